This design comes from an exercise in tuning for small area on the open sky130 flow, not from production work. Where RTL was checked, it was by simulation tests only, not by an equivalence proof against the original. Order is by start time. A run may have started before the one above it ended, and the first run may already hold edits. Some runs may be left out. An edit can pass the tests and still lose a function that they never use. Only the layout flow was run in runs 1 and 3; the RTL was not checked for function there. No driver is modelled on the clock port, so clocking that relies on it looks cheaper here than on a real chip.

**design/flow/config.mk**
```make
export PLATFORM = sky130hd
export DESIGN_NAME = controlador
export DESIGN_NICKNAME = controlador
export VERILOG_FILES = /design/flow/design.v
export SDC_FILE = /design/flow/constraint.sdc
export NUM_CORES = 4
export LEC_CHECK = 0
export CAP_MARGIN = 20
export CORE_MARGIN = 2
export CORE_UTILIZATION = 45
export PLACE_DENSITY = 0.6
export SLEW_MARGIN = 20
```
**design/flow/constraint.sdc**
```tcl
create_clock -name core_clock -period 40.0 [get_ports {clk}]
set_input_delay 8.0000 -clock core_clock [delete_from_list [all_inputs] [get_ports {clk}]]
set_output_delay 8.0000 -clock core_clock [all_outputs]
set_load 0.01 [all_outputs]
```
**design/flow/design.v**
```verilog
module uart #(
    parameter int FRECUENCIA_RELOJ = 25000000,
    parameter int VELOCIDAD_BAUD   = 115200
) (
    input  logic       clk,
    input  logic       rst_n,     
    input  logic       rx_entrada,
    output logic       tx_salida,
    output logic [7:0] dato_rx,
    output logic       rx_valido,
    input  logic       rx_leido,
    input  logic [7:0] dato_tx,
    input  logic       tx_inicio,
    output logic       tx_ocupado
);
    localparam int DIVISOR = FRECUENCIA_RELOJ / VELOCIDAD_BAUD / 16;
    logic [15:0] contador_baud;
    logic        pulso_muestreo;
    assign pulso_muestreo = (contador_baud == 0);
    always_ff @(posedge clk) begin
        if (!rst_n) contador_baud <= DIVISOR - 1;
        else begin
            contador_baud <= contador_baud - 1;
            if (contador_baud == 0) contador_baud <= DIVISOR - 1;
        end
    end
    logic rx_sinc1, rx_sinc2;
    always_ff @(posedge clk) begin
        rx_sinc1 <= rx_entrada;
        rx_sinc2 <= rx_sinc1;
    end
    logic       rx_en_proceso;
    logic [3:0] rx_muestras;
    logic [3:0] rx_indice_bit;
    logic [7:0] rx_buffer;
    always_ff @(posedge clk) begin
        if (!rst_n) begin
            rx_en_proceso <= 0; rx_muestras <= 0; rx_indice_bit <= 0;
            rx_valido <= 0; rx_buffer <= 0; dato_rx <= 0;
        end else begin
            if (rx_leido) rx_valido <= 0;  
            if (pulso_muestreo) begin
                if (!rx_en_proceso) begin
                    if (!rx_sinc2) begin  
                        rx_en_proceso <= 1;
                        rx_muestras   <= 7;
                        rx_indice_bit <= 0;
                    end
                end else begin
                    rx_muestras <= rx_muestras + 1;
                    if (rx_muestras == 0) begin
                        rx_indice_bit <= rx_indice_bit + 1;
                        if (rx_indice_bit == 0) begin  
                            if (rx_sinc2) rx_en_proceso <= 0;
                        end else if (rx_indice_bit == 9) begin  
                            rx_en_proceso <= 0;
                            if (rx_sinc2) begin  
                                dato_rx   <= rx_buffer;
                                rx_valido <= 1;
                            end
                        end else begin  
                            rx_buffer <= {rx_sinc2, rx_buffer[7:1]};
                        end
                    end
                end
            end
        end
    end
    logic [3:0] tx_indice_bit;
    logic [3:0] tx_muestras;
    logic [7:0] tx_buffer;
    always_ff @(posedge clk) begin
        if (!rst_n) begin
            tx_ocupado <= 0; tx_salida <= 1; 
            tx_muestras <= 0; tx_indice_bit <= 0; tx_buffer <= 0;
        end else begin
            if (tx_inicio && !tx_ocupado) begin
                tx_buffer     <= dato_tx;
                tx_indice_bit <= 0;
                tx_muestras   <= 0;
                tx_ocupado    <= 1;
            end
            if (pulso_muestreo && tx_ocupado) begin
                tx_muestras <= tx_muestras + 1;
                if (tx_muestras == 0) begin
                    tx_indice_bit <= tx_indice_bit + 1;
                    if (tx_indice_bit == 0)      tx_salida <= 0;  
                    else if (tx_indice_bit == 9) tx_salida <= 1;  
                    else if (tx_indice_bit == 10) begin           
                        tx_indice_bit <= 0;
                        tx_ocupado    <= 0;
                    end else begin                                
                        tx_salida <= tx_buffer[0];
                        tx_buffer <= {1'b0, tx_buffer[7:1]};
                    end
                end
            end
        end
    end
endmodule
module multiplicador (
    input  logic        clk,
    input  logic        rst_n,
    input  logic        iniciar,
    input  logic [15:0] operando_a,
    input  logic [15:0] operando_b,
    output logic [31:0] producto,
    output logic        terminado
);
    logic [15:0] b_temp;
    logic [4:0]  contador;
    logic        ocupado;
    always_ff @(posedge clk) begin
        if (!rst_n) begin
            terminado <= 0; ocupado <= 0; producto <= 0; b_temp <= 0; contador <= 0;
        end else begin
            if (iniciar && !ocupado) begin
                b_temp   <= operando_b;
                producto <= 0;
                ocupado  <= 1;
                terminado <= 0;
                contador <= 0;
            end else if (ocupado) begin
                if (contador == 16) begin
                    terminado <= 1;
                    ocupado   <= 0;
                end else begin
                    if (b_temp[0]) begin
                        producto <= producto + (32'(operando_a) << contador);
                    end
                    b_temp   <= b_temp >> 1;
                    contador <= contador + 1;
                end
            end
        end
    end
endmodule
module divisor (
    input  logic        clk,
    input  logic        rst_n,
    input  logic        iniciar,
    input  logic [15:0] dividendo,
    input  logic [15:0] divisor,
    output logic [31:0] cociente,
    output logic        terminado
);
    typedef enum logic [2:0] {REPOSO, INICIO, DESPLAZAR, VERIFICAR, CHECK_FIN, FIN} estados_t;
    estados_t estado;
    logic [31:0] reg_a;
    logic [15:0] reg_b;
    logic [4:0]  iteracion;
    logic [15:0] diferencia;
    assign diferencia = reg_a[31:16] - reg_b;
    always_ff @(posedge clk) begin
        if (!rst_n) begin
            terminado <= 0; cociente <= 0; estado <= REPOSO;
            reg_a <= 0; reg_b <= 0; iteracion <= 0;
        end else begin
            case (estado)
                REPOSO: begin
                    terminado <= 0;
                    if (iniciar) estado <= INICIO;
                end
                INICIO: begin
                    reg_a <= {16'b0, dividendo};
                    reg_b <= divisor;
                    iteracion <= 16;
                    estado <= DESPLAZAR;
                end
                DESPLAZAR: begin
                    reg_a <= reg_a << 1;
                    iteracion <= iteracion - 1;
                    estado <= VERIFICAR;
                end
                VERIFICAR: begin
                    if (reg_a[31:16] >= reg_b) begin
                        reg_a[31:16] <= reg_a[31:16] - reg_b;
                        reg_a[0] <= 1;  
                    end
                    estado <= CHECK_FIN;
                end
                CHECK_FIN: begin
                    if (iteracion == 0) estado <= FIN;
                    else estado <= DESPLAZAR;
                end
                FIN: begin
                    cociente <= reg_a;
                    terminado <= 1;
                    estado <= REPOSO;
                end
            endcase
        end
    end
endmodule
module raiz (
    input  logic        clk,
    input  logic        rst_n,
    input  logic        iniciar,
    input  logic [15:0] radicando,
    output logic [15:0] raiz_res,
    output logic        terminado
);
    logic [31:0] op_actual;
    logic [15:0] raiz_temp;
    logic [15:0] uno;
    logic        ocupado;
    always_ff @(posedge clk) begin
        if (!rst_n) begin
            terminado <= 0; ocupado <= 0; raiz_res <= 0;
        end else begin
            if (iniciar && !ocupado) begin
                op_actual <= radicando;
                raiz_temp <= 0;
                uno <= 1 << 14;  
                ocupado <= 1;
                terminado <= 0;
            end else if (ocupado) begin
                if (uno != 0) begin
                    if (op_actual >= (raiz_temp + uno)) begin
                        op_actual <= op_actual - (raiz_temp + uno);
                        raiz_temp <= (raiz_temp >> 1) + uno;
                    end else begin
                        raiz_temp <= raiz_temp >> 1;
                    end
                    uno <= uno >> 2;
                end else begin
                    raiz_res <= raiz_temp;
                    terminado <= 1;
                    ocupado <= 0;
                end
            end
        end
    end
endmodule
module bcd (
    input  logic        clk,
    input  logic        rst_n,
    input  logic        iniciar,
    input  logic [15:0] binario,
    output logic [19:0] bcd_salida,
    output logic        terminado
);
    logic [35:0] registro;
    logic [4:0]  contador;
    logic        ocupado;
    always_ff @(posedge clk) begin
        logic [35:0] temp;
        if (!rst_n) begin
            terminado <= 0; ocupado <= 0; contador <= 0; registro <= 0; bcd_salida <= 0;
        end else begin
            if (iniciar && !ocupado) begin
                registro <= {20'd0, binario};
                contador <= 0;
                ocupado  <= 1;
                terminado <= 0;
            end else if (ocupado) begin
                if (contador == 16) begin
                    bcd_salida <= registro[35:16];
                    terminado  <= 1;
                    ocupado    <= 0;
                end else begin
                    temp = registro;
                    if (temp[19:16] >= 5) temp[19:16] += 3;
                    if (temp[23:20] >= 5) temp[23:20] += 3;
                    if (temp[27:24] >= 5) temp[27:24] += 3;
                    if (temp[31:28] >= 5) temp[31:28] += 3;
                    if (temp[35:32] >= 5) temp[35:32] += 3;
                    registro <= temp << 1;
                    contador <= contador + 1;
                end
            end
        end
    end
endmodule
module controlador (
    input  logic       clk,
    input  logic       rst_n,
    input  logic       rx_pin,
    output logic       tx_pin
);
    typedef enum logic [4:0] {
        REPOSO,
        LEER_A, LEER_OP, LEER_B,
        VERIFICAR_Q, VERIFICAR_R,
        CALCULAR,
        INICIO_OP,
        ESPERA_RESULTADO,
        INICIO_CONV, PAUSA_CONV, ESPERA_CONV,
        ESPERA_TX,
        ERROR_1, ERROR_2, ERROR_3,
        IMPRIMIR_DIG_4, IMPRIMIR_DIG_3, IMPRIMIR_DIG_2, IMPRIMIR_DIG_1, IMPRIMIR_DIG_0,
        SALTO_LINEA_1, SALTO_LINEA_2
    } estados_t;
    estados_t estado;
    estados_t estado_siguiente;
    logic [31:0] op1, op2, resultado_calc;
    logic [7:0]  codigo_op;
    logic        bandera_lectura;
    logic        ceros_visibles;
    logic [7:0] rx_dato, tx_dato;
    logic       rx_listo, rx_ack, tx_start, tx_busy;
    uart #(.FRECUENCIA_RELOJ(25000000)) modulo_com (
        .clk(clk), .rst_n(rst_n),
        .rx_entrada(rx_pin), .tx_salida(tx_pin),
        .dato_rx(rx_dato), .rx_valido(rx_listo), .rx_leido(rx_ack),
        .dato_tx(tx_dato), .tx_inicio(tx_start), .tx_ocupado(tx_busy)
    );
    logic [31:0] res_mult, res_div;
    logic [15:0] res_raiz;
    logic        fin_mult, fin_div, fin_raiz, fin_bcd;
    logic        start_mult, start_div, start_raiz, start_bcd;
    logic [19:0] res_bcd;
    multiplicador u_mult (.clk(clk), .rst_n(rst_n), .iniciar(start_mult), .operando_a(op1[15:0]), .operando_b(op2[15:0]), .producto(res_mult), .terminado(fin_mult));
    divisor       u_div  (.clk(clk), .rst_n(rst_n), .iniciar(start_div),  .dividendo(op1[15:0]),  .divisor(op2[15:0]),   .cociente(res_div),  .terminado(fin_div));
    raiz          u_raiz (.clk(clk), .rst_n(rst_n), .iniciar(start_raiz), .radicando(op1[15:0]), .raiz_res(res_raiz),   .terminado(fin_raiz));
    bcd           u_conv (.clk(clk), .rst_n(rst_n), .iniciar(start_bcd),  .binario(resultado_calc[15:0]), .bcd_salida(res_bcd), .terminado(fin_bcd));
    always_ff @(posedge clk) begin
        if (!rst_n) begin
            estado <= REPOSO;
            op1 <= 0; op2 <= 0; resultado_calc <= 0; codigo_op <= 0;
            tx_start <= 0; start_mult <= 0; start_div <= 0; start_raiz <= 0; start_bcd <= 0;
            rx_ack <= 0; bandera_lectura <= 0; ceros_visibles <= 0;
        end else begin
            tx_start <= 0; start_mult <= 0; start_div <= 0; start_raiz <= 0; start_bcd <= 0; rx_ack <= 0;
            if (!rx_listo) bandera_lectura <= 0;
            case (estado)
                REPOSO: begin
                    op1 <= 0; op2 <= 0; estado <= LEER_A;
                end
                LEER_A: begin
                    if (rx_listo && !bandera_lectura) begin
                        bandera_lectura <= 1; rx_ack <= 1;
                        if (rx_dato >= 48 && rx_dato <= 57) begin
                            op1 <= (op1 * 10) + (rx_dato - 48);
                            tx_dato <= rx_dato; tx_start <= 1;
                        end else if (rx_dato == "+" || rx_dato == "-" || rx_dato == "*" || rx_dato == "/") begin
                            codigo_op <= rx_dato; tx_dato <= rx_dato; tx_start <= 1;
                            estado <= LEER_B;
                        end else if (rx_dato == "s") begin
                            tx_dato <= rx_dato; tx_start <= 1;
                            estado <= VERIFICAR_Q;
                        end
                    end
                end
                VERIFICAR_Q: begin
                    if (rx_listo && !bandera_lectura) begin
                        bandera_lectura <= 1; rx_ack <= 1;
                        if (rx_dato == "q") begin
                            tx_dato <= rx_dato; tx_start <= 1; estado <= VERIFICAR_R;
                        end else estado <= REPOSO;
                    end
                end
                VERIFICAR_R: begin
                    if (rx_listo && !bandera_lectura) begin
                        bandera_lectura <= 1; rx_ack <= 1;
                        if (rx_dato == "r") begin
                            tx_dato <= rx_dato; tx_start <= 1;
                            codigo_op <= "s"; estado <= CALCULAR;
                        end else estado <= REPOSO;
                    end
                end
                LEER_B: begin
                    if (rx_listo && !bandera_lectura) begin
                        bandera_lectura <= 1; rx_ack <= 1;
                        if (rx_dato >= 48 && rx_dato <= 57) begin
                            op2 <= (op2 * 10) + (rx_dato - 48);
                            tx_dato <= rx_dato; tx_start <= 1;
                        end else if (rx_dato == 13 || rx_dato == 61) begin
                            tx_dato <= 61; tx_start <= 1; estado <= CALCULAR;
                        end
                    end
                end
                CALCULAR: begin
                    if (!tx_busy) begin
                        case (codigo_op)
                            "+": begin resultado_calc <= op1 + op2; estado <= INICIO_CONV; end
                            "-": begin resultado_calc <= op1 - op2; estado <= INICIO_CONV; end
                            "*": begin start_mult <= 1; estado <= INICIO_OP; end  
                            "/": begin
                                if (op2 == 0) estado <= ERROR_1;
                                else begin start_div <= 1; estado <= INICIO_OP; end
                            end
                            "s": begin start_raiz <= 1; estado <= INICIO_OP; end
                            default: estado <= REPOSO;
                        endcase
                    end
                end
                INICIO_OP: begin
                    estado <= ESPERA_RESULTADO;
                end
                ESPERA_RESULTADO: begin
                    case (codigo_op)
                        "*": if (fin_mult) begin resultado_calc <= res_mult; estado <= INICIO_CONV; end
                        "/": if (fin_div)  begin resultado_calc <= res_div;  estado <= INICIO_CONV; end
                        "s": if (fin_raiz) begin resultado_calc <= {16'b0, res_raiz}; estado <= INICIO_CONV; end
                    endcase
                end
                INICIO_CONV: begin start_bcd <= 1; ceros_visibles <= 0; estado <= PAUSA_CONV; end
                PAUSA_CONV:  begin start_bcd <= 0; estado <= ESPERA_CONV; end
                ESPERA_CONV: begin if (fin_bcd) estado <= IMPRIMIR_DIG_4; end
                ESPERA_TX: estado <= estado_siguiente;
                ERROR_1: if(!tx_busy) begin tx_dato <= "E"; tx_start <= 1; estado_siguiente <= ERROR_2; estado <= ESPERA_TX; end
                ERROR_2: if(!tx_busy) begin tx_dato <= "r"; tx_start <= 1; estado_siguiente <= ERROR_3; estado <= ESPERA_TX; end
                ERROR_3: if(!tx_busy) begin tx_dato <= "r"; tx_start <= 1; estado_siguiente <= SALTO_LINEA_1; estado <= ESPERA_TX; end
                IMPRIMIR_DIG_4: if(!tx_busy) begin
                    if(res_bcd[19:16] > 0) begin tx_dato <= res_bcd[19:16] + 48; tx_start <= 1; ceros_visibles <= 1; estado_siguiente <= IMPRIMIR_DIG_3; estado <= ESPERA_TX; end
                    else estado <= IMPRIMIR_DIG_3;
                end
                IMPRIMIR_DIG_3: if(!tx_busy) begin
                    if(res_bcd[15:12] > 0 || ceros_visibles) begin tx_dato <= res_bcd[15:12] + 48; tx_start <= 1; ceros_visibles <= 1; estado_siguiente <= IMPRIMIR_DIG_2; estado <= ESPERA_TX; end
                    else estado <= IMPRIMIR_DIG_2;
                end
                IMPRIMIR_DIG_2: if(!tx_busy) begin
                    if(res_bcd[11:8] > 0 || ceros_visibles) begin tx_dato <= res_bcd[11:8] + 48; tx_start <= 1; ceros_visibles <= 1; estado_siguiente <= IMPRIMIR_DIG_1; estado <= ESPERA_TX; end
                    else estado <= IMPRIMIR_DIG_1;
                end
                IMPRIMIR_DIG_1: if(!tx_busy) begin
                    if(res_bcd[7:4] > 0 || ceros_visibles) begin tx_dato <= res_bcd[7:4] + 48; tx_start <= 1; ceros_visibles <= 1; estado_siguiente <= IMPRIMIR_DIG_0; estado <= ESPERA_TX; end
                    else estado <= IMPRIMIR_DIG_0;
                end
                IMPRIMIR_DIG_0: if(!tx_busy) begin
                    tx_dato <= res_bcd[3:0] + 48; tx_start <= 1; estado_siguiente <= SALTO_LINEA_1; estado <= ESPERA_TX;
                end
                SALTO_LINEA_1: if(!tx_busy) begin tx_dato <= 13; tx_start <= 1; estado_siguiente <= SALTO_LINEA_2; estado <= ESPERA_TX; end
                SALTO_LINEA_2: if(!tx_busy) begin tx_dato <= 10; tx_start <= 1; estado_siguiente <= REPOSO; estado <= ESPERA_TX; end
            endcase
        end
    end
endmodule
```
**design/flow/run.sh**
```bash
#!/bin/bash
# synth_recipe.tcl (not shown) runs the flow's synth.tcl, then flattens the netlist and writes it again
# the make line also repeats each setting of config.mk as NAME=value (left out here)
make -C /OpenROAD-flow-scripts/flow DESIGN_CONFIG=/design/flow/config.mk WORK_HOME=/design/flow/orfs CLKGATE_MAP_FILE= SYNTH_SCRIPT=/design/flow/synth_recipe.tcl finish
```
==> results of run 1 <==
[through the flow]
| stage | instances | worst slack [ns] |
|---|---|---|
| 2_1_floorplan | 3309 | 28.17 |
| 3_3_place_gp | 3957 | 29.41 |
| 3_5_place_dp | 3957 | 29.36 |
| 4_1_cts | 4048 | 30.00 |
| 5_1_grt | 4048 | 29.84 |
| 6_report | 4048 | 29.96 |
[layout make-up]
class,instances,area [µm²]
fillers,5627,29800
multi-input cells,2629,16800
flip-flops and latches,409,8880
clock buffers,68,1420
well taps,773,967
inverters,116,440
clock inverters,23,304
repair buffers,30,228
[layout by cell type (no fill, tap or decap), types with 14 or more instances in the layout]
cell type	count
a211oi_1	40
a21o_1	49
a21oi_1	362
a22oi_1	54
a311oi_1	20
a31oi_1	31
and2_1	18
and3_1	35
buf_4	27
clkbuf_16	51
dfxtp_1	340
edfxtp_1	69
ha_1	234
inv_1	113
mux2i_1	77
nand2_1	450
nand2b_1	37
nand3_1	87
nand4_1	22
nor2_1	343
nor2b_1	47
nor3_1	78
nor4_1	15
o211ai_1	14
o21a_1	21
o21ai_0	143
o21bai_1	28
o31ai_1	14
or3_1	36
xnor2_1	109
xor2_1	86
[sequential cells by signal, indices dropped and copies added, names as in the netlist, 20 cells and up]
register / cells
op2: 32
u_div.reg_a: 32
u_conv.bcd_salida: 20
u_conv.registro: 36
u_raiz.op_actual: 32
[cell families (layout without fill, tap and decap cells)]
family                   after synthesis  count (layout)  share of synthesized area
AND/OR/NAND/NOR                     1229            1229                      0.209
AO/OA/AOI/OAI                        874             874                      0.204
flip-flops                           409             409                      0.332
buffers and inverters                271             237                     0.0390
adder cells (fa/ha/maj)              242             242                      0.116
XOR/XNOR                             196             196                     0.0648
multiplexers                          88              88                     0.0352
[critical path, delay by kind of cell]
kind | cells | cell delay (ns)
buffers and inverters | 4 | 2.18
AO/OA/AOI/OAI | 1 | 0.19
[metal layers]
metal	GRT usage	wire length, µm	vias up	part of all wire
met5	0	0	-	0
met4	0.0708	1940	0	0.027
met3	0.0365	3930	126	0.054
met2	0.379	32300	569	0.45
met1	0.315	33900	11100	0.47
li1	-	-	11700	-
[worst min-delay path by stage]
stage / start / endpoint
floorplan: modulo_com.rx_sinc1 / modulo_com.rx_sinc2
global placement: modulo_com.rx_sinc1 / modulo_com.rx_sinc2
detailed placement: modulo_com.rx_sinc1 / modulo_com.rx_sinc2
CTS: modulo_com.rx_sinc1 / modulo_com.rx_sinc2
global route: modulo_com.rx_sinc1 / modulo_com.rx_sinc2
finish: modulo_com.rx_sinc1 / modulo_com.rx_sinc2
==> flow_summary.json, run 1 <==
{
  "max_freq_mhz": 99.6,
  "drt_iter0_drc": 1717,
  "start_util": 0.454,
  "die_h_um": 248,
  "place_area_mm2": 0.0273,
  "cp_cell_sequence": "buf_2 -> inv_6 -> buf_4 -> buf_4 -> o41ai_1",
  "yosys_warnings": 6,
  "fin_crit_ns": 10.04,
  "startpoint": "rst_n",
  "min_path_cells": 0,
  "tightest_slew_ns": 1.06,
  "status": "complete, no violations",
  "hold_buffers": 0,
  "final_area_mm2": 0.0291,
  "slowest_stage": "buf_4",
  "r2r-start": "op2[3]",
  "rrSetupSlack_ns": 34.19,
  "port-buffer-count": 3,
  "critical_path_peak_fanout": 89,
  "maxCapViolCount": 0,
  "seq_area_frac_synth": 0.332,
  "fp.coreArea_mm2": 0.0589,
  "fp.dieArea_mm2": 0.0614,
  "crit_arrival_ns": 10.51,
  "async_flop_share": 0,
  "syn_area_per_cell_um2": 8.08,
  "setup-tns-final_ns": 0,
  "hold_slack_ns": 0.330,
  "syn2layout_area_growth_pct": 8.77,
  "drtPass1Iterations": 6,
  "r2r-end": "op2[30]",
  "synth_area_leaders": "dfxtp_1, ha_1, edfxtp_1",
  "gp_congestion": 0.877,
  "report.final.hold_viol_count": 0,
  "netlist.area_leader.share": 0.255,
  "hpwl_mm": 51.0,
  "cts_buffer_depth": 3,
  "grt_remaining_overflow": 0,
  "synth_area_mm2": 0.0267,
  "fin_nets": 3480,
  "yosys.area.top_type": "dfxtp_1",
  "grt_max_degree": 90,
  "r2r_cells": 21,
  "ys_seq_elements": 409,
  "clk_pin_slew_ns": 0.06,
  "cts_tree": "built",
  "start_kind": "input port",
  "cp-end-kind": "register",
  "via_per_inst": 5.81,
  "crit_path_end": "resultado_calc[14]",
  "ios": 4,
  "synthFlopType": "dfxtp_1",
  "synth_cell_type_count": 84,
  "die_x_um": 248,
  "cts_sinks": 409,
  "vias": 23500,
  "grt_pass1_wl_mm": 116,
  "synth_commonest_cells": "nand2_1, a21oi_1, nor2_1",
  "fin_skew_ns": 0.0276,
  "ant_nets": 0,
  "n_antenna_cell": 0,
  "clock_latency_ns": 0.61,
  "cts_root_buf": "clkbuf_16",
  "hold_path_class": "register to register",
  "path_class": "input port to register",
  "row_count": 89,
  "wl_mm": 72.1,
  "drc": 0,
  "slew_violations": 0,
  "worstPathRequired_ns": 40.47,
  "cpMostUsedCell": "buf_4",
  "syn_nets": 3554,
  "synthCells": 3309,
  "fin_crit_sh": 0.251,
  "synth_edf_count": 69,
  "drive_gt1_frac": 0.0504,
  "antenna_found_initial": 0,
  "relSlewSlack": 0.295,
  "cts_made_buffers": 49,
  "slowest_delay_ns": 0.82,
  "rsz0062_at_grt": "false",
  "cts_setup_buffers": 0,
  "finalSetupViolCount": 0,
  "post_drt_wl_per_cell_um": 17.8,
  "yosysMostFrequentCell": "nand2_1",
  "grt_pass1_vias": 22100,
  "cts_resized": 0,
  "grt_util_all_layers": 0.232,
  "fin_util": 0.493,
  "h-tree-depth": 2
}
Power of run 1 is not shown: the default activity estimate is doubtful for this run.
==> run 2: changes to the inputs <==
==> design/flow/design.v (replaced) <==
module controlador (
    input  logic clk,
    input  logic rst_n,
    input  logic rx_pin,
    output logic tx_pin
);
    localparam logic [3:0] CLR = 4'd0, IDLE = 4'd1, RX = 4'd2, PROC = 4'd3,
                           ACC5 = 4'd4, ACC2 = 4'd5, LOAD = 4'd6, TX = 4'd7,
                           ADDSUB = 4'd8, SWAP = 4'd9, MULP = 4'd10, DSS = 4'd11,
                           DCMP = 4'd12, FIN = 4'd13, CCMP = 4'd14, CSUB = 4'd15;
    logic [3:0]  st;
    logic [4:0]  j;
    logic [3:0]  m13;      
    logic [5:0]  cnt;      
    logic [3:0]  seq;      
    logic [1:0]  cs;       
    logic [1:0]  op;       
    logic        shown, txq, rxs;
    logic [7:0]  S;        
    logic [15:0] A;
    logic [31:0] B;
    logic        c, d, h1, h2, ah1;
    wire [3:0] jl = j[3:0];
    wire       w2 = j[4];
    wire       end_pass = (j == 5'd31);
    wire       tick = (jl == 4'd15) && (m13 == 4'd12);
    wire       A_out = A[0];
    wire       B_out = B[0];
    wire sq  = (cs == 2'd2);
    wire mul = (cs == 2'd3) && (op == 2'b00);
    wire div = (cs == 2'd3) && (op == 2'b11);
    wire isdig = (S[7:4] == 4'h3) && (!S[3] || (S[2:1] == 2'b00));
    wire isop  = (S == 8'h2B) || (S == 8'h2D) || (S == 8'h2A) || (S == 8'h2F);
    wire is_s  = (S == 8'h73);
    wire is_q  = (S == 8'h71);
    wire is_r  = (S == 8'h72);
    wire is_eq = (S == 8'h3D) || (S == 8'h0D);
    wire digb = (j[4:2] == 3'b000) && S[j[1:0]];
    logic [15:0] kw;
    always_comb begin
        case (seq[1:0])
            2'd0: kw = 16'd10000;
            2'd1: kw = 16'd1000;
            2'd2: kw = 16'd100;
            default: kw = 16'd10;
        endcase
    end
    wire cbit = kw[jl];
    wire t_ss  = (jl == 4'd0) || ((jl[3:1] != 3'b000) && A[15]);
    wire t_cmp = (jl == 4'd0) || ((jl[3:1] != 3'b000) && A[14]);
    wire y_ss  = sq ? t_ss  : A_out;
    wire y_cmp = sq ? t_cmp : A_out;
    logic [7:0] kb;
    always_comb begin
        case (seq)
            4'd5:  kb = 8'h0D;
            4'd6:  kb = 8'h0A;
            4'd9:  kb = 8'h3D;
            4'd10: kb = 8'h45;
            4'd11, 4'd12: kb = 8'h72;
            default: kb = 8'h30;
        endcase
    end
    wire load_bit = (seq[3:2] == 2'b00 && !j[2]) ? B_out :
                    (seq == 4'd4 && !j[2])      ? A_out : kb[j[2:0]];
    logic x, y, cinit, cfirst;
    logic a_in, b_in, h_in;
    wire cc = cfirst ? cinit : c;
    wire s  = x ^ y ^ cc;
    wire co = (x & y) | (cc & (x ^ y));
    always_comb begin
        x = A_out; y = 1'b0; cinit = 1'b0; cfirst = (jl == 4'd0);
        a_in = A_out; b_in = B_out; h_in = B_out;
        case (st)
            CLR: begin a_in = 1'b0; b_in = 1'b0; end
            ACC5: begin
                cfirst = (j == 5'd0);
                if (cs == 2'd3) begin
                    x = B_out; y = (j[4:1] != 4'd0) && h2; b_in = s;
                end else begin
                    h_in = A_out;
                    x = A_out; y = (j[4:1] != 4'd0) && h2;
                    if (!w2) a_in = s;
                end
            end
            ACC2: begin
                cfirst = (j == 5'd0);
                x = (j != 5'd0) && h1; y = digb;
                if (cs == 2'd3) b_in = s;
                else begin
                    h_in = A_out;
                    if (!w2) a_in = s;
                end
            end
            ADDSUB: begin
                x = A_out; y = B_out ^ op[1]; cinit = op[1];
                if (!w2) a_in = s;
            end
            SWAP: begin
                if (!w2) begin a_in = B_out; b_in = A_out; end
                else b_in = 1'b0;
            end
            MULP: begin
                if (!w2) b_in = (jl == 4'd0) ? 1'b0 : h1;
                else begin
                    x = (jl != 4'd0) && h1; y = d & A_out; b_in = s;
                end
            end
            DSS: begin
                x = B_out; y = ~(d & y_ss); cinit = 1'b1;
                if (!w2) b_in = sq ? h2 : ((jl == 4'd0) ? d : h1);
                else begin
                    h_in = s;
                    b_in = sq ? h2 : h1;
                    if (sq) a_in = (jl == 4'd0) ? d : ah1;
                end
            end
            DCMP: begin
                x = B_out; y = ~y_cmp; cinit = 1'b1;
            end
            FIN: begin
                b_in = 1'b0;
                if ((mul && w2) || (div && !w2)) a_in = B_out;
            end
            CCMP: begin
                x = A_out; y = ~cbit; cinit = 1'b1;
            end
            CSUB: begin
                cinit = 1'b1;
                if (!w2) begin x = A_out; y = ~cbit; a_in = s; end
                else begin x = B_out; y = 1'b0; b_in = s; end
            end
            LOAD: if (seq[3:2] == 2'b00) b_in = 1'b0;
            default: ;
        endcase
    end
    wire bitslot = (cnt != 6'd0) && (cnt[5:4] == 2'b00) && (cnt[3:0] <= 4'd8);
    wire s_shift = ((st == RX || st == TX) && tick && bitslot) ||
                   (st == LOAD && j[4:3] == 2'b10);
    wire s_in = (st == LOAD) ? load_bit : rxs;
    assign tx_pin = txq;
    always_ff @(posedge clk) begin
        rxs <= rx_pin;
        A   <= {a_in, A[15:1]};
        B   <= {b_in, B[31:1]};
        h1  <= h_in;
        h2  <= h1;
        ah1 <= A_out;
        c   <= (st == SWAP) ? (((j == 5'd0) ? 1'b0 : c) | B_out) : co;
        if (s_shift) S <= {s_in, S[7:1]};
        if (st == IDLE && !rxs) m13 <= 4'd6;
        else if (jl == 4'd15) m13 <= (m13 == 4'd12) ? 4'd0 : m13 + 4'd1;
        if (!rst_n) begin
            st <= CLR; j <= 5'd0; txq <= 1'b1; cs <= 2'd0;
        end else begin
            j <= j + 5'd1;
            case (st)
                CLR: begin
                    cs <= 2'd0;
                    if (end_pass) st <= IDLE;
                end
                IDLE: if (!rxs) begin st <= RX; cnt <= 6'd0; end
                RX: if (tick) begin
                    cnt <= cnt + 6'd1;
                    if (cnt == 6'd9) st <= PROC;
                end
                PROC: if (end_pass) begin
                    cnt <= 6'd0; seq <= 4'd8;
                    case (cs)
                        2'd0: begin
                            if (isdig) st <= ACC5;
                            else if (isop) begin
                                op <= {S[2], S[2] ? S[1] : S[0]}; cs <= 2'd3; st <= TX;
                            end else if (is_s) begin cs <= 2'd1; st <= TX; end
                            else st <= IDLE;
                        end
                        2'd1: if (is_q) begin cs <= 2'd2; st <= TX; end else st <= CLR;
                        2'd2: if (is_r) begin seq <= 4'd9; st <= TX; end else st <= CLR;
                        default: begin
                            if (isdig) st <= ACC5;
                            else if (is_eq) begin seq <= 4'd9; st <= LOAD; end
                            else st <= IDLE;
                        end
                    endcase
                end
                ACC5: if (end_pass) st <= ACC2;
                ACC2: if (end_pass) st <= TX;
                LOAD: if (j == 5'd23) begin st <= TX; cnt <= 6'd0; end
                TX: begin
                    if (tick && cnt != 6'd11) begin
                        cnt <= cnt + 6'd1;
                        if (cnt == 6'd0) txq <= 1'b0;
                        else if (cnt <= 6'd8) txq <= S[0];
                        else txq <= 1'b1;
                    end
                    if (cnt == 6'd11 && end_pass) begin
                        case (seq)
                            4'd8: st <= IDLE;
                            4'd9: st <= (cs == 2'd3 && (op[1] ^ op[0])) ? ADDSUB : SWAP;
                            4'd0, 4'd1, 4'd2: begin seq <= seq + 4'd1; st <= CCMP; end
                            4'd6: st <= CLR;
                            4'd12: begin seq <= 4'd5; st <= LOAD; end
                            default: begin seq <= seq + 4'd1; st <= LOAD; end
                        endcase
                    end
                end
                ADDSUB: if (end_pass) st <= FIN;
                SWAP: if (end_pass) begin
                    cnt <= 6'd0; d <= 1'b0;
                    if (div && !(c | B_out)) begin seq <= 4'd10; st <= LOAD; end
                    else st <= mul ? MULP : DSS;
                end
                MULP: begin
                    if (j == 5'd15) d <= B_out;
                    if (end_pass) begin
                        cnt <= cnt + 6'd1;
                        if (cnt == 6'd15) st <= FIN;
                    end
                end
                DSS: if (end_pass) begin
                    d <= s;
                    cnt <= cnt + 6'd1;
                    if (cnt == (sq ? 6'd16 : 6'd32)) st <= FIN;
                    else st <= DCMP;
                end
                DCMP: if (end_pass) begin
                    d <= d | co;
                    cnt <= cnt + 6'd1;
                    st <= DSS;
                end
                FIN: if (end_pass) begin
                    seq <= 4'd0; shown <= 1'b0; st <= CCMP;
                end
                CCMP: begin
                    if (j == 5'd15) d <= co;
                    if (end_pass) begin
                        if (d) st <= CSUB;
                        else if (shown) st <= LOAD;
                        else begin
                            seq <= seq + 4'd1;
                            if (seq == 4'd3) st <= LOAD;
                        end
                    end
                end
                CSUB: begin
                    shown <= 1'b1;
                    if (end_pass) st <= CCMP;
                end
                default: st <= CLR;
            endcase
        end
    end
endmodule
==> run 2 against run 1 <==
Compared with the run above:
- hold slack better by 0.0014 ns
- clock skew down 0.013 ns
- sequential share of layout area up 9.6 points
- cell area down 83%
- global-route usage up 0.30 points
- final cell count down 84%
- critical path depth down 1
- maximum frequency up 5.5%
- wire length down 82%
- critical endpoint is now seq[0]
- highest routed layer unchanged
==> flow_summary.json, run 2 <==
{
  "status": "complete, no violations",
  "fill_cells": 1015,
  "synth_area_mm2": 0.00478,
  "hold_path_class": "register to register",
  "hold_buffers": 0,
  "drc": 0,
  "largestRegisters": "B (32), A (16), S (8)",
  "yosysMostFrequentCell": "dfxtp_1",
  "cts_root_buf": "clkbuf_8",
  "post_drt_wl_per_cell_um": 19.5,
  "regMostFlops": "B",
  "fin_crit_ns": 9.52,
  "fp.dieArea_mm2": 0.0115,
  "seq_area_frac_synth": 0.427,
  "yosys.area.top_type": "dfxtp_1",
  "synth_commonest_cells": "dfxtp_1, nor2_1, nand2_1",
  "slowest_stage": "clkdlybuf4s50_1",
  "fin_crit_sh": 0.238,
  "cts_setup_buffers": 0,
  "cts_resized": 0,
  "report.final.hold_viol_count": 0,
  "die_x_um": 107,
  "relSlewSlack": 0.333,
  "cts_buffer_depth": 2,
  "grt_pass1_vias": 3844,
  "grt_util_all_layers": 0.235,
  "worstPathRequired_ns": 40.11,
  "h-tree-depth": 3,
  "tightest_slew_ns": 0.999,
  "cts_tree": "built",
  "die_h_um": 107,
  "ios": 4,
  "yosys_warnings": 1,
  "ys_seq_elements": 91,
  "setup-tns-final_ns": 0,
  "slowest_delay_ns": 0.65,
  "port-buffer-count": 3,
  "via_per_inst": 6.28,
  "rrSetupSlack_ns": 36.14,
  "r2r-end": "B[31]",
  "finalSetupViolCount": 0,
  "hpwl_mm": 8.82,
  "ant_nets": 0,
  "cts_made_buffers": 9,
  "max_freq_mhz": 105,
  "rsz0062_at_grt": "false",
  "clock_latency_ns": 0.39,
  "crit_arrival_ns": 9.62,
  "fp.coreArea_mm2": 0.0103,
  "syn_area_per_cell_um2": 8.92,
  "gp_congestion": 0.964,
  "netlist.area_leader.share": 0.289,
  "slew_violations": 0,
  "layout_commonest_cell": "dfxtp_1",
  "antenna_found_initial": 0,
  "drtPass1Iterations": 5,
  "synthCells": 536,
  "syn2layout_area_growth_pct": 6.33,
  "wl_mm": 12.9,
  "grt_remaining_overflow": 0,
  "syn_nets": 557,
  "async_flop_share": 0,
  "drive_gt1_frac": 0.0630,
  "whs_endpoint": "B[10]",
  "path_class": "input port to register",
  "synthFlopType": "dfxtp_1",
  "vias": 4146,
  "n_antenna_cell": 0,
  "synth_edf_count": 22,
  "start_kind": "input port",
  "row_count": 37,
  "synth_area_leaders": "dfxtp_1, edfxtp_1, ha_1",
  "r2r_cells": 13,
  "cts_sinks": 91,
  "clk_pin_slew_ns": 0.09,
  "cp-end-kind": "register",
  "grt_max_degree": 39,
  "critPathTopFamily": "buffers and inverters",
  "path_buf_inv": 3,
  "synth_cell_type_count": 71,
  "startpoint": "rst_n",
  "drt_iter0_drc": 567,
  "fin_nets": 540,
  "largest_register_ffs": 32,
  "grt_pass1_wl_mm": 20.7,
  "r2r-start": "st[2]",
  "hp-start": "B[11]",
  "maxCapViolCount": 0,
  "critical_path_peak_fanout": 10,
  "fin_skew_ns": 0.0149,
  "cp_cell_sequence": "clkdlybuf4s50_1 -> clkinv_1 -> a2111oi_0 -> buf_4",
  "min_path_cells": 0,
  "start_util": 0.463,
  "layout_common_cells": "dfxtp_1, nor2_1, nand2_1"
}
==> run 2: cell types whose count changed after synthesis, sizes merged, moves of 70 or more <==
cell / before / now
xnor2: 109 / 6
a21oi: 363 / 37
mux2i: 77 / 7
clkbuf: 139 / 17
xor2: 86 / 7
o21ai: 146 / 31
nand2: 450 / 42
nor2: 346 / 49
inv: 114 / 18
dfxtp: 340 / 69
ha: 234 / 17
==> run 2: how the worst max path moves through the flow <==
stage                  end  slack, ns  cells after the start
floorplan           seq[0]      30.66                      2
global placement    seq[1]      30.08                      4
detailed placement  seq[0]      30.05                      4
CTS                 seq[0]      30.47                      4
global route        seq[0]      30.42                      4
finish              seq[0]      30.48                      4
==> run 2: kinds of logic (layout without fill, tap and decap cells) <==
| family | Yosys count | in the layout | share of synthesized area |
|---|---|---|---|
| and+or+nand+nor | 201 | 201 | 0.224 |
| AOI/OAI and AO/OA | 149 | 149 | 0.206 |
| DFF | 91 | 91 | 0.427 |
| buffers and inverters | 56 | 44 | 0.0510 |
| adders and majority gates | 18 | 18 | 0.0487 |
| xor gates and xnor gates | 13 | 13 | 0.0238 |
| muxes | 8 | 8 | 0.0194 |
==> run 2: routing by layer <==
| metal | vias up | track usage | share of wire |
|---|---|---|---|
| li1 | 1934 | - | - |
| met1 | 1965 | 0.334 | 0.44 |
| met2 | 210 | 0.336 | 0.44 |
| met3 | 37 | 0.0486 | 0.075 |
| met4 | 0 | 0.118 | 0.038 |
| met5 | - | 0 | 0 |
==> run 2: area by class of cell <==
class | instances | area (µm²) | area share
Multi-Input combinational cell | 389 | 2500 | 0.491
Sequential cell | 91 | 2040 | 0.402
Tap cell | 136 | 170 | 0.0335
Clock buffer | 10 | 138 | 0.0271
Clock inverter | 6 | 92.6 | 0.0182
Timing Repair Buffer | 9 | 75.1 | 0.0148
Inverter | 19 | 71.3 | 0.0140
==> run 2: per-stage QoR <==
stage | cells | worst slack (ns) | utilization | hold WS, ns | area [µm²]
2_1_floorplan | 536 | 30.66 | - | 0.310 | 4780
3_3_place_gp | 644 | 30.08 | 0.470 | 0.311 | 4850
3_5_place_dp | 644 | 30.05 | 0.470 | 0.312 | 4850
4_1_cts | 660 | 30.47 | 0.493 | 0.331 | 5080
5_1_grt | 660 | 30.42 | 0.493 | 0.328 | 5080
6_report | 660 | 30.48 | 0.493 | 0.331 | 5080
Power of run 2 is not shown: the default activity estimate is doubtful for this run.
==> run 3: changes to the inputs <==
==> design/flow/design.v (replaced) <==
module controlador (
    input  logic clk,
    input  logic rst_n,
    input  logic rx_pin,
    output logic tx_pin
);
    localparam logic [3:0] CLR = 4'd0, IDLE = 4'd1, RX = 4'd2, PROC = 4'd3,
                           ACC5 = 4'd4, ACC2 = 4'd5, LOAD = 4'd6, TX = 4'd7,
                           INIT = 4'd8, MUL = 4'd9, DIV = 4'd10, FIN = 4'd11,
                           CONV = 4'd12;
    logic [3:0]  st;
    logic [4:0]  j;
    logic [3:0]  m13;      
    logic [4:0]  cnt;      
    logic [3:0]  seq;      
    logic [1:0]  cs;       
    logic [1:0]  op;       
    logic        shown, txq, rxs;
    logic [7:0]  S;        
    logic [15:0] A;
    logic [31:0] B;
    logic        c, c2, d, h1, h2, ah1;
    wire [3:0] jl = j[3:0];
    wire       w2 = j[4];
    wire       end_pass = (j == 5'd31);
    wire       tick = (jl == 4'd15) && (m13 == 4'd12);
    wire       A_out = A[0];
    wire       B_out = B[0];
    wire sq     = (cs == 2'd2);
    wire err    = (cs == 2'd1);
    wire mul    = (cs == 2'd3) && (op == 2'b00);
    wire div    = (cs == 2'd3) && (op == 2'b11);
    wire addsub = (cs == 2'd3) && (op[1] ^ op[0]);
    wire isdig = (S[7:4] == 4'h3) && (!S[3] || (S[2:1] == 2'b00));
    wire isop  = (S == 8'h2B) || (S == 8'h2D) || (S == 8'h2A) || (S == 8'h2F);
    wire is_s  = (S == 8'h73);
    wire is_q  = (S == 8'h71);
    wire is_r  = (S == 8'h72);
    wire is_eq = (S == 8'h3D) || (S == 8'h0D);
    wire digb = (j[4:2] == 3'b000) && S[j[1:0]];
    logic [15:0] kw;
    always_comb begin
        case (seq[1:0])
            2'd0: kw = 16'd10000;
            2'd1: kw = 16'd1000;
            2'd2: kw = 16'd100;
            default: kw = 16'd10;
        endcase
    end
    wire cbit = kw[jl];
    wire t_old = (jl == 4'd0) || ((jl[3:1] != 3'b000) && A[15]);
    wire t_new = (jl == 4'd0) || ((jl[3:1] != 3'b000) && A[14]);
    wire y_sub = sq ? t_old : A_out;
    wire y_cmp = sq ? t_new : A_out;
    wire hsel  = sq ? h2 : h1;
    logic [7:0] kb;
    always_comb begin
        case (seq[2:0])
            3'd2:    kb = err ? 8'h45 : 8'h30;
            3'd3:    kb = err ? 8'h72 : 8'h30;
            3'd4:    kb = err ? 8'h72 : 8'h30;
            3'd5:    kb = 8'h0D;
            3'd6:    kb = 8'h0A;
            3'd7:    kb = 8'h3D;
            default: kb = 8'h30;
        endcase
    end
    wire load_bit = (!err && seq[3:2] == 2'b00 && !j[2]) ? B_out :
                    (!err && seq == 4'd4 && !j[2])      ? A_out : kb[j[2:0]];
    logic x, y, cinit, cfirst, x2, y2;
    logic a_in, b_in, h_in;
    wire cc  = cfirst ? cinit : c;
    wire s   = x ^ y ^ cc;
    wire co  = (x & y) | (cc & (x ^ y));
    wire cc2 = (jl == 4'd0) ? 1'b1 : c2;
    wire co2 = (x2 & y2) | (cc2 & (x2 ^ y2));
    always_comb begin
        x = A_out; y = 1'b0; cinit = 1'b0; cfirst = (jl == 4'd0);
        x2 = s; y2 = ~cbit;
        a_in = A_out; b_in = B_out; h_in = B_out;
        case (st)
            CLR: begin a_in = 1'b0; b_in = 1'b0; end
            ACC5: begin
                cfirst = (j == 5'd0);
                if (cs == 2'd3) begin
                    x = B_out; y = (j[4:1] != 4'd0) && h2; b_in = s;
                end else begin
                    h_in = A_out;
                    x = A_out; y = (j[4:1] != 4'd0) && h2;
                    if (!w2) a_in = s;
                end
            end
            ACC2: begin
                cfirst = (j == 5'd0);
                x = (j != 5'd0) && h1; y = digb;
                if (cs == 2'd3) b_in = s;
                else begin
                    h_in = A_out;
                    if (!w2) a_in = s;
                end
            end
            INIT: begin
                cfirst = (j == 5'd0);
                x = B_out; y = 1'b1;
                if (!w2) begin a_in = B_out; b_in = A_out; end
                else b_in = 1'b0;
            end
            MUL: begin
                if (!w2) b_in = (jl == 4'd0) ? 1'b0 : h1;
                else begin
                    x = (jl != 4'd0) && h1; y = d & A_out; b_in = s;
                end
            end
            DIV: begin
                x = B_out; y = ~(d & y_sub); cinit = 1'b1;
                x2 = hsel; y2 = ~y_cmp;
                if (!w2) b_in = sq ? h2 : ((jl == 4'd0) ? d : h1);
                else begin
                    h_in = s;
                    b_in = hsel;
                    if (sq) a_in = (jl == 4'd0) ? d : ah1;
                end
            end
            FIN: begin
                b_in = 1'b0;
                x = A_out; y = B_out ^ op[1]; cinit = op[1];
                if (addsub && !w2) a_in = s;
                if ((mul && w2) || (div && !w2)) a_in = B_out;
            end
            CONV: begin
                cinit = 1'b1;
                if (!w2) begin x = A_out; y = ~(d & cbit); a_in = s; end
                else begin x = B_out; y = 1'b0; cinit = d; b_in = s; end
            end
            LOAD: if (seq[3:2] == 2'b00) b_in = 1'b0;
            default: ;
        endcase
    end
    wire bitslot = (cnt != 5'd0) && (cnt[4] == 1'b0) && (cnt[3:0] <= 4'd8);
    wire s_shift = ((st == RX || st == TX) && tick && bitslot) ||
                   (st == LOAD && j[4:3] == 2'b10);
    wire s_in = (st == LOAD) ? load_bit : rxs;
    assign tx_pin = txq;
    always_ff @(posedge clk) begin
        rxs <= rx_pin;
        A   <= {a_in, A[15:1]};
        B   <= {b_in, B[31:1]};
        h1  <= h_in;
        h2  <= h1;
        ah1 <= A_out;
        c   <= co;
        c2  <= co2;
        if (s_shift) S <= {s_in, S[7:1]};
        if (st == IDLE && !rxs) m13 <= 4'd6;
        else if (jl == 4'd15) m13 <= (m13 == 4'd12) ? 4'd0 : m13 + 4'd1;
        if (!rst_n) begin
            st <= CLR; j <= 5'd0; txq <= 1'b1; cs <= 2'd0;
        end else begin
            j <= j + 5'd1;
            case (st)
                CLR: begin
                    cs <= 2'd0;
                    if (end_pass) st <= IDLE;
                end
                IDLE: if (!rxs) begin st <= RX; cnt <= 5'd0; end
                RX: if (tick) begin
                    cnt <= cnt + 5'd1;
                    if (cnt == 5'd9) st <= PROC;
                end
                PROC: if (end_pass) begin
                    cnt <= 5'd0; seq <= 4'd8;
                    case (cs)
                        2'd0: begin
                            if (isdig) st <= ACC5;
                            else if (isop) begin
                                op <= {S[2], S[2] ? S[1] : S[0]}; cs <= 2'd3; st <= TX;
                            end else if (is_s) begin cs <= 2'd1; st <= TX; end
                            else st <= IDLE;
                        end
                        2'd1: if (is_q) begin cs <= 2'd2; st <= TX; end else st <= CLR;
                        2'd2: if (is_r) begin seq <= 4'd7; st <= TX; end else st <= CLR;
                        default: begin
                            if (isdig) st <= ACC5;
                            else if (is_eq) begin seq <= 4'd7; st <= LOAD; end
                            else st <= IDLE;
                        end
                    endcase
                end
                ACC5: if (end_pass) st <= ACC2;
                ACC2: if (end_pass) st <= TX;
                LOAD: if (j == 5'd23) begin st <= TX; cnt <= 5'd0; end
                TX: begin
                    if (tick && cnt != 5'd11) begin
                        cnt <= cnt + 5'd1;
                        if (cnt == 5'd0) txq <= 1'b0;
                        else if (cnt <= 5'd8) txq <= S[0];
                        else txq <= 1'b1;
                    end
                    if (cnt == 5'd11 && end_pass) begin
                        if (seq[3]) st <= IDLE;
                        else if (seq == 4'd7) st <= addsub ? FIN : INIT;
                        else if (seq == 4'd6) st <= CLR;
                        else begin
                            seq <= seq + 4'd1;
                            st <= (seq[2:0] < 3'd3 && !err) ? CONV : LOAD;
                        end
                    end
                end
                INIT: if (end_pass) begin
                    cnt <= 5'd0; d <= 1'b0;
                    if (div && !co) begin cs <= 2'd1; seq <= 4'd2; st <= LOAD; end
                    else st <= mul ? MUL : DIV;
                end
                MUL: begin
                    if (j == 5'd15) d <= B_out;
                    if (end_pass) begin
                        cnt <= cnt + 5'd1;
                        if (cnt == 5'd15) st <= FIN;
                    end
                end
                DIV: if (end_pass) begin
                    d <= co2 | s;
                    cnt <= cnt + 5'd1;
                    if (cnt == (sq ? 5'd8 : 5'd16)) st <= FIN;
                end
                FIN: if (end_pass) begin
                    seq <= 4'd0; shown <= 1'b0; d <= 1'b0; st <= CONV;
                end
                CONV: begin
                    if (j == 5'd15) begin
                        d <= co2;
                        if (co2) shown <= 1'b1;
                    end
                    if (end_pass && !d) begin
                        if (shown) st <= LOAD;
                        else begin
                            seq <= seq + 4'd1;
                            if (seq == 4'd3) st <= LOAD;
                        end
                    end
                end
                default: st <= CLR;
            endcase
        end
    end
endmodule
==> design/flow/flow/run.sh (new file) <==
#!/bin/bash
set -euo pipefail
here=$(pwd)
rm -rf "$here/scripts"
cp -r "$FLOW_HOME/scripts" "$here/scripts"
cp "$here/flow/abc_area.script" "$here/scripts/abc_area.script"
bash standard.sh SCRIPTS_DIR="$here/scripts" finish > "$here/flow.log" 2>&1
==> design/flow/flow/abc_area.script (new file) <==
strash
&get -n
&deepsyn -T 20
&put
dch -f
amap
stime -c
==> design/flow/standard.sh (new file) <==
#!/bin/bash
# synth_recipe.tcl (not shown) runs the flow's synth.tcl, then flattens the netlist and writes it again
# the make line also repeats each setting of config.mk as NAME=value (left out here)
make -C /OpenROAD-flow-scripts/flow DESIGN_CONFIG=/design/flow/config.mk WORK_HOME=/design/flow/orfs CLKGATE_MAP_FILE= SYNTH_SCRIPT=/design/flow/synth_recipe.tcl "${@:-finish}"
--- a/design/flow/config.mk
+++ b/design/flow/config.mk
@@ -6,4 +6,5 @@
 export NUM_CORES = 4
 export LEC_CHECK = 0
+export ABC_AREA = 1
 export CAP_MARGIN = 20
 export CORE_MARGIN = 2
removed: design/flow/run.sh
==> run 3 against run 2 <==
Compared with the run above:
- utilization up 1.4 points
- count of clock-buffer cells in the layout down 1
- setup slack worse by 0.22 ns
- wire length down 18%
- flip-flop and latch count unchanged
- sequential share of layout area up 5.8 points
- cell area down 13%
- final cell count down 9.7%
- maximum frequency down 2.3%
- register-to-register slack worse by 0.69 ns
- synthesized area down 15%
- critical path type unchanged
- critical endpoint is now cnt[0]
- highest routed layer unchanged
==> flow_summary.json, run 3 <==
{
  "status": "complete, no violations",
  "critPathTopFamily": "buffers and inverters",
  "drt_iter0_drc": 355,
  "hold_buffers": 0,
  "synthCells": 467,
  "crit_arrival_ns": 9.74,
  "drtPass1Iterations": 5,
  "fin_crit_sh": 0.244,
  "cts_resized": 0,
  "die_h_um": 98.8,
  "row_count": 34,
  "place_area_mm2": 0.00423,
  "worstPathRequired_ns": 40.00,
  "vias": 3546,
  "slew_violations": 0,
  "die_x_um": 98.8,
  "tightest_slew_ns": 0.776,
  "rsz0062_at_grt": "false",
  "synth_area_leaders": "dfxtp_1, edfxtp_1, nor2_1",
  "post_drt_wl_per_cell_um": 17.6,
  "setup-tns-final_ns": 0,
  "gp_congestion": 1.00,
  "multi_input_area_mm2": 0.00177,
  "grt_max_degree": 19,
  "grt_pass1_vias": 3391,
  "fin_nets": 506,
  "start_kind": "input port",
  "n_antenna_cell": 0,
  "synth_edf_count": 21,
  "wl_mm": 10.5,
  "syn_area_per_cell_um2": 8.67,
  "path_class": "input port to register",
  "antenna_found_initial": 0,
  "synthFlopType": "dfxtp_1",
  "path_buf_inv": 2,
  "fp.dieArea_mm2": 0.00977,
  "yosys_warnings": 1,
  "max_freq_mhz": 103,
  "cp-end-kind": "register",
  "synth_cell_type_count": 39,
  "ant_nets": 0,
  "cp_cell_sequence": "clkdlybuf4s50_1 -> clkinv_1 -> nor3_1",
  "largest_register_ffs": 32,
  "layout_commonest_cell": "nor2_1",
  "dp_slack_ns": 29.84,
  "cts_tree": "built",
  "relSlewSlack": 0.474,
  "cts_sinks": 91,
  "yosys.area.top_type": "dfxtp_1",
  "report.final.hold_viol_count": 0,
  "hpwl_mm": 7.87,
  "async_flop_share": 0,
  "fill_cells": 841,
  "clock_latency_ns": 0.36,
  "grt_util_all_layers": 0.228,
  "syn_nets": 490,
  "ys_seq_elements": 91,
  "cts_setup_buffers": 0,
  "drc": 0,
  "cts_buffer_depth": 2,
  "fin_crit_ns": 9.74,
  "fp.coreArea_mm2": 0.00872,
  "finalSetupViolCount": 0,
  "worst_slack_ns": 30.26,
  "ios": 4,
  "syn2layout_area_growth_pct": 9.18,
  "final_area_mm2": 0.00442,
  "critical_path_peak_fanout": 14,
  "slowest_delay_ns": 0.74,
  "cts_root_buf": "clkbuf_8",
  "regMostFlops": "B",
  "cts_made_buffers": 9,
  "clk_pin_slew_ns": 0.10,
  "hold_path_class": "register to register",
  "maxCapViolCount": 0,
  "grt_pass1_wl_mm": 17.3,
  "start_util": 0.464,
  "grt_remaining_overflow": 0,
  "fin_skew_ns": 0.0132,
  "via_per_inst": 5.95,
  "yosysMostFrequentCell": "nor2_1",
  "drive_gt1_frac": 0.0369,
  "netlist.area_leader.share": 0.346,
  "largestRegisters": "B (32), A (16), S (8)",
  "layout_common_cells": "nor2_1, dfxtp_1, clkinv_1",
  "port-buffer-count": 3,
  "synth_area_mm2": 0.00405,
  "synth_commonest_cells": "nor2_1, dfxtp_1, clkinv_1",
  "regArea_mm2": 0.00203,
  "slowest_stage": "nor3_1",
  "seq_area_frac_synth": 0.502,
  "h-tree-depth": 3
}
run 3: layout make-up:
class | instances | area share
clock inverters | 7 | 0.0153
inverters | 65 | 0.0552
repair buffers | 5 | 0.0102
flip-flops and latches | 91 | 0.460
multi-input cells | 311 | 0.401
well taps | 108 | 0.0306
clock buffers | 9 | 0.0280
run 3: kinds of logic (layout without fill, tap and decap cells):
family | Yosys count | after routing | synth area share
flip-flops | 91 | 91 | 0.502
buffers and inverters | 65 | 86 | 0.0603
AO/OA/AOI/OAI | 116 | 116 | 0.189
adder cells (fa/ha/maj) | 20 | 20 | 0.0637
AND/OR/NAND/NOR | 175 | 175 | 0.185
run 3: worst paths after layout:
kind | from | end | slack, ns | cells past startpoint
worst max-delay path | rst_n | cnt[0] | 30.26 | 3
worst min-delay path | B[2] | B[1] | 0.33 | 0
worst max register to register | st[1] | seq[1] | 35.45 | 14
worst min register to register | B[2] | B[1] | 0.33 | 0
run 3: metrics by stage:
step,std cells,hold slack (ns),utilization
after detailed placement,580,0.312,0.485
after CTS,596,0.335,0.507
after global routing,596,0.341,0.507
final,596,0.327,0.507
after global placement,580,0.313,0.485
after floorplan,467,0.310,-
run 3: per-layer routing:
metal	up-vias	GRT usage	routed length [µm]
met4	0	0.0948	329
met5	-	0	0
met2	161	0.337	4520
met3	21	0.0674	886
met1	1664	0.313	4770
li1	1700	-	-
Power of run 3 is not shown: the default activity estimate is doubtful for this run.
==> run 4: changes to the inputs <==
--- a/design/flow/design.v
+++ b/design/flow/design.v
@@ -12,8 +12,7 @@
     logic [4:0]  j;
     logic [3:0]  m13;      
-    logic [4:0]  cnt;      
+    logic [3:0]  cnt;      
     logic [3:0]  seq;      
-    logic [1:0]  cs;       
-    logic [1:0]  op;       
+    logic [2:0]  cs;       
     logic        shown, txq, rxs;
     logic [7:0]  S;        
@@ -27,9 +26,9 @@
     wire       A_out = A[0];
     wire       B_out = B[0];
-    wire sq     = (cs == 2'd2);
-    wire err    = (cs == 2'd1);
-    wire mul    = (cs == 2'd3) && (op == 2'b00);
-    wire div    = (cs == 2'd3) && (op == 2'b11);
-    wire addsub = (cs == 2'd3) && (op[1] ^ op[0]);
+    wire sq     = (cs == 3'd2);
+    wire err    = (cs == 3'd1);
+    wire mul    = (cs == 3'd4);
+    wire div    = (cs == 3'd7);
+    wire addsub = cs[2] && (cs[1] ^ cs[0]);
     wire isdig = (S[7:4] == 4'h3) && (!S[3] || (S[2:1] == 2'b00));
     wire isop  = (S == 8'h2B) || (S == 8'h2D) || (S == 8'h2A) || (S == 8'h2F);
@@ -83,5 +82,5 @@
             ACC5: begin
                 cfirst = (j == 5'd0);
-                if (cs == 2'd3) begin
+                if (cs[2]) begin
                     x = B_out; y = (j[4:1] != 4'd0) && h2; b_in = s;
                 end else begin
@@ -94,5 +93,5 @@
                 cfirst = (j == 5'd0);
                 x = (j != 5'd0) && h1; y = digb;
-                if (cs == 2'd3) b_in = s;
+                if (cs[2]) b_in = s;
                 else begin
                     h_in = A_out;
@@ -124,7 +123,9 @@
             FIN: begin
                 b_in = 1'b0;
-                x = A_out; y = B_out ^ op[1]; cinit = op[1];
-                if (addsub && !w2) a_in = s;
-                if ((mul && w2) || (div && !w2)) a_in = B_out;
+                x = A_out; y = B_out ^ cs[1]; cinit = cs[1];
+                if (!w2) begin
+                    if (addsub) a_in = s;
+                    if (div || sq) a_in = (jl == 4'd0) ? d : (sq ? ah1 : h1);
+                end else if (mul) a_in = B_out;
             end
             CONV: begin
@@ -137,5 +138,5 @@
         endcase
     end
-    wire bitslot = (cnt != 5'd0) && (cnt[4] == 1'b0) && (cnt[3:0] <= 4'd8);
+    wire bitslot = (cnt != 4'd0) && (cnt <= 4'd8);
     wire s_shift = ((st == RX || st == TX) && tick && bitslot) ||
                    (st == LOAD && j[4:3] == 2'b10);
@@ -155,29 +156,29 @@
         else if (jl == 4'd15) m13 <= (m13 == 4'd12) ? 4'd0 : m13 + 4'd1;
         if (!rst_n) begin
-            st <= CLR; j <= 5'd0; txq <= 1'b1; cs <= 2'd0;
+            st <= CLR; j <= 5'd0; txq <= 1'b1; cs <= 3'd0;
         end else begin
             j <= j + 5'd1;
             case (st)
                 CLR: begin
-                    cs <= 2'd0;
+                    cs <= 3'd0;
                     if (end_pass) st <= IDLE;
                 end
-                IDLE: if (!rxs) begin st <= RX; cnt <= 5'd0; end
+                IDLE: if (!rxs) begin st <= RX; cnt <= 4'd0; end
                 RX: if (tick) begin
-                    cnt <= cnt + 5'd1;
-                    if (cnt == 5'd9) st <= PROC;
+                    cnt <= cnt + 4'd1;
+                    if (cnt == 4'd9) st <= PROC;
                 end
                 PROC: if (end_pass) begin
-                    cnt <= 5'd0; seq <= 4'd8;
+                    cnt <= 4'd0; seq <= 4'd8;
                     case (cs)
-                        2'd0: begin
+                        3'd0: begin
                             if (isdig) st <= ACC5;
                             else if (isop) begin
-                                op <= {S[2], S[2] ? S[1] : S[0]}; cs <= 2'd3; st <= TX;
-                            end else if (is_s) begin cs <= 2'd1; st <= TX; end
+                                cs <= {1'b1, S[2], S[2] ? S[1] : S[0]}; st <= TX;
+                            end else if (is_s) begin cs <= 3'd1; st <= TX; end
                             else st <= IDLE;
                         end
-                        2'd1: if (is_q) begin cs <= 2'd2; st <= TX; end else st <= CLR;
-                        2'd2: if (is_r) begin seq <= 4'd7; st <= TX; end else st <= CLR;
+                        3'd1: if (is_q) begin cs <= 3'd2; st <= TX; end else st <= CLR;
+                        3'd2: if (is_r) begin seq <= 4'd7; st <= TX; end else st <= CLR;
                         default: begin
                             if (isdig) st <= ACC5;
@@ -189,13 +190,13 @@
                 ACC5: if (end_pass) st <= ACC2;
                 ACC2: if (end_pass) st <= TX;
-                LOAD: if (j == 5'd23) begin st <= TX; cnt <= 5'd0; end
+                LOAD: if (j == 5'd23) begin st <= TX; cnt <= 4'd0; end
                 TX: begin
-                    if (tick && cnt != 5'd11) begin
-                        cnt <= cnt + 5'd1;
-                        if (cnt == 5'd0) txq <= 1'b0;
-                        else if (cnt <= 5'd8) txq <= S[0];
+                    if (tick && cnt != 4'd11) begin
+                        cnt <= cnt + 4'd1;
+                        if (cnt == 4'd0) txq <= 1'b0;
+                        else if (cnt <= 4'd8) txq <= S[0];
                         else txq <= 1'b1;
                     end
-                    if (cnt == 5'd11 && end_pass) begin
+                    if (cnt == 4'd11 && end_pass) begin
                         if (seq[3]) st <= IDLE;
                         else if (seq == 4'd7) st <= addsub ? FIN : INIT;
@@ -208,6 +209,6 @@
                 end
                 INIT: if (end_pass) begin
-                    cnt <= 5'd0; d <= 1'b0;
-                    if (div && !co) begin cs <= 2'd1; seq <= 4'd2; st <= LOAD; end
+                    cnt <= 4'd0; d <= 1'b0;
+                    if (div && !co) begin cs <= 3'd1; seq <= 4'd2; st <= LOAD; end
                     else st <= mul ? MUL : DIV;
                 end
@@ -215,12 +216,12 @@
                     if (j == 5'd15) d <= B_out;
                     if (end_pass) begin
-                        cnt <= cnt + 5'd1;
-                        if (cnt == 5'd15) st <= FIN;
+                        cnt <= cnt + 4'd1;
+                        if (cnt == 4'd15) st <= FIN;
                     end
                 end
                 DIV: if (end_pass) begin
                     d <= co2 | s;
-                    cnt <= cnt + 5'd1;
-                    if (cnt == (sq ? 5'd8 : 5'd16)) st <= FIN;
+                    cnt <= cnt + 4'd1;
+                    if (cnt[2:0] == 3'd7 && (sq || cnt[3])) st <= FIN;
                 end
                 FIN: if (end_pass) begin
==> run 4 against run 3 <==
Compared with the run above:
- critical path depth is 1 higher
- via count is 3.0% lower
- wire length is 0.95% higher
- clock skew is 0.0060 ns lower
- sequential share of layout area is 0.90 points lower
- utilization is 0.53 points lower
- synthesized cell count is 2.6% lower
- global-route usage is 0.10 points higher
- setup slack better by 0.11 ns
- register-to-register slack worse by 0.06 ns
- maximum frequency is 1.1% higher
- critical endpoint is now seq[2]
- largest cell class unchanged
- highest routed layer unchanged
==> flow_summary.json, run 4 <==
{
  "status": "complete, no violations",
  "grt_pass1_vias": 3244,
  "drt_iter0_drc": 342,
  "via_per_inst": 5.90,
  "hpwl_mm": 8.00,
  "gp_congestion": 0.981,
  "grt_remaining_overflow": 0,
  "slew_violations": 0,
  "post_drt_wl_per_cell_um": 18.2,
  "clk_pin_slew_ns": 0.09,
  "synth_commonest_cells": "dfxtp_1, nor2_1, clkinv_1",
  "drtPass1Iterations": 5,
  "die_h_um": 98.3,
  "vias": 3441,
  "hold_path_class": "register to register",
  "h-tree-depth": 3,
  "ys_seq_elements": 89,
  "yosys.area_share.simple": 0.177,
  "fp.dieArea_mm2": 0.00966,
  "synth_edf_count": 18,
  "regMostFlops": "B",
  "synthMuxAreaShare": 0,
  "async_flop_share": 0,
  "synth-adder-area-share": 0.0706,
  "grt_util_all_layers": 0.229,
  "hold_buffers": 0,
  "path_class": "input port to register",
  "syn_nets": 480,
  "rrSetupSlack_ns": 35.39,
  "syn_area_per_cell_um2": 8.80,
  "cp-end-kind": "register",
  "synth_area_leaders": "dfxtp_1, edfxtp_1, ha_1",
  "synthCells": 455,
  "die_x_um": 98.3,
  "worstPathRequired_ns": 40.08,
  "row_count": 34,
  "synth_compound_gate_area_share": 0.204,
  "port-buffer-count": 3,
  "cts_tree": "built",
  "crit_arrival_ns": 9.71,
  "hold_slack_ns": 0.328,
  "grt_max_degree": 17,
  "cts_root_buf": "clkbuf_8",
  "layout_commonest_cell": "dfxtp_1",
  "final_cells": 583,
  "drc": 0,
  "n_antenna_cell": 0,
  "layout_common_cells": "dfxtp_1, nor2_1, clkinv_1",
  "syn2layout_area_growth_pct": 8.72,
  "fin_crit_sh": 0.241,
  "yosys_warnings": 1,
  "report.final.hold_viol_count": 0,
  "synth_cell_type_count": 42,
  "cts_buffer_depth": 2,
  "dp_cells": 567,
  "cts_resized": 0,
  "cts_made_buffers": 9,
  "cts_setup_buffers": 0,
  "netlist.area_leader.share": 0.355,
  "tightest_slew_ns": 0.850,
  "yosysMostFrequentCell": "dfxtp_1",
  "wl_mm": 10.6,
  "fin_nets": 495,
  "setup-tns-final_ns": 0,
  "start_util": 0.461,
  "yosys.area.top_type": "dfxtp_1",
  "finalSetupViolCount": 0,
  "ant_nets": 0,
  "synth_top_family_by_area": "compound AO/OA/AOI/OAI gates",
  "fin_crit_ns": 9.64,
  "maxCapViolCount": 0,
  "start_kind": "input port",
  "synth_area_mm2": 0.00400,
  "synthFlopType": "dfxtp_1",
  "drive_gt1_frac": 0.0337,
  "clock_latency_ns": 0.36,
  "ios": 4,
  "cts_sinks": 89,
  "fp.coreArea_mm2": 0.00868,
  "relSlewSlack": 0.418,
  "antenna_found_initial": 0,
  "fin_skew_ns": 0.00719,
  "synth_xor_area_frac": 0,
  "seq_area_frac_synth": 0.490,
  "grt_pass1_wl_mm": 17.4,
  "largest_register_ffs": 32,
  "max_freq_mhz": 104,
  "largestRegisters": "B (32), A (16), S (8)",
  "rsz0062_at_grt": "false",
  "critical_path_peak_fanout": 5
}
-- run 4: changes by cell type in the layout (fill, tap and decap cells not counted), moves of 3 or more --
| cell | change |
|---|---|
| a21oi_1 | +5 |
| o32a_1 | -3 |
| o31ai_1 | +3 |
| a2111oi_0 | +3 |
| a221oi_1 | -3 |
| nor2_1 | -18 |
| nand3_1 | -5 |
| clkinv_1 | -3 |
| o21a_1 | +3 |
| edfxtp_1 | -3 |
| o21ai_0 | -8 |
| a311oi_1 | +5 |
-- run 4: cell type report --
type	instances	area, µm²
clock inverters	6	48.8
well taps	108	135
clock buffers	10	128
inverters	62	233
flip-flops and latches	89	1960
fillers	868	4330
multi-input cells	304	1810
repair buffers	4	37.5
-- run 4: critical path: stages --
cell and delay, ns:
clkdlybuf4s50_1 0.61, nand2_1 0.08, a2111oi_0 0.73, o21a_1 0.29
-- run 4: cell families after synthesis --
group,after synthesis
adders and majority gates,22
buffers and inverters,62
DFF,89
AOI/OAI and AO/OA,122
and+or+nand+nor,160
-- run 4: worst paths after layout --
path / from / end / cells after the start
worst max-delay path: rst_n / seq[2] / 4
worst min-delay path: B[10] / B[9] / 0
worst max register to register: st[0] / d / 19
worst min register to register: B[10] / B[9] / 0
-- run 4: routing by layer --
layer | vias up | part of all wire | global-route usage
li1 | 1670 | - | -
met1 | 1607 | 0.49 | 0.339
met2 | 139 | 0.42 | 0.330
met3 | 25 | 0.061 | 0.0494
met4 | 0 | 0.029 | 0.0822
met5 | - | 0 | 0
-- run 4: stage by stage --
step           setup slack, ns  instance area, µm²   util
5_1_grt                  30.22                4350  0.501
6_report                 30.36                4350  0.501
3_5_place_dp             29.97                4180  0.481
3_3_place_gp             30.09                4180  0.481
4_1_cts                  30.41                4350  0.501
2_1_floorplan            30.93                4000      -
Power of run 4 is not shown: the default activity estimate is doubtful for this run.
==> run 5: changes to the inputs <==
--- a/design/flow/config.mk
+++ b/design/flow/config.mk
@@ -7,7 +7,8 @@
 export LEC_CHECK = 0
 export ABC_AREA = 1
-export CAP_MARGIN = 20
+export CAP_MARGIN = 0
 export CORE_MARGIN = 2
-export CORE_UTILIZATION = 45
-export PLACE_DENSITY = 0.6
-export SLEW_MARGIN = 20
+export CORE_UTILIZATION = 70
+export HOLD_SLACK_MARGIN = 0
+export PLACE_DENSITY = 0.85
+export SLEW_MARGIN = 0
==> run 5 against run 4 <==
Compared with the run above:
- still clean
- non-clock buffer count fell by 1
- count of clock-buffer cells in the layout is 1 lower
- final cell count decreased by 6.3%
- global-route usage is 15 points higher
- flip-flop and latch count unchanged
- via count grew 13%
- sequential share of layout area grew 0.46 points
- utilization up 28 points
- hold slack gained 0.0042 ns
- maximum frequency is 1.0% higher
- critical path type unchanged
==> flow_summary.json, run 5 <==
{
  "status": "complete, no violations",
  "worstPathRequired_ns": 40.08,
  "r2r-start": "st[1]",
  "drive_gt1_frac": 0.0316,
  "fin_crit_sh": 0.239,
  "hold_path_class": "register to register",
  "ys_seq_elements": 89,
  "via_per_inst": 7.13,
  "grt_util_all_layers": 0.384,
  "top_usage_layer": "met2",
  "fin_skew_ns": 0.00570,
  "met3_usage": 0.0928,
  "cts_buffer_depth": 2,
  "fp.coreArea_mm2": 0.00551,
  "syn_area_per_cell_um2": 8.80,
  "start_util": 0.727,
  "hp-start": "B[30]",
  "crit_arrival_ns": 9.62,
  "slowest_delay_ns": 0.64,
  "regMostFlops": "B",
  "clk_pin_slew_ns": 0.09,
  "rsz0062_at_grt": "false",
  "synth_commonest_cells": "dfxtp_1, nor2_1, clkinv_1",
  "critPathTopFamily": "compound AO/OA/AOI/OAI gates",
  "drt_iter0_drc": 807,
  "maxCapViolCount": 0,
  "use_met1": 0.501,
  "gr-usage-met2": 0.609,
  "min_path_cells": 0,
  "tightest_slew_ns": 1.25,
  "clock_latency_ns": 0.37,
  "row_count": 27,
  "hold_buffers": 0,
  "grt_pass1_wl_mm": 18.1,
  "wl_mm": 11.4,
  "synth_area_mm2": 0.00400,
  "yosysMostFrequentCell": "dfxtp_1",
  "layout_common_cells": "dfxtp_1, nor2_1, clkinv_1",
  "max_freq_mhz": 105,
  "cts_made_buffers": 9,
  "seq_area_frac_synth": 0.490,
  "report.final.hold_viol_count": 0,
  "die_h_um": 79.6,
  "start_kind": "input port",
  "ant_nets": 0,
  "slowest_stage": "a2111oi_0",
  "synth_edf_count": 18,
  "synth_area_leaders": "dfxtp_1, edfxtp_1, ha_1",
  "slew_violations": 0,
  "r2r_cells": 19,
  "yosys_warnings": 1,
  "ios": 4,
  "gp_congestion": 1.05,
  "netlist.area_leader.share": 0.355,
  "post_drt_wl_per_cell_um": 20.9,
  "fin_nets": 494,
  "synthFlopType": "dfxtp_1",
  "antenna_found_initial": 0,
  "drc": 0,
  "fin_crit_ns": 9.54,
  "cts_tree": "built",
  "drtPass1Iterations": 6,
  "cp_cell_sequence": "clkdlybuf4s50_1 -> nand2_1 -> a2111oi_0 -> o21a_1",
  "h-tree-depth": 3,
  "dp_cells": 530,
  "largest_register_ffs": 32,
  "synthCells": 455,
  "syn_nets": 480,
  "syn2layout_area_growth_pct": 7.63,
  "grt_max_degree": 18,
  "hpwl_mm": 8.35,
  "cts_setup_buffers": 0,
  "path_buf_inv": 1,
  "grt_remaining_overflow": 0,
  "relSlewSlack": 0.164,
  "grt_pass1_vias": 3489,
  "finalSetupViolCount": 0,
  "fill_cells": 388,
  "cts_resized": 0,
  "path_depth": 4,
  "yosys.area.top_type": "dfxtp_1",
  "path_class": "input port to register",
  "place_area_mm2": 0.00412,
  "die_x_um": 79.6,
  "async_flop_share": 0,
  "fp.dieArea_mm2": 0.00634,
  "synth_cell_type_count": 42,
  "largestRegisters": "B (32), A (16), S (8)",
  "layout_commonest_cell": "dfxtp_1",
  "rrSetupSlack_ns": 35.18,
  "final_cells": 546,
  "critical_path_peak_fanout": 5,
  "r2r-end": "d",
  "port-buffer-count": 3,
  "cts_sinks": 89,
  "whs_endpoint": "B[29]",
  "setup-tns-final_ns": 0,
  "cts_root_buf": "clkbuf_8",
  "final_area_mm2": 0.00431,
  "n_antenna_cell": 0,
  "cp-end-kind": "register",
  "vias": 3892
}
[run 5: metrics by stage]
stage | worst slack [ns] | util | hold slack [ns]
2_1_floorplan | 30.93 | - | 0.310
3_3_place_gp | 30.13 | 0.749 | 0.311
6_report | 30.46 | 0.782 | 0.332
3_5_place_dp | 30.10 | 0.749 | 0.313
4_1_cts | 30.50 | 0.782 | 0.333
5_1_grt | 30.39 | 0.782 | 0.339
[run 5: how the worst max path moves through the flow]
stage                      from  endpoint  slack (ns)
after CTS                 rst_n    seq[0]       30.50
after floorplan           rst_n    seq[0]       30.93
after detailed placement  rst_n    seq[1]       30.10
after global routing      rst_n    cnt[3]       30.39
final                     rst_n    seq[0]       30.46
after global placement    rst_n    seq[0]       30.13
[run 5: logic make-up after synthesis]
| logic type | after synthesis | synth area share |
|---|---|---|
| flip-flops | 89 | 0.490 |
| adder cells (fa/ha/maj) | 22 | 0.0706 |
| AO/OA/AOI/OAI | 122 | 0.204 |
| buffers and inverters | 62 | 0.0581 |
| AND/OR/NAND/NOR | 160 | 0.177 |
[run 5: routing by layer]
layer	part of all wire	wire length [µm]	up-vias
met5	0	0	-
met4	0.050	576	0
met3	0.13	1480	89
met2	0.45	5140	343
met1	0.37	4240	1789
li1	-	-	1671
[run 5: cell type report]
class	count	area (µm²)	share of cell area
Multi-Input combinational cell	304	1810	0.420
Timing Repair Buffer	3	30.0	0.00697
Clock buffer	9	124	0.0288
Sequential cell	89	1960	0.455
Inverter	62	233	0.0540
Clock inverter	7	61.3	0.0142
Tap cell	72	90.1	0.0209
Power of run 5 is not shown: the default activity estimate is doubtful for this run.
==> run 6: changes to the inputs <==
==> design/flow/config.mk (replaced) <==
export PLATFORM = sky130hd
export DESIGN_NAME = controlador
export DESIGN_NICKNAME = controlador
export VERILOG_FILES = /design/flow/design.v
export SDC_FILE = /design/flow/constraint.sdc
export NUM_CORES = 4
export LEC_CHECK = 0
export ABC_AREA = 1
export CAP_MARGIN = 20
export CORE_MARGIN = 2
export CORE_UTILIZATION = 45
export CTS_BUF_LIST = sky130_fd_sc_hd__clkbuf_8
export CTS_CLUSTER_DIAMETER = 150
export CTS_CLUSTER_SIZE = 40
export PLACE_DENSITY = 0.6
export SLEW_MARGIN = 20
==> run 6 against run 5 <==
Compared with the run above:
- highest routed layer unchanged
- first-iteration DRC count fell by 58%
- die area rose by 52%
- maximum frequency fell by 1.0%
- flip-flop and latch count did not move
- wire length fell by 7.4%
- clock skew rose by 0.00075 ns
- synthesized cell count did not move
==> flow_summary.json, run 6 <==
{
  "async_flop_share": 0,
  "syn_nets": 480,
  "cts_buffer_depth": 2,
  "tightest_slew_ns": 0.851,
  "grt_pass1_vias": 3244,
  "syn_area_per_cell_um2": 8.80,
  "n_antenna_cell": 0,
  "synth_edf_count": 18,
  "largest_register_ffs": 32,
  "crit_arrival_ns": 9.72,
  "synth_area_leaders": "dfxtp_1, edfxtp_1, ha_1",
  "slowest_delay_ns": 0.73,
  "drtPass1Iterations": 5,
  "maxCapViolCount": 0,
  "cts_made_buffers": 9,
  "critical_path_peak_fanout": 5,
  "cp-end-kind": "register",
  "ant_nets": 0,
  "die_x_um": 98.3,
  "grt_remaining_overflow": 0,
  "worstPathRequired_ns": 40.07,
  "rsz0062_at_grt": "false",
  "die_h_um": 98.3,
  "wl_mm": 10.6,
  "yosys.area.top_type": "dfxtp_1",
  "post_drt_wl_per_cell_um": 18.2,
  "synthCells": 455,
  "cts_setup_buffers": 0,
  "fp.dieArea_mm2": 0.00966,
  "row_count": 34,
  "slowest_stage": "a2111oi_0",
  "syn2layout_area_growth_pct": 8.72,
  "report.final.hold_viol_count": 0,
  "clk_pin_slew_ns": 0.09,
  "ys_seq_elements": 89,
  "path_class": "input port to register",
  "cts_tree": "built",
  "synth_commonest_cells": "dfxtp_1, nor2_1, clkinv_1",
  "slew_violations": 0,
  "grt_max_degree": 17,
  "finalSetupViolCount": 0,
  "antenna_found_initial": 0,
  "netlist.area_leader.share": 0.355,
  "start_util": 0.461,
  "relSlewSlack": 0.418,
  "synthFlopType": "dfxtp_1",
  "hold_buffers": 0,
  "hpwl_mm": 8.00,
  "h-tree-depth": 3,
  "layout_commonest_cell": "dfxtp_1",
  "gp_congestion": 0.981,
  "regMostFlops": "B",
  "via_per_inst": 5.98,
  "fin_crit_ns": 9.64,
  "hold_path_class": "register to register",
  "start_kind": "input port",
  "cts_root_buf": "clkbuf_8",
  "port-buffer-count": 3,
  "cts_resized": 0,
  "synth_cell_type_count": 42,
  "grt_pass1_wl_mm": 17.4,
  "yosys_warnings": 1,
  "cp_cell_sequence": "clkdlybuf4s50_1 -> nand2_1 -> a2111oi_0 -> o21a_1",
  "max_freq_mhz": 104,
  "drive_gt1_frac": 0.0337,
  "fin_skew_ns": 0.00645,
  "clock_latency_ns": 0.36,
  "fin_nets": 495,
  "drc": 0,
  "largestRegisters": "B (32), A (16), S (8)",
  "cts_sinks": 89,
  "vias": 3484,
  "layout_common_cells": "dfxtp_1, nor2_1, clkinv_1",
  "fin_crit_sh": 0.241,
  "fp.coreArea_mm2": 0.00868,
  "drt_iter0_drc": 342,
  "seq_area_frac_synth": 0.490,
  "yosysMostFrequentCell": "dfxtp_1",
  "setup-tns-final_ns": 0,
  "status": "complete, no violations",
  "ios": 4,
  "grt_util_all_layers": 0.229,
  "synth_area_mm2": 0.00400
}
run 6: critical path, delay by kind of cell:
family                 cells  cell delay (ns)
AND/OR/NAND/NOR            1             0.08
buffers and inverters      1             0.61
AO/OA/AOI/OAI              2             1.02
run 6: metrics by stage:
step | setup WS (ns) | hold slack, ns | utilization | std cells | instance area [µm²]
CTS | 30.41 | 0.329 | 0.501 | 583 | 4350
finish | 30.36 | 0.328 | 0.501 | 583 | 4350
detailed placement | 29.97 | 0.312 | 0.481 | 567 | 4180
global route | 30.22 | 0.335 | 0.501 | 583 | 4350
floorplan | 30.93 | 0.310 | - | 455 | 4000
global placement | 30.09 | 0.310 | 0.481 | 567 | 4180
run 6: layer usage:
| metal | GRT usage | share of wire | wire, µm | vias to the layer above |
|---|---|---|---|---|
| li1 | - | - | - | 1668 |
| met1 | 0.339 | 0.48 | 5090 | 1621 |
| met2 | 0.330 | 0.42 | 4420 | 163 |
| met3 | 0.0494 | 0.068 | 718 | 32 |
| met4 | 0.0822 | 0.033 | 348 | 0 |
| met5 | 0 | 0 | 0 | - |
run 6: layout make-up:
type                    count  area (µm²)
fillers                   868        4330
flip-flops and latches     89        1960
multi-input cells         304        1810
inverters                  62         233
well taps                 108         135
clock buffers               9         124
clock inverters             7        52.6
repair buffers              4        37.5
run 6: cells by family (layout without fill, tap and decap cells):
group	count (synthesis)	count (layout)	synth area share
buffers and inverters	62	82	0.0581
flip-flops	89	89	0.490
AO/OA/AOI/OAI	122	122	0.204
AND/OR/NAND/NOR	160	160	0.177
adder cells (fa/ha/maj)	22	22	0.0706
run 6: worst paths after layout:
path | to | from | cells after the start | slack [ns]
worst max-delay path | seq[2] | rst_n | 4 | 30.36
worst min-delay path | B[9] | B[10] | 0 | 0.33
worst max register to register | d | st[0] | 19 | 35.44
worst min register to register | B[9] | B[10] | 0 | 0.33
Power of run 6 is not shown: the default activity estimate is doubtful for this run.
==> run 7: changes to the inputs <==
--- a/design/flow/config.mk
+++ b/design/flow/config.mk
@@ -10,7 +10,7 @@
 export CORE_MARGIN = 2
 export CORE_UTILIZATION = 45
-export CTS_BUF_LIST = sky130_fd_sc_hd__clkbuf_8
-export CTS_CLUSTER_DIAMETER = 150
-export CTS_CLUSTER_SIZE = 40
+export CTS_BUF_LIST = sky130_fd_sc_hd__clkbuf_16
+export CTS_CLUSTER_DIAMETER = 200
+export CTS_CLUSTER_SIZE = 50
 export PLACE_DENSITY = 0.6
 export SLEW_MARGIN = 20
==> run 7 against run 6 <==
Compared with the run above:
- cell area is 2.3% higher
- critical path depth stayed put
- die area stayed put
- synthesized cell count stayed put
- clock skew is 0.0022 ns lower
- wire length hardly changed
- final cell count stayed put
==> flow_summary.json, run 7 <==
{
  "cts_root_buf": "clkbuf_16",
  "synth_commonest_cells": "dfxtp_1, nor2_1, clkinv_1",
  "path_class": "input port to register",
  "multi_input_area_mm2": 0.00181,
  "syn_nets": 480,
  "setup-tns-final_ns": 0,
  "fin_crit_sh": 0.242,
  "slowest_stage": "a2111oi_0",
  "synth_edf_count": 18,
  "via_per_inst": 5.97,
  "status": "complete, no violations",
  "n_antenna_cell": 0,
  "cp_cell_sequence": "clkdlybuf4s50_1 -> nand2_1 -> a2111oi_0 -> o21a_1",
  "drtPass1Iterations": 6,
  "drive_gt1_frac": 0.0337,
  "place_area_mm2": 0.00418,
  "fill_cells": 852,
  "grt_pass1_vias": 3254,
  "vias": 3479,
  "post_drt_wl_per_cell_um": 18.1,
  "regArea_mm2": 0.00196,
  "synth_area_leaders": "dfxtp_1, edfxtp_1, ha_1",
  "dp_cells": 567,
  "finalSetupViolCount": 0,
  "largest_register_ffs": 32,
  "start_util": 0.461,
  "slew_violations": 0,
  "drt_iter0_drc": 341,
  "grt_max_degree": 17,
  "crit_arrival_ns": 9.72,
  "die_h_um": 98.3,
  "worst_slack_ns": 30.32,
  "relSlewSlack": 0.431,
  "tightest_slew_ns": 0.832,
  "max_freq_mhz": 103,
  "syn_area_per_cell_um2": 8.80,
  "clock_latency_ns": 0.34,
  "cts_resized": 0,
  "layout_common_cells": "dfxtp_1, nor2_1, clkinv_1",
  "critPathTopFamily": "compound AO/OA/AOI/OAI gates",
  "wl_mm": 10.6,
  "slowest_delay_ns": 0.74,
  "netlist.area_leader.share": 0.355,
  "report.final.hold_viol_count": 0,
  "dp_slack_ns": 29.97,
  "yosys.area.top_type": "dfxtp_1",
  "grt_pass1_wl_mm": 17.3,
  "yosysMostFrequentCell": "dfxtp_1",
  "layout_commonest_cell": "dfxtp_1",
  "gp_congestion": 0.981,
  "largestRegisters": "B (32), A (16), S (8)",
  "fin_skew_ns": 0.00421,
  "seq_area_frac_synth": 0.490,
  "hold_path_class": "register to register",
  "hold_buffers": 0,
  "cts_made_buffers": 9,
  "cts_setup_buffers": 0,
  "final_area_mm2": 0.00445,
  "final_cells": 583,
  "syn2layout_area_growth_pct": 11.3,
  "maxCapViolCount": 0,
  "rsz0062_at_grt": "false",
  "path_buf_inv": 1,
  "cts_buffer_depth": 2,
  "regMostFlops": "B",
  "start_kind": "input port",
  "fp.dieArea_mm2": 0.00966,
  "h-tree-depth": 3,
  "synthCells": 455,
  "die_x_um": 98.3,
  "antenna_found_initial": 0,
  "ios": 4,
  "port-buffer-count": 3,
  "grt_remaining_overflow": 0,
  "cp-end-kind": "register",
  "hpwl_mm": 8.00,
  "async_flop_share": 0,
  "worstPathRequired_ns": 40.05,
  "grt_util_all_layers": 0.228,
  "synth_area_mm2": 0.00400,
  "yosys_warnings": 1,
  "fin_nets": 495,
  "ant_nets": 0,
  "synthFlopType": "dfxtp_1",
  "cts_tree": "built",
  "fin_crit_ns": 9.68,
  "cts_sinks": 89,
  "critical_path_peak_fanout": 5,
  "synth_cell_type_count": 42,
  "clk_pin_slew_ns": 0.07,
  "fp.coreArea_mm2": 0.00868,
  "row_count": 34,
  "ys_seq_elements": 89,
  "drc": 0
}
[run 7: worst paths after layout]
check | from | to | slack (ns) | cells after the start
setup / recovery | rst_n | seq[2] | 30.32 | 4
hold / removal | B[10] | B[9] | 0.32 | 0
setup reg to reg | st[0] | d | 35.40 | 19
hold reg to reg | B[10] | B[9] | 0.32 | 0
[run 7: worst register-to-register path: cells and delay by family, from the launching register on]
kind,cells,cell delay [ns]
DFF,1,0.42
AOI/OAI and AO/OA,6,0.77
buffers and inverters,5,1.04
and+or+nand+nor,6,1.28
adders and majority gates,2,0.85
[run 7: metal layers]
metal | global-route usage | vias up | part of all wire
li1 | - | 1675 | -
met1 | 0.336 | 1620 | 0.47
met2 | 0.325 | 157 | 0.42
met3 | 0.0487 | 27 | 0.074
met4 | 0.0885 | 0 | 0.030
met5 | 0 | - | 0
[run 7: through the flow]
stage               hold slack, ns   util
finish                       0.324  0.513
global route                 0.333  0.513
CTS                          0.325  0.513
detailed placement           0.312  0.481
global placement             0.310  0.481
floorplan                    0.310      -
[run 7: area by class of cell]
| type | instances | area share |
|---|---|---|
| tap | 108 | 0.0303 |
| sequential | 89 | 0.441 |
| clock inverter | 7 | 0.0118 |
| multi-input combinational | 304 | 0.406 |
| timing repair buffer | 4 | 0.00843 |
| clock buffer | 9 | 0.0506 |
| inverter | 62 | 0.0523 |
[run 7: logic make-up after synthesis]
kind of cell / Yosys count / synth area share
and+or+nand+nor: 160 / 0.177
AOI/OAI and AO/OA: 122 / 0.204
DFF: 89 / 0.490
buffers and inverters: 62 / 0.0581
adders and majority gates: 22 / 0.0706
Power of run 7 is not shown: the default activity estimate is doubtful for this run.
==> run 8: changes to the inputs <==
==> design/flow/flow/run.sh (replaced) <==
#!/bin/bash
# The standard layout (standard.sh, ORFS's own scripts), with three
# changes to how the layout is made:
#  - ABC's area script (combinational logic only; flip-flops are mapped
#    before ABC runs, so the registers are those of the standard synthesis)
#    is replaced by a stronger area-oriented one (flow/abc_area.script);
#  - CTS does not add dummy loads for skew balancing;
#  - the port buffers use the smallest buffer cell.
set -euo pipefail
here=$(pwd)
rm -rf "$here/scripts"
cp -r "$FLOW_HOME/scripts" "$here/scripts"
cp "$here/flow/abc_area.script" "$here/scripts/abc_area.script"
sed -i 's/^log_cmd clock_tree_synthesis {\*}\$cts_args/lappend cts_args -dont_use_dummy_load\nlog_cmd clock_tree_synthesis {*}$cts_args/' "$here/scripts/cts.tcl"
sed -i 's/buffer_ports {\*}\[env_var_or_empty BUFFER_PORTS_ARGS\]/buffer_ports -buffer_cell sky130_fd_sc_hd__buf_1/' "$here/scripts/global_place.tcl"
grep -q dont_use_dummy_load "$here/scripts/cts.tcl"
grep -q "buffer_cell sky130_fd_sc_hd__buf_1" "$here/scripts/global_place.tcl"
bash standard.sh SCRIPTS_DIR="$here/scripts" finish > "$here/flow.log" 2>&1
--- a/design/flow/config.mk
+++ b/design/flow/config.mk
@@ -10,7 +10,4 @@
 export CORE_MARGIN = 2
 export CORE_UTILIZATION = 45
-export CTS_BUF_LIST = sky130_fd_sc_hd__clkbuf_16
-export CTS_CLUSTER_DIAMETER = 200
-export CTS_CLUSTER_SIZE = 50
 export PLACE_DENSITY = 0.6
 export SLEW_MARGIN = 20
==> run 8 against run 7 <==
Compared with the run above:
- utilization is 2.0 points lower
- count of clock-buffer cells in the layout stayed put
- critical path depth stayed put
- still clean
- flip-flop and latch count stayed put
- hold slack worse by 0.010 ns
- setup slack better by 0.42 ns
- wire length is 0.34% higher
- die area stayed put
- clock skew is 0.014 ns higher
- sequential share of layout area is 1.8 points higher
==> flow_summary.json, run 8 <==
{
  "hold_buffers": 0,
  "worstPathRequired_ns": 40.05,
  "netlist.area_leader.share": 0.355,
  "setup-tns-final_ns": 0,
  "row_count": 34,
  "layout_commonest_cell": "dfxtp_1",
  "grt_pass1_vias": 3343,
  "via_per_inst": 6.04,
  "fp.dieArea_mm2": 0.00966,
  "crit_arrival_ns": 9.31,
  "synth_cell_type_count": 42,
  "syn_nets": 480,
  "slew_violations": 0,
  "syn2layout_area_growth_pct": 6.94,
  "relSlewSlack": 0.483,
  "start_kind": "input port",
  "largestRegisters": "B (32), A (16), S (8)",
  "yosys.area.top_type": "dfxtp_1",
  "synth_area_mm2": 0.00400,
  "hold_path_class": "register to register",
  "whs_endpoint": "B[17]",
  "maxCapViolCount": 0,
  "critical_path_peak_fanout": 5,
  "die_h_um": 98.3,
  "synthFlopType": "dfxtp_1",
  "drt_iter0_drc": 467,
  "tightest_slew_ns": 0.756,
  "synth_area_leaders": "dfxtp_1, edfxtp_1, ha_1",
  "post_drt_wl_per_cell_um": 18.4,
  "cts_resized": 0,
  "yosys_warnings": 1,
  "start_util": 0.461,
  "fin_nets": 495,
  "clock_latency_ns": 0.36,
  "cp-end-kind": "register",
  "rsz0062_at_grt": "false",
  "wl_mm": 10.6,
  "grt_remaining_overflow": 0,
  "hpwl_mm": 7.94,
  "max_freq_mhz": 108,
  "yosysMostFrequentCell": "dfxtp_1",
  "status": "complete, no violations",
  "report.final.hold_viol_count": 0,
  "r2r_cells": 19,
  "grt_util_all_layers": 0.235,
  "min_path_cells": 0,
  "die_x_um": 98.3,
  "largest_register_ffs": 32,
  "regMostFlops": "B",
  "synthCells": 455,
  "async_flop_share": 0,
  "fp.coreArea_mm2": 0.00868,
  "fin_crit_sh": 0.231,
  "cts_tree": "built",
  "grt_pass1_wl_mm": 17.8,
  "fin_skew_ns": 0.0178,
  "layout_common_cells": "dfxtp_1, nor2_1, clkinv_1",
  "synth_edf_count": 18,
  "cts_setup_buffers": 0,
  "cts_sinks": 89,
  "r2r-end": "d",
  "grt_max_degree": 17,
  "rrSetupSlack_ns": 35.28,
  "clk_pin_slew_ns": 0.08,
  "port-buffer-count": 3,
  "path_class": "input port to register",
  "n_antenna_cell": 0,
  "ys_seq_elements": 89,
  "hp-start": "B[18]",
  "drive_gt1_frac": 0.0214,
  "seq_area_frac_synth": 0.490,
  "antenna_found_initial": 0,
  "r2r-start": "st[1]",
  "gp_congestion": 0.965,
  "drtPass1Iterations": 6,
  "synth_commonest_cells": "dfxtp_1, nor2_1, clkinv_1",
  "ios": 4,
  "vias": 3478,
  "ant_nets": 0,
  "cts_made_buffers": 9,
  "finalSetupViolCount": 0,
  "fin_crit_ns": 9.26,
  "drc": 0,
  "syn_area_per_cell_um2": 8.80
}
run 8: cell counts after synthesis:
No cell type changed its count.
run 8: worst max-delay path by stage:
| stage | from | to | cells past startpoint |
|---|---|---|---|
| 4_1_cts | rst_n | seq[0] | 4 |
| 5_1_grt | rst_n | seq[0] | 4 |
| 3_5_place_dp | rst_n | shown | 4 |
| 6_report | rst_n | seq[0] | 4 |
| 2_1_floorplan | rst_n | seq[0] | 3 |
| 3_3_place_gp | rst_n | shown | 4 |
run 8: critical path, stage by stage:
cell and delay, ns:
buf_1 0.24, nand2_1 0.09, a2111oi_0 0.70, o21a_1 0.28
run 8: through the flow:
step	area, µm²	setup slack (ns)	hold slack [ns]	cells	util
after CTS	4280	30.77	0.311	576	0.493
after detailed placement	4160	30.42	0.312	567	0.479
final	4280	30.74	0.314	576	0.493
after global placement	4160	30.46	0.311	567	0.479
after floorplan	4000	30.93	0.310	455	-
after global routing	4280	30.62	0.322	576	0.493
run 8: cells by family (layout without fill, tap and decap cells):
family	after synthesis	after routing	share of synthesized area
adders and majority gates	22	22	0.0706
and+or+nand+nor	160	160	0.177
buffers and inverters	62	75	0.0581
AOI/OAI and AO/OA	122	122	0.204
DFF	89	89	0.490
run 8: area by class of cell:
cell class,count,area (µm²)
clock buffer,9,124
fill,858,4400
inverter,62,233
multi-input combinational,304,1810
sequential,89,1960
tap,108,135
timing repair buffer,4,18.8
run 8: layer usage:
metal,vias up,share of wire,global-route usage
li1,1661,-,-
met1,1591,0.46,0.335
met2,188,0.42,0.343
met3,38,0.088,0.0580
met4,0,0.036,0.0948
met5,-,0,0
Power of run 8 is not shown: the default activity estimate is doubtful for this run.
==> run 9: changes to the inputs <==
==> design/flow/flow/run.sh (replaced) <==
#!/bin/bash
# The standard layout (standard.sh, ORFS's own scripts), with these
# changes to how the layout is made:
#  - ABC's area script (combinational logic only; flip-flops are mapped
#    before ABC runs, so the registers are those of the standard synthesis)
#    is replaced by a stronger area-oriented one (flow/abc_area.script);
#  - CTS does not add dummy loads for skew balancing, and after CTS each
#    clock buffer is downsized as far as the clock-pin slew allows
#    (flow/ck_down.tcl);
#  - the port buffers use the smallest buffer cell.
# All tool output goes to flow.log and ORFS's per-step logs under orfs/logs.
set -euo pipefail
here=$(pwd)
rm -rf "$here/scripts"
cp -r "$FLOW_HOME/scripts" "$here/scripts"
cp "$here/flow/abc_area.script" "$here/scripts/abc_area.script"
cp "$here/flow/ck_down.tcl" "$here/scripts/ck_down.tcl"
sed -i 's/^log_cmd clock_tree_synthesis {\*}\$cts_args/lappend cts_args -dont_use_dummy_load\nlog_cmd clock_tree_synthesis {*}$cts_args\nsource $::env(SCRIPTS_DIR)\/ck_down.tcl/' "$here/scripts/cts.tcl"
sed -i 's/buffer_ports {\*}\[env_var_or_empty BUFFER_PORTS_ARGS\]/buffer_ports -buffer_cell sky130_fd_sc_hd__buf_1/' "$here/scripts/global_place.tcl"
grep -q dont_use_dummy_load "$here/scripts/cts.tcl"
grep -q ck_down.tcl "$here/scripts/cts.tcl"
grep -q "buffer_cell sky130_fd_sc_hd__buf_1" "$here/scripts/global_place.tcl"
bash standard.sh SCRIPTS_DIR="$here/scripts" finish > "$here/flow.log" 2>&1
==> design/flow/flow/ck_down.tcl (new file) <==
proc ck_max_slew {} {
  set mx 0
  foreach p [get_pins -of_objects [all_registers] -filter "is_clock==1"] {
    set s [get_property $p slew_max]
    if {$s > $mx} {set mx $s}
  }
  return $mx
}
set_propagated_clock [all_clocks]
estimate_parasitics -placement
puts "ck_down: max clock pin slew before [ck_max_slew]"
foreach inst [get_cells -filter "ref_name == sky130_fd_sc_hd__clkbuf_8"] {
  foreach smaller {sky130_fd_sc_hd__clkbuf_2 sky130_fd_sc_hd__clkbuf_4} {
    replace_cell $inst $smaller
    estimate_parasitics -placement
    if {[ck_max_slew] <= 0.110} {
      puts "ck_down: [get_full_name $inst] -> $smaller"
      break
    }
    replace_cell $inst sky130_fd_sc_hd__clkbuf_8
    estimate_parasitics -placement
  }
}
puts "ck_down: max clock pin slew after [ck_max_slew]"
unset_propagated_clock [all_clocks]
==> run 9 against run 8 <==
Compared with the run above:
- maximum frequency grew 1.6%
- via count grew 0.66%
- count of clock-buffer cells in the layout is the same
- cell area shrank 0.50%
- non-clock buffer count is the same
==> flow_summary.json, run 9 <==
{
  "status": "complete, no violations",
  "top_usage_layer": "met2",
  "drc": 0,
  "port-buffer-count": 3,
  "synth_area_mm2": 0.00400,
  "rsz0062_at_grt": "false",
  "fin_crit_sh": 0.228,
  "ys_seq_elements": 89,
  "cts_setup_buffers": 0,
  "fin_skew_ns": 0.0369,
  "syn_nets": 480,
  "rrSetupSlack_ns": 35.35,
  "critical_path_peak_fanout": 12,
  "grt_remaining_overflow": 0,
  "grt_pass1_vias": 3345,
  "crit_arrival_ns": 9.36,
  "post_drt_wl_per_cell_um": 18.5,
  "regMostFlops": "B",
  "grt_max_degree": 17,
  "yosys_warnings": 1,
  "synth_cell_type_count": 42,
  "die_x_um": 98.3,
  "via_per_inst": 6.08,
  "fin_nets": 495,
  "start_util": 0.461,
  "wl_mm": 10.6,
  "syn_area_per_cell_um2": 8.80,
  "vias": 3501,
  "max_freq_mhz": 110,
  "r2r-end": "d",
  "slew_violations": 0,
  "drtPass1Iterations": 5,
  "seq_area_frac_synth": 0.490,
  "use_met1": 0.334,
  "tightest_slew_ns": 0.799,
  "path_class": "input port to register",
  "gr-usage-met2": 0.343,
  "worstPathRequired_ns": 40.25,
  "clk_pin_slew_ns": 0.09,
  "synth_commonest_cells": "dfxtp_1, nor2_1, clkinv_1",
  "synth_area_leaders": "dfxtp_1, edfxtp_1, ha_1",
  "cts_made_buffers": 9,
  "whs_endpoint": "B[17]",
  "cp-end-kind": "register",
  "grt_pass1_wl_mm": 17.8,
  "maxCapViolCount": 0,
  "gp_congestion": 0.965,
  "yosysMostFrequentCell": "dfxtp_1",
  "grt_util_all_layers": 0.235,
  "synthFlopType": "dfxtp_1",
  "largestRegisters": "B (32), A (16), S (8)",
  "synth_edf_count": 18,
  "cts_sinks": 89,
  "row_count": 34,
  "min_path_cells": 0,
  "synthCells": 455,
  "fp.coreArea_mm2": 0.00868,
  "met3_usage": 0.0580,
  "cts_resized": 0,
  "layout_commonest_cell": "dfxtp_1",
  "die_h_um": 98.3,
  "drt_iter0_drc": 371,
  "fin_util": 0.491,
  "clock_latency_ns": 0.54,
  "fill_cells": 862,
  "antenna_found_initial": 0,
  "layout_common_cells": "dfxtp_1, nor2_1, clkinv_1",
  "largest_register_ffs": 32,
  "syn2layout_area_growth_pct": 6.41,
  "drive_gt1_frac": 0.0214,
  "hp-start": "B[18]",
  "finalSetupViolCount": 0,
  "r2r_cells": 19,
  "hold_buffers": 0,
  "setup-tns-final_ns": 0,
  "ios": 4,
  "n_antenna_cell": 0,
  "hpwl_mm": 7.94,
  "report.final.hold_viol_count": 0,
  "r2r-start": "st[0]",
  "relSlewSlack": 0.454,
  "fp.dieArea_mm2": 0.00966,
  "netlist.area_leader.share": 0.355,
  "yosys.area.top_type": "dfxtp_1",
  "async_flop_share": 0,
  "start_kind": "input port",
  "cts_tree": "built",
  "hold_path_class": "register to register",
  "ant_nets": 0,
  "fin_crit_ns": 9.11
}
-- run 9: cell count changes in the layout (fill, tap and decap cells not counted) --
| cell | change |
|---|---|
| clkbuf_2 | +1 |
| clkbuf_4 | +2 |
| clkbuf_8 | -3 |
-- run 9: cell type report --
class | instances | area (µm²) | area share
Clock buffer | 9 | 103 | 0.0241
Inverter | 62 | 233 | 0.0546
Multi-Input combinational cell | 304 | 1810 | 0.425
Sequential cell | 89 | 1960 | 0.461
Tap cell | 108 | 135 | 0.0317
Timing Repair Buffer | 4 | 18.8 | 0.00441
-- run 9: layer usage --
layer  vias to the layer above  share of wire  wire length, µm
li1                       1660              -                -
met1                      1608           0.46             4910
met2                       185           0.41             4390
met3                        48          0.083              884
met4                         0          0.043              463
met5                         -              0                0
-- run 9: worst max path at each step --
stage | startpoint | to | slack [ns] | cells past startpoint
floorplan | rst_n | seq[0] | 30.93 | 3
global placement | rst_n | shown | 30.46 | 4
detailed placement | rst_n | shown | 30.42 | 4
CTS | rst_n | shown | 30.38 | 4
global route | rst_n | shown | 30.86 | 4
finish | rst_n | shown | 30.89 | 4
-- run 9: worst max-delay path, stage by stage --
cell and delay (ns):
buf_1 0.24, clkinv_1 0.45, a211oi_1 0.48, o21a_1 0.19
-- run 9: cells by family after synthesis --
kind of cell / Yosys count / share of synthesized area
DFF: 89 / 0.490
adders and majority gates: 22 / 0.0706
AOI/OAI and AO/OA: 122 / 0.204
buffers and inverters: 62 / 0.0581
and+or+nand+nor: 160 / 0.177
-- run 9: stage by stage --
step / hold slack [ns] / setup slack (ns) / cells / instance area (µm²)
floorplan: 0.310 / 30.93 / 455 / 4000
global placement: 0.311 / 30.46 / 567 / 4160
detailed placement: 0.312 / 30.42 / 567 / 4160
CTS: 0.312 / 30.38 / 576 / 4260
global route: 0.323 / 30.86 / 576 / 4260
finish: 0.315 / 30.89 / 576 / 4260
Power of run 9 is not shown: the default activity estimate is doubtful for this run.
==> run 10: changes to the inputs <==
--- a/design/flow/design.v
+++ b/design/flow/design.v
@@ -13,6 +13,5 @@
     logic [3:0]  m13;      
     logic [3:0]  cnt;      
-    logic [3:0]  seq;      
-    logic [2:0]  cs;       
+    logic [3:0]  cs;
     logic        shown, txq, rxs;
     logic [7:0]  S;        
@@ -26,9 +25,9 @@
     wire       A_out = A[0];
     wire       B_out = B[0];
-    wire sq     = (cs == 3'd2);
-    wire err    = (cs == 3'd1);
-    wire mul    = (cs == 3'd4);
-    wire div    = (cs == 3'd7);
-    wire addsub = cs[2] && (cs[1] ^ cs[0]);
+    wire sq     = (cs == 4'd2);
+    wire mul    = (cs == 4'd4);
+    wire div    = (cs == 4'd7);
+    wire addsub = (cs[3:2] == 2'b01) && (cs[1] ^ cs[0]);
+    wire err    = d;           
     wire isdig = (S[7:4] == 4'h3) && (!S[3] || (S[2:1] == 2'b00));
     wire isop  = (S == 8'h2B) || (S == 8'h2D) || (S == 8'h2A) || (S == 8'h2F);
@@ -37,8 +36,9 @@
     wire is_r  = (S == 8'h72);
     wire is_eq = (S == 8'h3D) || (S == 8'h0D);
+    wire calc  = S[6] ? !S[0] : (S[4] && S[3] && S[2]);
     wire digb = (j[4:2] == 3'b000) && S[j[1:0]];
     logic [15:0] kw;
     always_comb begin
-        case (seq[1:0])
+        case (cs[1:0])
             2'd0: kw = 16'd10000;
             2'd1: kw = 16'd1000;
@@ -55,16 +55,16 @@
     logic [7:0] kb;
     always_comb begin
-        case (seq[2:0])
-            3'd2:    kb = err ? 8'h45 : 8'h30;
-            3'd3:    kb = err ? 8'h72 : 8'h30;
-            3'd4:    kb = err ? 8'h72 : 8'h30;
-            3'd5:    kb = 8'h0D;
-            3'd6:    kb = 8'h0A;
-            3'd7:    kb = 8'h3D;
-            default: kb = 8'h30;
+        case (cs)
+            4'd10:   kb = err ? 8'h45 : 8'h30;
+            4'd11:   kb = err ? 8'h72 : 8'h30;
+            4'd12:   kb = err ? 8'h72 : 8'h30;
+            4'd13:   kb = 8'h0D;
+            4'd14:   kb = 8'h0A;
+            4'd8, 4'd9: kb = 8'h30;
+            default: kb = 8'h3D;        
         endcase
     end
-    wire load_bit = (!err && seq[3:2] == 2'b00 && !j[2]) ? B_out :
-                    (!err && seq == 4'd4 && !j[2])      ? A_out : kb[j[2:0]];
+    wire load_bit = (!err && cs[3:2] == 2'b10 && !j[2]) ? B_out :
+                    (!err && cs == 4'd12 && !j[2])      ? A_out : kb[j[2:0]];
     logic x, y, cinit, cfirst, x2, y2;
     logic a_in, b_in, h_in;
@@ -134,5 +134,5 @@
                 else begin x = B_out; y = 1'b0; cinit = d; b_in = s; end
             end
-            LOAD: if (seq[3:2] == 2'b00) b_in = 1'b0;
+            LOAD: if (cs[3:2] == 2'b10) b_in = 1'b0;
             default: ;
         endcase
@@ -141,5 +141,5 @@
     wire s_shift = ((st == RX || st == TX) && tick && bitslot) ||
                    (st == LOAD && j[4:3] == 2'b10);
-    wire s_in = (st == LOAD) ? load_bit : rxs;
+    wire s_in = (st == LOAD) ? load_bit : (st == TX) ? S[0] : rxs;
     assign tx_pin = txq;
     always_ff @(posedge clk) begin
@@ -156,10 +156,10 @@
         else if (jl == 4'd15) m13 <= (m13 == 4'd12) ? 4'd0 : m13 + 4'd1;
         if (!rst_n) begin
-            st <= CLR; j <= 5'd0; txq <= 1'b1; cs <= 3'd0;
+            st <= CLR; j <= 5'd0; txq <= 1'b1; cs <= 4'd0;
         end else begin
             j <= j + 5'd1;
             case (st)
                 CLR: begin
-                    cs <= 3'd0;
+                    cs <= 4'd0;
                     if (end_pass) st <= IDLE;
                 end
@@ -170,18 +170,18 @@
                 end
                 PROC: if (end_pass) begin
-                    cnt <= 4'd0; seq <= 4'd8;
-                    case (cs)
+                    cnt <= 4'd0;
+                    case (cs[2:0])
                         3'd0: begin
                             if (isdig) st <= ACC5;
                             else if (isop) begin
-                                cs <= {1'b1, S[2], S[2] ? S[1] : S[0]}; st <= TX;
-                            end else if (is_s) begin cs <= 3'd1; st <= TX; end
+                                cs <= {2'b01, S[2], S[2] ? S[1] : S[0]}; st <= TX;
+                            end else if (is_s) begin cs <= 4'd1; st <= TX; end
                             else st <= IDLE;
                         end
-                        3'd1: if (is_q) begin cs <= 3'd2; st <= TX; end else st <= CLR;
-                        3'd2: if (is_r) begin seq <= 4'd7; st <= TX; end else st <= CLR;
+                        3'd1: if (is_q) begin cs <= 4'd2; st <= TX; end else st <= CLR;
+                        3'd2: if (is_r) st <= TX; else st <= CLR;
                         default: begin
                             if (isdig) st <= ACC5;
-                            else if (is_eq) begin seq <= 4'd7; st <= LOAD; end
+                            else if (is_eq) st <= LOAD;
                             else st <= IDLE;
                         end
@@ -199,10 +199,9 @@
                     end
                     if (cnt == 4'd11 && end_pass) begin
-                        if (seq[3]) st <= IDLE;
-                        else if (seq == 4'd7) st <= addsub ? FIN : INIT;
-                        else if (seq == 4'd6) st <= CLR;
+                        if (!cs[3]) st <= !calc ? IDLE : addsub ? FIN : INIT;
+                        else if (cs == 4'd14) st <= CLR;
                         else begin
-                            seq <= seq + 4'd1;
-                            st <= (seq[2:0] < 3'd3 && !err) ? CONV : LOAD;
+                            cs <= cs + 4'd1;
+                            st <= (cs < 4'd11 && !err) ? CONV : LOAD;
                         end
                     end
@@ -210,5 +209,5 @@
                 INIT: if (end_pass) begin
                     cnt <= 4'd0; d <= 1'b0;
-                    if (div && !co) begin cs <= 3'd1; seq <= 4'd2; st <= LOAD; end
+                    if (div && !co) begin cs <= 4'd10; d <= 1'b1; st <= LOAD; end
                     else st <= mul ? MUL : DIV;
                 end
@@ -226,5 +225,5 @@
                 end
                 FIN: if (end_pass) begin
-                    seq <= 4'd0; shown <= 1'b0; d <= 1'b0; st <= CONV;
+                    cs <= 4'd8; shown <= 1'b0; d <= 1'b0; st <= CONV;
                 end
                 CONV: begin
@@ -236,6 +235,6 @@
                         if (shown) st <= LOAD;
                         else begin
-                            seq <= seq + 4'd1;
-                            if (seq == 4'd3) st <= LOAD;
+                            cs <= cs + 4'd1;
+                            if (cs == 4'd11) st <= LOAD;
                         end
                     end
==> run 10 against run 9 <==
Compared with the run above:
- hold slack worse by 0.0070 ns
- global-route usage is 1.7 points higher
- synthesized cell count is 0.44% lower
- via count is 0.83% higher
- synthesized area is 3.7% lower
- die area is 3.5% lower
- final cell count is 0.69% lower
- maximum frequency is 0.40% higher
- critical endpoint unchanged
- highest routed layer unchanged
==> flow_summary.json, run 10 <==
{
  "status": "complete, no violations",
  "synth_edf_count": 14,
  "syn_nets": 473,
  "seq_area_frac_synth": 0.483,
  "start_util": 0.467,
  "clk_pin_slew_ns": 0.10,
  "report.final.hold_viol_count": 0,
  "cp-end-kind": "register",
  "drc": 0,
  "yosys.area.top_type": "dfxtp_1",
  "fp.coreArea_mm2": 0.00826,
  "drive_gt1_frac": 0.0236,
  "fin_skew_ns": 0.0268,
  "rsz0062_at_grt": "false",
  "regMostFlops": "B",
  "ys_seq_elements": 86,
  "syn_area_per_cell_um2": 8.51,
  "start_kind": "input port",
  "grt_pass1_vias": 3275,
  "synthFlopType": "dfxtp_1",
  "layout_commonest_cell": "nor2_1",
  "synth_cell_type_count": 40,
  "finalSetupViolCount": 0,
  "fp.dieArea_mm2": 0.00933,
  "yosys_warnings": 1,
  "use_met1": 0.358,
  "fin_crit_sh": 0.227,
  "syn2layout_area_growth_pct": 6.42,
  "hold_buffers": 0,
  "worstPathRequired_ns": 40.25,
  "synth_area_mm2": 0.00386,
  "vias": 3530,
  "row_count": 33,
  "synth_commonest_cells": "nor2_1, dfxtp_1, clkinv_1",
  "maxCapViolCount": 0,
  "slowest_stage": "a2111oi_0",
  "fin_util": 0.497,
  "cts_tree": "built",
  "cp_cell_sequence": "buf_1 -> clkinv_1 -> a2111oi_0 -> o21a_1",
  "max_freq_mhz": 110,
  "cts_sinks": 86,
  "via_per_inst": 6.17,
  "cts_made_buffers": 9,
  "slew_violations": 0,
  "whs_endpoint": "A[2]",
  "min_path_cells": 0,
  "critical_path_peak_fanout": 12,
  "yosysMostFrequentCell": "nor2_1",
  "r2r-start": "st[3]",
  "hp-start": "A[3]",
  "netlist.area_leader.share": 0.374,
  "grt_remaining_overflow": 0,
  "die_h_um": 96.6,
  "gp_congestion": 0.989,
  "ios": 4,
  "port-buffer-count": 3,
  "wl_mm": 10.9,
  "hold_path_class": "register to register",
  "cts_resized": 0,
  "r2r_cells": 19,
  "met3_usage": 0.0597,
  "r2r-end": "d",
  "cts_setup_buffers": 0,
  "relSlewSlack": 0.545,
  "n_antenna_cell": 0,
  "drtPass1Iterations": 5,
  "slowest_delay_ns": 0.64,
  "fin_crit_ns": 9.08,
  "ant_nets": 0,
  "grt_util_all_layers": 0.252,
  "fin_nets": 489,
  "largest_register_ffs": 32,
  "gr-usage-met2": 0.367,
  "die_x_um": 96.6,
  "clock_latency_ns": 0.53,
  "largestRegisters": "B (32), A (16), S (8)",
  "post_drt_wl_per_cell_um": 19.0,
  "antenna_found_initial": 0,
  "drt_iter0_drc": 364,
  "path_class": "input port to register",
  "tightest_slew_ns": 0.676,
  "top_usage_layer": "met2",
  "setup-tns-final_ns": 0,
  "hpwl_mm": 7.98,
  "layout_common_cells": "nor2_1, dfxtp_1, clkinv_1",
  "grt_pass1_wl_mm": 17.3,
  "async_flop_share": 0,
  "synthCells": 453,
  "crit_arrival_ns": 9.32,
  "synth_area_leaders": "dfxtp_1, edfxtp_1, nor2_1",
  "grt_max_degree": 18,
  "rrSetupSlack_ns": 34.96
}
[run 10: cell count changes in the layout (fill, tap and decap cells not counted), moves of 5 or more]
cell      before  now
a21oi_1       28   23
ha_1          21   16
nand2_1       37   27
nand3_1        6   16
nor2_1        67   86
nor3_1        28   20
o211ai_1       1    7
[run 10: logic make-up (layout without fill, tap and decap cells)]
| kind of cell | after synthesis | count (layout) | share of synthesized area |
|---|---|---|---|
| compound gates | 119 | 119 | 0.209 |
| fa+ha+maj | 17 | 17 | 0.0571 |
| buf+inv | 62 | 76 | 0.0603 |
| flops | 86 | 86 | 0.483 |
| simple gates | 169 | 169 | 0.190 |
[run 10: critical path: cells and delay by family]
kind	cells	cell delay [ns]
buf+inv	2	0.47
compound gates	2	0.85
[run 10: how the worst max path moves through the flow]
stage,from,cells after the start,endpoint
floorplan,rst_n,3,shown
global placement,rst_n,4,shown
detailed placement,rst_n,4,shown
CTS,rst_n,4,shown
global route,rst_n,4,shown
finish,rst_n,4,shown
[run 10: final cells by class]
| class | count | area [µm²] |
|---|---|---|
| timing repair buffer | 5 | 26.3 |
| tap | 105 | 131 |
| sequential | 86 | 1860 |
| clock buffer | 9 | 90.1 |
| fill | 832 | 4150 |
| inverter | 62 | 233 |
| multi-input combinational | 305 | 1760 |
[run 10: per-layer routing]
| layer | vias to the layer above | part of all wire |
|---|---|---|
| met5 | - | 0 |
| met2 | 202 | 0.44 |
| met4 | 0 | 0.025 |
| met1 | 1654 | 0.45 |
| li1 | 1640 | - |
| met3 | 34 | 0.087 |
[run 10: metrics by stage]
step | setup slack (ns) | area [µm²] | hold slack (ns) | std cells
global route | 30.64 | 4100 | 0.322 | 572
detailed placement | 30.35 | 4010 | 0.312 | 563
finish | 30.92 | 4100 | 0.308 | 572
floorplan | 30.82 | 3860 | 0.310 | 453
global placement | 30.41 | 4010 | 0.312 | 563
CTS | 30.35 | 4100 | 0.312 | 572
Power of run 10 is not shown: the default activity estimate is doubtful for this run.
==> run 11: changes to the inputs <==
--- a/design/flow/config.mk
+++ b/design/flow/config.mk
@@ -9,5 +9,5 @@
 export CAP_MARGIN = 20
 export CORE_MARGIN = 2
-export CORE_UTILIZATION = 45
-export PLACE_DENSITY = 0.6
+export CORE_UTILIZATION = 80
+export PLACE_DENSITY = 0.9
 export SLEW_MARGIN = 20
==> run 11 against run 10 <==
Compared with the run above:
- synthesized cell count unchanged
- utilization increased by 36 points
- sequential share of layout area increased by 0.73 points
==> flow_summary.json, run 11 <==
{
  "status": "complete, no violations",
  "start_util": 0.822,
  "drtPass1Iterations": 10,
  "fin_crit_sh": 0.227,
  "clk_pin_slew_ns": 0.08,
  "synth_cell_type_count": 40,
  "hold_path_class": "register to register",
  "setup-tns-final_ns": 0,
  "fill_cells": 274,
  "whs_endpoint": "B[20]",
  "grt_max_degree": 16,
  "die_h_um": 73.4,
  "yosys_warnings": 1,
  "max_freq_mhz": 110,
  "yosys.area.top_type": "dfxtp_1",
  "cp-end-kind": "register",
  "synth_edf_count": 14,
  "via_per_inst": 7.25,
  "hpwl_mm": 7.88,
  "netlist.area_leader.share": 0.374,
  "fin_skew_ns": 0.0256,
  "synthCells": 453,
  "syn_area_per_cell_um2": 8.51,
  "layout_commonest_cell": "nor2_1",
  "drive_gt1_frac": 0.0215,
  "port-buffer-count": 3,
  "synth_area_leaders": "dfxtp_1, edfxtp_1, nor2_1",
  "fp.dieArea_mm2": 0.00539,
  "grt_pass1_vias": 3458,
  "post_drt_wl_per_cell_um": 20.9,
  "start_kind": "input port",
  "yosysMostFrequentCell": "nor2_1",
  "fin_nets": 487,
  "die_x_um": 73.4,
  "grt_util_all_layers": 0.432,
  "layout_common_cells": "nor2_1, dfxtp_1, clkinv_1",
  "min_path_cells": 0,
  "async_flop_share": 0,
  "largest_register_ffs": 32,
  "rsz0062_at_grt": "false",
  "ios": 4,
  "crit_arrival_ns": 9.36,
  "fin_crit_ns": 9.08,
  "vias": 3765,
  "maxCapViolCount": 0,
  "critical_path_peak_fanout": 12,
  "slowest_stage": "a2111oi_0",
  "fp.coreArea_mm2": 0.00469,
  "largestRegisters": "B (32), A (16), S (8)",
  "syn2layout_area_growth_pct": 4.74,
  "ant_nets": 0,
  "seq_area_frac_synth": 0.483,
  "wl_mm": 10.8,
  "relSlewSlack": 0.334,
  "cts_sinks": 86,
  "regMostFlops": "B",
  "cts_tree": "built",
  "row_count": 25,
  "synthFlopType": "dfxtp_1",
  "drc": 0,
  "slew_violations": 0,
  "ys_seq_elements": 86,
  "path_class": "input port to register",
  "gp_congestion": 1.14,
  "tightest_slew_ns": 0.992,
  "syn_nets": 473,
  "synth_commonest_cells": "nor2_1, dfxtp_1, clkinv_1",
  "cts_resized": 0,
  "r2r-end": "d",
  "hold_buffers": 0,
  "antenna_found_initial": 0,
  "hp-start": "B[21]",
  "rrSetupSlack_ns": 34.59,
  "grt_remaining_overflow": 0,
  "cts_made_buffers": 9,
  "synth_area_mm2": 0.00386,
  "worstPathRequired_ns": 40.27,
  "cp_cell_sequence": "buf_1 -> clkinv_1 -> a2111oi_0 -> o21a_1",
  "hold_slack_ns": 0.324,
  "r2r_cells": 18,
  "regArea_mm2": 0.00186,
  "n_antenna_cell": 0,
  "multi_input_area_mm2": 0.00177,
  "cts_setup_buffers": 0,
  "r2r-start": "cs[1]",
  "report.final.hold_viol_count": 0,
  "drt_iter0_drc": 701,
  "slowest_delay_ns": 0.65,
  "finalSetupViolCount": 0,
  "clock_latency_ns": 0.56,
  "grt_pass1_wl_mm": 17.1
}
run 11: cell counts after synthesis:
Identical to the previous run, type by type.
run 11: per-stage QoR:
step | setup slack, ns | area, µm² | utilization | instances
after floorplan | 30.82 | 3860 | - | 453
after global placement | 30.45 | 3940 | 0.839 | 510
after detailed placement | 30.38 | 3940 | 0.839 | 510
after CTS | 30.37 | 4030 | 0.859 | 519
after global routing | 30.75 | 4040 | 0.861 | 519
final | 30.92 | 4040 | 0.861 | 519
run 11: worst max-delay path by stage:
stage                     start  endpoint  cells past startpoint
after detailed placement  rst_n     shown                      4
final                     rst_n     shown                      4
after floorplan           rst_n     shown                      3
after global placement    rst_n     shown                      4
after CTS                 rst_n     shown                      4
after global routing      rst_n     shown                      4
run 11: cells by family (layout without fill, tap and decap cells):
family / after synthesis / after routing / share of synthesized area
adder cells (fa/ha/maj): 17 / 17 / 0.0571
AO/OA/AOI/OAI: 119 / 119 / 0.209
buffers and inverters: 62 / 74 / 0.0603
AND/OR/NAND/NOR: 169 / 169 / 0.190
flip-flops: 86 / 86 / 0.483
run 11: area by class of cell:
class | count | area share
Sequential cell | 86 | 0.461
Inverter | 62 | 0.0576
Tap cell | 54 | 0.0167
Multi-Input combinational cell | 305 | 0.438
Timing Repair Buffer | 3 | 0.00279
Clock buffer | 9 | 0.0239
run 11: worst max-delay path, delay by kind of cell:
kind | cells | cell delay (ns)
buf+inv | 2 | 0.48
compound gates | 2 | 0.87
run 11: layer usage:
| metal | GRT usage | share of wire |
|---|---|---|
| met5 | 0 | 0 |
| met1 | 0.545 | 0.36 |
| met4 | 0.248 | 0.059 |
| met2 | 0.646 | 0.44 |
| met3 | 0.148 | 0.14 |
Power of run 11 is not shown: the default activity estimate is doubtful for this run.
==> run 12: changes to the inputs <==
--- a/design/flow/config.mk
+++ b/design/flow/config.mk
@@ -9,5 +9,5 @@
 export CAP_MARGIN = 20
 export CORE_MARGIN = 2
-export CORE_UTILIZATION = 80
-export PLACE_DENSITY = 0.9
+export CORE_UTILIZATION = 65
+export PLACE_DENSITY = 0.8
 export SLEW_MARGIN = 20
==> run 12 against run 11 <==
Compared with the run above:
- synthesized cell count decreased by 1.5%
- utilization decreased by 16 points
- synthesized area increased by 0.13%
- die area increased by 22%
- count of clock-buffer cells in the layout unchanged
- critical path type is now register to output pin
- sequential share of layout area decreased by 0.14 points
- cell area increased by 0.31%
- final cell count increased by 2.9%
- via count decreased by 7.6%
- flip-flop and latch count unchanged
- wire length decreased by 5.2%
==> flow_summary.json, run 12 <==
{
  "critPathTopFamily": "flip-flops",
  "gp_congestion": 1.01,
  "fill_cells": 479,
  "report.final.hold_viol_count": 0,
  "row_count": 28,
  "synth_cell_type_count": 43,
  "cts_made_buffers": 9,
  "synthFlopType": "dfxtp_1",
  "yosys.area.top_type": "dfxtp_1",
  "post_drt_wl_per_cell_um": 19.2,
  "antenna_found_initial": 0,
  "grt_pass1_wl_mm": 16.5,
  "relSlewSlack": 0.482,
  "cts_resized": 0,
  "startpoint": "txq",
  "hold_buffers": 0,
  "die_h_um": 81.1,
  "grt_max_degree": 16,
  "drtPass1Iterations": 6,
  "synth_area_leaders": "dfxtp_1, edfxtp_1, nor2_1",
  "start_kind": "register",
  "synth_xor_area_frac": 0,
  "netlist.area_leader.share": 0.373,
  "grt_pass1_vias": 3291,
  "clock_latency_ns": 0.52,
  "yosys_warnings": 1,
  "hpwl_mm": 7.67,
  "hp-start": "B[18]",
  "layout_common_cells": "nor2_1, dfxtp_1, clkinv_1",
  "synth_edf_count": 14,
  "vias": 3478,
  "fin_crit_sh": 0.224,
  "fin_nets": 481,
  "maxCapViolCount": 0,
  "grt_util_all_layers": 0.337,
  "synthCells": 446,
  "drt_iter0_drc": 579,
  "fp.coreArea_mm2": 0.00582,
  "syn_nets": 466,
  "cts_tree": "built",
  "slew_violations": 0,
  "r2r-start": "cs[1]",
  "ant_nets": 0,
  "synth_area_mm2": 0.00386,
  "fin_crit_ns": 8.97,
  "finalSetupViolCount": 0,
  "clk_pin_slew_ns": 0.11,
  "synth-adder-area-share": 0.0570,
  "tightest_slew_ns": 0.758,
  "ios": 4,
  "fin_skew_ns": 0.0332,
  "port-buffer-count": 3,
  "fp.dieArea_mm2": 0.00657,
  "worstPathRequired_ns": 32.00,
  "drive_gt1_frac": 0.0218,
  "max_freq_mhz": 111,
  "rrSetupSlack_ns": 35.16,
  "cp-end-kind": "output pin",
  "start_util": 0.664,
  "synth_top_family_by_area": "compound AO/OA/AOI/OAI gates",
  "async_flop_share": 0,
  "largestRegisters": "B (32), A (16), S (8)",
  "cp_cell_sequence": "buf_1",
  "n_antenna_cell": 0,
  "via_per_inst": 6.51,
  "ys_seq_elements": 86,
  "yosysMostFrequentCell": "nor2_1",
  "cts_sinks": 86,
  "seq_area_frac_synth": 0.482,
  "layout_commonest_cell": "nor2_1",
  "setup-tns-final_ns": 0,
  "yosys.area_share.simple": 0.177,
  "wl_mm": 10.3,
  "largest_register_ffs": 32,
  "synth_commonest_cells": "nor2_1, dfxtp_1, clkinv_1",
  "path_buf_inv": 1,
  "slowest_stage": "dfxtp_1",
  "synthMuxAreaShare": 0,
  "hold_path_class": "register to register",
  "crit_arrival_ns": 0.97,
  "status": "complete, no violations",
  "synth_compound_gate_area_share": 0.220,
  "cts_setup_buffers": 0,
  "rsz0062_at_grt": "false",
  "regMostFlops": "B",
  "die_x_um": 81.1,
  "critical_path_peak_fanout": 2,
  "path_class": "register to output pin",
  "syn2layout_area_growth_pct": 4.93,
  "drc": 0,
  "syn_area_per_cell_um2": 8.66,
  "slowest_delay_ns": 0.33,
  "grt_remaining_overflow": 0
}
run 12: path summary, 6_finish.rpt:
path	end	depth (start not counted)
max	tx_pin	1
min reg2reg	B[17]	0
min	B[17]	0
max reg2reg	d	19
run 12: layout make-up:
cell class	instances	area, µm²	share of cell area
inverters	66	248	0.0611
clock buffers	9	77.6	0.0191
multi-input cells	294	1750	0.432
flip-flops and latches	86	1860	0.460
well taps	75	93.8	0.0232
repair buffers	4	18.8	0.00463
run 12: kinds of logic (layout without fill, tap and decap cells):
logic type                 after synthesis  in the layout
adders and majority gates               17             17
and+or+nand+nor                        155            155
AOI/OAI and AO/OA                      122            122
buffers and inverters                   66             79
DFF                                     86             86
run 12: routing by layer:
layer,vias up,global-route usage,share of wire
met5,-,0,0
met4,0,0.115,0.032
met3,45,0.0900,0.097
met2,228,0.538,0.46
met1,1561,0.444,0.41
li1,1644,-,-
run 12: metrics by stage:
step	cell area, µm²	util	hold slack, ns	setup slack, ns	cells
2_1_floorplan	3860	-	0.310	31.04	446
3_3_place_gp	3970	0.683	0.311	30.61	525
3_5_place_dp	3970	0.683	0.312	30.55	525
4_1_cts	4050	0.697	0.312	30.55	534
5_1_grt	4050	0.697	0.304	30.98	534
6_report	4050	0.697	0.302	31.03	534
run 12: worst register-to-register path: cells and delay by family (launching register included):
kind	cells	cell delay [ns]
AO/OA/AOI/OAI	7	1.07
adder cells (fa/ha/maj)	3	1.33
buffers and inverters	4	0.61
flip-flops	1	0.53
AND/OR/NAND/NOR	5	1.05
Power of run 12 is not shown: the default activity estimate is doubtful for this run.
==> run 13: changes to the inputs <==
==> design/flow/flow/abc_area.script (replaced) <==
strash
&get -n
&deepsyn -J 1000
&put
dch -f
amap
stime -c
==> run 13 against run 12 <==
Compared with the run above:
- hold slack better by 0.013 ns
- flip-flop and latch count stayed put
- still clean
- largest cell class unchanged
- critical path type is now input port to register
- global-route usage is 0.085 points higher
- die area is 1.3% lower
- sequential share of layout area is 0.68 points higher
- cell area is 1.5% lower
==> flow_summary.json, run 13 <==
{
  "report.final.hold_viol_count": 0,
  "post_drt_wl_per_cell_um": 19.2,
  "synth_commonest_cells": "nor2_1, dfxtp_1, clkinv_1",
  "fin_crit_ns": 9.17,
  "relSlewSlack": 0.477,
  "yosys.area.top_type": "dfxtp_1",
  "layout_common_cells": "nor2_1, dfxtp_1, clkinv_1",
  "via_per_inst": 6.64,
  "setup-tns-final_ns": 0,
  "fin_skew_ns": 0.0359,
  "clock_latency_ns": 0.53,
  "rrSetupSlack_ns": 35.34,
  "grt_max_degree": 17,
  "cp-end-kind": "register",
  "fp.coreArea_mm2": 0.00557,
  "row_count": 27,
  "rsz0062_at_grt": "false",
  "yosys_warnings": 1,
  "slowest_stage": "nor3_1",
  "grt_pass1_vias": 3255,
  "cts_resized": 0,
  "grt_util_all_layers": 0.338,
  "cts_made_buffers": 9,
  "wl_mm": 10.2,
  "grt_pass1_wl_mm": 16.1,
  "drive_gt1_frac": 0.0195,
  "maxCapViolCount": 0,
  "r2r-start": "st[3]",
  "min_path_cells": 0,
  "finalSetupViolCount": 0,
  "path_buf_inv": 2,
  "max_freq_mhz": 109,
  "whs_endpoint": "B[14]",
  "vias": 3547,
  "r2r_cells": 18,
  "gp_congestion": 1.06,
  "status": "complete, no violations",
  "clk_pin_slew_ns": 0.10,
  "fin_nets": 484,
  "die_h_um": 80.5,
  "synthFlopType": "dfxtp_1",
  "drt_iter0_drc": 419,
  "start_kind": "input port",
  "n_antenna_cell": 0,
  "syn_area_per_cell_um2": 8.46,
  "layout_commonest_cell": "nor2_1",
  "fp.dieArea_mm2": 0.00649,
  "yosysMostFrequentCell": "nor2_1",
  "start_util": 0.683,
  "crit_arrival_ns": 9.57,
  "hold_buffers": 0,
  "cts_sinks": 86,
  "synth_area_mm2": 0.00381,
  "synth_area_leaders": "dfxtp_1, edfxtp_1, nor2_1",
  "ys_seq_elements": 86,
  "netlist.area_leader.share": 0.379,
  "ios": 4,
  "fin_crit_sh": 0.229,
  "regMostFlops": "B",
  "cts_tree": "built",
  "path_depth": 6,
  "tightest_slew_ns": 0.782,
  "drc": 0,
  "synth_edf_count": 14,
  "critPathTopFamily": "compound AO/OA/AOI/OAI gates",
  "port-buffer-count": 3,
  "r2r-end": "shown",
  "seq_area_frac_synth": 0.489,
  "synthCells": 450,
  "drtPass1Iterations": 8,
  "critical_path_peak_fanout": 10,
  "ant_nets": 0,
  "antenna_found_initial": 0,
  "cp_cell_sequence": "buf_1 -> clkinv_1 -> nor3_1 -> o2111ai_1 -> o21ai_0 -> o221ai_1",
  "hp-start": "B[15]",
  "path_class": "input port to register",
  "hpwl_mm": 7.49,
  "slowest_delay_ns": 0.36,
  "cts_setup_buffers": 0,
  "fill_cells": 449,
  "slew_violations": 0,
  "hold_path_class": "register to register",
  "largestRegisters": "B (32), A (16), S (8)",
  "async_flop_share": 0,
  "grt_remaining_overflow": 0,
  "worstPathRequired_ns": 40.39,
  "die_x_um": 80.5,
  "syn_nets": 470,
  "synth_cell_type_count": 38,
  "syn2layout_area_growth_pct": 4.86,
  "largest_register_ffs": 32
}
==> run 13: changes by cell type after synthesis, sizes merged, moves of 3 or more <==
| cell | previous run | this run |
|---|---|---|
| a211oi | 7 | 3 |
| a31oi | 15 | 9 |
| nor3 | 18 | 22 |
| or2 | 5 | 2 |
| nor2 | 76 | 79 |
| nand3 | 3 | 9 |
| a22oi | 6 | 2 |
| o21ai | 18 | 42 |
| clkinv | 66 | 63 |
==> run 13: worst max-delay path by stage <==
stage | endpoint | start
after floorplan | cs[2] | rst_n
after global placement | cs[2] | rst_n
after detailed placement | cs[2] | rst_n
after CTS | cs[0] | rst_n
after global routing | cs[2] | rst_n
final | cs[2] | rst_n
==> run 13: stage by stage <==
stage / worst slack [ns] / hold WS, ns / utilization / instances / cell area (µm²)
after floorplan: 30.84 / 0.310 / - / 450 / 3810
after global placement: 30.40 / 0.311 / 0.701 / 525 / 3910
after detailed placement: 30.35 / 0.313 / 0.701 / 525 / 3910
after CTS: 30.34 / 0.312 / 0.716 / 534 / 3990
after global routing: 30.63 / 0.319 / 0.716 / 534 / 3990
final: 30.83 / 0.314 / 0.716 / 534 / 3990
==> run 13: kinds of logic after synthesis <==
family / synth area share
flip-flops: 0.489
AND/OR/NAND/NOR: 0.179
AO/OA/AOI/OAI: 0.212
adder cells (fa/ha/maj): 0.0578
buffers and inverters: 0.0621
==> run 13: per-layer routing <==
layer  up-vias  part of all wire  global-route usage
met1      1605              0.40               0.423
met5         -                 0                   0
li1       1625                 -                   -
met2       266              0.43               0.508
met4         0             0.042               0.158
met3        51              0.12               0.138
==> run 13: layout make-up <==
type | count | area [µm²] | share of cell area
Clock buffer | 9 | 83.8 | 0.0210
Sequential cell | 86 | 1860 | 0.466
Multi-Input combinational cell | 301 | 1710 | 0.428
Timing Repair Buffer | 3 | 11.3 | 0.00282
Inverter | 63 | 236 | 0.0592
Tap cell | 72 | 90.1 | 0.0226
Power of run 13 is not shown: the default activity estimate is doubtful for this run.
==> run 14: changes to the inputs <==
--- a/design/flow/design.v
+++ b/design/flow/design.v
@@ -52,5 +52,5 @@
     wire y_sub = sq ? t_old : A_out;
     wire y_cmp = sq ? t_new : A_out;
-    wire hsel  = sq ? h2 : h1;
+    wire sq_upd = sq && !cnt[0];
     logic [7:0] kb;
     always_comb begin
@@ -113,10 +113,10 @@
             DIV: begin
                 x = B_out; y = ~(d & y_sub); cinit = 1'b1;
-                x2 = hsel; y2 = ~y_cmp;
-                if (!w2) b_in = sq ? h2 : ((jl == 4'd0) ? d : h1);
+                x2 = h1; y2 = ~y_cmp;
+                if (!w2) b_in = (jl == 4'd0) ? d : h1;
                 else begin
                     h_in = s;
-                    b_in = hsel;
-                    if (sq) a_in = (jl == 4'd0) ? d : ah1;
+                    b_in = h1;
+                    if (sq_upd) a_in = (jl == 4'd0) ? d : ah1;
                 end
             end
@@ -220,7 +220,7 @@
                 end
                 DIV: if (end_pass) begin
-                    d <= co2 | s;
+                    d <= (co2 | s) & !sq_upd;
                     cnt <= cnt + 4'd1;
-                    if (cnt[2:0] == 3'd7 && (sq || cnt[3])) st <= FIN;
+                    if (cnt == 4'd15) st <= FIN;
                 end
                 FIN: if (end_pass) begin
==> run 14 against run 13 <==
Compared with the run above:
- synthesized area is 1.2% lower
- final cell count down 1.3%
- global-route usage grew 0.57 points
- maximum frequency decreased by 3.7%
- critical path depth stayed put
- setup slack got worse by 0.36 ns
- utilization shrank 0.11 points
- count of clock-buffer cells in the layout unchanged
- critical path type unchanged
==> flow_summary.json, run 14 <==
{
  "start_util": 0.679,
  "regMostFlops": "B",
  "final_area_mm2": 0.00396,
  "fin_nets": 476,
  "vias": 3576,
  "antenna_found_initial": 0,
  "tightest_slew_ns": 0.648,
  "synth_cell_type_count": 37,
  "grt_pass1_vias": 3412,
  "synthCells": 442,
  "row_count": 27,
  "grt_util_all_layers": 0.343,
  "cts_sinks": 86,
  "layout_common_cells": "nor2_1, dfxtp_1, clkinv_1",
  "relSlewSlack": 0.564,
  "setup-tns-final_ns": 0,
  "final_cells": 527,
  "synth_edf_count": 14,
  "fin_crit_ns": 9.53,
  "largest_register_ffs": 32,
  "gp_congestion": 1.03,
  "start_kind": "input port",
  "yosysMostFrequentCell": "nor2_1",
  "drive_gt1_frac": 0.0220,
  "n_antenna_cell": 0,
  "finalSetupViolCount": 0,
  "path_class": "input port to register",
  "cp-end-kind": "register",
  "report.final.hold_viol_count": 0,
  "synth_area_leaders": "dfxtp_1, edfxtp_1, nor2_1",
  "status": "complete, no violations",
  "ys_seq_elements": 86,
  "via_per_inst": 6.79,
  "grt_pass1_wl_mm": 16.7,
  "dp_cells": 518,
  "cts_tree": "built",
  "clk_pin_slew_ns": 0.10,
  "cts_made_buffers": 9,
  "async_flop_share": 0,
  "rsz0062_at_grt": "false",
  "slew_violations": 0,
  "critical_path_peak_fanout": 11,
  "ios": 4,
  "fin_crit_sh": 0.238,
  "drc": 0,
  "synth_commonest_cells": "nor2_1, dfxtp_1, clkinv_1",
  "die_h_um": 80.1,
  "fp.coreArea_mm2": 0.00554,
  "post_drt_wl_per_cell_um": 19.6,
  "place_area_mm2": 0.00387,
  "fp.dieArea_mm2": 0.00642,
  "clock_latency_ns": 0.53,
  "fill_cells": 456,
  "crit_arrival_ns": 9.80,
  "syn_nets": 461,
  "max_freq_mhz": 105,
  "yosys.area.top_type": "dfxtp_1",
  "worstPathRequired_ns": 40.27,
  "hold_buffers": 0,
  "netlist.area_leader.share": 0.383,
  "yosys_warnings": 1,
  "grt_remaining_overflow": 0,
  "hpwl_mm": 7.63,
  "port-buffer-count": 3,
  "layout_commonest_cell": "nor2_1",
  "wl_mm": 10.3,
  "seq_area_frac_synth": 0.495,
  "synthFlopType": "dfxtp_1",
  "hold_path_class": "register to register",
  "die_x_um": 80.1,
  "cts_resized": 0,
  "drt_iter0_drc": 664,
  "syn2layout_area_growth_pct": 5.29,
  "maxCapViolCount": 0,
  "drtPass1Iterations": 7,
  "syn_area_per_cell_um2": 8.51,
  "cts_setup_buffers": 0,
  "hold_slack_ns": 0.325,
  "synth_area_mm2": 0.00376,
  "ant_nets": 0,
  "largestRegisters": "B (32), A (16), S (8)",
  "grt_max_degree": 16,
  "fin_skew_ns": 0.0317
}
run 14: worst paths after layout:
path         slack, ns  startpoint  cells after the start    end
min               0.32        B[7]                      0   B[6]
max              30.47       rst_n                      6  shown
max reg2reg      35.41       cs[1]                     16      d
min reg2reg       0.32        B[7]                      0   B[6]
run 14: area by class of cell:
class	instances	area [µm²]	area share
well taps	72	90.1	0.0227
flip-flops and latches	86	1860	0.470
inverters	62	233	0.0587
multi-input cells	294	1670	0.421
clock buffers	9	90.1	0.0227
repair buffers	4	18.8	0.00474
run 14: metrics by stage:
step | setup WS [ns] | util
6_report | 30.47 | 0.715
3_5_place_dp | 29.94 | 0.699
4_1_cts | 29.93 | 0.715
2_1_floorplan | 30.60 | -
5_1_grt | 30.15 | 0.715
3_3_place_gp | 30.05 | 0.699
run 14: metal layers:
layer,vias to the layer above,global-route usage,part of all wire
li1,1603,-,-
met1,1623,0.463,0.39
met2,281,0.533,0.44
met3,69,0.0753,0.13
met4,0,0.147,0.040
met5,-,0,0
run 14: worst max-delay path, stage by stage:
cell and delay, ns:
buf_1 0.26, clkinv_1 0.37, nor2_1 0.23, clkinv_1 0.14, a2111oi_0 0.58, o21a_1 0.21
run 14: cell families (layout without fill, tap and decap cells):
logic type | count (synthesis) | count (layout) | share of synthesized area
simple gates | 156 | 156 | 0.175
compound gates | 122 | 122 | 0.214
flops | 86 | 86 | 0.495
buf+inv | 62 | 75 | 0.0618
fa+ha+maj | 16 | 16 | 0.0552
Power of run 14 is not shown: the default activity estimate is doubtful for this run.
==> run 15: changes to the inputs <==
--- a/design/flow/config.mk
+++ b/design/flow/config.mk
@@ -9,5 +9,5 @@
 export CAP_MARGIN = 20
 export CORE_MARGIN = 2
-export CORE_UTILIZATION = 65
-export PLACE_DENSITY = 0.8
+export CORE_UTILIZATION = 72
+export PLACE_DENSITY = 0.85
 export SLEW_MARGIN = 20
==> run 15 against run 14 <==
Compared with the run above:
- still clean
- setup slack improved by 0.020 ns
- non-clock buffer count did not move
- die area fell by 9.3%
- largest cell class unchanged
==> flow_summary.json, run 15 <==
{
  "synth_area_leaders": "dfxtp_1, edfxtp_1, nor2_1",
  "async_flop_share": 0,
  "maxCapViolCount": 0,
  "cp-end-kind": "register",
  "startpoint": "rst_n",
  "via_per_inst": 6.94,
  "die_x_um": 76.3,
  "critical_path_peak_fanout": 11,
  "cts_tree": "built",
  "drt_iter0_drc": 731,
  "synthFlopType": "dfxtp_1",
  "netlist.area_leader.share": 0.383,
  "crit_arrival_ns": 9.75,
  "worst_slack_ns": 30.49,
  "n_antenna_cell": 0,
  "fin_crit_ns": 9.51,
  "report.final.hold_viol_count": 0,
  "syn_nets": 461,
  "ant_nets": 0,
  "rrSetupSlack_ns": 35.47,
  "finalSetupViolCount": 0,
  "start_kind": "input port",
  "status": "complete, no violations",
  "die_h_um": 76.3,
  "fin_util": 0.780,
  "post_drt_wl_per_cell_um": 19.6,
  "seq_area_frac_synth": 0.495,
  "drtPass1Iterations": 7,
  "drc": 0,
  "setup-tns-final_ns": 0,
  "syn_area_per_cell_um2": 8.51,
  "vias": 3645,
  "yosys_warnings": 1,
  "hp-start": "B[7]",
  "wl_mm": 10.3,
  "r2r_cells": 16,
  "start_util": 0.742,
  "r2r-end": "d",
  "worstPathRequired_ns": 40.24,
  "grt_pass1_vias": 3369,
  "cts_setup_buffers": 0,
  "syn2layout_area_growth_pct": 5.22,
  "synthCells": 442,
  "drive_gt1_frac": 0.0220,
  "clock_latency_ns": 0.52,
  "min_path_cells": 0,
  "max_freq_mhz": 105,
  "met2_length_mm": 4.30,
  "grt_pass1_wl_mm": 16.5,
  "relSlewSlack": 0.550,
  "dp_slack_ns": 30.02,
  "cts_resized": 0,
  "fp.coreArea_mm2": 0.00507,
  "fin_nets": 476,
  "cts_sinks": 86,
  "fin_crit_sh": 0.238,
  "gp_congestion": 1.07,
  "antenna_found_initial": 0,
  "hold_buffers": 0,
  "r2r-start": "cs[1]",
  "port-buffer-count": 3,
  "synth_cell_type_count": 37,
  "row_count": 26,
  "layout_common_cells": "nor2_1, dfxtp_1, clkinv_1",
  "synth_commonest_cells": "nor2_1, dfxtp_1, clkinv_1",
  "synth_area_mm2": 0.00376,
  "rsz0062_at_grt": "false",
  "grt_max_degree": 17,
  "ios": 4,
  "grt_util_all_layers": 0.364,
  "path_class": "input port to register",
  "fin_skew_ns": 0.0361,
  "yosysMostFrequentCell": "nor2_1",
  "ys_seq_elements": 86,
  "slew_violations": 0,
  "layout_commonest_cell": "nor2_1",
  "hpwl_mm": 7.63,
  "wl_met3_mm": 1.44,
  "yosys.area.top_type": "dfxtp_1",
  "largest_register_ffs": 32,
  "final_area_mm2": 0.00396,
  "tightest_slew_ns": 0.658,
  "regMostFlops": "B",
  "clk_pin_slew_ns": 0.09,
  "dr.max_layer_used": "met4",
  "met1_length_mm": 3.90,
  "whs_endpoint": "B[6]",
  "cts_made_buffers": 9,
  "place_area_mm2": 0.00387,
  "largestRegisters": "B (32), A (16), S (8)",
  "fp.dieArea_mm2": 0.00582,
  "synth_edf_count": 14,
  "grt_remaining_overflow": 0,
  "hold_path_class": "register to register"
}
==> run 15: cell counts after synthesis <==
Identical to the previous run, type by type.
==> run 15: logic make-up after synthesis <==
kind of cell	share of synthesized area
simple gates	0.175
compound gates	0.214
flops	0.495
buf+inv	0.0618
fa+ha+maj	0.0552
==> run 15: how the worst max path moves through the flow <==
stage	endpoint	slack (ns)	cells after the start
floorplan	shown	30.60	5
global placement	shown	30.02	6
detailed placement	shown	30.02	6
CTS	shown	30.02	6
global route	shown	30.30	6
finish	shown	30.49	6
==> run 15: critical path, cell delays in order <==
cell and delay, ns:
buf_1 0.23, clkinv_1 0.34, nor2_1 0.22, clkinv_1 0.12
a2111oi_0 0.61, o21a_1 0.22
==> run 15: cell type report <==
type	instances	area [µm²]
Sequential cell	86	1860
Multi-Input combinational cell	294	1670
Fill cell	364	1110
Inverter	62	233
Clock buffer	9	90.1
Tap cell	70	87.6
Timing Repair Buffer	4	18.8
==> run 15: stage by stage <==
step | hold WS, ns | cells
finish | 0.320 | 525
global route | 0.333 | 525
floorplan | 0.310 | 442
global placement | 0.311 | 516
detailed placement | 0.312 | 516
CTS | 0.313 | 525
==> run 15: per-layer routing <==
layer  up-vias  track usage
met5         -            0
met1      1591        0.489
met3        97        0.104
li1       1605            -
met4         0        0.182
met2       352        0.541
Power of run 15 is not shown: the default activity estimate is doubtful for this run.
==> run 16: changes to the inputs <==
--- a/design/flow/flow/ck_down.tcl
+++ b/design/flow/flow/ck_down.tcl
@@ -14,5 +14,5 @@
     replace_cell $inst $smaller
     estimate_parasitics -placement
-    if {[ck_max_slew] <= 0.110} {
+    if {[ck_max_slew] <= 0.115} {
       puts "ck_down: [get_full_name $inst] -> $smaller"
       break
--- a/design/flow/config.mk
+++ b/design/flow/config.mk
@@ -9,5 +9,5 @@
 export CAP_MARGIN = 20
 export CORE_MARGIN = 2
-export CORE_UTILIZATION = 72
-export PLACE_DENSITY = 0.85
+export CORE_UTILIZATION = 65
+export PLACE_DENSITY = 0.8
 export SLEW_MARGIN = 20
==> run 16 against run 15 <==
Compared with the run above:
- still clean
- cell area is essentially flat
- global-route usage fell by 2.0 points
- highest routed layer unchanged
- synthesized area is the same
- synthesized cell count unchanged
==> flow_summary.json, run 16 <==
{
  "status": "complete, no violations",
  "yosys_warnings": 1,
  "grt_remaining_overflow": 0,
  "grt_util_all_layers": 0.343,
  "layout_commonest_cell": "nor2_1",
  "hold_buffers": 0,
  "fin_crit_sh": 0.238,
  "fp.dieArea_mm2": 0.00642,
  "crit_arrival_ns": 9.80,
  "grt_pass1_vias": 3412,
  "yosysMostFrequentCell": "nor2_1",
  "clock_latency_ns": 0.53,
  "finalSetupViolCount": 0,
  "multi_input_area_mm2": 0.00167,
  "die_h_um": 80.1,
  "netlist.area_leader.share": 0.383,
  "drt_iter0_drc": 664,
  "grt_pass1_wl_mm": 16.7,
  "worstPathRequired_ns": 40.27,
  "hpwl_mm": 7.63,
  "drtPass1Iterations": 7,
  "ant_nets": 0,
  "grt_max_degree": 16,
  "ys_seq_elements": 86,
  "rrSetupSlack_ns": 35.41,
  "layout_common_cells": "nor2_1, dfxtp_1, clkinv_1",
  "place_area_mm2": 0.00387,
  "port-buffer-count": 3,
  "largest_register_ffs": 32,
  "fp.coreArea_mm2": 0.00554,
  "rsz0062_at_grt": "false",
  "drc": 0,
  "start_util": 0.679,
  "yosys.area.top_type": "dfxtp_1",
  "max_freq_mhz": 105,
  "die_x_um": 80.1,
  "clk_pin_slew_ns": 0.10,
  "vias": 3576,
  "start_kind": "input port",
  "drive_gt1_frac": 0.0220,
  "synthCells": 442,
  "cts_made_buffers": 9,
  "cts_sinks": 86,
  "gp_congestion": 1.03,
  "syn_area_per_cell_um2": 8.51,
  "synth_commonest_cells": "nor2_1, dfxtp_1, clkinv_1",
  "maxCapViolCount": 0,
  "antenna_found_initial": 0,
  "synthFlopType": "dfxtp_1",
  "post_drt_wl_per_cell_um": 19.6,
  "syn_nets": 461,
  "fin_skew_ns": 0.0317,
  "regArea_mm2": 0.00186,
  "async_flop_share": 0,
  "row_count": 27,
  "report.final.hold_viol_count": 0,
  "hold_path_class": "register to register",
  "synth_cell_type_count": 37,
  "critical_path_peak_fanout": 11,
  "fill_cells": 456,
  "final_area_mm2": 0.00396,
  "cts_setup_buffers": 0,
  "largestRegisters": "B (32), A (16), S (8)",
  "relSlewSlack": 0.564,
  "cts_tree": "built",
  "syn2layout_area_growth_pct": 5.29,
  "via_per_inst": 6.79,
  "fin_nets": 476,
  "cp-end-kind": "register",
  "n_antenna_cell": 0,
  "wl_mm": 10.3,
  "ios": 4,
  "synth_area_mm2": 0.00376,
  "setup-tns-final_ns": 0,
  "synth_area_leaders": "dfxtp_1, edfxtp_1, nor2_1",
  "tightest_slew_ns": 0.648,
  "slew_violations": 0,
  "fin_crit_ns": 9.53,
  "path_class": "input port to register",
  "seq_area_frac_synth": 0.495,
  "synth_edf_count": 14,
  "regMostFlops": "B",
  "cts_resized": 0
}
## run 16: cell counts in the layout (fill, tap and decap cells not counted)
Identical to the previous run, type by type.
## run 16: worst paths after layout
path,startpoint,end,depth (start not counted)
min reg2reg,B[7],B[6],0
max,rst_n,shown,6
max reg2reg,cs[1],d,16
min,B[7],B[6],0
## run 16: metrics by stage
| step | cells | setup slack, ns | util | hold WS (ns) |
|---|---|---|---|---|
| detailed placement | 518 | 29.94 | 0.699 | 0.312 |
| finish | 527 | 30.47 | 0.715 | 0.325 |
| floorplan | 442 | 30.60 | - | 0.310 |
| CTS | 527 | 29.93 | 0.715 | 0.312 |
| global placement | 518 | 30.05 | 0.699 | 0.310 |
| global route | 527 | 30.15 | 0.715 | 0.332 |
## run 16: layer usage
| layer | GRT usage | wire length (µm) | vias to the layer above |
|---|---|---|---|
| li1 | - | - | 1603 |
| met1 | 0.463 | 4050 | 1623 |
| met2 | 0.533 | 4540 | 281 |
| met3 | 0.0753 | 1320 | 69 |
| met4 | 0.147 | 414 | 0 |
| met5 | 0 | 0 | - |
## run 16: layout make-up
| class | count | share of cell area |
|---|---|---|
| multi-input cells | 294 | 0.421 |
| clock buffers | 9 | 0.0227 |
| well taps | 72 | 0.0227 |
| repair buffers | 4 | 0.00474 |
| inverters | 62 | 0.0587 |
| flip-flops and latches | 86 | 0.470 |
## run 16: logic make-up (layout without fill, tap and decap cells)
family          count (synthesis)  in the layout  synth area share
compound gates                122            122             0.214
fa+ha+maj                      16             16            0.0552
buf+inv                        62             75            0.0618
flops                          86             86             0.495
simple gates                  156            156             0.175
## run 16: worst max-delay path, cell delays in order
cell and delay (ns):
buf_1 0.26, clkinv_1 0.37, nor2_1 0.23, clkinv_1 0.14, a2111oi_0 0.58, o21a_1 0.21
Power of run 16 is not shown: the default activity estimate is doubtful for this run.
==> run 17: changes to the inputs <==
==> design/flow/flow/abc_area.script (replaced) <==
strash
&get -n
&deepsyn -J 1000
&put
dch -f
amap -F 20 -A 30
stime -c
--- a/design/flow/flow/ck_down.tcl
+++ b/design/flow/flow/ck_down.tcl
@@ -14,5 +14,5 @@
     replace_cell $inst $smaller
     estimate_parasitics -placement
-    if {[ck_max_slew] <= 0.115} {
+    if {[ck_max_slew] <= 0.110} {
       puts "ck_down: [get_full_name $inst] -> $smaller"
       break
==> run 17 against run 16 <==
Compared with the run above:
- critical path type unchanged
- global-route usage shrank 1.4 points
- utilization shrank 0.18 points
- clock skew grew 0.0011 ns
- via count shrank 4.2%
- critical endpoint unchanged
- non-clock buffer count is the same
- final cell count shrank 2.7%
- flip-flop and latch count is the same
- die area shrank 0.26%
- critical path depth shrank 2
==> flow_summary.json, run 17 <==
{
  "report.final.hold_viol_count": 0,
  "fp.dieArea_mm2": 0.00640,
  "syn2layout_area_growth_pct": 5.30,
  "start_util": 0.678,
  "regMostFlops": "B",
  "netlist.area_leader.share": 0.384,
  "status": "complete, no violations",
  "cts_sinks": 86,
  "ys_seq_elements": 86,
  "ios": 4,
  "largest_register_ffs": 32,
  "yosys.area.top_type": "dfxtp_1",
  "setup-tns-final_ns": 0,
  "port-buffer-count": 3,
  "hold_buffers": 0,
  "vias": 3425,
  "n_antenna_cell": 0,
  "fp.coreArea_mm2": 0.00554,
  "grt_remaining_overflow": 0,
  "relSlewSlack": 0.479,
  "gp_congestion": 1.01,
  "synth_cell_type_count": 43,
  "layout_commonest_cell": "dfxtp_1",
  "dp_slack_ns": 30.52,
  "place_area_mm2": 0.00386,
  "fin_crit_ns": 8.97,
  "ant_nets": 0,
  "grt_util_all_layers": 0.330,
  "worstPathRequired_ns": 40.22,
  "yosysMostFrequentCell": "dfxtp_1",
  "seq_area_frac_synth": 0.496,
  "syn_nets": 447,
  "path_class": "input port to register",
  "async_flop_share": 0,
  "synth_edf_count": 14,
  "rsz0062_at_grt": "false",
  "drtPass1Iterations": 5,
  "cts_resized": 0,
  "die_h_um": 80.0,
  "drc": 0,
  "clk_pin_slew_ns": 0.09,
  "critical_path_peak_fanout": 8,
  "row_count": 27,
  "cts_tree": "built",
  "via_per_inst": 6.68,
  "fin_skew_ns": 0.0328,
  "finalSetupViolCount": 0,
  "synthFlopType": "dfxtp_1",
  "largestRegisters": "B (32), A (16), S (8)",
  "grt_pass1_wl_mm": 15.8,
  "grt_pass1_vias": 3060,
  "max_freq_mhz": 111,
  "start_kind": "input port",
  "worst_slack_ns": 31.03,
  "crit_arrival_ns": 9.19,
  "hpwl_mm": 7.43,
  "synth_area_mm2": 0.00375,
  "syn_area_per_cell_um2": 8.77,
  "die_x_um": 80.0,
  "slew_violations": 0,
  "hold_path_class": "register to register",
  "wl_mm": 10.0,
  "synthCells": 428,
  "drt_iter0_drc": 559,
  "final_area_mm2": 0.00395,
  "min_path_cells": 0,
  "clock_latency_ns": 0.52,
  "fin_nets": 462,
  "post_drt_wl_per_cell_um": 19.5,
  "grt_max_degree": 16,
  "cp-end-kind": "register",
  "cts_made_buffers": 9,
  "yosys_warnings": 1,
  "synth_area_leaders": "dfxtp_1, edfxtp_1, clkinv_1",
  "fin_crit_sh": 0.224,
  "r2r_cells": 27,
  "layout_common_cells": "dfxtp_1, clkinv_1, nor2_1",
  "synth_commonest_cells": "dfxtp_1, clkinv_1, nor2_1",
  "cts_setup_buffers": 0,
  "maxCapViolCount": 0,
  "drive_gt1_frac": 0.0227,
  "tightest_slew_ns": 0.762,
  "antenna_found_initial": 0
}
-- run 17: final cells by class --
cell class	instances	area (µm²)
Fill cell	442	1590
Timing Repair Buffer	4	18.8
Clock buffer	9	90.1
Inverter	61	229
Multi-Input combinational cell	281	1660
Sequential cell	86	1860
Tap cell	72	90.1
-- run 17: layer usage --
metal / vias to the layer above / GRT usage / part of all wire
met5: - / 0 / 0
met4: 0 / 0.146 / 0.037
met3: 43 / 0.0645 / 0.11
met2: 255 / 0.503 / 0.45
met1: 1553 / 0.455 / 0.41
li1: 1574 / - / -
-- run 17: metrics by stage --
step,hold WS [ns],utilization,std cells
final,0.315,0.713,513
after global routing,0.318,0.713,513
after CTS,0.312,0.713,513
after detailed placement,0.313,0.697,504
after global placement,0.310,0.697,504
after floorplan,0.310,-,428
-- run 17: path summary, 6_finish.rpt --
kind          from  endpoint  slack [ns]
max          rst_n     shown       31.03
min          A[12]     A[11]        0.32
max reg2reg  st[3]     cs[2]       34.47
min reg2reg  A[12]     A[11]        0.32
-- run 17: cell families after synthesis --
kind of cell	Yosys count	synth area share
buf+inv	61	0.0610
xor+xnor	1	0.00233
simple gates	138	0.161
flops	86	0.496
fa+ha+maj	16	0.0553
compound gates	126	0.224
-- run 17: critical path, stage by stage --
cell	delay, ns
buf_1	0.36
nand2_1	0.18
nor4_1	0.46
o21a_1	0.19
Power of run 17 is not shown: the default activity estimate is doubtful for this run.

==> what the ideal ports hide <==
How much do the figures lean on ideal ports? The routed layouts below were timed once more, with nothing changed but the port constraints. Step 1, drivers: a clkbuf_16 drives clk and a buf_2 each remaining input, both assumed. Step 2 also shifts input and output timing later by t, the mid clock arrival at the registers, as if the neighbouring blocks saw the same clock. Three values: ideal, step 1, step 2; two values: the first two.
run	t (ns)	slack for setup (ns)	worst register clock-pin slew, ns
run 1	0.654	29.960 / 29.987 / 29.333	0.06 / 0.06
run 2	0.414	30.482 / 30.494 / 30.080	0.10 / 0.10
run 3	0.386	30.257 / 30.267 / 29.881	0.10 / 0.10
run 4	0.393	30.364 / 30.374 / 29.981	0.09 / 0.09
run 5	0.396	30.460 / 30.461 / 30.065	0.09 / 0.09
run 6	0.388	30.359 / 30.368 / 29.980	0.09 / 0.09
run 7	0.374	30.324 / 30.340 / 29.966	0.07 / 0.07
run 8	0.379	30.741 / 30.748 / 30.369	0.09 / 0.09
run 9	0.555	30.886 / 30.890 / 30.334	0.11 / 0.11
run 10	0.546	30.923 / 30.933 / 30.387	0.10 / 0.10
run 11	0.570	30.916 / 30.920 / 30.350	0.09 / 0.09
run 12	0.530	31.026 / 30.997 / 30.571	0.11 / 0.11
run 13	0.541	30.827 / 30.834 / 30.293	0.11 / 0.11
run 14	0.549	30.470 / 30.480 / 29.931	0.10 / 0.10
run 15	0.536	30.490 / 30.497 / 29.961	0.10 / 0.10
run 16	0.549	30.470 / 30.480 / 29.931	0.10 / 0.10
run 17	0.534	31.026 / 31.003 / 30.494	0.11 / 0.11
After both steps setup and hold are still met in every run listed. For run 1, which loses most, drivers alone change the setup slack by +0.027 ns; drivers and shift together by -0.627 ns.
